Background: an optimization exercise with open tools, aiming at small area. Do not read the settings as production practice.
RTL that was checked went through simulation tests only; none was proved equivalent to the original.
Order is by start time. A run may have started before the one above it ended, and the first run may already hold edits.
The series may have gaps, and a smaller design here may also do less where the tests do not look.
Only the layout flow was run in runs 4, 5, 8, 10 and 11; the RTL was not checked for function there.
No driver is modelled on the clock port, so clocking that relies on it looks cheaper here than on a real chip.
Power is estimated from default activity; no workload was simulated.

File: run.sh
#!/bin/bash
# synth_recipe.tcl (not shown) runs the flow's synth.tcl, then flattens the netlist and writes it again
# the make line also repeats each setting of config.mk as NAME=value (left out here)
make -C /OpenROAD-flow-scripts/flow DESIGN_CONFIG=/design/flow/config.mk WORK_HOME=/design/flow/orfs CLKGATE_MAP_FILE= SYNTH_SCRIPT=/design/flow/synth_recipe.tcl finish
File: config.mk
export PLATFORM = sky130hd
export DESIGN_NAME = multiplier
export DESIGN_NICKNAME = multiplier
export VERILOG_FILES = /design/flow/design.v
export SDC_FILE = /design/flow/constraint.sdc
export NUM_CORES = 4
export LEC_CHECK = 0
export CAP_MARGIN = 20
export CORE_MARGIN = 2
export CORE_UTILIZATION = 40
export SLEW_MARGIN = 20
File: constraint.sdc
create_clock -name core_clock -period 7.5 [get_ports {clk}]
set_input_delay 1.5000 -clock core_clock [delete_from_list [all_inputs] [get_ports {clk}]]
set_output_delay 1.5000 -clock core_clock [all_outputs]
set_load 0.01 [all_outputs]
File: design.v
module multiplier(
  input wire clk,
  input wire rst_n,
  input wire [15:0]a,
  input wire [15:0]b,
  output reg [31:0] res);
  always @(posedge clk or negedge rst_n) begin
    if(!rst_n) begin
      res<=0;
    end
    else begin
      res<=a*b;
    end
  end
endmodule
==> results by group, run 1 <==
Run status
  – Outcome: complete, no violations

Yosys
  – Cell Area, Synth: 9460 µm²
  – Syn_area_per_cell: 9.13 µm²
  – Synth Net Count: about 1400
  – Post-synth EDFFs: 0
  – Ys Warns: 1
  – Yosys reg bits: 32
  – Yosys top cell by area: fa_1
  – Largest cells by area after synthesis: fa_1, ha_1, inv_1
  – Synth Flop Type: dfrtp_1
  – Post-synth top cells: inv_1, fa_1, nand2_1, and2_1, ha_1
  – Most frequent cell after synthesis: inv_1
  – Sequential-to-total area share from yosys stat: approximately 8.5%
  – Cell variety after synth: 47
  – Post-synth ARST share: 100%
  – Mapped Cells: 1036
  – Post-synth top area share: between 40 and 50%

Finish
  – Area growth syn-to-layout: 15.5%
  – ANT cells: 0
  – Layout cell share with drive strength beyond 1: 6.42%
  – Largest register FFs: 32
  – Layout Nets: 1453
  – Biggest regs: res (32)
  – Fill cells: 2267
  – Biggest register: res

Timing
  – Final period util: 94.7%
  – Max transition margin: between 60% and 70%
  – Final hold violation count: 0
  – Fin Setup TNS: 0 ps
  – Final setup vio count: 0
  – Fin crit period: a little over 7000 ps
  – RSZ-0062 raised after global routing: no
  – Worst slew pin tran: between 500 and 600 ps
  – Slew Limit Fails: 0
  – Max Fclk: around 140 MHz

Worst setup path
  – Crit Path Class: input port to flip-flop
  – Peak per-stage delay on the critical path: roughly 700 ps
  – Crit-path cells: clkdlybuf4s50_1 -> and2_1 -> fa_1 -> inv_1 -> fa_1 -> inv_1 -> fa_1 -> fa_1 -> fa_1 -> inv_1 -> fa_1 -> inv_1 -> ha_1 -> a21oi_2 -> o21bai_1 -> a221o_1 -> a31oi_4 -> a31oi_1 -> xor2_1
  – Worst Setup SP: a[11]
  – Worst Path Buf+Inv: 5
  – Largest delay share family, worst path: adder cells
  – Startpoint Class: input port
  – Required @ worst endpoint: 7660 ps
  – CP max stage cell: clkdlybuf4s50_1
  – CP dominant cell by count: fa_1
  – Crit path DAT: around 7300 ps
  – Stages on the worst setup path: 19
  – Critical path peak fanout: 10
  – Crit end category: flip-flop

CTS
  – CTS sink cnt: 32
  – Clk root buf: clkbuf_16
  – Post-CTS setup buffers: 0
  – Cts repair resizes: 0
  – Clock transition at path regs: 60 ps
  – Inserted Clock Buffers: 5
  – H-tree Lvls: 2
  – CTS tree: yes
  – CTS max path bufs: 2
  – Hold buffers post-CTS: 0

Global routing
  – Largest net degree at the start of global routing: 33
  – GR Overflow Total: 0
  – Vias in the first global route: roughly 7500
  – GRT Util Overall: 18.8%
  – First-pass GRT wire length: 36900 µm
  – Initial antenna violation count: 0

Detailed routing
  – DRT Pass-1 Iters: 5
  – Routed WL: about 22000 µm
  – Vias: a little over 7000
  – Drt wl/cell: roughly 15 µm
  – Antenna Violating Nets Remaining: 0
  – Starting DRC count in detailed routing: approximately 320
  – # DRC: 0
  – Via density: about 4.9

Floorplanning
  – Row cnt: 56
  – Die height: between 150 and 200 µm
  – Die ar.: 24900 µm²
  – Io pins: 66
  – Width of the die: ~160 µm
  – Core area: 23300 µm²
  – Initial cell density of the core: 40.6%

Hold path
  – Tightest Hold Check Type: input port to async pin

Job
  – Number of max-cap violations: 0

Placed design
  – GPL Wtd Cong: approximately 0.86
  – PortBufs: 65
  – Final HPWL DP: 19400 µm
## layout by cell type (no fill, tap or decap), types with 2 or more instances in the layout
cell / count
a41oi_1: 2
xnor2_1: 19
nor3_1: 8
o21a_1: 2
xor2_1: 8
nor2_1: 15
clkbuf_16: 5
fa_1: 194
clkdlybuf4s50_1: 65
a21o_1: 10
nor3_2: 2
clkinvlp_4: 2
a21o_2: 2
buf_12: 3
nand2b_1: 3
a21oi_1: 21
nand3_1: 9
inv_1: 224
ha_1: 104
and2_1: 126
a31o_1: 2
nand4_1: 9
buf_4: 51
a211oi_1: 3
a221o_1: 2
nor2b_1: 4
o21ai_0: 8
o21ai_1: 9
nand2_1: 151
a31oi_1: 6
o21bai_1: 4
dfrtp_1: 32
## cell type report
cell class	instances	area (µm²)	area share [%]
clock buffer	6	139	1.27
tap	319	399	3.65
clock inverter	2	15.0	0.137
multi-input combinational	739	7640	69.9
sequential	32	801	7.33
inverter	224	841	7.70
timing repair buffer	119	1090	10.0
## per-stage QoR
stage / util (%) / area (µm²) / hold slack (ps) / worst slack (ps) / cells
finish: 46.8 / 10900 / 1610 / 395 / 1441
global placement: 46.2 / 10800 / 1930 / 155 / 1433
detailed placement: 46.2 / 10800 / 1940 / 134 / 1433
CTS: 46.8 / 10900 / 1630 / 407 / 1441
floorplan: - / 9460 / 1200 / 952 / 1036
global route: 46.8 / 10900 / 1650 / 199 / 1441
## cell families after synthesis
group	Yosys count	synth area share, %
flip-flops	32	8.46
buffers and inverters	265	10.8
XOR/XNOR	27	2.50
AND/OR/NAND/NOR	330	17.3
adder cells (fa/ha/maj)	298	54.8
AO/OA/AOI/OAI	84	6.06
## per-layer routing
metal | up-vias | routed length (µm) | track usage, %
met5 | - | 0 | 0
met4 | 0 | 219 | 2.38
met3 | 16 | 693 | 1.78
met2 | 123 | 11900 | 35.4
met1 | 3609 | 9330 | 24.0
li1 | 3289 | - | -
## final timing paths
kind	end
max	res[27]$_DFF_PN0_
min	res[26]$_DFF_PN0_
max in group asynchronous	res[0]$_DFF_PN0_
min in group core_clock	res[0]$_DFF_PN0_
Power of run 1 is not shown: default switching activity piles up to over one toggle a cycle in this logic, so the estimate is an artifact.
==> inputs of run 2 (changes only) <==
==> design.v (replaced) <==
module multiplier(
  input wire clk,
  input wire rst_n,
  input wire [15:0] a,
  input wire [15:0] b,
  output reg [31:0] res);
  wire w1;
  wire w2;
  wire w3;
  wire w4;
  wire w5;
  wire w6;
  wire w7;
  wire w8;
  wire w9;
  wire w10;
  wire w11;
  wire w12;
  wire w13;
  wire w14;
  wire w15;
  wire w16;
  wire w17;
  wire w18;
  wire w19;
  wire w20;
  wire w21;
  wire w22;
  wire w23;
  wire w24;
  wire w25;
  wire w26;
  wire w27;
  wire w28;
  wire w29;
  wire w30;
  wire w31;
  wire w32;
  wire w33;
  wire w34;
  wire w35;
  wire w36;
  wire w37;
  wire w38;
  wire w39;
  wire w40;
  wire w41;
  wire w42;
  wire w43;
  wire w44;
  wire w45;
  wire w46;
  wire w47;
  wire w48;
  wire w49;
  wire w50;
  wire w51;
  wire w52;
  wire w53;
  wire w54;
  wire w55;
  wire w56;
  wire w57;
  wire w58;
  wire w59;
  wire w60;
  wire w61;
  wire w62;
  wire w63;
  wire w64;
  wire w65;
  wire w66;
  wire w67;
  wire w68;
  wire w69;
  wire w70;
  wire w71;
  wire w72;
  wire w73;
  wire w74;
  wire w75;
  wire w76;
  wire w77;
  wire w78;
  wire w79;
  wire w80;
  wire w81;
  wire w82;
  wire w83;
  wire w84;
  wire w85;
  wire w86;
  wire w87;
  wire w88;
  wire w89;
  wire w90;
  wire w91;
  wire w92;
  wire w93;
  wire w94;
  wire w95;
  wire w96;
  wire w97;
  wire w98;
  wire w99;
  wire w100;
  wire w101;
  wire w102;
  wire w103;
  wire w104;
  wire w105;
  wire w106;
  wire w107;
  wire w108;
  wire w109;
  wire w110;
  wire w111;
  wire w112;
  wire w113;
  wire w114;
  wire w115;
  wire w116;
  wire w117;
  wire w118;
  wire w119;
  wire w120;
  wire w121;
  wire w122;
  wire w123;
  wire w124;
  wire w125;
  wire w126;
  wire w127;
  wire w128;
  wire w129;
  wire w130;
  wire w131;
  wire w132;
  wire w133;
  wire w134;
  wire w135;
  wire w136;
  wire w137;
  wire w138;
  wire w139;
  wire w140;
  wire w141;
  wire w142;
  wire w143;
  wire w144;
  wire w145;
  wire w146;
  wire w147;
  wire w148;
  wire w149;
  wire w150;
  wire w151;
  wire w152;
  wire w153;
  wire w154;
  wire w155;
  wire w156;
  wire w157;
  wire w158;
  wire w159;
  wire w160;
  wire w161;
  wire w162;
  wire w163;
  wire w164;
  wire w165;
  wire w166;
  wire w167;
  wire w168;
  wire w169;
  wire w170;
  wire w171;
  wire w172;
  wire w173;
  wire w174;
  wire w175;
  wire w176;
  wire w177;
  wire w178;
  wire w179;
  wire w180;
  wire w181;
  wire w182;
  wire w183;
  wire w184;
  wire w185;
  wire w186;
  wire w187;
  wire w188;
  wire w189;
  wire w190;
  wire w191;
  wire w192;
  wire w193;
  wire w194;
  wire w195;
  wire w196;
  wire w197;
  wire w198;
  wire w199;
  wire w200;
  wire w201;
  wire w202;
  wire w203;
  wire w204;
  wire w205;
  wire w206;
  wire w207;
  wire w208;
  wire w209;
  wire w210;
  wire w211;
  wire w212;
  wire w213;
  wire w214;
  wire w215;
  wire w216;
  wire w217;
  wire w218;
  wire w219;
  wire w220;
  wire w221;
  wire w222;
  wire w223;
  wire w224;
  wire w225;
  wire w226;
  wire w227;
  wire w228;
  wire w229;
  wire w230;
  wire w231;
  wire w232;
  wire w233;
  wire w234;
  wire w235;
  wire w236;
  wire w237;
  wire w238;
  wire w239;
  wire w240;
  wire w241;
  wire w242;
  wire w243;
  wire w244;
  wire w245;
  wire w246;
  wire w247;
  wire w248;
  wire w249;
  wire w250;
  wire w251;
  wire w252;
  wire w253;
  wire w254;
  wire w255;
  wire w256;
  wire w257;
  wire w258;
  wire w259;
  wire w260;
  wire w261;
  wire w262;
  wire w263;
  wire w264;
  wire w265;
  wire w266;
  wire w267;
  wire w268;
  wire w269;
  wire w270;
  wire w271;
  wire w272;
  wire w273;
  wire w274;
  wire w275;
  wire w276;
  wire w277;
  wire w278;
  wire w279;
  wire w280;
  wire w281;
  wire w282;
  wire w283;
  wire w284;
  wire w285;
  wire w286;
  wire w287;
  wire w288;
  wire w289;
  wire w290;
  wire w291;
  wire w292;
  wire w293;
  wire w294;
  wire w295;
  wire w296;
  wire w297;
  wire w298;
  wire w299;
  wire w300;
  wire w301;
  wire w302;
  wire w303;
  wire w304;
  wire w305;
  wire w306;
  wire w307;
  wire w308;
  wire w309;
  wire w310;
  wire w311;
  wire w312;
  wire w313;
  wire w314;
  wire w315;
  wire w316;
  wire w317;
  wire w318;
  wire w319;
  wire w320;
  wire w321;
  wire w322;
  wire w323;
  wire w324;
  wire w325;
  wire w326;
  wire w327;
  wire w328;
  wire w329;
  wire w330;
  wire w331;
  wire w332;
  wire w333;
  wire w334;
  wire w335;
  wire w336;
  wire w337;
  wire w338;
  wire w339;
  wire w340;
  wire w341;
  wire w342;
  wire w343;
  wire w344;
  wire w345;
  wire w346;
  wire w347;
  wire w348;
  wire w349;
  wire w350;
  wire w351;
  wire w352;
  wire w353;
  wire w354;
  wire w355;
  wire w356;
  wire w357;
  wire w358;
  wire w359;
  wire w360;
  wire w361;
  wire w362;
  wire w363;
  wire w364;
  wire w365;
  wire w366;
  wire w367;
  wire w368;
  wire w369;
  wire w370;
  wire w371;
  wire w372;
  wire w373;
  wire w374;
  wire w375;
  wire w376;
  wire w377;
  wire w378;
  wire w379;
  wire w380;
  wire w381;
  wire w382;
  wire w383;
  wire w384;
  wire w385;
  wire w386;
  wire w387;
  wire w388;
  wire w389;
  wire w390;
  wire w391;
  wire w392;
  wire w393;
  wire w394;
  wire w395;
  wire w396;
  wire w397;
  wire w398;
  wire w399;
  wire w400;
  wire w401;
  wire w402;
  wire w403;
  wire w404;
  wire w405;
  wire w406;
  wire w407;
  wire w408;
  wire w409;
  wire w410;
  wire w411;
  wire w412;
  wire w413;
  wire w414;
  wire w415;
  wire w416;
  wire w417;
  wire w418;
  wire w419;
  wire w420;
  wire w421;
  wire w422;
  wire w423;
  wire w424;
  wire w425;
  wire w426;
  wire w427;
  wire w428;
  wire w429;
  wire w430;
  wire w431;
  wire w432;
  wire w433;
  wire w434;
  wire w435;
  wire w436;
  wire w437;
  wire w438;
  wire w439;
  wire w440;
  wire w441;
  wire w442;
  wire w443;
  wire w444;
  wire w445;
  wire w446;
  wire w447;
  wire w448;
  wire w449;
  wire w450;
  wire w451;
  wire w452;
  wire w453;
  wire w454;
  wire w455;
  wire w456;
  wire w457;
  wire w458;
  wire w459;
  wire w460;
  wire w461;
  wire w462;
  wire w463;
  wire w464;
  wire w465;
  wire w466;
  wire w467;
  wire w468;
  wire w469;
  wire w470;
  wire w471;
  wire w472;
  wire w473;
  wire w474;
  wire w475;
  wire w476;
  wire w477;
  wire w478;
  wire w479;
  wire w480;
  wire w481;
  wire w482;
  wire w483;
  wire w484;
  wire w485;
  wire w486;
  wire w487;
  wire w488;
  wire w489;
  wire w490;
  wire w491;
  wire w492;
  wire w493;
  wire w494;
  wire w495;
  wire w496;
  wire w497;
  wire w498;
  wire w499;
  wire w500;
  wire w501;
  wire w502;
  wire w503;
  wire w504;
  wire w505;
  wire w506;
  wire w507;
  wire w508;
  wire w509;
  wire w510;
  wire w511;
  wire w512;
  wire w513;
  wire w514;
  wire w515;
  wire w516;
  wire w517;
  wire w518;
  wire w519;
  wire w520;
  wire w521;
  wire w522;
  wire w523;
  wire w524;
  wire w525;
  wire w526;
  wire w527;
  wire w528;
  wire w529;
  wire w530;
  wire w531;
  wire w532;
  wire w533;
  wire w534;
  wire w535;
  wire w536;
  wire w537;
  wire w538;
  wire w539;
  wire w540;
  wire w541;
  wire w542;
  wire w543;
  wire w544;
  wire w545;
  wire w546;
  wire w547;
  wire w548;
  wire w549;
  wire w550;
  wire w551;
  wire w552;
  wire w553;
  wire w554;
  wire w555;
  wire w556;
  wire w557;
  wire w558;
  wire w559;
  wire w560;
  wire w561;
  wire w562;
  wire w563;
  wire w564;
  wire w565;
  wire w566;
  wire w567;
  wire w568;
  wire w569;
  wire w570;
  wire w571;
  wire w572;
  wire w573;
  wire w574;
  wire w575;
  wire w576;
  wire w577;
  wire w578;
  wire w579;
  wire w580;
  wire w581;
  wire w582;
  wire w583;
  wire w584;
  wire w585;
  wire w586;
  wire w587;
  wire w588;
  wire w589;
  wire w590;
  wire w591;
  wire w592;
  wire w593;
  wire w594;
  wire w595;
  wire w596;
  wire w597;
  wire w598;
  wire w599;
  wire w600;
  wire w601;
  wire w602;
  wire w603;
  wire w604;
  wire w605;
  wire w606;
  wire w607;
  wire w608;
  wire w609;
  wire w610;
  wire w611;
  wire w612;
  wire w613;
  wire w614;
  wire w615;
  wire w616;
  wire w617;
  wire w618;
  wire w619;
  wire w620;
  wire w621;
  wire w622;
  wire w623;
  wire w624;
  wire w625;
  wire w626;
  wire w627;
  wire w628;
  wire w629;
  wire w630;
  wire w631;
  wire w632;
  wire w633;
  wire w634;
  wire w635;
  wire w636;
  wire w637;
  wire w638;
  wire w639;
  wire w640;
  wire w641;
  wire w642;
  wire w643;
  wire w644;
  wire w645;
  wire w646;
  wire w647;
  wire w648;
  wire w649;
  wire w650;
  wire w651;
  wire w652;
  wire w653;
  wire w654;
  wire w655;
  wire w656;
  wire w657;
  wire w658;
  wire w659;
  wire w660;
  wire w661;
  wire w662;
  wire w663;
  wire w664;
  wire w665;
  wire w666;
  wire w667;
  wire w668;
  wire w669;
  wire w670;
  wire w671;
  wire w672;
  wire w673;
  wire w674;
  wire w675;
  wire w676;
  wire w677;
  wire w678;
  wire w679;
  wire w680;
  wire w681;
  wire w682;
  wire w683;
  wire w684;
  wire w685;
  wire w686;
  wire w687;
  wire w688;
  wire w689;
  wire w690;
  wire w691;
  wire w692;
  wire w693;
  wire w694;
  wire w695;
  wire w696;
  wire w697;
  wire w698;
  wire w699;
  wire w700;
  wire w701;
  wire w702;
  wire w703;
  wire w704;
  wire w705;
  wire w706;
  wire w707;
  wire w708;
  wire w709;
  wire w710;
  wire w711;
  wire w712;
  wire w713;
  wire w714;
  wire w715;
  wire w716;
  wire w717;
  wire w718;
  wire w719;
  wire w720;
  wire w721;
  wire w722;
  wire w723;
  wire w724;
  wire w725;
  wire w726;
  wire w727;
  wire w728;
  wire w729;
  wire w730;
  wire w731;
  wire w732;
  wire w733;
  wire w734;
  wire w735;
  wire w736;
  wire w737;
  wire w738;
  wire w739;
  wire w740;
  wire w741;
  wire w742;
  wire w743;
  wire w744;
  wire w745;
  wire w746;
  wire w747;
  wire w748;
  wire w749;
  wire w750;
  wire w751;
  wire w752;
  wire w753;
  wire w754;
  wire w755;
  wire w756;
  wire w757;
  wire w758;
  wire w759;
  wire w760;
  wire w761;
  wire w762;
  wire w763;
  wire w764;
  wire w765;
  wire w766;
  wire w767;
  wire w769;
  wire w770;
  wire w771;
  wire w772;
  wire w773;
  wire w774;
  wire w775;
  wire w776;
  wire w777;
  wire w778;
  wire w779;
  wire w780;
  wire w781;
  wire w782;
  wire w783;
  wire w784;
  wire w785;
  wire w786;
  wire w787;
  wire w788;
  wire w789;
  wire w790;
  wire w791;
  wire w792;
  wire w793;
  wire w795;
  wire w796;
  wire w797;
  wire w798;
  wire w799;
  wire w800;
  wire w801;
  wire w802;
  wire w803;
  wire w804;
  wire w805;
  wire w806;
  wire w807;
  wire w808;
  wire w809;
  wire w810;
  wire w811;
  wire w812;
  wire w813;
  wire w814;
  wire w815;
  wire w816;
  wire w817;
  wire w818;
  wire w819;
  wire w821;
  wire w822;
  wire w823;
  wire w824;
  wire w825;
  wire w826;
  wire w827;
  wire w828;
  wire w829;
  wire w830;
  wire w831;
  wire w832;
  wire w833;
  wire w834;
  wire w835;
  wire w836;
  wire w837;
  wire w838;
  wire w839;
  wire w841;
  wire w842;
  wire w843;
  wire w844;
  wire w845;
  wire w846;
  wire w847;
  wire w848;
  wire w849;
  wire w850;
  wire w851;
  wire w852;
  wire w853;
  wire w854;
  wire w855;
  wire w856;
  wire [31:0] p;
  c_inv u0 (a[0], w1);
  c_inv u1 (a[1], w2);
  c_inv u2 (a[2], w3);
  c_inv u3 (a[3], w4);
  c_inv u4 (a[4], w5);
  c_inv u5 (a[5], w6);
  c_inv u6 (a[6], w7);
  c_inv u7 (a[7], w8);
  c_inv u8 (a[8], w9);
  c_inv u9 (a[9], w10);
  c_inv u10 (a[10], w11);
  c_inv u11 (a[11], w12);
  c_inv u12 (a[12], w13);
  c_inv u13 (a[13], w14);
  c_inv u14 (a[14], w15);
  c_inv u15 (a[15], w16);
  c_inv u16 (b[0], w17);
  c_inv u17 (b[1], w18);
  c_inv u18 (b[2], w19);
  c_inv u19 (b[3], w20);
  c_inv u20 (b[4], w21);
  c_inv u21 (b[5], w22);
  c_inv u22 (b[6], w23);
  c_inv u23 (b[7], w24);
  c_inv u24 (b[8], w25);
  c_inv u25 (b[9], w26);
  c_inv u26 (b[10], w27);
  c_inv u27 (b[11], w28);
  c_inv u28 (b[12], w29);
  c_inv u29 (b[13], w30);
  c_inv u30 (b[14], w31);
  c_inv u31 (b[15], w32);
  c_nor u32 (w1, w17, w33);
  c_nor u33 (w1, w18, w34);
  c_nor u34 (w1, w19, w35);
  c_nor u35 (w1, w20, w36);
  c_nor u36 (w1, w21, w37);
  c_nor u37 (w1, w22, w38);
  c_nor u38 (w1, w23, w39);
  c_nor u39 (w1, w24, w40);
  c_nor u40 (w1, w25, w41);
  c_nor u41 (w1, w26, w42);
  c_nor u42 (w1, w27, w43);
  c_nor u43 (w1, w28, w44);
  c_nor u44 (w1, w29, w45);
  c_nor u45 (w1, w30, w46);
  c_nor u46 (w1, w31, w47);
  c_nor u47 (w1, w32, w48);
  c_nor u48 (w2, w17, w49);
  c_nor u49 (w2, w18, w50);
  c_nor u50 (w2, w19, w51);
  c_nor u51 (w2, w20, w52);
  c_nor u52 (w2, w21, w53);
  c_nor u53 (w2, w22, w54);
  c_nor u54 (w2, w23, w55);
  c_nor u55 (w2, w24, w56);
  c_nor u56 (w2, w25, w57);
  c_nor u57 (w2, w26, w58);
  c_nor u58 (w2, w27, w59);
  c_nor u59 (w2, w28, w60);
  c_nor u60 (w2, w29, w61);
  c_nor u61 (w2, w30, w62);
  c_nor u62 (w2, w31, w63);
  c_nor u63 (w2, w32, w64);
  c_nor u64 (w3, w17, w65);
  c_nor u65 (w3, w18, w66);
  c_nor u66 (w3, w19, w67);
  c_nor u67 (w3, w20, w68);
  c_nor u68 (w3, w21, w69);
  c_nor u69 (w3, w22, w70);
  c_nor u70 (w3, w23, w71);
  c_nor u71 (w3, w24, w72);
  c_nor u72 (w3, w25, w73);
  c_nor u73 (w3, w26, w74);
  c_nor u74 (w3, w27, w75);
  c_nor u75 (w3, w28, w76);
  c_nor u76 (w3, w29, w77);
  c_nor u77 (w3, w30, w78);
  c_nor u78 (w3, w31, w79);
  c_nor u79 (w3, w32, w80);
  c_nor u80 (w4, w17, w81);
  c_nor u81 (w4, w18, w82);
  c_nor u82 (w4, w19, w83);
  c_nor u83 (w4, w20, w84);
  c_nor u84 (w4, w21, w85);
  c_nor u85 (w4, w22, w86);
  c_nor u86 (w4, w23, w87);
  c_nor u87 (w4, w24, w88);
  c_nor u88 (w4, w25, w89);
  c_nor u89 (w4, w26, w90);
  c_nor u90 (w4, w27, w91);
  c_nor u91 (w4, w28, w92);
  c_nor u92 (w4, w29, w93);
  c_nor u93 (w4, w30, w94);
  c_nor u94 (w4, w31, w95);
  c_nor u95 (w4, w32, w96);
  c_nor u96 (w5, w17, w97);
  c_nor u97 (w5, w18, w98);
  c_nor u98 (w5, w19, w99);
  c_nor u99 (w5, w20, w100);
  c_nor u100 (w5, w21, w101);
  c_nor u101 (w5, w22, w102);
  c_nor u102 (w5, w23, w103);
  c_nor u103 (w5, w24, w104);
  c_nor u104 (w5, w25, w105);
  c_nor u105 (w5, w26, w106);
  c_nor u106 (w5, w27, w107);
  c_nor u107 (w5, w28, w108);
  c_nor u108 (w5, w29, w109);
  c_nor u109 (w5, w30, w110);
  c_nor u110 (w5, w31, w111);
  c_nor u111 (w5, w32, w112);
  c_nor u112 (w6, w17, w113);
  c_nor u113 (w6, w18, w114);
  c_nor u114 (w6, w19, w115);
  c_nor u115 (w6, w20, w116);
  c_nor u116 (w6, w21, w117);
  c_nor u117 (w6, w22, w118);
  c_nor u118 (w6, w23, w119);
  c_nor u119 (w6, w24, w120);
  c_nor u120 (w6, w25, w121);
  c_nor u121 (w6, w26, w122);
  c_nor u122 (w6, w27, w123);
  c_nor u123 (w6, w28, w124);
  c_nor u124 (w6, w29, w125);
  c_nor u125 (w6, w30, w126);
  c_nor u126 (w6, w31, w127);
  c_nor u127 (w6, w32, w128);
  c_nor u128 (w7, w17, w129);
  c_nor u129 (w7, w18, w130);
  c_nor u130 (w7, w19, w131);
  c_nor u131 (w7, w20, w132);
  c_nor u132 (w7, w21, w133);
  c_nor u133 (w7, w22, w134);
  c_nor u134 (w7, w23, w135);
  c_nor u135 (w7, w24, w136);
  c_nor u136 (w7, w25, w137);
  c_nor u137 (w7, w26, w138);
  c_nor u138 (w7, w27, w139);
  c_nor u139 (w7, w28, w140);
  c_nor u140 (w7, w29, w141);
  c_nor u141 (w7, w30, w142);
  c_nor u142 (w7, w31, w143);
  c_nor u143 (w7, w32, w144);
  c_nor u144 (w8, w17, w145);
  c_nor u145 (w8, w18, w146);
  c_nor u146 (w8, w19, w147);
  c_nor u147 (w8, w20, w148);
  c_nor u148 (w8, w21, w149);
  c_nor u149 (w8, w22, w150);
  c_nor u150 (w8, w23, w151);
  c_nor u151 (w8, w24, w152);
  c_nor u152 (w8, w25, w153);
  c_nor u153 (w8, w26, w154);
  c_nor u154 (w8, w27, w155);
  c_nor u155 (w8, w28, w156);
  c_nor u156 (w8, w29, w157);
  c_nor u157 (w8, w30, w158);
  c_nor u158 (w8, w31, w159);
  c_nor u159 (w8, w32, w160);
  c_nor u160 (w9, w17, w161);
  c_nor u161 (w9, w18, w162);
  c_nor u162 (w9, w19, w163);
  c_nor u163 (w9, w20, w164);
  c_nor u164 (w9, w21, w165);
  c_nor u165 (w9, w22, w166);
  c_nor u166 (w9, w23, w167);
  c_nor u167 (w9, w24, w168);
  c_nor u168 (w9, w25, w169);
  c_nor u169 (w9, w26, w170);
  c_nor u170 (w9, w27, w171);
  c_nor u171 (w9, w28, w172);
  c_nor u172 (w9, w29, w173);
  c_nor u173 (w9, w30, w174);
  c_nor u174 (w9, w31, w175);
  c_nor u175 (w9, w32, w176);
  c_nor u176 (w10, w17, w177);
  c_nor u177 (w10, w18, w178);
  c_nor u178 (w10, w19, w179);
  c_nor u179 (w10, w20, w180);
  c_nor u180 (w10, w21, w181);
  c_nor u181 (w10, w22, w182);
  c_nor u182 (w10, w23, w183);
  c_nor u183 (w10, w24, w184);
  c_nor u184 (w10, w25, w185);
  c_nor u185 (w10, w26, w186);
  c_nor u186 (w10, w27, w187);
  c_nor u187 (w10, w28, w188);
  c_nor u188 (w10, w29, w189);
  c_nor u189 (w10, w30, w190);
  c_nor u190 (w10, w31, w191);
  c_nor u191 (w10, w32, w192);
  c_nor u192 (w11, w17, w193);
  c_nor u193 (w11, w18, w194);
  c_nor u194 (w11, w19, w195);
  c_nor u195 (w11, w20, w196);
  c_nor u196 (w11, w21, w197);
  c_nor u197 (w11, w22, w198);
  c_nor u198 (w11, w23, w199);
  c_nor u199 (w11, w24, w200);
  c_nor u200 (w11, w25, w201);
  c_nor u201 (w11, w26, w202);
  c_nor u202 (w11, w27, w203);
  c_nor u203 (w11, w28, w204);
  c_nor u204 (w11, w29, w205);
  c_nor u205 (w11, w30, w206);
  c_nor u206 (w11, w31, w207);
  c_nor u207 (w11, w32, w208);
  c_nor u208 (w12, w17, w209);
  c_nor u209 (w12, w18, w210);
  c_nor u210 (w12, w19, w211);
  c_nor u211 (w12, w20, w212);
  c_nor u212 (w12, w21, w213);
  c_nor u213 (w12, w22, w214);
  c_nor u214 (w12, w23, w215);
  c_nor u215 (w12, w24, w216);
  c_nor u216 (w12, w25, w217);
  c_nor u217 (w12, w26, w218);
  c_nor u218 (w12, w27, w219);
  c_nor u219 (w12, w28, w220);
  c_nor u220 (w12, w29, w221);
  c_nor u221 (w12, w30, w222);
  c_nor u222 (w12, w31, w223);
  c_nor u223 (w12, w32, w224);
  c_nor u224 (w13, w17, w225);
  c_nor u225 (w13, w18, w226);
  c_nor u226 (w13, w19, w227);
  c_nor u227 (w13, w20, w228);
  c_nor u228 (w13, w21, w229);
  c_nor u229 (w13, w22, w230);
  c_nor u230 (w13, w23, w231);
  c_nor u231 (w13, w24, w232);
  c_nor u232 (w13, w25, w233);
  c_nor u233 (w13, w26, w234);
  c_nor u234 (w13, w27, w235);
  c_nor u235 (w13, w28, w236);
  c_nor u236 (w13, w29, w237);
  c_nor u237 (w13, w30, w238);
  c_nor u238 (w13, w31, w239);
  c_nor u239 (w13, w32, w240);
  c_nor u240 (w14, w17, w241);
  c_nor u241 (w14, w18, w242);
  c_nor u242 (w14, w19, w243);
  c_nor u243 (w14, w20, w244);
  c_nor u244 (w14, w21, w245);
  c_nor u245 (w14, w22, w246);
  c_nor u246 (w14, w23, w247);
  c_nor u247 (w14, w24, w248);
  c_nor u248 (w14, w25, w249);
  c_nor u249 (w14, w26, w250);
  c_nor u250 (w14, w27, w251);
  c_nor u251 (w14, w28, w252);
  c_nor u252 (w14, w29, w253);
  c_nor u253 (w14, w30, w254);
  c_nor u254 (w14, w31, w255);
  c_nor u255 (w14, w32, w256);
  c_nor u256 (w15, w17, w257);
  c_nor u257 (w15, w18, w258);
  c_nor u258 (w15, w19, w259);
  c_nor u259 (w15, w20, w260);
  c_nor u260 (w15, w21, w261);
  c_nor u261 (w15, w22, w262);
  c_nor u262 (w15, w23, w263);
  c_nor u263 (w15, w24, w264);
  c_nor u264 (w15, w25, w265);
  c_nor u265 (w15, w26, w266);
  c_nor u266 (w15, w27, w267);
  c_nor u267 (w15, w28, w268);
  c_nor u268 (w15, w29, w269);
  c_nor u269 (w15, w30, w270);
  c_nor u270 (w15, w31, w271);
  c_nor u271 (w15, w32, w272);
  c_nor u272 (w16, w17, w273);
  c_nor u273 (w16, w18, w274);
  c_nor u274 (w16, w19, w275);
  c_nor u275 (w16, w20, w276);
  c_nor u276 (w16, w21, w277);
  c_nor u277 (w16, w22, w278);
  c_nor u278 (w16, w23, w279);
  c_nor u279 (w16, w24, w280);
  c_nor u280 (w16, w25, w281);
  c_nor u281 (w16, w26, w282);
  c_nor u282 (w16, w27, w283);
  c_nor u283 (w16, w28, w284);
  c_nor u284 (w16, w29, w285);
  c_nor u285 (w16, w30, w286);
  c_nor u286 (w16, w31, w287);
  c_nor u287 (w16, w32, w288);
  c_ha u288 (w46, w61, w289, w290);
  c_fa u289 (w47, w62, w77, w291, w292);
  c_ha u290 (w92, w107, w293, w294);
  c_fa u291 (w48, w63, w78, w295, w296);
  c_fa u292 (w93, w108, w123, w297, w298);
  c_ha u293 (w138, w153, w299, w300);
  c_fa u294 (w64, w79, w94, w301, w302);
  c_fa u295 (w109, w124, w139, w303, w304);
  c_ha u296 (w154, w169, w305, w306);
  c_fa u297 (w80, w95, w110, w307, w308);
  c_fa u298 (w125, w140, w155, w309, w310);
  c_fa u299 (w96, w111, w126, w311, w312);
  c_ha u300 (w42, w57, w313, w314);
  c_fa u301 (w43, w58, w73, w315, w316);
  c_ha u302 (w88, w103, w317, w318);
  c_fa u303 (w44, w59, w74, w319, w320);
  c_fa u304 (w89, w104, w119, w321, w322);
  c_ha u305 (w134, w149, w323, w324);
  c_fa u306 (w45, w60, w75, w325, w326);
  c_fa u307 (w90, w105, w120, w327, w328);
  c_fa u308 (w135, w150, w165, w329, w330);
  c_ha u309 (w180, w195, w331, w332);
  c_fa u310 (w76, w91, w106, w333, w334);
  c_fa u311 (w121, w136, w151, w335, w336);
  c_fa u312 (w166, w181, w196, w337, w338);
  c_fa u313 (w211, w226, w241, w339, w340);
  c_fa u314 (w122, w137, w152, w341, w342);
  c_fa u315 (w167, w182, w197, w343, w344);
  c_fa u316 (w212, w227, w242, w345, w346);
  c_fa u317 (w257, w290, w293, w347, w348);
  c_fa u318 (w168, w183, w198, w349, w350);
  c_fa u319 (w213, w228, w243, w351, w352);
  c_fa u320 (w258, w273, w294, w353, w354);
  c_fa u321 (w299, w292, w295, w355, w356);
  c_fa u322 (w184, w199, w214, w357, w358);
  c_fa u323 (w229, w244, w259, w359, w360);
  c_fa u324 (w274, w300, w305, w361, w362);
  c_fa u325 (w296, w298, w301, w363, w364);
  c_fa u326 (w170, w185, w200, w365, w366);
  c_fa u327 (w215, w230, w245, w367, w368);
  c_fa u328 (w260, w275, w306, w369, w370);
  c_fa u329 (w302, w304, w307, w371, w372);
  c_fa u330 (w141, w156, w171, w373, w374);
  c_fa u331 (w186, w201, w216, w375, w376);
  c_fa u332 (w231, w246, w261, w377, w378);
  c_fa u333 (w276, w308, w310, w379, w380);
  c_fa u334 (w112, w127, w142, w381, w382);
  c_fa u335 (w157, w172, w187, w383, w384);
  c_fa u336 (w202, w217, w232, w385, w386);
  c_fa u337 (w247, w262, w277, w387, w388);
  c_fa u338 (w128, w143, w158, w389, w390);
  c_fa u339 (w173, w188, w203, w391, w392);
  c_fa u340 (w218, w233, w248, w393, w394);
  c_fa u341 (w144, w159, w174, w395, w396);
  c_fa u342 (w189, w204, w219, w397, w398);
  c_fa u343 (w160, w175, w190, w399, w400);
  c_ha u344 (w39, w54, w401, w402);
  c_fa u345 (w40, w55, w70, w403, w404);
  c_ha u346 (w85, w100, w405, w406);
  c_fa u347 (w41, w56, w71, w407, w408);
  c_fa u348 (w86, w101, w116, w409, w410);
  c_ha u349 (w131, w146, w411, w412);
  c_fa u350 (w72, w87, w102, w413, w414);
  c_fa u351 (w117, w132, w147, w415, w416);
  c_fa u352 (w162, w177, w313, w417, w418);
  c_fa u353 (w118, w133, w148, w419, w420);
  c_fa u354 (w163, w178, w193, w421, w422);
  c_fa u355 (w314, w317, w315, w423, w424);
  c_fa u356 (w164, w179, w194, w425, w426);
  c_fa u357 (w209, w318, w323, w427, w428);
  c_fa u358 (w316, w319, w321, w429, w430);
  c_fa u359 (w210, w225, w324, w431, w432);
  c_fa u360 (w331, w320, w322, w433, w434);
  c_fa u361 (w325, w327, w329, w435, w436);
  c_fa u362 (w332, w289, w326, w437, w438);
  c_fa u363 (w328, w330, w333, w439, w440);
  c_fa u364 (w335, w337, w339, w441, w442);
  c_fa u365 (w334, w336, w338, w443, w444);
  c_fa u366 (w340, w341, w343, w445, w446);
  c_fa u367 (w345, w291, w347, w447, w448);
  c_fa u368 (w342, w344, w346, w449, w450);
  c_fa u369 (w349, w351, w297, w451, w452);
  c_fa u370 (w348, w353, w355, w453, w454);
  c_fa u371 (w350, w352, w357, w455, w456);
  c_fa u372 (w359, w303, w354, w457, w458);
  c_fa u373 (w361, w356, w363, w459, w460);
  c_fa u374 (w358, w360, w365, w461, w462);
  c_fa u375 (w367, w309, w362, w463, w464);
  c_fa u376 (w369, w364, w371, w465, w466);
  c_fa u377 (w366, w368, w373, w467, w468);
  c_fa u378 (w375, w377, w311, w469, w470);
  c_fa u379 (w370, w372, w379, w471, w472);
  c_fa u380 (w374, w376, w378, w473, w474);
  c_fa u381 (w312, w381, w383, w475, w476);
  c_fa u382 (w385, w387, w380, w477, w478);
  c_fa u383 (w263, w278, w382, w479, w480);
  c_fa u384 (w384, w386, w388, w481, w482);
  c_fa u385 (w389, w391, w393, w483, w484);
  c_fa u386 (w234, w249, w264, w485, w486);
  c_fa u387 (w279, w390, w392, w487, w488);
  c_fa u388 (w394, w395, w397, w489, w490);
  c_fa u389 (w205, w220, w235, w491, w492);
  c_fa u390 (w250, w265, w280, w493, w494);
  c_fa u391 (w396, w398, w399, w495, w496);
  c_fa u392 (w176, w191, w206, w497, w498);
  c_fa u393 (w221, w236, w251, w499, w500);
  c_fa u394 (w266, w281, w400, w501, w502);
  c_fa u395 (w192, w207, w222, w503, w504);
  c_fa u396 (w237, w252, w267, w505, w506);
  c_fa u397 (w208, w223, w238, w507, w508);
  c_ha u398 (w37, w52, w509, w510);
  c_fa u399 (w38, w53, w68, w511, w512);
  c_ha u400 (w83, w98, w513, w514);
  c_fa u401 (w69, w84, w99, w515, w516);
  c_fa u402 (w114, w129, w401, w517, w518);
  c_fa u403 (w115, w130, w145, w519, w520);
  c_fa u404 (w402, w405, w403, w521, w522);
  c_fa u405 (w161, w406, w411, w523, w524);
  c_fa u406 (w404, w407, w409, w525, w526);
  c_fa u407 (w412, w408, w410, w527, w528);
  c_fa u408 (w413, w415, w417, w529, w530);
  c_fa u409 (w414, w416, w419, w531, w532);
  c_fa u410 (w421, w418, w423, w533, w534);
  c_fa u411 (w420, w422, w425, w535, w536);
  c_fa u412 (w427, w424, w429, w537, w538);
  c_fa u413 (w426, w428, w431, w539, w540);
  c_fa u414 (w430, w433, w435, w541, w542);
  c_fa u415 (w432, w434, w437, w543, w544);
  c_fa u416 (w436, w439, w441, w545, w546);
  c_fa u417 (w438, w440, w442, w547, w548);
  c_fa u418 (w443, w445, w447, w549, w550);
  c_fa u419 (w444, w446, w449, w551, w552);
  c_fa u420 (w451, w448, w453, w553, w554);
  c_fa u421 (w450, w452, w455, w555, w556);
  c_fa u422 (w457, w454, w459, w557, w558);
  c_fa u423 (w456, w458, w461, w559, w560);
  c_fa u424 (w463, w460, w465, w561, w562);
  c_fa u425 (w462, w467, w469, w563, w564);
  c_fa u426 (w464, w466, w471, w565, w566);
  c_fa u427 (w468, w470, w473, w567, w568);
  c_fa u428 (w475, w477, w472, w569, w570);
  c_fa u429 (w474, w479, w476, w571, w572);
  c_fa u430 (w481, w483, w478, w573, w574);
  c_fa u431 (w485, w480, w482, w575, w576);
  c_fa u432 (w484, w487, w489, w577, w578);
  c_fa u433 (w486, w491, w493, w579, w580);
  c_fa u434 (w488, w490, w495, w581, w582);
  c_fa u435 (w492, w494, w497, w583, w584);
  c_fa u436 (w499, w496, w501, w585, w586);
  c_fa u437 (w282, w498, w500, w587, w588);
  c_fa u438 (w503, w505, w502, w589, w590);
  c_fa u439 (w253, w268, w283, w591, w592);
  c_fa u440 (w504, w506, w507, w593, w594);
  c_fa u441 (w224, w239, w254, w595, w596);
  c_fa u442 (w269, w284, w508, w597, w598);
  c_fa u443 (w240, w255, w270, w599, w600);
  c_ha u444 (w36, w51, w601, w602);
  c_fa u445 (w67, w82, w97, w603, w604);
  c_fa u446 (w113, w510, w513, w605, w606);
  c_fa u447 (w514, w512, w515, w607, w608);
  c_fa u448 (w516, w519, w518, w609, w610);
  c_fa u449 (w520, w523, w522, w611, w612);
  c_fa u450 (w524, w526, w527, w613, w614);
  c_fa u451 (w528, w531, w530, w615, w616);
  c_fa u452 (w532, w535, w534, w617, w618);
  c_fa u453 (w536, w539, w538, w619, w620);
  c_fa u454 (w540, w543, w542, w621, w622);
  c_fa u455 (w544, w547, w546, w623, w624);
  c_fa u456 (w548, w551, w550, w625, w626);
  c_fa u457 (w552, w555, w554, w627, w628);
  c_fa u458 (w556, w559, w558, w629, w630);
  c_fa u459 (w560, w563, w562, w631, w632);
  c_fa u460 (w564, w567, w566, w633, w634);
  c_fa u461 (w568, w571, w573, w635, w636);
  c_fa u462 (w575, w572, w577, w637, w638);
  c_fa u463 (w579, w576, w578, w639, w640);
  c_fa u464 (w580, w583, w582, w641, w642);
  c_fa u465 (w584, w587, w589, w643, w644);
  c_fa u466 (w591, w588, w593, w645, w646);
  c_fa u467 (w592, w595, w594, w647, w648);
  c_fa u468 (w285, w596, w599, w649, w650);
  c_fa u469 (w256, w271, w286, w651, w652);
  c_ha u470 (w35, w50, w653, w654);
  c_fa u471 (w66, w81, w601, w655, w656);
  c_fa u472 (w602, w509, w603, w657, w658);
  c_fa u473 (w604, w511, w605, w659, w660);
  c_fa u474 (w606, w517, w607, w661, w662);
  c_fa u475 (w608, w521, w609, w663, w664);
  c_fa u476 (w525, w610, w611, w665, w666);
  c_fa u477 (w529, w612, w613, w667, w668);
  c_fa u478 (w614, w533, w615, w669, w670);
  c_fa u479 (w537, w616, w617, w671, w672);
  c_fa u480 (w541, w618, w619, w673, w674);
  c_fa u481 (w545, w620, w621, w675, w676);
  c_fa u482 (w549, w622, w623, w677, w678);
  c_fa u483 (w624, w553, w625, w679, w680);
  c_fa u484 (w557, w626, w627, w681, w682);
  c_fa u485 (w561, w628, w629, w683, w684);
  c_fa u486 (w565, w630, w631, w685, w686);
  c_fa u487 (w569, w632, w633, w687, w688);
  c_fa u488 (w570, w634, w635, w689, w690);
  c_fa u489 (w574, w637, w636, w691, w692);
  c_fa u490 (w581, w638, w639, w693, w694);
  c_fa u491 (w585, w640, w641, w695, w696);
  c_fa u492 (w586, w642, w643, w697, w698);
  c_fa u493 (w590, w645, w644, w699, w700);
  c_fa u494 (w597, w646, w647, w701, w702);
  c_fa u495 (w598, w649, w648, w703, w704);
  c_fa u496 (w600, w651, w650, w705, w706);
  c_fa u497 (w272, w287, w652, w707, w708);
  c_ha u498 (w34, w49, w709, w710);
  c_fa u499 (w65, w710, w653, w711, w712);
  c_fa u500 (w654, w712, w655, w713, w714);
  c_fa u501 (w656, w657, w714, w715, w716);
  c_ha u502 (w658, w659, w717, w718);
  c_xor u503 (w717, w716, w719);
  c_a21oi u504 (w717, w716, w718, w720);
  c_xor u505 (w660, w661, w721);
  c_nor u506 (w660, w661, w722);
  c_xnor u507 (w721, w720, w723);
  c_a21oi u508 (w721, w720, w722, w724);
  c_ha u509 (w662, w663, w725, w726);
  c_xor u510 (w725, w724, w727);
  c_a21oi u511 (w725, w724, w726, w728);
  c_xor u512 (w664, w665, w729);
  c_nor u513 (w664, w665, w730);
  c_xnor u514 (w729, w728, w731);
  c_a21oi u515 (w729, w728, w730, w732);
  c_ha u516 (w666, w667, w733, w734);
  c_xor u517 (w733, w732, w735);
  c_a21oi u518 (w733, w732, w734, w736);
  c_xor u519 (w668, w669, w737);
  c_nor u520 (w668, w669, w738);
  c_xnor u521 (w737, w736, w739);
  c_a21oi u522 (w737, w736, w738, w740);
  c_ha u523 (w670, w671, w741, w742);
  c_xor u524 (w741, w740, w743);
  c_a21oi u525 (w741, w740, w742, w744);
  c_xor u526 (w672, w673, w745);
  c_nor u527 (w672, w673, w746);
  c_xnor u528 (w745, w744, w747);
  c_a21oi u529 (w745, w744, w746, w748);
  c_ha u530 (w674, w675, w749, w750);
  c_xor u531 (w749, w748, w751);
  c_a21oi u532 (w749, w748, w750, w752);
  c_xor u533 (w676, w677, w753);
  c_nor u534 (w676, w677, w754);
  c_xnor u535 (w753, w752, w755);
  c_a21oi u536 (w753, w752, w754, w756);
  c_ha u537 (w678, w679, w757, w758);
  c_xor u538 (w757, w756, w759);
  c_a21oi u539 (w757, w756, w758, w760);
  c_xor u540 (w680, w681, w761);
  c_nor u541 (w680, w681, w762);
  c_xnor u542 (w761, w760, w763);
  c_a21oi u543 (w761, w760, w762, w764);
  c_inv u544 (w764, w765);
  c_ha u545 (w682, w683, w766, w767);
  c_nor u546 (w682, w683, w769);
  c_inv u547 (w767, w770);
  c_xor u548 (w684, w685, w771);
  c_nor u549 (w684, w685, w772);
  c_a21oi u550 (w771, w770, w772, w773);
  c_a21oi u551 (w771, w769, w772, w774);
  c_ha u552 (w686, w687, w775, w776);
  c_a21oi u553 (w775, w773, w776, w777);
  c_a21oi u554 (w775, w774, w776, w778);
  c_xor u555 (w688, w689, w779);
  c_nor u556 (w688, w689, w780);
  c_a21oi u557 (w779, w777, w780, w781);
  c_a21oi u558 (w779, w778, w780, w782);
  c_xor u559 (w766, w764, w783);
  c_o21ai u560 (w765, w769, w770, w784);
  c_xor u561 (w771, w784, w785);
  c_a21oi u562 (w764, w774, w773, w786);
  c_xnor u563 (w775, w786, w787);
  c_o21ai u564 (w765, w778, w777, w788);
  c_xor u565 (w779, w788, w789);
  c_a21oi u566 (w764, w782, w781, w790);
  c_inv u567 (w790, w791);
  c_ha u568 (w690, w691, w792, w793);
  c_nor u569 (w690, w691, w795);
  c_inv u570 (w793, w796);
  c_xor u571 (w692, w693, w797);
  c_nor u572 (w692, w693, w798);
  c_a21oi u573 (w797, w796, w798, w799);
  c_a21oi u574 (w797, w795, w798, w800);
  c_ha u575 (w694, w695, w801, w802);
  c_a21oi u576 (w801, w799, w802, w803);
  c_a21oi u577 (w801, w800, w802, w804);
  c_xor u578 (w696, w697, w805);
  c_nor u579 (w696, w697, w806);
  c_a21oi u580 (w805, w803, w806, w807);
  c_a21oi u581 (w805, w804, w806, w808);
  c_xor u582 (w792, w791, w809);
  c_o21ai u583 (w790, w795, w796, w810);
  c_xor u584 (w797, w810, w811);
  c_a21oi u585 (w791, w800, w799, w812);
  c_xnor u586 (w801, w812, w813);
  c_o21ai u587 (w790, w804, w803, w814);
  c_xor u588 (w805, w814, w815);
  c_a21oi u589 (w791, w808, w807, w816);
  c_inv u590 (w816, w817);
  c_ha u591 (w698, w699, w818, w819);
  c_nor u592 (w698, w699, w821);
  c_inv u593 (w819, w822);
  c_xor u594 (w700, w701, w823);
  c_nor u595 (w700, w701, w824);
  c_a21oi u596 (w823, w822, w824, w825);
  c_a21oi u597 (w823, w821, w824, w826);
  c_ha u598 (w702, w703, w827, w828);
  c_a21oi u599 (w827, w825, w828, w829);
  c_a21oi u600 (w827, w826, w828, w830);
  c_xor u601 (w818, w817, w831);
  c_o21ai u602 (w816, w821, w822, w832);
  c_xor u603 (w823, w832, w833);
  c_a21oi u604 (w817, w826, w825, w834);
  c_xnor u605 (w827, w834, w835);
  c_o21ai u606 (w816, w830, w829, w836);
  c_inv u607 (w836, w837);
  c_ha u608 (w704, w705, w838, w839);
  c_nor u609 (w704, w705, w841);
  c_inv u610 (w839, w842);
  c_xor u611 (w706, w707, w843);
  c_nor u612 (w706, w707, w844);
  c_a21oi u613 (w843, w842, w844, w845);
  c_a21oi u614 (w843, w841, w844, w846);
  c_ha u615 (w708, w288, w847, w848);
  c_a21oi u616 (w847, w845, w848, w849);
  c_a21oi u617 (w847, w846, w848, w850);
  c_xor u618 (w838, w836, w851);
  c_o21ai u619 (w837, w841, w842, w852);
  c_xor u620 (w843, w852, w853);
  c_a21oi u621 (w836, w846, w845, w854);
  c_xnor u622 (w847, w854, w855);
  c_o21ai u623 (w837, w850, w849, w856);
  assign p[0] = w33;
  assign p[1] = w709;
  assign p[2] = w711;
  assign p[3] = w713;
  assign p[4] = w715;
  assign p[5] = w719;
  assign p[6] = w723;
  assign p[7] = w727;
  assign p[8] = w731;
  assign p[9] = w735;
  assign p[10] = w739;
  assign p[11] = w743;
  assign p[12] = w747;
  assign p[13] = w751;
  assign p[14] = w755;
  assign p[15] = w759;
  assign p[16] = w763;
  assign p[17] = w783;
  assign p[18] = w785;
  assign p[19] = w787;
  assign p[20] = w789;
  assign p[21] = w809;
  assign p[22] = w811;
  assign p[23] = w813;
  assign p[24] = w815;
  assign p[25] = w831;
  assign p[26] = w833;
  assign p[27] = w835;
  assign p[28] = w851;
  assign p[29] = w853;
  assign p[30] = w855;
  assign p[31] = w856;
  always @(posedge clk or negedge rst_n) begin
    if (!rst_n) res <= 32'd0;
    else res <= p;
  end
endmodule
module c_a21oi(input wire a1, input wire a2, input wire b1, output wire o);
  assign o = ~((a1 & a2) | b1);
endmodule
module c_fa(input wire x, input wire y, input wire z, output wire s, output wire c);
  assign s = x ^ y ^ z;
  assign c = (x & y) | (x & z) | (y & z);
endmodule
module c_ha(input wire x, input wire y, output wire s, output wire c);
  assign s = x ^ y;
  assign c = x & y;
endmodule
module c_inv(input wire x, output wire o);
  assign o = ~x;
endmodule
module c_nor(input wire x, input wire y, output wire o);
  assign o = ~(x | y);
endmodule
module c_o21ai(input wire a1, input wire a2, input wire b1, output wire o);
  assign o = ~((a1 | a2) & b1);
endmodule
module c_xnor(input wire x, input wire y, output wire o);
  assign o = ~(x ^ y);
endmodule
module c_xor(input wire x, input wire y, output wire o);
  assign o = x ^ y;
endmodule
--- a/config.mk
+++ b/config.mk
@@ -11 +11,3 @@
 export SLEW_MARGIN = 20
+export SYNTH_HIERARCHICAL = 1
+export SYNTH_MINIMUM_KEEP_SIZE = 0
==> results by group, run 2 <==
Placed design
  – PortBufs: 65 (unchanged)
  – Post-place instance area: 8300 µm² (was 10800 µm²)
  – Final HPWL DP: 16000 µm (was 19400 µm)
  – GPL Wtd Cong: 0.920 (was 0.858)

CTS
  – CTS sink cnt: 32 (unchanged)
  – CTS max path bufs: 2 (unchanged)
  – Hold buffers post-CTS: 0 (unchanged)
  – Post-CTS setup buffers: 0 (unchanged)
  – Cts repair resizes: 0 (unchanged)
  – CTS tree: yes (unchanged)
  – H-tree Lvls: 2 (unchanged)
  – Inserted Clock Buffers: 5 (unchanged)
  – Clk root buf: clkbuf_16 (unchanged)
  – Clock transition at path regs: 60 ps (about the same)

Timing
  – Final setup vio count: 0 (unchanged)
  – Max Fclk: 143 MHz (was 141 MHz)
  – Fin crit period: 6980 ps (was 7110 ps)
  – Final period util: 93.1% (was 94.7%)
  – Worst slew pin tran: 790 ps (was 583 ps)
  – Fin Setup TNS: 0 ps (unchanged)
  – Final hold violation count: 0 (unchanged)
  – Max transition margin: 47.3% (was 61.0%)
  – Slew Limit Fails: 0 (unchanged)
  – RSZ-0062 raised after global routing: no (unchanged)

Job
  – Number of max-cap violations: 0 (unchanged)

Finish
  – Layout cell share with drive strength beyond 1: 12.0% (was 6.42%)
  – Storage element area: 801 µm² (unchanged)
  – Layout Nets: 1036 (was 1453)
  – Most frequent cells in the layout: nor2_1, fa_1, clkdlybuf4s50_1 (was inv_1, fa_1, nand2_1)
  – Area growth syn-to-layout: 20.4% (was 15.5%)
  – Largest register FFs: 32 (unchanged)
  – Biggest regs: res (32) (unchanged)
  – Commonest non-fill, non-tap cell in the layout: nor2_1 (was inv_1)
  – Fill cells: 1576 (was 2267)
  – Design Area, Final: 8450 µm² (was 10900 µm²)
  – ANT cells: 0 (unchanged)
  – Biggest register: res (unchanged)
  – Multi-input gate area: 6070 µm² (was 7640 µm²)

Worst setup path
  – Startpoint Class: input port (unchanged)
  – Crit path capture: res[29]$_DFF_PN0_ (was res[27]$_DFF_PN0_)
  – Peak per-stage delay on the critical path: 560 ps (was 700 ps)
  – Crit-path cells: clkdlybuf4s50_1 -> inv_1 -> nor2_1 -> fa_1 -> fa_1 -> fa_1 -> fa_1 -> xor2_1 -> a21oi_2 -> a21oi_2 -> a21oi_2 -> a21oi_2 -> a21oi_2 -> a21oi_2 -> a21oi_2 -> a21oi_2 -> a21oi_2 -> a21oi_2 -> inv_1 -> a21oi_2 -> o21ai_1 -> inv_1 -> o21ai_1 -> xor2_1 (was clkdlybuf4s50_1 -> and2_1 -> fa_1 -> inv_1 -> fa_1 -> inv_1 -> fa_1 -> fa_1 -> fa_1 -> inv_1 -> fa_1 -> inv_1 -> ha_1 -> a21oi_2 -> o21bai_1 -> a221o_1 -> a31oi_4 -> a31oi_1 -> xor2_1)
  – CP max stage cell: fa_1 (was clkdlybuf4s50_1)
  – Crit Path Class: input port to flip-flop (unchanged)
  – Worst Setup SP: b[5] (was a[11])
  – Required @ worst endpoint: 7660 ps (about the same)
  – Crit path DAT: 7140 ps (was 7260 ps)
  – Critical path peak fanout: 11 (was 10)
  – Crit end category: flip-flop (unchanged)
  – CP dominant cell by count: a21oi_2 (was fa_1)

Yosys
  – Syn_area_per_cell: 10.7 µm² (was 9.13 µm²)
  – Post-synth top area share: 56.5% (was 41.0%)
  – Most frequent cell after synthesis: nor2_1 (was inv_1)
  – Yosys top cell by area: fa_1 (unchanged)
  – Cell variety after synth: 9 (was 47)
  – Mapped Cells: 656 (was 1036)
  – Post-synth ARST share: 100% (unchanged)
  – Cell Area, Synth: 7020 µm² (was 9460 µm²)
  – Post-synth top cells: nor2_1, fa_1, inv_1, a21oi_2, dfrtp_1 (was inv_1, fa_1, nand2_1, and2_1, ha_1)
  – Post-synth EDFFs: 0 (unchanged)
  – Largest cells by area after synthesis: fa_1, nor2_1, dfrtp_1 (was fa_1, ha_1, inv_1)
  – Synth Net Count: 918 (was 1368)
  – Sequential-to-total area share from yosys stat: 11.4% (was 8.46%)
  – Ys Warns: 7 (was 1)
  – Yosys reg bits: 32 (unchanged)
  – Synth Flop Type: dfrtp_1 (unchanged)

Detailed routing
  – Drt wl/cell: 19.1 µm (was 15.3 µm)
  – Starting DRC count in detailed routing: 349 (was 324)
  – Vias: 5221 (was 7037)
  – Via density: 5.22 (was 4.88)
  – DRT Pass-1 Iters: 4 (was 5)
  – Antenna Violating Nets Remaining: 0 (unchanged)
  – Routed WL: 19100 µm (was 22100 µm)
  – # DRC: 0 (unchanged)

Floorplanning
  – Width of the die: 136 µm (was 158 µm)
  – Row cnt: 48 (was 56)
  – Initial cell density of the core: 40.7% (was 40.6%)
  – Die height: 136 µm (was 158 µm)
  – Die ar.: 18600 µm² (was 24900 µm²)
  – Core area: 17200 µm² (was 23300 µm²)
  – Io pins: 66 (unchanged)

Global routing
  – Vias in the first global route: 6137 (was 7484)
  – GRT Util Overall: 22.8% (was 18.8%)
  – First-pass GRT wire length: 31600 µm (was 36900 µm)
  – GR Overflow Total: 0 (unchanged)
  – Initial antenna violation count: 0 (unchanged)
  – Largest net degree at the start of global routing: 33 (unchanged)

Run status
  – Outcome: complete, no violations (unchanged)

Hold path
  – Tightest Hold Check Type: input port to async pin (unchanged)
==> run 2: cell count changes in the layout (fill, tap and decap cells not counted), sizes merged, moves of 10 or more <==
cell / change
a21o: -12
a21oi: +16
and2: -126
ha: -74
inv: -184
nand2: -151
nor2: +257
nor3: -10
xor2: +20
==> run 2: worst max-delay path, delay by kind of cell <==
family	cells	cell delay, ps
xor gates and xnor gates	2	420
buffers and inverters	4	1010
adders and majority gates	4	1990
AOI/OAI and AO/OA	13	2060
and+or+nand+nor	1	150
==> run 2: layout make-up <==
type / count / share of cell area (%)
clock buffers: 5 / 1.48
repair buffers: 111 / 11.9
well taps: 225 / 3.33
inverters: 40 / 1.78
flip-flops and latches: 32 / 9.48
multi-input cells: 584 / 71.8
clock inverters: 3 / 0.222
==> run 2: metrics by stage <==
step | hold WS, ps | worst slack (ps) | instances | utilization (%)
CTS | 1330 | 499 | 1000 | 49.0
detailed placement | 1650 | 210 | 992 | 48.2
global placement | 1640 | 256 | 992 | 48.2
finish | 1290 | 519 | 1000 | 49.0
floorplan | 1200 | 1060 | 656 | -
global route | 1370 | 56.3 | 1000 | 49.0
==> run 2: metal layers <==
layer | track usage (%) | routed length [µm] | vias up | part of all wire (%)
met3 | 5.59 | 1410 | 39 | 7.3
met5 | 0 | 0 | - | 0
met1 | 27.7 | 7090 | 2745 | 37
met4 | 9.03 | 728 | 0 | 3.8
met2 | 39.2 | 9920 | 191 | 52
li1 | - | - | 2246 | -
==> run 2: worst min-delay path by stage <==
stage                       endpoint  start  slack, ps
floorplan           res[0]$_DFF_PN0_  rst_n       1200
global placement    res[2]$_DFF_PN0_  rst_n       1640
detailed placement  res[1]$_DFF_PN0_  rst_n       1650
CTS                 res[1]$_DFF_PN0_  rst_n       1330
global route        res[2]$_DFF_PN0_  rst_n       1370
finish              res[2]$_DFF_PN0_  rst_n       1290
==> run 2: logic make-up (layout without fill, tap and decap cells) <==
logic type,Yosys count,after routing,share of synthesized area [%]
flip-flops,32,32,11.4
AO/OA/AOI/OAI,46,46,5.31
AND/OR/NAND/NOR,272,272,14.6
adder cells (fa/ha/maj),228,228,61.8
buffers and inverters,40,159,2.14
XOR/XNOR,38,38,4.74
==> run 2: modules after synthesis, one instance, submodules excluded <==
module | flops+latches | area, µm² | cells
multiplier | 32 | 801 | 32
c_fa | 0 | 20.0 | 1
c_ha | 0 | 12.5 | 1
c_a21oi | 0 | 8.76 | 1
c_xnor | 0 | 8.76 | 1
c_xor | 0 | 8.76 | 1
c_o21ai | 0 | 5.00 | 1
c_inv | 0 | 3.75 | 1
c_nor | 0 | 3.75 | 1
Power of run 2 is not shown: the default activity estimate is doubtful for this run.
==> inputs of run 3 (changes only) <==
==> flow/run.sh (new file) <==
#!/bin/bash
# Own layout flow: the standard flow (standard.sh), with
#  - port buffers of the smallest buffer cell (buf_1) instead of the default choice,
#  - the a21oi cells that synthesis upsized put back to a21oi_1 before floorplanning
#    (the resizer upsizes again wherever timing needs it).
set -euo pipefail
here=$(pwd)
export BUFFER_PORTS_ARGS="-buffer_cell sky130_fd_sc_hd__buf_1"
export PRE_FLOORPLAN_TCL="$here/flow/pre_floorplan.tcl"
bash standard.sh > "$here/standard_flow.log" 2>&1
==> flow/pre_floorplan.tcl (new file) <==
# Put cells that synthesis upsized back to their smallest size; the resizer upsizes
# again where timing needs it.
set db [ord::get_db]
set swaps {sky130_fd_sc_hd__a21oi_2 sky130_fd_sc_hd__a21oi_1 sky130_fd_sc_hd__o21ai_2 sky130_fd_sc_hd__o21ai_1}
set n 0
foreach inst [[ord::get_db_block] getInsts] {
  set m [[$inst getMaster] getName]
  if {[dict exists $swaps $m]} {
    $inst swapMaster [$db findMaster [dict get $swaps $m]]
    incr n
  }
}
puts "pre_floorplan: downsized $n cells"
==> standard.sh (new file) <==
#!/bin/bash
# synth_recipe.tcl (not shown) runs the flow's synth.tcl, then flattens the netlist and writes it again
# the make line also repeats each setting of config.mk as NAME=value (left out here)
make -C /OpenROAD-flow-scripts/flow DESIGN_CONFIG=/design/flow/config.mk WORK_HOME=/design/flow/orfs CLKGATE_MAP_FILE= SYNTH_SCRIPT=/design/flow/synth_recipe.tcl "${@:-finish}"
--- a/config.mk
+++ b/config.mk
@@ -9,3 +9,5 @@
 export CORE_MARGIN = 2
-export CORE_UTILIZATION = 40
+export CORE_UTILIZATION = 70
+export CTS_BUF_LIST = sky130_fd_sc_hd__clkbuf_4 sky130_fd_sc_hd__clkbuf_8
+export GPL_TIMING_DRIVEN = 0
 export SLEW_MARGIN = 20
removed: run.sh
==> results by group, run 3 <==
Finish
  – Layout cell share with drive strength beyond 1: 8.70% (was 12.0%)
  – Largest register FFs: 32 (unchanged)
  – Most frequent cells in the layout: nor2_1, fa_1, buf_1 (was nor2_1, fa_1, clkdlybuf4s50_1)
  – ANT cells: 0 (unchanged)
  – Biggest register: res (unchanged)
  – Fill cells: 600 (was 1576)
  – Final Non-Filler Cells: 903 (was 1000)
  – Layout Nets: 1031 (was 1036)
  – Design Area, Final: 7790 µm² (was 8450 µm²)
  – Biggest regs: res (32) (unchanged)
  – Commonest non-fill, non-tap cell in the layout: nor2_1 (unchanged)

Global routing
  – First-pass GRT wire length: 27200 µm (was 31600 µm)
  – Initial antenna violation count: 0 (unchanged)
  – Largest net degree at the start of global routing: 33 (unchanged)
  – GRT Util Overall: 34.9% (was 22.8%)
  – Vias in the first global route: 5606 (was 6137)
  – GR Overflow Total: 0 (unchanged)

CTS
  – Clk root buf: clkbuf_8 (was clkbuf_16)
  – CTS sink cnt: 32 (unchanged)
  – H-tree Lvls: 2 (unchanged)
  – Inserted Clock Buffers: 5 (unchanged)
  – CTS max path bufs: 2 (unchanged)
  – Clock transition at path regs: 70 ps (was 60 ps)
  – CTS tree: yes (unchanged)

Timing
  – Final setup vio count: 0 (unchanged)
  – Final period util: 97.1% (was 93.1%)
  – Worst slew pin tran: 741 ps (was 790 ps)
  – Final hold violation count: 0 (unchanged)
  – Fin Setup TNS: 0 ps (unchanged)
  – Max Fclk: 137 MHz (was 143 MHz)
  – Max transition margin: 50.6% (was 47.3%)
  – Slew Limit Fails: 0 (unchanged)
  – Fin crit period: 7280 ps (was 6980 ps)

Run status
  – Outcome: complete, no violations (unchanged)

Floorplanning
  – Row cnt: 36 (was 48)
  – Width of the die: 103 µm (was 136 µm)
  – Die height: 103 µm (was 136 µm)
  – Die ar.: 10600 µm² (was 18600 µm²)
  – Initial cell density of the core: 71.3% (was 40.7%)
  – Io pins: 66 (unchanged)
  – Core area: 9640 µm² (was 17200 µm²)

Worst setup path
  – CP max stage cell: fa_1 (unchanged)
  – Crit-path cells: buf_1 -> clkinvlp_4 -> nor2_1 -> fa_1 -> fa_1 -> fa_1 -> fa_1 -> fa_1 -> ha_1 -> a21oi_1 -> a21oi_1 -> a21oi_1 -> a21oi_1 -> a21oi_1 -> a21oi_4 -> a21oi_2 -> inv_1 -> a21oi_2 -> o21ai_1 -> inv_1 -> o21ai_1 -> xor2_1 (was clkdlybuf4s50_1 -> inv_1 -> nor2_1 -> fa_1 -> fa_1 -> fa_1 -> fa_1 -> xor2_1 -> a21oi_2 -> a21oi_2 -> a21oi_2 -> a21oi_2 -> a21oi_2 -> a21oi_2 -> a21oi_2 -> a21oi_2 -> a21oi_2 -> a21oi_2 -> inv_1 -> a21oi_2 -> o21ai_1 -> inv_1 -> o21ai_1 -> xor2_1)
  – Startpoint Class: input port (unchanged)
  – Critical path peak fanout: 16 (was 11)
  – Crit path DAT: 7450 ps (was 7140 ps)
  – Crit Path Class: input port to flip-flop (unchanged)
  – Peak per-stage delay on the critical path: 540 ps (was 560 ps)
  – Worst Path Buf+Inv: 4 (unchanged)
  – Largest delay share family, worst path: adder cells (was compound AO/OA/AOI/OAI gates)
  – Required @ worst endpoint: 7670 ps (was 7660 ps)
  – Crit end category: flip-flop (unchanged)

Detailed routing
  – Antenna Violating Nets Remaining: 0 (unchanged)
  – # DRC: 0 (unchanged)
  – Vias: 5459 (was 5221)
  – Starting DRC count in detailed routing: 490 (was 349)
  – Via density: 6.05 (was 5.22)
  – Drt wl/cell: 19.9 µm (was 19.1 µm)
  – Routed WL: 18000 µm (was 19100 µm)
  – DRT Pass-1 Iters: 7 (was 4)

Power and ir drop
  – Internal power: between 1500 and 2000 µW
  – Comb power frac: a little under nine tenths
  – VDD IR-drop max: 0.620 mV
  – Switching share of power: between 50% and 60%
  – Clock share of power: under 10%
  – Net switching power: roughly 1800 µW
  – Lkg Pwr: approximately 0.0036 µW
  – Flop pwr share: roughly a tenth
  – Cell Pwr Density: roughly 450 nW/µm²

Placed design
  – Placed Cells: 854 (was 992)
  – Final HPWL DP: 12900 µm (was 16000 µm)
  – GPL Wtd Cong: 0.893 (was 0.920)
  – Post-place instance area: 7290 µm² (was 8300 µm²)
  – PortBufs: 65 (unchanged)

Yosys
  – Ys Warns: 7 (unchanged)
  – Synth Net Count: 918 (unchanged)
  – Mapped Cells: 656 (unchanged)

Job
  – Number of max-cap violations: 0 (unchanged)

Hold path
  – Tightest Hold Check Type: input port to async pin (unchanged)
==> run 3: per-stage QoR <==
stage                     utilization [%]  total power (µW)  worst slack [ps]  hold WS [ps]
final                                80.8              3520               221          1270
after global routing                 80.8              3900             -43.6          1320
after CTS                            77.1              3390              3.69          1290
after detailed placement             75.6              3220              -379          1610
after global placement               75.6              3090              -164          1940
after floorplan                         -              2600               871          1200
==> run 3: final timing paths <==
check | to | startpoint | cells after the start | slack [ps]
min in group core_clock | res[0]$_DFF_PN0_ | a[0] | 4 | 1720
worst min-delay path | res[9]$_DFF_PN0_ | rst_n | 1 | 1270
max in group asynchronous | res[22]$_DFF_PN0_ | rst_n | 1 | 5770
worst max-delay path | res[29]$_DFF_PN0_ | b[9] | 22 | 220
==> run 3: power by group through the flow <==
stage / Clock (µW) / Combinational, µW / Sequential [µW]
6_report: 152 / 3010 / 349
5_1_grt: 165 / 3370 / 362
4_1_cts: 157 / 2880 / 349
3_5_place_dp: 0 / 2870 / 352
3_3_place_gp: 0 / 2730 / 353
2_1_floorplan: 0 / 2200 / 400
==> run 3: cell type report <==
cell class / count / area (µm²) / area share, %
Sequential cell: 32 / 801 / 10.3
Clock buffer: 8 / 97.6 / 1.25
Multi-Input combinational cell: 584 / 5940 / 76.3
Tap cell: 133 / 166 / 2.14
Inverter: 40 / 203 / 2.60
Timing Repair Buffer: 106 / 578 / 7.42
==> run 3: timing repair <==
action | in CTS | in global routing
endpoints found under the setup margin | 2 | 7
hold buffers | 0 | 0
buffers inserted | 4 | 37
gates resized for setup | 5 | 13
hold endpoints to repair | 0 | 0
==> run 3: layer usage <==
layer	global-route usage [%]	vias up	wire length, µm
li1	-	2233	-
met1	42.7	2772	6080
met2	60.4	374	9380
met3	6.31	80	1680
met4	15.9	0	870
met5	3.85	-	0
==> inputs of run 4 (changes only) <==
--- a/design.v
+++ b/design.v
@@ -773,2 +773,3 @@
   wire w767;
+  wire w768;
   wire w769;
@@ -798,2 +799,3 @@
   wire w793;
+  wire w794;
   wire w795;
@@ -823,37 +825,3 @@
   wire w819;
-  wire w821;
-  wire w822;
-  wire w823;
-  wire w824;
-  wire w825;
-  wire w826;
-  wire w827;
-  wire w828;
-  wire w829;
-  wire w830;
-  wire w831;
-  wire w832;
-  wire w833;
-  wire w834;
-  wire w835;
-  wire w836;
-  wire w837;
-  wire w838;
-  wire w839;
-  wire w841;
-  wire w842;
-  wire w843;
-  wire w844;
-  wire w845;
-  wire w846;
-  wire w847;
-  wire w848;
-  wire w849;
-  wire w850;
-  wire w851;
-  wire w852;
-  wire w853;
-  wire w854;
-  wire w855;
-  wire w856;
+  wire w820;
   wire [31:0] p;
@@ -1403,82 +1371,51 @@
   c_a21oi u543 (w761, w760, w762, w764);
-  c_inv u544 (w764, w765);
-  c_ha u545 (w682, w683, w766, w767);
-  c_nor u546 (w682, w683, w769);
-  c_inv u547 (w767, w770);
-  c_xor u548 (w684, w685, w771);
-  c_nor u549 (w684, w685, w772);
-  c_a21oi u550 (w771, w770, w772, w773);
-  c_a21oi u551 (w771, w769, w772, w774);
-  c_ha u552 (w686, w687, w775, w776);
-  c_a21oi u553 (w775, w773, w776, w777);
-  c_a21oi u554 (w775, w774, w776, w778);
-  c_xor u555 (w688, w689, w779);
-  c_nor u556 (w688, w689, w780);
-  c_a21oi u557 (w779, w777, w780, w781);
-  c_a21oi u558 (w779, w778, w780, w782);
-  c_xor u559 (w766, w764, w783);
-  c_o21ai u560 (w765, w769, w770, w784);
-  c_xor u561 (w771, w784, w785);
-  c_a21oi u562 (w764, w774, w773, w786);
-  c_xnor u563 (w775, w786, w787);
-  c_o21ai u564 (w765, w778, w777, w788);
-  c_xor u565 (w779, w788, w789);
-  c_a21oi u566 (w764, w782, w781, w790);
-  c_inv u567 (w790, w791);
-  c_ha u568 (w690, w691, w792, w793);
-  c_nor u569 (w690, w691, w795);
-  c_inv u570 (w793, w796);
-  c_xor u571 (w692, w693, w797);
-  c_nor u572 (w692, w693, w798);
-  c_a21oi u573 (w797, w796, w798, w799);
-  c_a21oi u574 (w797, w795, w798, w800);
-  c_ha u575 (w694, w695, w801, w802);
-  c_a21oi u576 (w801, w799, w802, w803);
-  c_a21oi u577 (w801, w800, w802, w804);
-  c_xor u578 (w696, w697, w805);
-  c_nor u579 (w696, w697, w806);
-  c_a21oi u580 (w805, w803, w806, w807);
+  c_ha u544 (w682, w683, w765, w766);
+  c_xor u545 (w765, w764, w767);
+  c_a21oi u546 (w765, w764, w766, w768);
+  c_xor u547 (w684, w685, w769);
+  c_nor u548 (w684, w685, w770);
+  c_xnor u549 (w769, w768, w771);
+  c_a21oi u550 (w769, w768, w770, w772);
+  c_ha u551 (w686, w687, w773, w774);
+  c_xor u552 (w773, w772, w775);
+  c_a21oi u553 (w773, w772, w774, w776);
+  c_xor u554 (w688, w689, w777);
+  c_nor u555 (w688, w689, w778);
+  c_xnor u556 (w777, w776, w779);
+  c_a21oi u557 (w777, w776, w778, w780);
+  c_ha u558 (w690, w691, w781, w782);
+  c_xor u559 (w781, w780, w783);
+  c_a21oi u560 (w781, w780, w782, w784);
+  c_xor u561 (w692, w693, w785);
+  c_nor u562 (w692, w693, w786);
+  c_xnor u563 (w785, w784, w787);
+  c_a21oi u564 (w785, w784, w786, w788);
+  c_ha u565 (w694, w695, w789, w790);
+  c_xor u566 (w789, w788, w791);
+  c_a21oi u567 (w789, w788, w790, w792);
+  c_xor u568 (w696, w697, w793);
+  c_nor u569 (w696, w697, w794);
+  c_xnor u570 (w793, w792, w795);
+  c_a21oi u571 (w793, w792, w794, w796);
+  c_ha u572 (w698, w699, w797, w798);
+  c_xor u573 (w797, w796, w799);
+  c_a21oi u574 (w797, w796, w798, w800);
+  c_xor u575 (w700, w701, w801);
+  c_nor u576 (w700, w701, w802);
+  c_xnor u577 (w801, w800, w803);
+  c_a21oi u578 (w801, w800, w802, w804);
+  c_ha u579 (w702, w703, w805, w806);
+  c_xor u580 (w805, w804, w807);
   c_a21oi u581 (w805, w804, w806, w808);
-  c_xor u582 (w792, w791, w809);
-  c_o21ai u583 (w790, w795, w796, w810);
-  c_xor u584 (w797, w810, w811);
-  c_a21oi u585 (w791, w800, w799, w812);
-  c_xnor u586 (w801, w812, w813);
-  c_o21ai u587 (w790, w804, w803, w814);
-  c_xor u588 (w805, w814, w815);
-  c_a21oi u589 (w791, w808, w807, w816);
-  c_inv u590 (w816, w817);
-  c_ha u591 (w698, w699, w818, w819);
-  c_nor u592 (w698, w699, w821);
-  c_inv u593 (w819, w822);
-  c_xor u594 (w700, w701, w823);
-  c_nor u595 (w700, w701, w824);
-  c_a21oi u596 (w823, w822, w824, w825);
-  c_a21oi u597 (w823, w821, w824, w826);
-  c_ha u598 (w702, w703, w827, w828);
-  c_a21oi u599 (w827, w825, w828, w829);
-  c_a21oi u600 (w827, w826, w828, w830);
-  c_xor u601 (w818, w817, w831);
-  c_o21ai u602 (w816, w821, w822, w832);
-  c_xor u603 (w823, w832, w833);
-  c_a21oi u604 (w817, w826, w825, w834);
-  c_xnor u605 (w827, w834, w835);
-  c_o21ai u606 (w816, w830, w829, w836);
-  c_inv u607 (w836, w837);
-  c_ha u608 (w704, w705, w838, w839);
-  c_nor u609 (w704, w705, w841);
-  c_inv u610 (w839, w842);
-  c_xor u611 (w706, w707, w843);
-  c_nor u612 (w706, w707, w844);
-  c_a21oi u613 (w843, w842, w844, w845);
-  c_a21oi u614 (w843, w841, w844, w846);
-  c_ha u615 (w708, w288, w847, w848);
-  c_a21oi u616 (w847, w845, w848, w849);
-  c_a21oi u617 (w847, w846, w848, w850);
-  c_xor u618 (w838, w836, w851);
-  c_o21ai u619 (w837, w841, w842, w852);
-  c_xor u620 (w843, w852, w853);
-  c_a21oi u621 (w836, w846, w845, w854);
-  c_xnor u622 (w847, w854, w855);
-  c_o21ai u623 (w837, w850, w849, w856);
+  c_xor u582 (w704, w705, w809);
+  c_nor u583 (w704, w705, w810);
+  c_xnor u584 (w809, w808, w811);
+  c_a21oi u585 (w809, w808, w810, w812);
+  c_ha u586 (w706, w707, w813, w814);
+  c_xor u587 (w813, w812, w815);
+  c_a21oi u588 (w813, w812, w814, w816);
+  c_xor u589 (w708, w288, w817);
+  c_nor u590 (w708, w288, w818);
+  c_xnor u591 (w817, w816, w819);
+  c_a21oi u592 (w817, w816, w818, w820);
   assign p[0] = w33;
@@ -1500,17 +1437,17 @@
   assign p[16] = w763;
-  assign p[17] = w783;
-  assign p[18] = w785;
-  assign p[19] = w787;
-  assign p[20] = w789;
-  assign p[21] = w809;
-  assign p[22] = w811;
-  assign p[23] = w813;
-  assign p[24] = w815;
-  assign p[25] = w831;
-  assign p[26] = w833;
-  assign p[27] = w835;
-  assign p[28] = w851;
-  assign p[29] = w853;
-  assign p[30] = w855;
-  assign p[31] = w856;
+  assign p[17] = w767;
+  assign p[18] = w771;
+  assign p[19] = w775;
+  assign p[20] = w779;
+  assign p[21] = w783;
+  assign p[22] = w787;
+  assign p[23] = w791;
+  assign p[24] = w795;
+  assign p[25] = w799;
+  assign p[26] = w803;
+  assign p[27] = w807;
+  assign p[28] = w811;
+  assign p[29] = w815;
+  assign p[30] = w819;
+  assign p[31] = w820;
   always @(posedge clk or negedge rst_n) begin
@@ -1537,5 +1474,2 @@
 endmodule
-module c_o21ai(input wire a1, input wire a2, input wire b1, output wire o);
-  assign o = ~((a1 | a2) & b1);
-endmodule
 module c_xnor(input wire x, input wire y, output wire o);
==> results by group, run 4 <==
Run status
  – Outcome: aborted with a tool error (was complete, no violations)
  – Exit stage: global routing
  – Error: [ERROR GRT-0232] Routing congestion too high. Check the congestion heatmap in the GUI.

Floorplanning
  – Initial cell density of the core: 72.5% (was 71.3%)
  – Io pins: 66 (unchanged)
  – Row cnt: 35 (was 36)
  – Die height: 102 µm (was 103 µm)
  – Width of the die: 102 µm (was 103 µm)

Placed design
  – Pre-CTS WS: -1430 ps (was -379 ps)
  – Final HPWL DP: 12300 µm (was 12900 µm)
  – Placed Cells: 820 (was 854)
  – GPL Wtd Cong: 0.886 (was 0.893)
  – PortBufs: 65 (unchanged)
  – Post-place instance area: 7330 µm² (was 7290 µm²)

CTS
  – H-tree Lvls: 2 (unchanged)
  – Clk root buf: clkbuf_8 (unchanged)
  – CTS max path bufs: 2 (unchanged)
  – Hold buffers post-CTS: 0 (unchanged)
  – Inserted Clock Buffers: 5 (unchanged)

Yosys
  – Mapped Cells: 625 (was 656)
  – Ys Warns: 7 (unchanged)
  – Synth Net Count: 886 (was 918)

Global routing
  – Largest net degree at the start of global routing: 18
  – GR Overflow Total: approximately 390
  – GRT Util Overall: 90.1%

Timing
  – Pin type at the end of the worst path: sequential cell input
  – Worst-slack endpoint at the end of global-route timing repair: res[30]$_DFF_PN0_/D
-- run 4: metrics by stage --
step           util [%]  hold WS, ps
3_3_place_gp       78.6         1940
3_5_place_dp       78.9         1460
2_1_floorplan         -         1200
4_1_cts            87.8         1130
-- run 4: worst min-delay path by stage --
stage / from / end / slack [ps] / cells past startpoint
floorplan: rst_n / res[0]$_DFF_PN0_ / 1200 / 0
global placement: res[20]$_DFF_PN0_ / res[20] / 1940 / 1
detailed placement: rst_n / res[3]$_DFF_PN0_ / 1460 / 1
CTS: rst_n / res[18]$_DFF_PN0_ / 1130 / 1
-- run 4: timing repair --
item,4_1_cts
resized for setup,24
cloned,1
hold endpoints to repair,0
pin swaps,14
setup endpoints to repair,7
buffers inserted,76
-- run 4: metal layers --
metal / track usage [%] / GRT overflow
met1: 84.6 / 2
met2: 107 / 214
met3: 71.8 / 4
met4: 108 / 172
met5: 22.6 / 0
==> inputs of run 5 (changes only) <==
==> design.v (replaced) <==
module multiplier(
  input wire clk,
  input wire rst_n,
  input wire [15:0] a,
  input wire [15:0] b,
  output reg [31:0] res);
  wire w1;
  wire w2;
  wire w3;
  wire w4;
  wire w5;
  wire w6;
  wire w7;
  wire w8;
  wire w9;
  wire w10;
  wire w11;
  wire w12;
  wire w13;
  wire w14;
  wire w15;
  wire w16;
  wire w17;
  wire w18;
  wire w19;
  wire w20;
  wire w21;
  wire w22;
  wire w23;
  wire w24;
  wire w25;
  wire w26;
  wire w27;
  wire w28;
  wire w29;
  wire w30;
  wire w31;
  wire w32;
  wire w33;
  wire w34;
  wire w35;
  wire w36;
  wire w37;
  wire w38;
  wire w39;
  wire w40;
  wire w41;
  wire w42;
  wire w43;
  wire w44;
  wire w45;
  wire w46;
  wire w47;
  wire w48;
  wire w49;
  wire w50;
  wire w51;
  wire w52;
  wire w53;
  wire w54;
  wire w55;
  wire w56;
  wire w57;
  wire w58;
  wire w59;
  wire w60;
  wire w61;
  wire w62;
  wire w63;
  wire w64;
  wire w65;
  wire w66;
  wire w67;
  wire w68;
  wire w69;
  wire w70;
  wire w71;
  wire w72;
  wire w73;
  wire w74;
  wire w75;
  wire w76;
  wire w77;
  wire w78;
  wire w79;
  wire w80;
  wire w81;
  wire w82;
  wire w83;
  wire w84;
  wire w85;
  wire w86;
  wire w87;
  wire w88;
  wire w89;
  wire w90;
  wire w91;
  wire w92;
  wire w93;
  wire w94;
  wire w95;
  wire w96;
  wire w97;
  wire w98;
  wire w99;
  wire w100;
  wire w101;
  wire w102;
  wire w103;
  wire w104;
  wire w105;
  wire w106;
  wire w107;
  wire w108;
  wire w109;
  wire w110;
  wire w111;
  wire w112;
  wire w113;
  wire w114;
  wire w115;
  wire w116;
  wire w117;
  wire w118;
  wire w119;
  wire w120;
  wire w121;
  wire w122;
  wire w123;
  wire w124;
  wire w125;
  wire w126;
  wire w127;
  wire w128;
  wire w129;
  wire w130;
  wire w131;
  wire w132;
  wire w133;
  wire w134;
  wire w135;
  wire w136;
  wire w137;
  wire w138;
  wire w139;
  wire w140;
  wire w141;
  wire w142;
  wire w143;
  wire w144;
  wire w145;
  wire w146;
  wire w147;
  wire w148;
  wire w149;
  wire w150;
  wire w151;
  wire w152;
  wire w153;
  wire w154;
  wire w155;
  wire w156;
  wire w157;
  wire w158;
  wire w159;
  wire w160;
  wire w161;
  wire w162;
  wire w163;
  wire w164;
  wire w165;
  wire w166;
  wire w167;
  wire w168;
  wire w169;
  wire w170;
  wire w171;
  wire w172;
  wire w173;
  wire w174;
  wire w175;
  wire w176;
  wire w177;
  wire w178;
  wire w179;
  wire w180;
  wire w181;
  wire w182;
  wire w183;
  wire w184;
  wire w185;
  wire w186;
  wire w187;
  wire w188;
  wire w189;
  wire w190;
  wire w191;
  wire w192;
  wire w193;
  wire w194;
  wire w195;
  wire w196;
  wire w197;
  wire w198;
  wire w199;
  wire w200;
  wire w201;
  wire w202;
  wire w203;
  wire w204;
  wire w205;
  wire w206;
  wire w207;
  wire w208;
  wire w209;
  wire w210;
  wire w211;
  wire w212;
  wire w213;
  wire w214;
  wire w215;
  wire w216;
  wire w217;
  wire w218;
  wire w219;
  wire w220;
  wire w221;
  wire w222;
  wire w223;
  wire w224;
  wire w225;
  wire w226;
  wire w227;
  wire w228;
  wire w229;
  wire w230;
  wire w231;
  wire w232;
  wire w233;
  wire w234;
  wire w235;
  wire w236;
  wire w237;
  wire w238;
  wire w239;
  wire w240;
  wire w241;
  wire w242;
  wire w243;
  wire w244;
  wire w245;
  wire w246;
  wire w247;
  wire w248;
  wire w249;
  wire w250;
  wire w251;
  wire w252;
  wire w253;
  wire w254;
  wire w255;
  wire w256;
  wire w257;
  wire w258;
  wire w259;
  wire w260;
  wire w261;
  wire w262;
  wire w263;
  wire w264;
  wire w265;
  wire w266;
  wire w267;
  wire w268;
  wire w269;
  wire w270;
  wire w271;
  wire w272;
  wire w273;
  wire w274;
  wire w275;
  wire w276;
  wire w277;
  wire w278;
  wire w279;
  wire w280;
  wire w281;
  wire w282;
  wire w283;
  wire w284;
  wire w285;
  wire w286;
  wire w287;
  wire w288;
  wire w289;
  wire w290;
  wire w291;
  wire w292;
  wire w293;
  wire w294;
  wire w295;
  wire w296;
  wire w297;
  wire w298;
  wire w299;
  wire w300;
  wire w301;
  wire w302;
  wire w303;
  wire w304;
  wire w305;
  wire w306;
  wire w307;
  wire w308;
  wire w309;
  wire w310;
  wire w311;
  wire w312;
  wire w313;
  wire w314;
  wire w315;
  wire w316;
  wire w317;
  wire w318;
  wire w319;
  wire w320;
  wire w321;
  wire w322;
  wire w323;
  wire w324;
  wire w325;
  wire w326;
  wire w327;
  wire w328;
  wire w329;
  wire w330;
  wire w331;
  wire w332;
  wire w333;
  wire w334;
  wire w335;
  wire w336;
  wire w337;
  wire w338;
  wire w339;
  wire w340;
  wire w341;
  wire w342;
  wire w343;
  wire w344;
  wire w345;
  wire w346;
  wire w347;
  wire w348;
  wire w349;
  wire w350;
  wire w351;
  wire w352;
  wire w353;
  wire w354;
  wire w355;
  wire w356;
  wire w357;
  wire w358;
  wire w359;
  wire w360;
  wire w361;
  wire w362;
  wire w363;
  wire w364;
  wire w365;
  wire w366;
  wire w367;
  wire w368;
  wire w369;
  wire w370;
  wire w371;
  wire w372;
  wire w373;
  wire w374;
  wire w375;
  wire w376;
  wire w377;
  wire w378;
  wire w379;
  wire w380;
  wire w381;
  wire w382;
  wire w383;
  wire w384;
  wire w385;
  wire w386;
  wire w387;
  wire w388;
  wire w389;
  wire w390;
  wire w391;
  wire w392;
  wire w393;
  wire w394;
  wire w395;
  wire w396;
  wire w397;
  wire w398;
  wire w399;
  wire w400;
  wire w401;
  wire w402;
  wire w403;
  wire w404;
  wire w405;
  wire w406;
  wire w407;
  wire w408;
  wire w409;
  wire w410;
  wire w411;
  wire w412;
  wire w413;
  wire w414;
  wire w415;
  wire w416;
  wire w417;
  wire w418;
  wire w419;
  wire w420;
  wire w421;
  wire w422;
  wire w423;
  wire w424;
  wire w425;
  wire w426;
  wire w427;
  wire w428;
  wire w429;
  wire w430;
  wire w431;
  wire w432;
  wire w433;
  wire w434;
  wire w435;
  wire w436;
  wire w437;
  wire w438;
  wire w439;
  wire w440;
  wire w441;
  wire w442;
  wire w443;
  wire w444;
  wire w445;
  wire w446;
  wire w447;
  wire w448;
  wire w449;
  wire w450;
  wire w451;
  wire w452;
  wire w453;
  wire w454;
  wire w455;
  wire w456;
  wire w457;
  wire w458;
  wire w459;
  wire w460;
  wire w461;
  wire w462;
  wire w463;
  wire w464;
  wire w465;
  wire w466;
  wire w467;
  wire w468;
  wire w469;
  wire w470;
  wire w471;
  wire w472;
  wire w473;
  wire w474;
  wire w475;
  wire w476;
  wire w477;
  wire w478;
  wire w479;
  wire w480;
  wire w481;
  wire w482;
  wire w483;
  wire w484;
  wire w485;
  wire w486;
  wire w487;
  wire w488;
  wire w489;
  wire w490;
  wire w491;
  wire w492;
  wire w493;
  wire w494;
  wire w495;
  wire w496;
  wire w497;
  wire w498;
  wire w499;
  wire w500;
  wire w501;
  wire w502;
  wire w503;
  wire w504;
  wire w505;
  wire w506;
  wire w507;
  wire w508;
  wire w509;
  wire w510;
  wire w511;
  wire w512;
  wire w513;
  wire w514;
  wire w515;
  wire w516;
  wire w517;
  wire w518;
  wire w519;
  wire w520;
  wire w521;
  wire w522;
  wire w523;
  wire w524;
  wire w525;
  wire w526;
  wire w527;
  wire w528;
  wire w529;
  wire w530;
  wire w531;
  wire w532;
  wire w533;
  wire w534;
  wire w535;
  wire w536;
  wire w537;
  wire w538;
  wire w539;
  wire w540;
  wire w541;
  wire w542;
  wire w543;
  wire w544;
  wire w545;
  wire w546;
  wire w547;
  wire w548;
  wire w549;
  wire w550;
  wire w551;
  wire w552;
  wire w553;
  wire w554;
  wire w555;
  wire w556;
  wire w557;
  wire w558;
  wire w559;
  wire w560;
  wire w561;
  wire w562;
  wire w563;
  wire w564;
  wire w565;
  wire w566;
  wire w567;
  wire w568;
  wire w569;
  wire w570;
  wire w571;
  wire w572;
  wire w573;
  wire w574;
  wire w575;
  wire w576;
  wire w577;
  wire w578;
  wire w579;
  wire w580;
  wire w581;
  wire w582;
  wire w583;
  wire w584;
  wire w585;
  wire w586;
  wire w587;
  wire w588;
  wire w589;
  wire w590;
  wire w591;
  wire w592;
  wire w593;
  wire w594;
  wire w595;
  wire w596;
  wire w597;
  wire w598;
  wire w599;
  wire w600;
  wire w601;
  wire w602;
  wire w603;
  wire w604;
  wire w605;
  wire w606;
  wire w607;
  wire w608;
  wire w609;
  wire w610;
  wire w611;
  wire w612;
  wire w613;
  wire w614;
  wire w615;
  wire w616;
  wire w617;
  wire w618;
  wire w619;
  wire w620;
  wire w621;
  wire w622;
  wire w623;
  wire w624;
  wire w625;
  wire w626;
  wire w627;
  wire w628;
  wire w629;
  wire w630;
  wire w631;
  wire w632;
  wire w633;
  wire w634;
  wire w635;
  wire w636;
  wire w637;
  wire w638;
  wire w639;
  wire w640;
  wire w641;
  wire w642;
  wire w643;
  wire w644;
  wire w645;
  wire w646;
  wire w647;
  wire w648;
  wire w649;
  wire w650;
  wire w651;
  wire w652;
  wire w653;
  wire w654;
  wire w655;
  wire w656;
  wire w657;
  wire w658;
  wire w659;
  wire w660;
  wire w661;
  wire w662;
  wire w663;
  wire w664;
  wire w665;
  wire w666;
  wire w667;
  wire w668;
  wire w669;
  wire w670;
  wire w671;
  wire w672;
  wire w673;
  wire w674;
  wire w675;
  wire w676;
  wire w677;
  wire w678;
  wire w679;
  wire w680;
  wire w681;
  wire w682;
  wire w683;
  wire w684;
  wire w685;
  wire w686;
  wire w687;
  wire w688;
  wire w689;
  wire w690;
  wire w691;
  wire w692;
  wire w693;
  wire w694;
  wire w695;
  wire w696;
  wire w697;
  wire w698;
  wire w699;
  wire w700;
  wire w701;
  wire w702;
  wire w703;
  wire w704;
  wire w705;
  wire w706;
  wire w707;
  wire w708;
  wire w709;
  wire w710;
  wire w711;
  wire w712;
  wire w713;
  wire w714;
  wire w715;
  wire w716;
  wire w717;
  wire w718;
  wire w719;
  wire w720;
  wire w721;
  wire w722;
  wire w723;
  wire w724;
  wire w725;
  wire w726;
  wire w727;
  wire w728;
  wire w729;
  wire w730;
  wire w731;
  wire w732;
  wire w733;
  wire w734;
  wire w735;
  wire w736;
  wire w737;
  wire w738;
  wire w739;
  wire w740;
  wire w741;
  wire w742;
  wire w743;
  wire w744;
  wire w745;
  wire w746;
  wire w747;
  wire w748;
  wire w749;
  wire w750;
  wire w751;
  wire w752;
  wire w753;
  wire w754;
  wire w755;
  wire w756;
  wire w757;
  wire w758;
  wire w759;
  wire w760;
  wire w761;
  wire w762;
  wire w763;
  wire w764;
  wire w765;
  wire w766;
  wire w767;
  wire w768;
  wire w769;
  wire w770;
  wire w771;
  wire w772;
  wire w773;
  wire w774;
  wire w775;
  wire w776;
  wire w777;
  wire w778;
  wire w779;
  wire w780;
  wire w781;
  wire w782;
  wire w783;
  wire w784;
  wire w785;
  wire w786;
  wire w787;
  wire w788;
  wire w789;
  wire w790;
  wire w791;
  wire w792;
  wire w793;
  wire w794;
  wire w795;
  wire w796;
  wire w797;
  wire w798;
  wire w799;
  wire w800;
  wire w801;
  wire w802;
  wire w803;
  wire w804;
  wire w805;
  wire w806;
  wire w807;
  wire w808;
  wire w809;
  wire w810;
  wire w811;
  wire w812;
  wire w813;
  wire w814;
  wire w815;
  wire w816;
  wire w817;
  wire w818;
  wire w819;
  wire w820;
  wire w821;
  wire w822;
  wire w823;
  wire w824;
  wire w825;
  wire w826;
  wire w827;
  wire w828;
  wire w829;
  wire [31:0] p;
  c_nand u0 (a[0], b[0], w1);
  c_nand u1 (a[0], b[1], w2);
  c_nand u2 (a[0], b[2], w3);
  c_nand u3 (a[0], b[3], w4);
  c_nand u4 (a[0], b[4], w5);
  c_nand u5 (a[0], b[5], w6);
  c_nand u6 (a[0], b[6], w7);
  c_nand u7 (a[0], b[7], w8);
  c_nand u8 (a[0], b[8], w9);
  c_nand u9 (a[0], b[9], w10);
  c_nand u10 (a[0], b[10], w11);
  c_nand u11 (a[0], b[11], w12);
  c_nand u12 (a[0], b[12], w13);
  c_nand u13 (a[0], b[13], w14);
  c_nand u14 (a[0], b[14], w15);
  c_nand u15 (a[0], b[15], w16);
  c_nand u16 (a[1], b[0], w17);
  c_nand u17 (a[1], b[1], w18);
  c_nand u18 (a[1], b[2], w19);
  c_nand u19 (a[1], b[3], w20);
  c_nand u20 (a[1], b[4], w21);
  c_nand u21 (a[1], b[5], w22);
  c_nand u22 (a[1], b[6], w23);
  c_nand u23 (a[1], b[7], w24);
  c_nand u24 (a[1], b[8], w25);
  c_nand u25 (a[1], b[9], w26);
  c_nand u26 (a[1], b[10], w27);
  c_nand u27 (a[1], b[11], w28);
  c_nand u28 (a[1], b[12], w29);
  c_nand u29 (a[1], b[13], w30);
  c_nand u30 (a[1], b[14], w31);
  c_nand u31 (a[1], b[15], w32);
  c_nand u32 (a[2], b[0], w33);
  c_nand u33 (a[2], b[1], w34);
  c_nand u34 (a[2], b[2], w35);
  c_nand u35 (a[2], b[3], w36);
  c_nand u36 (a[2], b[4], w37);
  c_nand u37 (a[2], b[5], w38);
  c_nand u38 (a[2], b[6], w39);
  c_nand u39 (a[2], b[7], w40);
  c_nand u40 (a[2], b[8], w41);
  c_nand u41 (a[2], b[9], w42);
  c_nand u42 (a[2], b[10], w43);
  c_nand u43 (a[2], b[11], w44);
  c_nand u44 (a[2], b[12], w45);
  c_nand u45 (a[2], b[13], w46);
  c_nand u46 (a[2], b[14], w47);
  c_nand u47 (a[2], b[15], w48);
  c_nand u48 (a[3], b[0], w49);
  c_nand u49 (a[3], b[1], w50);
  c_nand u50 (a[3], b[2], w51);
  c_nand u51 (a[3], b[3], w52);
  c_nand u52 (a[3], b[4], w53);
  c_nand u53 (a[3], b[5], w54);
  c_nand u54 (a[3], b[6], w55);
  c_nand u55 (a[3], b[7], w56);
  c_nand u56 (a[3], b[8], w57);
  c_nand u57 (a[3], b[9], w58);
  c_nand u58 (a[3], b[10], w59);
  c_nand u59 (a[3], b[11], w60);
  c_nand u60 (a[3], b[12], w61);
  c_nand u61 (a[3], b[13], w62);
  c_nand u62 (a[3], b[14], w63);
  c_nand u63 (a[3], b[15], w64);
  c_nand u64 (a[4], b[0], w65);
  c_nand u65 (a[4], b[1], w66);
  c_nand u66 (a[4], b[2], w67);
  c_nand u67 (a[4], b[3], w68);
  c_nand u68 (a[4], b[4], w69);
  c_nand u69 (a[4], b[5], w70);
  c_nand u70 (a[4], b[6], w71);
  c_nand u71 (a[4], b[7], w72);
  c_nand u72 (a[4], b[8], w73);
  c_nand u73 (a[4], b[9], w74);
  c_nand u74 (a[4], b[10], w75);
  c_nand u75 (a[4], b[11], w76);
  c_nand u76 (a[4], b[12], w77);
  c_nand u77 (a[4], b[13], w78);
  c_nand u78 (a[4], b[14], w79);
  c_nand u79 (a[4], b[15], w80);
  c_nand u80 (a[5], b[0], w81);
  c_nand u81 (a[5], b[1], w82);
  c_nand u82 (a[5], b[2], w83);
  c_nand u83 (a[5], b[3], w84);
  c_nand u84 (a[5], b[4], w85);
  c_nand u85 (a[5], b[5], w86);
  c_nand u86 (a[5], b[6], w87);
  c_nand u87 (a[5], b[7], w88);
  c_nand u88 (a[5], b[8], w89);
  c_nand u89 (a[5], b[9], w90);
  c_nand u90 (a[5], b[10], w91);
  c_nand u91 (a[5], b[11], w92);
  c_nand u92 (a[5], b[12], w93);
  c_nand u93 (a[5], b[13], w94);
  c_nand u94 (a[5], b[14], w95);
  c_nand u95 (a[5], b[15], w96);
  c_nand u96 (a[6], b[0], w97);
  c_nand u97 (a[6], b[1], w98);
  c_nand u98 (a[6], b[2], w99);
  c_nand u99 (a[6], b[3], w100);
  c_nand u100 (a[6], b[4], w101);
  c_nand u101 (a[6], b[5], w102);
  c_nand u102 (a[6], b[6], w103);
  c_nand u103 (a[6], b[7], w104);
  c_nand u104 (a[6], b[8], w105);
  c_nand u105 (a[6], b[9], w106);
  c_nand u106 (a[6], b[10], w107);
  c_nand u107 (a[6], b[11], w108);
  c_nand u108 (a[6], b[12], w109);
  c_nand u109 (a[6], b[13], w110);
  c_nand u110 (a[6], b[14], w111);
  c_nand u111 (a[6], b[15], w112);
  c_nand u112 (a[7], b[0], w113);
  c_nand u113 (a[7], b[1], w114);
  c_nand u114 (a[7], b[2], w115);
  c_nand u115 (a[7], b[3], w116);
  c_nand u116 (a[7], b[4], w117);
  c_nand u117 (a[7], b[5], w118);
  c_nand u118 (a[7], b[6], w119);
  c_nand u119 (a[7], b[7], w120);
  c_nand u120 (a[7], b[8], w121);
  c_nand u121 (a[7], b[9], w122);
  c_nand u122 (a[7], b[10], w123);
  c_nand u123 (a[7], b[11], w124);
  c_nand u124 (a[7], b[12], w125);
  c_nand u125 (a[7], b[13], w126);
  c_nand u126 (a[7], b[14], w127);
  c_nand u127 (a[7], b[15], w128);
  c_nand u128 (a[8], b[0], w129);
  c_nand u129 (a[8], b[1], w130);
  c_nand u130 (a[8], b[2], w131);
  c_nand u131 (a[8], b[3], w132);
  c_nand u132 (a[8], b[4], w133);
  c_nand u133 (a[8], b[5], w134);
  c_nand u134 (a[8], b[6], w135);
  c_nand u135 (a[8], b[7], w136);
  c_nand u136 (a[8], b[8], w137);
  c_nand u137 (a[8], b[9], w138);
  c_nand u138 (a[8], b[10], w139);
  c_nand u139 (a[8], b[11], w140);
  c_nand u140 (a[8], b[12], w141);
  c_nand u141 (a[8], b[13], w142);
  c_nand u142 (a[8], b[14], w143);
  c_nand u143 (a[8], b[15], w144);
  c_nand u144 (a[9], b[0], w145);
  c_nand u145 (a[9], b[1], w146);
  c_nand u146 (a[9], b[2], w147);
  c_nand u147 (a[9], b[3], w148);
  c_nand u148 (a[9], b[4], w149);
  c_nand u149 (a[9], b[5], w150);
  c_nand u150 (a[9], b[6], w151);
  c_nand u151 (a[9], b[7], w152);
  c_nand u152 (a[9], b[8], w153);
  c_nand u153 (a[9], b[9], w154);
  c_nand u154 (a[9], b[10], w155);
  c_nand u155 (a[9], b[11], w156);
  c_nand u156 (a[9], b[12], w157);
  c_nand u157 (a[9], b[13], w158);
  c_nand u158 (a[9], b[14], w159);
  c_nand u159 (a[9], b[15], w160);
  c_nand u160 (a[10], b[0], w161);
  c_nand u161 (a[10], b[1], w162);
  c_nand u162 (a[10], b[2], w163);
  c_nand u163 (a[10], b[3], w164);
  c_nand u164 (a[10], b[4], w165);
  c_nand u165 (a[10], b[5], w166);
  c_nand u166 (a[10], b[6], w167);
  c_nand u167 (a[10], b[7], w168);
  c_nand u168 (a[10], b[8], w169);
  c_nand u169 (a[10], b[9], w170);
  c_nand u170 (a[10], b[10], w171);
  c_nand u171 (a[10], b[11], w172);
  c_nand u172 (a[10], b[12], w173);
  c_nand u173 (a[10], b[13], w174);
  c_nand u174 (a[10], b[14], w175);
  c_nand u175 (a[10], b[15], w176);
  c_nand u176 (a[11], b[0], w177);
  c_nand u177 (a[11], b[1], w178);
  c_nand u178 (a[11], b[2], w179);
  c_nand u179 (a[11], b[3], w180);
  c_nand u180 (a[11], b[4], w181);
  c_nand u181 (a[11], b[5], w182);
  c_nand u182 (a[11], b[6], w183);
  c_nand u183 (a[11], b[7], w184);
  c_nand u184 (a[11], b[8], w185);
  c_nand u185 (a[11], b[9], w186);
  c_nand u186 (a[11], b[10], w187);
  c_nand u187 (a[11], b[11], w188);
  c_nand u188 (a[11], b[12], w189);
  c_nand u189 (a[11], b[13], w190);
  c_nand u190 (a[11], b[14], w191);
  c_nand u191 (a[11], b[15], w192);
  c_nand u192 (a[12], b[0], w193);
  c_nand u193 (a[12], b[1], w194);
  c_nand u194 (a[12], b[2], w195);
  c_nand u195 (a[12], b[3], w196);
  c_nand u196 (a[12], b[4], w197);
  c_nand u197 (a[12], b[5], w198);
  c_nand u198 (a[12], b[6], w199);
  c_nand u199 (a[12], b[7], w200);
  c_nand u200 (a[12], b[8], w201);
  c_nand u201 (a[12], b[9], w202);
  c_nand u202 (a[12], b[10], w203);
  c_nand u203 (a[12], b[11], w204);
  c_nand u204 (a[12], b[12], w205);
  c_nand u205 (a[12], b[13], w206);
  c_nand u206 (a[12], b[14], w207);
  c_nand u207 (a[12], b[15], w208);
  c_nand u208 (a[13], b[0], w209);
  c_nand u209 (a[13], b[1], w210);
  c_nand u210 (a[13], b[2], w211);
  c_nand u211 (a[13], b[3], w212);
  c_nand u212 (a[13], b[4], w213);
  c_nand u213 (a[13], b[5], w214);
  c_nand u214 (a[13], b[6], w215);
  c_nand u215 (a[13], b[7], w216);
  c_nand u216 (a[13], b[8], w217);
  c_nand u217 (a[13], b[9], w218);
  c_nand u218 (a[13], b[10], w219);
  c_nand u219 (a[13], b[11], w220);
  c_nand u220 (a[13], b[12], w221);
  c_nand u221 (a[13], b[13], w222);
  c_nand u222 (a[13], b[14], w223);
  c_nand u223 (a[13], b[15], w224);
  c_nand u224 (a[14], b[0], w225);
  c_nand u225 (a[14], b[1], w226);
  c_nand u226 (a[14], b[2], w227);
  c_nand u227 (a[14], b[3], w228);
  c_nand u228 (a[14], b[4], w229);
  c_nand u229 (a[14], b[5], w230);
  c_nand u230 (a[14], b[6], w231);
  c_nand u231 (a[14], b[7], w232);
  c_nand u232 (a[14], b[8], w233);
  c_nand u233 (a[14], b[9], w234);
  c_nand u234 (a[14], b[10], w235);
  c_nand u235 (a[14], b[11], w236);
  c_nand u236 (a[14], b[12], w237);
  c_nand u237 (a[14], b[13], w238);
  c_nand u238 (a[14], b[14], w239);
  c_nand u239 (a[14], b[15], w240);
  c_nand u240 (a[15], b[0], w241);
  c_nand u241 (a[15], b[1], w242);
  c_nand u242 (a[15], b[2], w243);
  c_nand u243 (a[15], b[3], w244);
  c_nand u244 (a[15], b[4], w245);
  c_nand u245 (a[15], b[5], w246);
  c_nand u246 (a[15], b[6], w247);
  c_nand u247 (a[15], b[7], w248);
  c_nand u248 (a[15], b[8], w249);
  c_nand u249 (a[15], b[9], w250);
  c_nand u250 (a[15], b[10], w251);
  c_nand u251 (a[15], b[11], w252);
  c_nand u252 (a[15], b[12], w253);
  c_nand u253 (a[15], b[13], w254);
  c_nand u254 (a[15], b[14], w255);
  c_nand u255 (a[15], b[15], w256);
  c_fa u256 (w14, w29, w44, w257, w258);
  c_fa u257 (w15, w30, w45, w259, w260);
  c_fa u258 (w60, w75, w90, w261, w262);
  c_fa u259 (w16, w31, w46, w263, w264);
  c_fa u260 (w61, w76, w91, w265, w266);
  c_fa u261 (w106, w121, w136, w267, w268);
  c_fa u262 (w32, w47, w62, w269, w270);
  c_fa u263 (w77, w92, w107, w271, w272);
  c_fa u264 (w122, w137, w152, w273, w274);
  c_fa u265 (w48, w63, w78, w275, w276);
  c_fa u266 (w93, w108, w123, w277, w278);
  c_fa u267 (w64, w79, w94, w279, w280);
  c_fa u268 (w10, w25, w40, w281, w282);
  c_fa u269 (w11, w26, w41, w283, w284);
  c_fa u270 (w56, w71, w86, w285, w286);
  c_fa u271 (w12, w27, w42, w287, w288);
  c_fa u272 (w57, w72, w87, w289, w290);
  c_fa u273 (w102, w117, w132, w291, w292);
  c_fa u274 (w13, w28, w43, w293, w294);
  c_fa u275 (w58, w73, w88, w295, w296);
  c_fa u276 (w103, w118, w133, w297, w298);
  c_fa u277 (w148, w163, w178, w299, w300);
  c_fa u278 (w59, w74, w89, w301, w302);
  c_fa u279 (w104, w119, w134, w303, w304);
  c_fa u280 (w149, w164, w179, w305, w306);
  c_fa u281 (w194, w209, w257, w307, w308);
  c_fa u282 (w105, w120, w135, w309, w310);
  c_fa u283 (w150, w165, w180, w311, w312);
  c_fa u284 (w195, w210, w225, w313, w314);
  c_fa u285 (w258, w259, w261, w315, w316);
  c_fa u286 (w151, w166, w181, w317, w318);
  c_fa u287 (w196, w211, w226, w319, w320);
  c_fa u288 (w241, w260, w262, w321, w322);
  c_fa u289 (w263, w265, w267, w323, w324);
  c_fa u290 (w167, w182, w197, w325, w326);
  c_fa u291 (w212, w227, w242, w327, w328);
  c_fa u292 (w264, w266, w268, w329, w330);
  c_fa u293 (w269, w271, w273, w331, w332);
  c_fa u294 (w138, w153, w168, w333, w334);
  c_fa u295 (w183, w198, w213, w335, w336);
  c_fa u296 (w228, w243, w270, w337, w338);
  c_fa u297 (w272, w274, w275, w339, w340);
  c_fa u298 (w109, w124, w139, w341, w342);
  c_fa u299 (w154, w169, w184, w343, w344);
  c_fa u300 (w199, w214, w229, w345, w346);
  c_fa u301 (w244, w276, w278, w347, w348);
  c_fa u302 (w80, w95, w110, w349, w350);
  c_fa u303 (w125, w140, w155, w351, w352);
  c_fa u304 (w170, w185, w200, w353, w354);
  c_fa u305 (w215, w230, w245, w355, w356);
  c_fa u306 (w96, w111, w126, w357, w358);
  c_fa u307 (w141, w156, w171, w359, w360);
  c_fa u308 (w186, w201, w216, w361, w362);
  c_fa u309 (w112, w127, w142, w363, w364);
  c_fa u310 (w157, w172, w187, w365, w366);
  c_fa u311 (w128, w143, w158, w367, w368);
  c_fa u312 (w7, w22, w37, w369, w370);
  c_fa u313 (w8, w23, w38, w371, w372);
  c_fa u314 (w53, w68, w83, w373, w374);
  c_fa u315 (w9, w24, w39, w375, w376);
  c_fa u316 (w54, w69, w84, w377, w378);
  c_fa u317 (w99, w114, w129, w379, w380);
  c_fa u318 (w55, w70, w85, w381, w382);
  c_fa u319 (w100, w115, w130, w383, w384);
  c_xnor u320 (w145, w281, w385);
  c_or2 u321 (w145, w281, w386);
  c_fa u322 (w101, w116, w131, w387, w388);
  c_fa u323 (w146, w161, w282, w389, w390);
  c_xnor u324 (w283, w285, w391);
  c_or2 u325 (w283, w285, w392);
  c_fa u326 (w147, w162, w177, w393, w394);
  c_fa u327 (w284, w286, w287, w395, w396);
  c_xnor u328 (w289, w291, w397);
  c_or2 u329 (w289, w291, w398);
  c_fa u330 (w193, w288, w290, w399, w400);
  c_fa u331 (w292, w293, w295, w401, w402);
  c_xnor u332 (w297, w299, w403);
  c_or2 u333 (w297, w299, w404);
  c_fa u334 (w294, w296, w298, w405, w406);
  c_fa u335 (w300, w301, w303, w407, w408);
  c_xnor u336 (w305, w307, w409);
  c_or2 u337 (w305, w307, w410);
  c_fa u338 (w302, w304, w306, w411, w412);
  c_fa u339 (w309, w311, w313, w413, w414);
  c_xnor u340 (w308, w315, w415);
  c_or2 u341 (w308, w315, w416);
  c_fa u342 (w310, w312, w314, w417, w418);
  c_fa u343 (w317, w319, w316, w419, w420);
  c_xnor u344 (w321, w323, w421);
  c_or2 u345 (w321, w323, w422);
  c_fa u346 (w318, w320, w325, w423, w424);
  c_fa u347 (w327, w322, w324, w425, w426);
  c_xnor u348 (w329, w331, w427);
  c_or2 u349 (w329, w331, w428);
  c_fa u350 (w326, w328, w333, w429, w430);
  c_fa u351 (w335, w277, w330, w431, w432);
  c_fa u352 (w337, w332, w339, w433, w434);
  c_fa u353 (w334, w336, w341, w435, w436);
  c_fa u354 (w343, w345, w279, w437, w438);
  c_fa u355 (w338, w340, w347, w439, w440);
  c_fa u356 (w342, w344, w346, w441, w442);
  c_fa u357 (w280, w349, w351, w443, w444);
  c_fa u358 (w353, w355, w348, w445, w446);
  c_fa u359 (w231, w246, w350, w447, w448);
  c_fa u360 (w352, w354, w356, w449, w450);
  c_fa u361 (w357, w359, w361, w451, w452);
  c_fa u362 (w202, w217, w232, w453, w454);
  c_fa u363 (w247, w358, w360, w455, w456);
  c_fa u364 (w362, w363, w365, w457, w458);
  c_fa u365 (w173, w188, w203, w459, w460);
  c_fa u366 (w218, w233, w248, w461, w462);
  c_fa u367 (w364, w366, w367, w463, w464);
  c_fa u368 (w144, w159, w174, w465, w466);
  c_fa u369 (w189, w204, w219, w467, w468);
  c_fa u370 (w234, w249, w368, w469, w470);
  c_fa u371 (w160, w175, w190, w471, w472);
  c_fa u372 (w205, w220, w235, w473, w474);
  c_fa u373 (w176, w191, w206, w475, w476);
  c_fa u374 (w5, w20, w35, w477, w478);
  c_fa u375 (w6, w21, w36, w479, w480);
  c_fa u376 (w51, w66, w81, w481, w482);
  c_fa u377 (w52, w67, w82, w483, w484);
  c_xnor u378 (w97, w369, w485);
  c_or2 u379 (w97, w369, w486);
  c_fa u380 (w98, w113, w370, w487, w488);
  c_xnor u381 (w371, w373, w489);
  c_or2 u382 (w371, w373, w490);
  c_fa u383 (w372, w374, w375, w491, w492);
  c_xnor u384 (w377, w379, w493);
  c_or2 u385 (w377, w379, w494);
  c_fa u386 (w376, w378, w380, w495, w496);
  c_fa u387 (w381, w383, w385, w497, w498);
  c_fa u388 (w382, w384, w387, w499, w500);
  c_fa u389 (w386, w391, w389, w501, w502);
  c_fa u390 (w388, w393, w392, w503, w504);
  c_fa u391 (w397, w390, w395, w505, w506);
  c_fa u392 (w394, w398, w403, w507, w508);
  c_fa u393 (w396, w399, w401, w509, w510);
  c_fa u394 (w404, w400, w402, w511, w512);
  c_fa u395 (w405, w407, w409, w513, w514);
  c_fa u396 (w406, w408, w411, w515, w516);
  c_fa u397 (w413, w410, w415, w517, w518);
  c_fa u398 (w412, w414, w417, w519, w520);
  c_fa u399 (w416, w421, w419, w521, w522);
  c_fa u400 (w418, w423, w422, w523, w524);
  c_fa u401 (w427, w420, w425, w525, w526);
  c_fa u402 (w424, w429, w428, w527, w528);
  c_fa u403 (w426, w431, w433, w529, w530);
  c_fa u404 (w430, w435, w437, w531, w532);
  c_fa u405 (w432, w434, w439, w533, w534);
  c_fa u406 (w436, w438, w441, w535, w536);
  c_fa u407 (w443, w445, w440, w537, w538);
  c_fa u408 (w442, w447, w444, w539, w540);
  c_fa u409 (w449, w451, w446, w541, w542);
  c_fa u410 (w453, w448, w450, w543, w544);
  c_fa u411 (w452, w455, w457, w545, w546);
  c_fa u412 (w454, w459, w461, w547, w548);
  c_fa u413 (w456, w458, w463, w549, w550);
  c_fa u414 (w460, w462, w465, w551, w552);
  c_fa u415 (w467, w469, w464, w553, w554);
  c_fa u416 (w250, w466, w468, w555, w556);
  c_fa u417 (w471, w473, w470, w557, w558);
  c_fa u418 (w221, w236, w251, w559, w560);
  c_fa u419 (w472, w474, w475, w561, w562);
  c_fa u420 (w192, w207, w222, w563, w564);
  c_fa u421 (w237, w252, w476, w565, w566);
  c_fa u422 (w208, w223, w238, w567, w568);
  c_fa u423 (w4, w19, w34, w569, w570);
  c_fa u424 (w50, w65, w477, w571, w572);
  c_fa u425 (w478, w479, w481, w573, w574);
  c_fa u426 (w480, w482, w483, w575, w576);
  c_fa u427 (w484, w486, w489, w577, w578);
  c_fa u428 (w490, w493, w488, w579, w580);
  c_fa u429 (w494, w492, w495, w581, w582);
  c_fa u430 (w496, w499, w498, w583, w584);
  c_fa u431 (w500, w503, w502, w585, w586);
  c_fa u432 (w504, w507, w506, w587, w588);
  c_fa u433 (w508, w510, w511, w589, w590);
  c_fa u434 (w512, w515, w514, w591, w592);
  c_fa u435 (w516, w519, w518, w593, w594);
  c_fa u436 (w520, w523, w522, w595, w596);
  c_fa u437 (w524, w527, w526, w597, w598);
  c_fa u438 (w531, w528, w530, w599, w600);
  c_fa u439 (w532, w535, w534, w601, w602);
  c_fa u440 (w536, w539, w541, w603, w604);
  c_fa u441 (w540, w543, w545, w605, w606);
  c_fa u442 (w547, w544, w546, w607, w608);
  c_fa u443 (w548, w551, w550, w609, w610);
  c_fa u444 (w552, w555, w557, w611, w612);
  c_fa u445 (w559, w556, w561, w613, w614);
  c_fa u446 (w560, w563, w565, w615, w616);
  c_fa u447 (w253, w564, w567, w617, w618);
  c_fa u448 (w224, w239, w254, w619, w620);
  c_fa u449 (w3, w18, w33, w621, w622);
  c_xnor u450 (w49, w569, w623);
  c_or2 u451 (w49, w569, w624);
  c_xnor u452 (w570, w571, w625);
  c_or2 u453 (w570, w571, w626);
  c_xnor u454 (w572, w573, w627);
  c_or2 u455 (w572, w573, w628);
  c_fa u456 (w485, w574, w575, w629, w630);
  c_fa u457 (w487, w576, w577, w631, w632);
  c_fa u458 (w491, w578, w579, w633, w634);
  c_fa u459 (w580, w497, w581, w635, w636);
  c_fa u460 (w582, w501, w583, w637, w638);
  c_fa u461 (w505, w584, w585, w639, w640);
  c_fa u462 (w509, w586, w587, w641, w642);
  c_fa u463 (w513, w588, w589, w643, w644);
  c_fa u464 (w517, w590, w591, w645, w646);
  c_fa u465 (w521, w592, w593, w647, w648);
  c_fa u466 (w525, w594, w595, w649, w650);
  c_fa u467 (w529, w596, w597, w651, w652);
  c_fa u468 (w533, w598, w599, w653, w654);
  c_fa u469 (w537, w600, w601, w655, w656);
  c_fa u470 (w538, w603, w602, w657, w658);
  c_fa u471 (w542, w605, w604, w659, w660);
  c_fa u472 (w549, w606, w607, w661, w662);
  c_fa u473 (w553, w608, w609, w663, w664);
  c_fa u474 (w554, w610, w611, w665, w666);
  c_fa u475 (w558, w613, w612, w667, w668);
  c_fa u476 (w562, w615, w614, w669, w670);
  c_fa u477 (w566, w617, w616, w671, w672);
  c_fa u478 (w568, w619, w618, w673, w674);
  c_fa u479 (w240, w255, w620, w675, w676);
  c_inv u480 (w1, w677);
  c_xor u481 (w2, w17, w678);
  c_nor u482 (w2, w17, w679);
  c_xnor u483 (w621, w679, w680);
  c_nor2b u484 (w621, w679, w681);
  c_xor u485 (w622, w623, w682);
  c_nor u486 (w622, w623, w683);
  c_xor u487 (w682, w681, w684);
  c_a21oi u488 (w682, w681, w683, w685);
  c_ha u489 (w624, w625, w686, w687);
  c_xnor u490 (w686, w685, w688);
  c_a21oi u491 (w686, w685, w687, w689);
  c_xor u492 (w626, w627, w690);
  c_nor u493 (w626, w627, w691);
  c_xor u494 (w690, w689, w692);
  c_a21oi u495 (w690, w689, w691, w693);
  c_ha u496 (w628, w629, w694, w695);
  c_xnor u497 (w694, w693, w696);
  c_a21oi u498 (w694, w693, w695, w697);
  c_xor u499 (w630, w631, w698);
  c_nor u500 (w630, w631, w699);
  c_xor u501 (w698, w697, w700);
  c_a21oi u502 (w698, w697, w699, w701);
  c_ha u503 (w632, w633, w702, w703);
  c_xnor u504 (w702, w701, w704);
  c_a21oi u505 (w702, w701, w703, w705);
  c_xor u506 (w634, w635, w706);
  c_nor u507 (w634, w635, w707);
  c_xor u508 (w706, w705, w708);
  c_a21oi u509 (w706, w705, w707, w709);
  c_ha u510 (w636, w637, w710, w711);
  c_xnor u511 (w710, w709, w712);
  c_a21oi u512 (w710, w709, w711, w713);
  c_xor u513 (w638, w639, w714);
  c_nor u514 (w638, w639, w715);
  c_xor u515 (w714, w713, w716);
  c_a21oi u516 (w714, w713, w715, w717);
  c_ha u517 (w640, w641, w718, w719);
  c_xnor u518 (w718, w717, w720);
  c_a21oi u519 (w718, w717, w719, w721);
  c_inv u520 (w721, w722);
  c_xor u521 (w642, w643, w723);
  c_nor u522 (w642, w643, w724);
  c_nand u523 (w642, w643, w725);
  c_xor u524 (w644, w645, w726);
  c_nor u525 (w644, w645, w727);
  c_a21oi u526 (w726, w724, w727, w728);
  c_a21oi u527 (w726, w725, w727, w729);
  c_ha u528 (w646, w647, w730, w731);
  c_a21oi u529 (w730, w728, w731, w732);
  c_a21oi u530 (w730, w729, w731, w733);
  c_xor u531 (w723, w721, w734);
  c_a21oi u532 (w721, w725, w724, w735);
  c_xnor u533 (w726, w735, w736);
  c_o21ai u534 (w722, w729, w728, w737);
  c_xor u535 (w730, w737, w738);
  c_a21oi u536 (w721, w733, w732, w739);
  c_inv u537 (w739, w740);
  c_xor u538 (w648, w649, w741);
  c_nor u539 (w648, w649, w742);
  c_nand u540 (w648, w649, w743);
  c_xor u541 (w650, w651, w744);
  c_nor u542 (w650, w651, w745);
  c_a21oi u543 (w744, w742, w745, w746);
  c_a21oi u544 (w744, w743, w745, w747);
  c_ha u545 (w652, w653, w748, w749);
  c_a21oi u546 (w748, w746, w749, w750);
  c_a21oi u547 (w748, w747, w749, w751);
  c_xor u548 (w654, w655, w752);
  c_nor u549 (w654, w655, w753);
  c_a21oi u550 (w752, w750, w753, w754);
  c_a21oi u551 (w752, w751, w753, w755);
  c_xor u552 (w741, w740, w756);
  c_a21oi u553 (w740, w743, w742, w757);
  c_xnor u554 (w744, w757, w758);
  c_o21ai u555 (w739, w747, w746, w759);
  c_xor u556 (w748, w759, w760);
  c_a21oi u557 (w740, w751, w750, w761);
  c_xnor u558 (w752, w761, w762);
  c_o21ai u559 (w739, w755, w754, w763);
  c_inv u560 (w763, w764);
  c_xor u561 (w656, w657, w765);
  c_nor u562 (w656, w657, w766);
  c_nand u563 (w656, w657, w767);
  c_xor u564 (w658, w659, w768);
  c_nor u565 (w658, w659, w769);
  c_a21oi u566 (w768, w766, w769, w770);
  c_a21oi u567 (w768, w767, w769, w771);
  c_ha u568 (w660, w661, w772, w773);
  c_a21oi u569 (w772, w770, w773, w774);
  c_a21oi u570 (w772, w771, w773, w775);
  c_xor u571 (w662, w663, w776);
  c_nor u572 (w662, w663, w777);
  c_a21oi u573 (w776, w774, w777, w778);
  c_a21oi u574 (w776, w775, w777, w779);
  c_ha u575 (w664, w665, w780, w781);
  c_a21oi u576 (w780, w778, w781, w782);
  c_a21oi u577 (w780, w779, w781, w783);
  c_xor u578 (w765, w763, w784);
  c_a21oi u579 (w763, w767, w766, w785);
  c_xnor u580 (w768, w785, w786);
  c_o21ai u581 (w764, w771, w770, w787);
  c_xor u582 (w772, w787, w788);
  c_a21oi u583 (w763, w775, w774, w789);
  c_xnor u584 (w776, w789, w790);
  c_o21ai u585 (w764, w779, w778, w791);
  c_xor u586 (w780, w791, w792);
  c_a21oi u587 (w763, w783, w782, w793);
  c_inv u588 (w793, w794);
  c_xor u589 (w666, w667, w795);
  c_nor u590 (w666, w667, w796);
  c_nand u591 (w666, w667, w797);
  c_xor u592 (w668, w669, w798);
  c_nor u593 (w668, w669, w799);
  c_a21oi u594 (w798, w796, w799, w800);
  c_a21oi u595 (w798, w797, w799, w801);
  c_ha u596 (w670, w671, w802, w803);
  c_a21oi u597 (w802, w800, w803, w804);
  c_a21oi u598 (w802, w801, w803, w805);
  c_xor u599 (w672, w673, w806);
  c_nor u600 (w672, w673, w807);
  c_a21oi u601 (w806, w804, w807, w808);
  c_a21oi u602 (w806, w805, w807, w809);
  c_ha u603 (w674, w675, w810, w811);
  c_a21oi u604 (w810, w808, w811, w812);
  c_a21oi u605 (w810, w809, w811, w813);
  c_xor u606 (w676, w256, w814);
  c_nor u607 (w676, w256, w815);
  c_a21oi u608 (w814, w812, w815, w816);
  c_a21oi u609 (w814, w813, w815, w817);
  c_xor u610 (w795, w794, w818);
  c_a21oi u611 (w794, w797, w796, w819);
  c_xnor u612 (w798, w819, w820);
  c_o21ai u613 (w793, w801, w800, w821);
  c_xor u614 (w802, w821, w822);
  c_a21oi u615 (w794, w805, w804, w823);
  c_xnor u616 (w806, w823, w824);
  c_o21ai u617 (w793, w809, w808, w825);
  c_xor u618 (w810, w825, w826);
  c_a21oi u619 (w794, w813, w812, w827);
  c_xnor u620 (w814, w827, w828);
  c_o21ai u621 (w793, w817, w816, w829);
  assign p[0] = w677;
  assign p[1] = w678;
  assign p[2] = w680;
  assign p[3] = w684;
  assign p[4] = w688;
  assign p[5] = w692;
  assign p[6] = w696;
  assign p[7] = w700;
  assign p[8] = w704;
  assign p[9] = w708;
  assign p[10] = w712;
  assign p[11] = w716;
  assign p[12] = w720;
  assign p[13] = w734;
  assign p[14] = w736;
  assign p[15] = w738;
  assign p[16] = w756;
  assign p[17] = w758;
  assign p[18] = w760;
  assign p[19] = w762;
  assign p[20] = w784;
  assign p[21] = w786;
  assign p[22] = w788;
  assign p[23] = w790;
  assign p[24] = w792;
  assign p[25] = w818;
  assign p[26] = w820;
  assign p[27] = w822;
  assign p[28] = w824;
  assign p[29] = w826;
  assign p[30] = w828;
  assign p[31] = w829;
  always @(posedge clk or negedge rst_n) begin
    if (!rst_n) res <= 32'd0;
    else res <= p;
  end
endmodule
module c_a21oi(input wire a1, input wire a2, input wire b1, output wire o);
  assign o = ~((a1 & a2) | b1);
endmodule
module c_fa(input wire x, input wire y, input wire z, output wire s, output wire c);
  assign s = x ^ y ^ z;
  assign c = (x & y) | (x & z) | (y & z);
endmodule
module c_ha(input wire x, input wire y, output wire s, output wire c);
  assign s = x ^ y;
  assign c = x & y;
endmodule
module c_inv(input wire x, output wire o);
  assign o = ~x;
endmodule
module c_nand(input wire x, input wire y, output wire o);
  assign o = ~(x & y);
endmodule
module c_nor(input wire x, input wire y, output wire o);
  assign o = ~(x | y);
endmodule
module c_nor2b(input wire a, input wire bn, output wire o);
  assign o = ~(a | ~bn);
endmodule
module c_o21ai(input wire a1, input wire a2, input wire b1, output wire o);
  assign o = ~((a1 | a2) & b1);
endmodule
module c_or2(input wire x, input wire y, output wire o);
  assign o = x | y;
endmodule
module c_xnor(input wire x, input wire y, output wire o);
  assign o = ~(x ^ y);
endmodule
module c_xor(input wire x, input wire y, output wire o);
  assign o = x ^ y;
endmodule
--- a/config.mk
+++ b/config.mk
@@ -9,3 +9,3 @@
 export CORE_MARGIN = 2
-export CORE_UTILIZATION = 70
+export CORE_UTILIZATION = 65
 export CTS_BUF_LIST = sky130_fd_sc_hd__clkbuf_4 sky130_fd_sc_hd__clkbuf_8
==> results by group, run 5 <==
Run status
  – Outcome: complete, no violations (was aborted with a tool error)

Timing
  – Hold Slack: ~1000 ps
  – Max Fclk: around 140 MHz
  – RSZ-0062 raised after global routing: no
  – Final setup vio count: 0
  – Fin Setup TNS: 0 ps
  – Worst slew pin tran: about 1100 ps
  – Fin crit period: around 7300 ps
  – Final period util: between 90% and 100%
  – Max transition margin: around 29%
  – Slew Limit Fails: 0
  – Final hold violation count: 0

Global routing
  – GR Overflow Total: 0
  – Vias in the first global route: between 5000 and 6000
  – Largest net degree at the start of global routing: 30
  – GR Layer Usage met3: under 10%
  – First-pass GRT wire length: 29400 µm
  – Initial antenna violation count: 0
  – GRT Util Overall: around a third
  – Busiest layer in global routing: met2
  – M2 GR Usage: a little over three fifths
  – M1 GR Usage: a little over two fifths

CTS
  – Hold buffers post-CTS: 0 (unchanged)
  – CTS max path bufs: 2 (unchanged)
  – H-tree Lvls: 2 (unchanged)
  – CTS tree: yes
  – Clk root buf: clkbuf_8 (unchanged)
  – Clock transition at path regs: roughly 80 ps
  – Inserted Clock Buffers: 5 (unchanged)
  – CTS sink cnt: 32

Detailed routing
  – Routed WL: 17900 µm
  – # DRC: 0
  – Vias: approximately 5200
  – Antenna Violating Nets Remaining: 0
  – Starting DRC count in detailed routing: between 300 and 400
  – Drt wl/cell: between 20 and 25 µm
  – Via density: slightly above 6
  – DRT Pass-1 Iters: 5

Worst setup path
  – Critical path peak fanout: 16
  – Crit path DAT: roughly 7500 ps
  – Crit Path Class: input port to flip-flop
  – Startpoint Class: input port
  – Crit end category: flip-flop
  – Required @ worst endpoint: 7720 ps

Yosys
  – Synth Net Count: 895 (was 886)
  – Ys Warns: 7 (unchanged)
  – Mapped Cells: 654 (was 625)

Finish
  – ANT cells: 0
  – Fill cells: 775
  – Biggest regs: res (32)
  – Layout cell share with drive strength beyond 1: under 10%
  – Most frequent cells in the layout: nand2_1, fa_1, buf_1
  – Design Area, Final: 7410 µm²
  – Final Non-Filler Cells: 864
  – Largest register FFs: 32
  – Biggest register: res
  – Layout Nets: slightly below 1000
  – Commonest non-fill, non-tap cell in the layout: nand2_1

Floorplanning
  – Core area: roughly 10000 µm²
  – Row cnt: 37 (was 35)
  – Die height: 107 µm (was 102 µm)
  – Initial cell density of the core: 66.6% (was 72.5%)
  – Io pins: 66 (unchanged)
  – Width of the die: 107 µm (was 102 µm)
  – Die ar.: ~11000 µm²

Placed design
  – GPL Wtd Cong: 0.899 (was 0.886)
  – Post-place instance area: 7280 µm² (was 7330 µm²)
  – PortBufs: 65 (unchanged)
  – Placed Cells: 856 (was 820)
  – Final HPWL DP: 13100 µm (was 12300 µm)

Job
  – Number of max-cap violations: 0

Hold path
  – Tightest Hold Check Type: input port to async pin
==> run 5: repair_timing <==
item	in CTS	in global routing
resized for setup	0	13
buffers inserted	0	0
endpoints found under the hold margin	0	0
setup endpoints to repair	0	3
==> run 5: through the flow <==
stage | util [%] | worst slack, ps
2_1_floorplan | - | 1580
4_1_cts | 71.9 | 306
5_1_grt | 72.1 | 3.18
3_3_place_gp | 70.6 | 39.3
3_5_place_dp | 70.8 | -11.2
6_report | 72.1 | 200
==> run 5: final timing paths <==
check	startpoint	endpoint	slack [ps]	cells past startpoint
min in group core_clock	a[0]	res[0]$_DFF_PN0_	1730	3
min	rst_n	res[15]$_DFF_PN0_	1010	1
max	b[12]	res[28]$_DFF_PN0_	200	17
max in group asynchronous	rst_n	res[17]$_DFF_PN0_	6120	2
==> run 5: routing by layer <==
layer / up-vias / part of all wire (%)
li1: 2178 / -
met1: 2717 / 36
met2: 281 / 54
met3: 68 / 6.0
met4: 0 / 4.6
met5: - / 0
==> run 5: area by class of cell <==
cell class / count / area (µm²) / share of cell area [%]
Inverter: 5 / 18.8 / 0.253
Clock buffer: 5 / 68.8 / 0.928
Clock inverter: 3 / 42.5 / 0.574
Timing Repair Buffer: 66 / 290 / 3.92
Multi-Input combinational cell: 617 / 6020 / 81.2
Sequential cell: 32 / 801 / 10.8
Tap cell: 136 / 170 / 2.30
==> run 5: worst max-delay path: stages <==
cell     delay (ps)
buf_1           710
nand2_1         210
fa_1            620
fa_1            470
xnor2_1         180
fa_1            440
fa_1            570
fa_1            460
xor2_1          220
a21oi_1         220
a21oi_1         100
a21oi_1         520
o21ai_1         320
a21oi_1         450
inv_1           170
a21oi_1         210
xnor2_1         140
Power of run 5 is not shown: the default activity estimate is doubtful for this run.
==> inputs of run 6 (changes only) <==
--- a/design.v
+++ b/design.v
@@ -827,10 +827,2 @@
   wire w821;
-  wire w822;
-  wire w823;
-  wire w824;
-  wire w825;
-  wire w826;
-  wire w827;
-  wire w828;
-  wire w829;
   wire [31:0] p;
@@ -1356,104 +1348,96 @@
   c_a21oi u519 (w718, w717, w719, w721);
-  c_inv u520 (w721, w722);
-  c_xor u521 (w642, w643, w723);
-  c_nor u522 (w642, w643, w724);
-  c_nand u523 (w642, w643, w725);
-  c_xor u524 (w644, w645, w726);
-  c_nor u525 (w644, w645, w727);
-  c_a21oi u526 (w726, w724, w727, w728);
-  c_a21oi u527 (w726, w725, w727, w729);
-  c_ha u528 (w646, w647, w730, w731);
-  c_a21oi u529 (w730, w728, w731, w732);
+  c_xor u520 (w642, w643, w722);
+  c_nor u521 (w642, w643, w723);
+  c_xor u522 (w722, w721, w724);
+  c_a21oi u523 (w722, w721, w723, w725);
+  c_ha u524 (w644, w645, w726, w727);
+  c_xnor u525 (w726, w725, w728);
+  c_a21oi u526 (w726, w725, w727, w729);
+  c_xor u527 (w646, w647, w730);
+  c_nor u528 (w646, w647, w731);
+  c_xor u529 (w730, w729, w732);
   c_a21oi u530 (w730, w729, w731, w733);
-  c_xor u531 (w723, w721, w734);
-  c_a21oi u532 (w721, w725, w724, w735);
-  c_xnor u533 (w726, w735, w736);
-  c_o21ai u534 (w722, w729, w728, w737);
-  c_xor u535 (w730, w737, w738);
-  c_a21oi u536 (w721, w733, w732, w739);
-  c_inv u537 (w739, w740);
-  c_xor u538 (w648, w649, w741);
-  c_nor u539 (w648, w649, w742);
-  c_nand u540 (w648, w649, w743);
-  c_xor u541 (w650, w651, w744);
-  c_nor u542 (w650, w651, w745);
-  c_a21oi u543 (w744, w742, w745, w746);
-  c_a21oi u544 (w744, w743, w745, w747);
-  c_ha u545 (w652, w653, w748, w749);
-  c_a21oi u546 (w748, w746, w749, w750);
-  c_a21oi u547 (w748, w747, w749, w751);
-  c_xor u548 (w654, w655, w752);
-  c_nor u549 (w654, w655, w753);
-  c_a21oi u550 (w752, w750, w753, w754);
-  c_a21oi u551 (w752, w751, w753, w755);
-  c_xor u552 (w741, w740, w756);
-  c_a21oi u553 (w740, w743, w742, w757);
-  c_xnor u554 (w744, w757, w758);
-  c_o21ai u555 (w739, w747, w746, w759);
-  c_xor u556 (w748, w759, w760);
-  c_a21oi u557 (w740, w751, w750, w761);
-  c_xnor u558 (w752, w761, w762);
-  c_o21ai u559 (w739, w755, w754, w763);
-  c_inv u560 (w763, w764);
-  c_xor u561 (w656, w657, w765);
-  c_nor u562 (w656, w657, w766);
-  c_nand u563 (w656, w657, w767);
-  c_xor u564 (w658, w659, w768);
-  c_nor u565 (w658, w659, w769);
-  c_a21oi u566 (w768, w766, w769, w770);
-  c_a21oi u567 (w768, w767, w769, w771);
-  c_ha u568 (w660, w661, w772, w773);
-  c_a21oi u569 (w772, w770, w773, w774);
-  c_a21oi u570 (w772, w771, w773, w775);
-  c_xor u571 (w662, w663, w776);
-  c_nor u572 (w662, w663, w777);
-  c_a21oi u573 (w776, w774, w777, w778);
-  c_a21oi u574 (w776, w775, w777, w779);
-  c_ha u575 (w664, w665, w780, w781);
-  c_a21oi u576 (w780, w778, w781, w782);
-  c_a21oi u577 (w780, w779, w781, w783);
-  c_xor u578 (w765, w763, w784);
-  c_a21oi u579 (w763, w767, w766, w785);
-  c_xnor u580 (w768, w785, w786);
-  c_o21ai u581 (w764, w771, w770, w787);
-  c_xor u582 (w772, w787, w788);
-  c_a21oi u583 (w763, w775, w774, w789);
-  c_xnor u584 (w776, w789, w790);
-  c_o21ai u585 (w764, w779, w778, w791);
-  c_xor u586 (w780, w791, w792);
-  c_a21oi u587 (w763, w783, w782, w793);
-  c_inv u588 (w793, w794);
-  c_xor u589 (w666, w667, w795);
-  c_nor u590 (w666, w667, w796);
-  c_nand u591 (w666, w667, w797);
-  c_xor u592 (w668, w669, w798);
-  c_nor u593 (w668, w669, w799);
-  c_a21oi u594 (w798, w796, w799, w800);
-  c_a21oi u595 (w798, w797, w799, w801);
-  c_ha u596 (w670, w671, w802, w803);
+  c_ha u531 (w648, w649, w734, w735);
+  c_xnor u532 (w734, w733, w736);
+  c_a21oi u533 (w734, w733, w735, w737);
+  c_inv u534 (w737, w738);
+  c_xor u535 (w650, w651, w739);
+  c_nor u536 (w650, w651, w740);
+  c_nand u537 (w650, w651, w741);
+  c_xor u538 (w652, w653, w742);
+  c_nor u539 (w652, w653, w743);
+  c_a21oi u540 (w742, w740, w743, w744);
+  c_a21oi u541 (w742, w741, w743, w745);
+  c_ha u542 (w654, w655, w746, w747);
+  c_a21oi u543 (w746, w744, w747, w748);
+  c_a21oi u544 (w746, w745, w747, w749);
+  c_xor u545 (w739, w737, w750);
+  c_a21oi u546 (w737, w741, w740, w751);
+  c_xnor u547 (w742, w751, w752);
+  c_o21ai u548 (w738, w745, w744, w753);
+  c_xor u549 (w746, w753, w754);
+  c_a21oi u550 (w737, w749, w748, w755);
+  c_inv u551 (w755, w756);
+  c_xor u552 (w656, w657, w757);
+  c_nor u553 (w656, w657, w758);
+  c_nand u554 (w656, w657, w759);
+  c_xor u555 (w658, w659, w760);
+  c_nor u556 (w658, w659, w761);
+  c_a21oi u557 (w760, w758, w761, w762);
+  c_a21oi u558 (w760, w759, w761, w763);
+  c_ha u559 (w660, w661, w764, w765);
+  c_a21oi u560 (w764, w762, w765, w766);
+  c_a21oi u561 (w764, w763, w765, w767);
+  c_xor u562 (w757, w756, w768);
+  c_a21oi u563 (w756, w759, w758, w769);
+  c_xnor u564 (w760, w769, w770);
+  c_o21ai u565 (w755, w763, w762, w771);
+  c_xor u566 (w764, w771, w772);
+  c_a21oi u567 (w756, w767, w766, w773);
+  c_inv u568 (w773, w774);
+  c_xor u569 (w662, w663, w775);
+  c_nor u570 (w662, w663, w776);
+  c_nand u571 (w662, w663, w777);
+  c_xor u572 (w664, w665, w778);
+  c_nor u573 (w664, w665, w779);
+  c_a21oi u574 (w778, w776, w779, w780);
+  c_a21oi u575 (w778, w777, w779, w781);
+  c_ha u576 (w666, w667, w782, w783);
+  c_a21oi u577 (w782, w780, w783, w784);
+  c_a21oi u578 (w782, w781, w783, w785);
+  c_xor u579 (w668, w669, w786);
+  c_nor u580 (w668, w669, w787);
+  c_a21oi u581 (w786, w784, w787, w788);
+  c_a21oi u582 (w786, w785, w787, w789);
+  c_xor u583 (w775, w774, w790);
+  c_a21oi u584 (w774, w777, w776, w791);
+  c_xnor u585 (w778, w791, w792);
+  c_o21ai u586 (w773, w781, w780, w793);
+  c_xor u587 (w782, w793, w794);
+  c_a21oi u588 (w774, w785, w784, w795);
+  c_xnor u589 (w786, w795, w796);
+  c_o21ai u590 (w773, w789, w788, w797);
+  c_inv u591 (w797, w798);
+  c_xor u592 (w670, w671, w799);
+  c_nor u593 (w670, w671, w800);
+  c_nand u594 (w670, w671, w801);
+  c_xor u595 (w672, w673, w802);
+  c_nor u596 (w672, w673, w803);
   c_a21oi u597 (w802, w800, w803, w804);
   c_a21oi u598 (w802, w801, w803, w805);
-  c_xor u599 (w672, w673, w806);
-  c_nor u600 (w672, w673, w807);
-  c_a21oi u601 (w806, w804, w807, w808);
-  c_a21oi u602 (w806, w805, w807, w809);
-  c_ha u603 (w674, w675, w810, w811);
+  c_ha u599 (w674, w675, w806, w807);
+  c_a21oi u600 (w806, w804, w807, w808);
+  c_a21oi u601 (w806, w805, w807, w809);
+  c_xor u602 (w676, w256, w810);
+  c_nor u603 (w676, w256, w811);
   c_a21oi u604 (w810, w808, w811, w812);
   c_a21oi u605 (w810, w809, w811, w813);
-  c_xor u606 (w676, w256, w814);
-  c_nor u607 (w676, w256, w815);
-  c_a21oi u608 (w814, w812, w815, w816);
-  c_a21oi u609 (w814, w813, w815, w817);
-  c_xor u610 (w795, w794, w818);
-  c_a21oi u611 (w794, w797, w796, w819);
-  c_xnor u612 (w798, w819, w820);
-  c_o21ai u613 (w793, w801, w800, w821);
-  c_xor u614 (w802, w821, w822);
-  c_a21oi u615 (w794, w805, w804, w823);
-  c_xnor u616 (w806, w823, w824);
-  c_o21ai u617 (w793, w809, w808, w825);
-  c_xor u618 (w810, w825, w826);
-  c_a21oi u619 (w794, w813, w812, w827);
-  c_xnor u620 (w814, w827, w828);
-  c_o21ai u621 (w793, w817, w816, w829);
+  c_xor u606 (w799, w797, w814);
+  c_a21oi u607 (w797, w801, w800, w815);
+  c_xnor u608 (w802, w815, w816);
+  c_o21ai u609 (w798, w805, w804, w817);
+  c_xor u610 (w806, w817, w818);
+  c_a21oi u611 (w797, w809, w808, w819);
+  c_xnor u612 (w810, w819, w820);
+  c_o21ai u613 (w798, w813, w812, w821);
   assign p[0] = w677;
@@ -1471,21 +1455,21 @@
   assign p[12] = w720;
-  assign p[13] = w734;
-  assign p[14] = w736;
-  assign p[15] = w738;
-  assign p[16] = w756;
-  assign p[17] = w758;
-  assign p[18] = w760;
-  assign p[19] = w762;
-  assign p[20] = w784;
-  assign p[21] = w786;
-  assign p[22] = w788;
+  assign p[13] = w724;
+  assign p[14] = w728;
+  assign p[15] = w732;
+  assign p[16] = w736;
+  assign p[17] = w750;
+  assign p[18] = w752;
+  assign p[19] = w754;
+  assign p[20] = w768;
+  assign p[21] = w770;
+  assign p[22] = w772;
   assign p[23] = w790;
   assign p[24] = w792;
-  assign p[25] = w818;
-  assign p[26] = w820;
-  assign p[27] = w822;
-  assign p[28] = w824;
-  assign p[29] = w826;
-  assign p[30] = w828;
-  assign p[31] = w829;
+  assign p[25] = w794;
+  assign p[26] = w796;
+  assign p[27] = w814;
+  assign p[28] = w816;
+  assign p[29] = w818;
+  assign p[30] = w820;
+  assign p[31] = w821;
   always @(posedge clk or negedge rst_n) begin
==> results by group, run 6 <==
Timing
  – Final WS setup: 322 ps (was 200 ps)
  – Final setup vio count: 0 (unchanged)
  – Slew Limit Fails: 0 (unchanged)
  – Worst slew pin tran: 1050 ps (was 1060 ps)
  – Fin crit period: 7180 ps (was 7300 ps)
  – Final hold violation count: 0 (unchanged)
  – Max transition margin: 29.7% (was 29.0%)
  – Final period util: 95.7% (was 97.3%)
  – RSZ-0062 raised after global routing: no (unchanged)
  – Max Fclk: 139 MHz (was 137 MHz)

Global routing
  – First-pass GRT wire length: 28200 µm (was 29400 µm)
  – GR Overflow Total: 0 (unchanged)
  – Initial antenna violation count: 0 (unchanged)
  – GRT Util Overall: 33.2% (was 34.9%)
  – Largest net degree at the start of global routing: 25 (was 30)
  – Vias in the first global route: 5938 (was 5965)

Detailed routing
  – DRT Pass-1 Iters: 5 (unchanged)
  – Wl on met1: 6480 µm (was 6420 µm)
  – Metal3 WL: 1360 µm (was 1080 µm)
  – Highest routed layer: met4 (unchanged)
  – Antenna Violating Nets Remaining: 0 (unchanged)
  – Vias: 5139 (was 5244)
  – Routed WL: 17100 µm (was 17900 µm)
  – Drt wl/cell: 20.0 µm (was 20.8 µm)
  – Starting DRC count in detailed routing: 288 (was 332)
  – Via density: 6.00 (was 6.07)
  – # DRC: 0 (unchanged)
  – Met2 WL: 8760 µm (was 9600 µm)

Worst setup path
  – Required @ worst endpoint: 7680 ps (was 7720 ps)
  – Startpoint Class: input port (unchanged)
  – Crit end category: flip-flop (unchanged)
  – Crit Path Class: input port to flip-flop (unchanged)
  – Critical path peak fanout: 16 (unchanged)
  – Crit path DAT: 7360 ps (was 7520 ps)

Placed design
  – GPL Wtd Cong: 0.829 (was 0.899)
  – Final HPWL DP: 12700 µm (was 13100 µm)
  – Pre-CTS WS: -558 ps (was -11.2 ps)
  – PortBufs: 65 (unchanged)

CTS
  – Clk root buf: clkbuf_8 (unchanged)
  – Inserted Clock Buffers: 5 (unchanged)
  – Post-CTS setup buffers: 0 (unchanged)
  – H-tree Lvls: 2 (unchanged)
  – CTS max path bufs: 2 (unchanged)
  – Clock transition at path regs: 80 ps (about the same)
  – CTS sink cnt: 32 (unchanged)
  – CTS tree: yes (unchanged)

Finish
  – Most frequent cells in the layout: nand2_1, fa_1, buf_1 (unchanged)
  – ANT cells: 0 (unchanged)
  – Commonest non-fill, non-tap cell in the layout: nand2_1 (unchanged)
  – Layout cell share with drive strength beyond 1: 4.31% (was 2.20%)
  – Fill cells: 777 (was 775)
  – Layout Nets: 960 (was 968)
  – Biggest register: res (unchanged)
  – Biggest regs: res (32) (unchanged)
  – Largest register FFs: 32 (unchanged)

Floorplanning
  – Die ar.: 11300 µm² (was 11400 µm²)
  – Io pins: 66 (unchanged)
  – Initial cell density of the core: 66.5% (was 66.6%)
  – Core area: 10200 µm² (was 10300 µm²)
  – Width of the die: 106 µm (was 107 µm)
  – Row cnt: 37 (unchanged)
  – Die height: 106 µm (was 107 µm)

Yosys
  – Mapped Cells: 646 (was 654)
  – Synth Net Count: 887 (was 895)
  – Ys Warns: 7 (unchanged)

Job
  – Number of max-cap violations: 0 (unchanged)

Run status
  – Outcome: complete, no violations (unchanged)

Hold path
  – Tightest Hold Check Type: input port to async pin (unchanged)
[run 6: critical path, cell delays in order]
cell	delay (ps)
buf_1	670
nand2_1	190
fa_1	560
or2_1	250
fa_1	510
fa_1	590
fa_1	470
xor2_1	200
a21oi_1	270
a21oi_1	160
a21oi_1	240
a21oi_1	140
a21oi_1	260
a21oi_2	150
a21oi_1	270
inv_1	130
a21oi_2	320
o21ai_2	140
inv_1	90
o21ai_1	70
xor2_1	160
[run 6: final timing paths]
path,end,slack (ps),from
worst max-delay path,res[29]$_DFF_PN0_,320,b[9]
worst min-delay path,res[15]$_DFF_PN0_,1060,rst_n
max in group asynchronous,res[29]$_DFF_PN0_,6020,rst_n
min in group core_clock,res[0]$_DFF_PN0_,1660,b[0]
[run 6: what timing repair did]
item / CTS / global route
hold buffers: 0 / 0
resized for setup: 16 / 20
endpoints found under the setup margin: 8 / 9
pin swaps: 0 / 0
[run 6: through the flow]
| stage | hold WS (ps) | instance area [µm²] | util (%) | cells | TNS [ps] |
|---|---|---|---|---|---|
| floorplan | 1200 | 6800 | - | 646 | 0 |
| global placement | 1940 | 7210 | 70.5 | 847 | -1800 |
| detailed placement | 1390 | 7240 | 70.8 | 848 | -3860 |
| CTS | 1060 | 7400 | 72.4 | 856 | 0 |
| global route | 1070 | 7420 | 72.5 | 856 | 0 |
| finish | 1060 | 7420 | 72.5 | 856 | 0 |
[run 6: metal layers]
metal	vias to the layer above	track usage, %
met2	285	56.9
met1	2667	42.0
li1	2141	-
met3	46	6.38
met4	0	13.0
met5	-	0
[run 6: cell type report]
class	count	area, µm²	share of cell area, %
Clock inverter	2	35.0	0.472
Sequential cell	32	801	10.8
Clock buffer	6	76.3	1.03
Inverter	5	18.8	0.253
Timing Repair Buffer	66	324	4.37
Tap cell	136	170	2.29
Multi-Input combinational cell	609	5990	80.8
Power of run 6 is not shown: the default activity estimate is doubtful for this run.
==> inputs of run 7 (changes only) <==
==> flow/run.sh (replaced) <==
#!/bin/bash
# Own layout flow: the standard flow (standard.sh), with
#  - port buffers of the smallest buffer cell (buf_1) instead of the default choice,
#  - the a21oi/o21ai cells that synthesis upsized put back to size 1 before floorplanning
#    (the resizer upsizes again wherever timing needs it),
#  - clock tree synthesis with small clock buffers and no dummy loads.
set -euo pipefail
here=$(pwd)
export BUFFER_PORTS_ARGS="-buffer_cell sky130_fd_sc_hd__buf_1"
export PRE_FLOORPLAN_TCL="$here/flow/pre_floorplan.tcl"
export CTS_ARGS="-sink_clustering_enable -repair_clock_nets -dont_use_dummy_load -buf_list sky130_fd_sc_hd__clkbuf_4 -root_buf sky130_fd_sc_hd__clkbuf_4 -sink_clustering_size 8 -sink_clustering_max_diameter 60"
bash standard.sh > "$here/standard_flow.log" 2>&1
--- a/config.mk
+++ b/config.mk
@@ -9,4 +9,3 @@
 export CORE_MARGIN = 2
-export CORE_UTILIZATION = 65
-export CTS_BUF_LIST = sky130_fd_sc_hd__clkbuf_4 sky130_fd_sc_hd__clkbuf_8
+export CORE_UTILIZATION = 70
 export GPL_TIMING_DRIVEN = 0
==> results by group, run 7 <==
CTS
  – Post-CTS setup buffers: 0 (unchanged)
  – Clock transition at path regs: 120 ps (was 80 ps)
  – Cts repair resizes: 13 (was 16)
  – Inserted Clock Buffers: 5 (unchanged)
  – H-tree Lvls: 2 (unchanged)
  – Hold buffers post-CTS: 0 (unchanged)
  – CTS tree: yes (unchanged)
  – CTS max path bufs: 2 (unchanged)
  – CTS sink cnt: 32 (unchanged)
  – Clk root buf: clkbuf_4 (was clkbuf_8)

Floorplanning
  – Core area: 9330 µm² (was 10200 µm²)
  – Io pins: 66 (unchanged)
  – Width of the die: 103 µm (was 106 µm)
  – Die height: 103 µm (was 106 µm)
  – Row cnt: 35 (was 37)
  – Initial cell density of the core: 72.9% (was 66.5%)
  – Die ar.: 10500 µm² (was 11300 µm²)

Detailed routing
  – Drt wl/cell: 20.3 µm (was 20.0 µm)
  – Via density: 6.20 (was 6.00)
  – Vias: 5236 (was 5139)
  – # DRC: 0 (unchanged)
  – Routed WL: 17100 µm (about the same)
  – DRT Pass-1 Iters: 6 (was 5)
  – Antenna Violating Nets Remaining: 0 (unchanged)
  – Starting DRC count in detailed routing: 275 (was 288)

Yosys
  – Ys Warns: 7 (unchanged)
  – Mapped Cells: 646 (unchanged)
  – Synth Net Count: 887 (unchanged)

Worst setup path
  – CP dominant cell by count: a21oi_1 (unchanged)
  – Startpoint Class: input port (unchanged)
  – Largest delay share family, worst path: adder cells (unchanged)
  – Critical path peak fanout: 16 (unchanged)
  – Peak per-stage delay on the critical path: 650 ps (was 670 ps)
  – Crit path DAT: 7440 ps (was 7360 ps)
  – Crit-path cells: clkdlybuf4s15_1 -> nand2_1 -> fa_1 -> fa_1 -> fa_1 -> fa_1 -> fa_1 -> xor2_1 -> a21oi_1 -> a21oi_1 -> a21oi_1 -> a21oi_1 -> a21oi_1 -> a21oi_2 -> a21oi_1 -> inv_1 -> a21oi_2 -> o21ai_2 -> inv_1 -> o21ai_1 -> xor2_1 (was buf_1 -> nand2_1 -> fa_1 -> or2_1 -> fa_1 -> fa_1 -> fa_1 -> xor2_1 -> a21oi_1 -> a21oi_1 -> a21oi_1 -> a21oi_1 -> a21oi_1 -> a21oi_2 -> a21oi_1 -> inv_1 -> a21oi_2 -> o21ai_2 -> inv_1 -> o21ai_1 -> xor2_1)
  – Crit Path Class: input port to flip-flop (unchanged)
  – Crit end category: flip-flop (unchanged)
  – Required @ worst endpoint: 7740 ps (was 7680 ps)
  – Worst Path Buf+Inv: 3 (unchanged)
  – CP max stage cell: clkdlybuf4s15_1 (was buf_1)

Finish
  – Biggest register: res (unchanged)
  – Fin util: 78.2% (was 72.5%)
  – Layout cell share with drive strength beyond 1: 3.63% (was 4.31%)
  – ANT cells: 0 (unchanged)
  – Fill cells: 632 (was 777)
  – Commonest non-fill, non-tap cell in the layout: nand2_1 (unchanged)
  – Most frequent cells in the layout: nand2_1, fa_1, buf_1 (unchanged)
  – Biggest regs: res (32) (unchanged)
  – Layout Nets: 959 (was 960)
  – Storage element area: 801 µm² (unchanged)
  – Largest register FFs: 32 (unchanged)
  – Multi-input gate area: 5990 µm² (unchanged)
  – Final Non-Filler Cells: 845 (was 856)

Job
  – Number of max-cap violations: 0 (unchanged)

Timing
  – Worst slew pin tran: 1030 ps (was 1050 ps)
  – Slew Limit Fails: 0 (unchanged)
  – Final hold violation count: 0 (unchanged)
  – Final setup vio count: 0 (unchanged)
  – Fin crit period: 7200 ps (was 7180 ps)
  – Max Fclk: 139 MHz (about the same)
  – Final period util: 96.0% (was 95.7%)
  – Max transition margin: 31.0% (was 29.7%)
  – Final WS setup: 302 ps (was 322 ps)
  – RSZ-0062 raised after global routing: no (unchanged)

Global routing
  – Largest net degree at the start of global routing: 33 (was 25)
  – GRT Util Overall: 35.8% (was 33.2%)
  – First-pass GRT wire length: 27900 µm (was 28200 µm)
  – GR Overflow Total: 0 (unchanged)
  – Vias in the first global route: 5876 (was 5938)
  – Initial antenna violation count: 0 (unchanged)

Placed design
  – Pre-CTS WS: -571 ps (was -558 ps)
  – GPL Wtd Cong: 0.860 (was 0.829)
  – Final HPWL DP: 12700 µm (about the same)
  – PortBufs: 65 (unchanged)
  – Placed Cells: 840 (was 848)

Run status
  – Outcome: complete, no violations (unchanged)

Hold path
  – Tightest Hold Check Type: input port to async pin (unchanged)
==> run 7: metal layers <==
layer	track usage, %	share of wire (%)	vias to the layer above
met2	59.2	50	368
met5	0	0	-
li1	-	-	2142
met1	48.5	36	2662
met3	6.10	9.6	64
met4	14.1	3.8	0
==> run 7: metrics by stage <==
stage / hold WS, ps / cell area (µm²) / setup TNS, ps
2_1_floorplan: 1200 / 6800 / 0
3_3_place_gp: 1940 / 7210 / -1340
3_5_place_dp: 1620 / 7210 / -3630
4_1_cts: 1240 / 7290 / 0
5_1_grt: 1270 / 7300 / 0
6_report: 1200 / 7300 / 0
==> run 7: cell type report <==
cell class                 count  area share [%]
multi-input combinational    609            82.1
sequential                    32            11.0
timing repair buffer          65            3.94
tap                          129            2.21
clock buffer                   5           0.514
inverter                       5           0.257
==> run 7: worst max-delay path by stage <==
stage	startpoint	to	cells past startpoint
2_1_floorplan	a[1]	res[29]$_DFF_PN0_	22
3_3_place_gp	b[5]	res[29]$_DFF_PN0_	24
3_5_place_dp	b[5]	res[29]$_DFF_PN0_	24
4_1_cts	b[7]	res[29]$_DFF_PN0_	21
5_1_grt	b[4]	res[29]$_DFF_PN0_	26
6_report	b[9]	res[29]$_DFF_PN0_	21
Power of run 7 is not shown: the default activity estimate is doubtful for this run.
==> inputs of run 8 (changes only) <==
--- a/design.v
+++ b/design.v
@@ -815,14 +815,2 @@
   wire w809;
-  wire w810;
-  wire w811;
-  wire w812;
-  wire w813;
-  wire w814;
-  wire w815;
-  wire w816;
-  wire w817;
-  wire w818;
-  wire w819;
-  wire w820;
-  wire w821;
   wire [31:0] p;
@@ -1362,82 +1350,69 @@
   c_a21oi u533 (w734, w733, w735, w737);
-  c_inv u534 (w737, w738);
-  c_xor u535 (w650, w651, w739);
-  c_nor u536 (w650, w651, w740);
-  c_nand u537 (w650, w651, w741);
-  c_xor u538 (w652, w653, w742);
-  c_nor u539 (w652, w653, w743);
-  c_a21oi u540 (w742, w740, w743, w744);
-  c_a21oi u541 (w742, w741, w743, w745);
-  c_ha u542 (w654, w655, w746, w747);
-  c_a21oi u543 (w746, w744, w747, w748);
+  c_xor u534 (w650, w651, w738);
+  c_nor u535 (w650, w651, w739);
+  c_xor u536 (w738, w737, w740);
+  c_a21oi u537 (w738, w737, w739, w741);
+  c_ha u538 (w652, w653, w742, w743);
+  c_xnor u539 (w742, w741, w744);
+  c_a21oi u540 (w742, w741, w743, w745);
+  c_xor u541 (w654, w655, w746);
+  c_nor u542 (w654, w655, w747);
+  c_xor u543 (w746, w745, w748);
   c_a21oi u544 (w746, w745, w747, w749);
-  c_xor u545 (w739, w737, w750);
-  c_a21oi u546 (w737, w741, w740, w751);
-  c_xnor u547 (w742, w751, w752);
-  c_o21ai u548 (w738, w745, w744, w753);
-  c_xor u549 (w746, w753, w754);
-  c_a21oi u550 (w737, w749, w748, w755);
-  c_inv u551 (w755, w756);
-  c_xor u552 (w656, w657, w757);
-  c_nor u553 (w656, w657, w758);
-  c_nand u554 (w656, w657, w759);
-  c_xor u555 (w658, w659, w760);
-  c_nor u556 (w658, w659, w761);
-  c_a21oi u557 (w760, w758, w761, w762);
-  c_a21oi u558 (w760, w759, w761, w763);
-  c_ha u559 (w660, w661, w764, w765);
-  c_a21oi u560 (w764, w762, w765, w766);
-  c_a21oi u561 (w764, w763, w765, w767);
-  c_xor u562 (w757, w756, w768);
-  c_a21oi u563 (w756, w759, w758, w769);
-  c_xnor u564 (w760, w769, w770);
-  c_o21ai u565 (w755, w763, w762, w771);
-  c_xor u566 (w764, w771, w772);
-  c_a21oi u567 (w756, w767, w766, w773);
-  c_inv u568 (w773, w774);
-  c_xor u569 (w662, w663, w775);
-  c_nor u570 (w662, w663, w776);
-  c_nand u571 (w662, w663, w777);
-  c_xor u572 (w664, w665, w778);
-  c_nor u573 (w664, w665, w779);
-  c_a21oi u574 (w778, w776, w779, w780);
-  c_a21oi u575 (w778, w777, w779, w781);
-  c_ha u576 (w666, w667, w782, w783);
-  c_a21oi u577 (w782, w780, w783, w784);
-  c_a21oi u578 (w782, w781, w783, w785);
-  c_xor u579 (w668, w669, w786);
-  c_nor u580 (w668, w669, w787);
-  c_a21oi u581 (w786, w784, w787, w788);
-  c_a21oi u582 (w786, w785, w787, w789);
-  c_xor u583 (w775, w774, w790);
-  c_a21oi u584 (w774, w777, w776, w791);
-  c_xnor u585 (w778, w791, w792);
-  c_o21ai u586 (w773, w781, w780, w793);
-  c_xor u587 (w782, w793, w794);
-  c_a21oi u588 (w774, w785, w784, w795);
-  c_xnor u589 (w786, w795, w796);
-  c_o21ai u590 (w773, w789, w788, w797);
-  c_inv u591 (w797, w798);
-  c_xor u592 (w670, w671, w799);
-  c_nor u593 (w670, w671, w800);
-  c_nand u594 (w670, w671, w801);
-  c_xor u595 (w672, w673, w802);
-  c_nor u596 (w672, w673, w803);
-  c_a21oi u597 (w802, w800, w803, w804);
-  c_a21oi u598 (w802, w801, w803, w805);
-  c_ha u599 (w674, w675, w806, w807);
-  c_a21oi u600 (w806, w804, w807, w808);
-  c_a21oi u601 (w806, w805, w807, w809);
-  c_xor u602 (w676, w256, w810);
-  c_nor u603 (w676, w256, w811);
-  c_a21oi u604 (w810, w808, w811, w812);
-  c_a21oi u605 (w810, w809, w811, w813);
-  c_xor u606 (w799, w797, w814);
-  c_a21oi u607 (w797, w801, w800, w815);
-  c_xnor u608 (w802, w815, w816);
-  c_o21ai u609 (w798, w805, w804, w817);
-  c_xor u610 (w806, w817, w818);
-  c_a21oi u611 (w797, w809, w808, w819);
-  c_xnor u612 (w810, w819, w820);
-  c_o21ai u613 (w798, w813, w812, w821);
+  c_ha u545 (w656, w657, w750, w751);
+  c_xnor u546 (w750, w749, w752);
+  c_a21oi u547 (w750, w749, w751, w753);
+  c_xor u548 (w658, w659, w754);
+  c_nor u549 (w658, w659, w755);
+  c_xor u550 (w754, w753, w756);
+  c_a21oi u551 (w754, w753, w755, w757);
+  c_ha u552 (w660, w661, w758, w759);
+  c_xnor u553 (w758, w757, w760);
+  c_a21oi u554 (w758, w757, w759, w761);
+  c_inv u555 (w761, w762);
+  c_xor u556 (w662, w663, w763);
+  c_nor u557 (w662, w663, w764);
+  c_nand u558 (w662, w663, w765);
+  c_xor u559 (w664, w665, w766);
+  c_nor u560 (w664, w665, w767);
+  c_a21oi u561 (w766, w764, w767, w768);
+  c_a21oi u562 (w766, w765, w767, w769);
+  c_ha u563 (w666, w667, w770, w771);
+  c_a21oi u564 (w770, w768, w771, w772);
+  c_a21oi u565 (w770, w769, w771, w773);
+  c_xor u566 (w668, w669, w774);
+  c_nor u567 (w668, w669, w775);
+  c_a21oi u568 (w774, w772, w775, w776);
+  c_a21oi u569 (w774, w773, w775, w777);
+  c_xor u570 (w763, w761, w778);
+  c_a21oi u571 (w761, w765, w764, w779);
+  c_xnor u572 (w766, w779, w780);
+  c_o21ai u573 (w762, w769, w768, w781);
+  c_xor u574 (w770, w781, w782);
+  c_a21oi u575 (w761, w773, w772, w783);
+  c_xnor u576 (w774, w783, w784);
+  c_o21ai u577 (w762, w777, w776, w785);
+  c_inv u578 (w785, w786);
+  c_xor u579 (w670, w671, w787);
+  c_nor u580 (w670, w671, w788);
+  c_nand u581 (w670, w671, w789);
+  c_xor u582 (w672, w673, w790);
+  c_nor u583 (w672, w673, w791);
+  c_a21oi u584 (w790, w788, w791, w792);
+  c_a21oi u585 (w790, w789, w791, w793);
+  c_ha u586 (w674, w675, w794, w795);
+  c_a21oi u587 (w794, w792, w795, w796);
+  c_a21oi u588 (w794, w793, w795, w797);
+  c_xor u589 (w676, w256, w798);
+  c_nor u590 (w676, w256, w799);
+  c_a21oi u591 (w798, w796, w799, w800);
+  c_a21oi u592 (w798, w797, w799, w801);
+  c_xor u593 (w787, w785, w802);
+  c_a21oi u594 (w785, w789, w788, w803);
+  c_xnor u595 (w790, w803, w804);
+  c_o21ai u596 (w786, w793, w792, w805);
+  c_xor u597 (w794, w805, w806);
+  c_a21oi u598 (w785, w797, w796, w807);
+  c_xnor u599 (w798, w807, w808);
+  c_o21ai u600 (w786, w801, w800, w809);
   assign p[0] = w677;
@@ -1459,17 +1434,17 @@
   assign p[16] = w736;
-  assign p[17] = w750;
-  assign p[18] = w752;
-  assign p[19] = w754;
-  assign p[20] = w768;
-  assign p[21] = w770;
-  assign p[22] = w772;
-  assign p[23] = w790;
-  assign p[24] = w792;
-  assign p[25] = w794;
-  assign p[26] = w796;
-  assign p[27] = w814;
-  assign p[28] = w816;
-  assign p[29] = w818;
-  assign p[30] = w820;
-  assign p[31] = w821;
+  assign p[17] = w740;
+  assign p[18] = w744;
+  assign p[19] = w748;
+  assign p[20] = w752;
+  assign p[21] = w756;
+  assign p[22] = w760;
+  assign p[23] = w778;
+  assign p[24] = w780;
+  assign p[25] = w782;
+  assign p[26] = w784;
+  assign p[27] = w802;
+  assign p[28] = w804;
+  assign p[29] = w806;
+  assign p[30] = w808;
+  assign p[31] = w809;
   always @(posedge clk or negedge rst_n) begin
==> results by group, run 8 <==
Run status
  – Outcome: complete, no violations (unchanged)

Worst setup path
  – Startpoint Class: input port (unchanged)
  – Critical path peak fanout: 16 (unchanged)
  – Peak per-stage delay on the critical path: 560 ps (was 650 ps)
  – CP max stage cell: buf_1 (was clkdlybuf4s15_1)
  – Crit path DAT: 7330 ps (was 7440 ps)
  – Required @ worst endpoint: 7780 ps (was 7740 ps)
  – Crit Path Class: input port to flip-flop (unchanged)
  – Crit-path cells: buf_1 -> nand2_1 -> fa_1 -> fa_1 -> fa_1 -> fa_1 -> fa_1 -> fa_1 -> ha_1 -> a21oi_2 -> a21oi_2 -> a21oi_2 -> a21oi_2 -> a21oi_2 -> a21oi_1 -> a21oi_2 -> inv_1 -> o21ai_4 -> inv_1 -> o21ai_1 -> xor2_1 (was clkdlybuf4s15_1 -> nand2_1 -> fa_1 -> fa_1 -> fa_1 -> fa_1 -> fa_1 -> xor2_1 -> a21oi_1 -> a21oi_1 -> a21oi_1 -> a21oi_1 -> a21oi_1 -> a21oi_2 -> a21oi_1 -> inv_1 -> a21oi_2 -> o21ai_2 -> inv_1 -> o21ai_1 -> xor2_1)
  – Crit end category: flip-flop (unchanged)

Floorplanning
  – Die ar.: 10400 µm² (was 10500 µm²)
  – Width of the die: 102 µm (was 103 µm)
  – Core area: 9280 µm² (was 9330 µm²)
  – Row cnt: 35 (unchanged)
  – Io pins: 66 (unchanged)
  – Die height: 102 µm (was 103 µm)
  – Initial cell density of the core: 72.7% (was 72.9%)

Detailed routing
  – Starting DRC count in detailed routing: 335 (was 275)
  – Routed WL: 16500 µm (was 17100 µm)
  – DRT Pass-1 Iters: 8 (was 6)
  – Drt wl/cell: 19.8 µm (was 20.3 µm)
  – # DRC: 0 (unchanged)
  – Via density: 6.08 (was 6.20)
  – Antenna Violating Nets Remaining: 0 (unchanged)
  – Vias: 5071 (was 5236)

Finish
  – Biggest regs: res (32) (unchanged)
  – Layout cell share with drive strength beyond 1: 6.81% (was 3.63%)
  – Fin util: 79.2% (was 78.2%)
  – Fill cells: 599 (was 632)
  – Most frequent cells in the layout: nand2_1, fa_1, buf_1 (unchanged)
  – Commonest non-fill, non-tap cell in the layout: nand2_1 (unchanged)
  – Biggest register: res (unchanged)
  – Layout Nets: 949 (was 959)
  – ANT cells: 0 (unchanged)
  – Largest register FFs: 32 (unchanged)

Global routing
  – First-pass GRT wire length: 27800 µm (was 27900 µm)
  – Vias in the first global route: 5671 (was 5876)
  – Largest net degree at the start of global routing: 25 (was 33)
  – Initial antenna violation count: 0 (unchanged)
  – GRT Util Overall: 36.0% (was 35.8%)
  – GR Overflow Total: 0 (unchanged)

Timing
  – Fin Setup TNS: 0 ps (unchanged)
  – Final period util: 94.1% (was 96.0%)
  – Max transition margin: 32.3% (was 31.0%)
  – Max Fclk: 142 MHz (was 139 MHz)
  – Fin crit period: 7060 ps (was 7200 ps)
  – Final setup vio count: 0 (unchanged)
  – RSZ-0062 raised after global routing: no (unchanged)
  – Final hold violation count: 0 (unchanged)
  – Slew Limit Fails: 0 (unchanged)
  – Worst slew pin tran: 1020 ps (was 1030 ps)

CTS
  – CTS sink cnt: 32 (unchanged)
  – CTS max path bufs: 2 (unchanged)
  – Clk root buf: clkbuf_4 (unchanged)
  – H-tree Lvls: 2 (unchanged)
  – Inserted Clock Buffers: 5 (unchanged)
  – Hold buffers post-CTS: 0 (unchanged)
  – CTS tree: yes (unchanged)
  – Clock transition at path regs: 120 ps (about the same)

Yosys
  – Ys Warns: 7 (unchanged)
  – Mapped Cells: 633 (was 646)
  – Synth Net Count: 875 (was 887)

Power and ir drop
  – Lkg Pwr: 0.00261 µW
  – VDD IR-drop max: between 0.8 and 0.9 mV
  – Cell Pwr Density: around 460 nW/µm²

Job
  – Number of max-cap violations: 0 (unchanged)

Hold path
  – Tightest Hold Check Type: input port to async pin (unchanged)

Placed design
  – Final HPWL DP: 12000 µm (was 12700 µm)
  – GPL Wtd Cong: 0.843 (was 0.860)
  – PortBufs: 65 (unchanged)
[run 8: cell count changes in the layout (fill, tap and decap cells not counted), sizes merged, moves of 2 or more]
cell | previous run | this run
a21oi | 42 | 36
buf | 53 | 62
clkbuf | 13 | 7
clkdlybuf4s18 | 2 | 0
inv | 5 | 3
nand2 | 260 | 258
o21ai | 6 | 4
xor2 | 33 | 31
[run 8: worst paths after layout]
| path | startpoint | to | cells after the start |
|---|---|---|---|
| worst max-delay path | b[14] | res[29]$_DFF_PN0_ | 21 |
| worst min-delay path | rst_n | res[16]$_DFF_PN0_ | 1 |
| min in group core_clock | b[1] | res[1]$_DFF_PN0_ | 3 |
| max in group asynchronous | rst_n | res[27]$_DFF_PN0_ | 2 |
[run 8: routing by layer]
| layer | up-vias | track usage [%] | wire, µm |
|---|---|---|---|
| met4 | 0 | 11.8 | 507 |
| li1 | 2100 | - | - |
| met3 | 39 | 7.25 | 1590 |
| met2 | 308 | 59.6 | 8370 |
| met5 | - | 0 | 0 |
| met1 | 2624 | 49.0 | 6050 |
[run 8: power by group]
| part | switching (µW) | internal (µW) |
|---|---|---|
| sequential | 17.8 | 329 |
| clock | 70.7 | 31.5 |
| combinational | 1640 | 1300 |
| total | 1720 | 1660 |
[run 8: through the flow]
| stage | instance area, µm² | total power, µW | instances | hold slack, ps | worst slack [ps] |
|---|---|---|---|---|---|
| 4_1_cts | 7310 | 3210 | 834 | 995 | 0.465 |
| 5_1_grt | 7360 | 3790 | 834 | 1000 | 12.1 |
| 6_report | 7360 | 3380 | 834 | 1000 | 444 |
| 2_1_floorplan | 6750 | 2450 | 633 | 1200 | 601 |
| 3_5_place_dp | 7180 | 3020 | 828 | 1400 | -1270 |
| 3_3_place_gp | 7150 | 2880 | 827 | 1940 | -1030 |
[run 8: layout make-up]
class	instances	area, µm²	area share, %
multi-input cells	598	5990	81.4
flip-flops and latches	32	801	10.9
repair buffers	67	357	4.85
well taps	129	161	2.19
clock buffers	5	37.5	0.510
inverters	3	11.3	0.153
[run 8: repair_timing]
item | in CTS | in global routing
buffers inserted | 1 | 0
resized for setup | 64 | 14
pin swaps | 1 | 0
endpoints found under the setup margin | 9 | 9
[run 8: worst max-delay path, delay by kind of cell]
| kind | cells | cell delay (ps) |
|---|---|---|
| AOI/OAI and AO/OA | 9 | 1530 |
| xor gates and xnor gates | 1 | 140 |
| adders and majority gates | 7 | 3220 |
| buffers and inverters | 3 | 760 |
| and+or+nand+nor | 1 | 150 |
==> inputs of run 9 (changes only) <==
==> design.v: back to that of run 6 <==
--- a/config.mk
+++ b/config.mk
@@ -7,7 +7,7 @@
 export LEC_CHECK = 0
-export CAP_MARGIN = 20
+export CAP_MARGIN = 10
 export CORE_MARGIN = 2
-export CORE_UTILIZATION = 70
+export CORE_UTILIZATION = 78
 export GPL_TIMING_DRIVEN = 0
-export SLEW_MARGIN = 20
+export SLEW_MARGIN = 10
 export SYNTH_HIERARCHICAL = 1
==> results by group, run 9 <==
Timing
  – Max transition margin: 29.2% (was 32.3%)
  – RSZ-0062 raised after global routing: no (unchanged)
  – Fin Setup TNS: 0 ps (unchanged)
  – Max Fclk: 141 MHz (was 142 MHz)
  – Final setup vio count: 0 (unchanged)
  – Worst slew pin tran: 1060 ps (was 1020 ps)
  – Final hold violation count: 0 (unchanged)
  – Fin crit period: 7070 ps (was 7060 ps)
  – Final WS setup: 426 ps (was 444 ps)
  – Final period util: 94.3% (was 94.1%)
  – Slew Limit Fails: 0 (unchanged)

CTS
  – H-tree Lvls: 2 (unchanged)
  – Clk root buf: clkbuf_4 (unchanged)
  – Clock transition at path regs: 120 ps (about the same)
  – CTS sink cnt: 32 (unchanged)
  – Inserted Clock Buffers: 5 (unchanged)
  – Cts repair resizes: 8 (was 64)
  – Post-CTS setup buffers: 0 (was 1)
  – CTS max path bufs: 2 (unchanged)
  – CTS tree: yes (unchanged)
  – Hold buffers post-CTS: 0 (unchanged)

Global routing
  – Largest net degree at the start of global routing: 33 (was 25)
  – GRT Util Overall: 39.1% (was 36.0%)
  – Initial antenna violation count: 0 (unchanged)
  – First-pass GRT wire length: 28600 µm (was 27800 µm)
  – GR Overflow Total: 0 (unchanged)
  – Vias in the first global route: 6074 (was 5671)

Finish
  – Largest register FFs: 32 (unchanged)
  – Design Area, Final: 7260 µm² (was 7360 µm²)
  – Commonest non-fill, non-tap cell in the layout: nand2_1 (unchanged)
  – Biggest regs: res (32) (unchanged)
  – Layout Nets: 959 (was 949)
  – Final Non-Filler Cells: 824 (was 834)
  – Fill cells: 480 (was 599)
  – ANT cells: 0 (unchanged)
  – Layout cell share with drive strength beyond 1: 3.91% (was 6.81%)
  – Most frequent cells in the layout: nand2_1, fa_1, buf_1 (unchanged)
  – Biggest register: res (unchanged)

Detailed routing
  – Starting DRC count in detailed routing: 463 (was 335)
  – Routed WL: 17100 µm (was 16500 µm)
  – Via density: 6.36 (was 6.08)
  – Vias: 5242 (was 5071)
  – # DRC: 0 (unchanged)
  – DRT Pass-1 Iters: 7 (was 8)
  – Antenna Violating Nets Remaining: 0 (unchanged)
  – Drt wl/cell: 20.7 µm (was 19.8 µm)

Yosys
  – Synth Net Count: 887 (was 875)
  – Ys Warns: 7 (unchanged)
  – Mapped Cells: 646 (was 633)

Floorplanning
  – Core area: 8590 µm² (was 9280 µm²)
  – Initial cell density of the core: 79.1% (was 72.7%)
  – Die ar.: 9480 µm² (was 10400 µm²)
  – Row cnt: 34 (was 35)
  – Width of the die: 97.4 µm (was 102 µm)
  – Io pins: 66 (unchanged)
  – Die height: 97.4 µm (was 102 µm)

Placed design
  – Placed Cells: 819 (was 828)
  – Final HPWL DP: 12500 µm (was 12000 µm)
  – PortBufs: 65 (unchanged)
  – Post-place instance area: 7180 µm² (about the same)
  – GPL Wtd Cong: 0.859 (was 0.843)
  – Pre-CTS WS: -455 ps (was -1270 ps)

Worst setup path
  – Crit end category: flip-flop (unchanged)
  – Critical path peak fanout: 16 (unchanged)
  – Startpoint Class: input port (unchanged)
  – Crit Path Class: input port to flip-flop (unchanged)
  – Required @ worst endpoint: 7770 ps (was 7780 ps)
  – Crit path DAT: 7340 ps (was 7330 ps)

Job
  – Number of max-cap violations: 0 (unchanged)

Hold path
  – Tightest Hold Check Type: input port to async pin (unchanged)

Run status
  – Outcome: complete, no violations (unchanged)
## run 9: routing by layer
layer	wire length, µm	track usage, %	vias up
met3	2090	9.42	71
met1	5720	49.9	2614
met4	591	16.2	0
li1	-	-	2144
met5	0	0	-
met2	8670	65.4	413
## run 9: worst max-delay path, stage by stage
cell and delay [ps]:
clkdlybuf4s15_2 450, nand2_1 150, fa_1 490, fa_1 440, fa_1 560, fa_1 450
ha_1 360, a21oi_1 270, a21oi_1 140, a21oi_1 250, a21oi_1 160, a21oi_1 250
a21oi_1 140, a21oi_1 220, a21oi_1 150, a21oi_2 280, a21oi_1 150, inv_1 150
a21oi_2 120, o21ai_2 250, inv_1 90, o21ai_1 160, xor2_1 150
## run 9: path summary, 6_finish.rpt
check | from | slack, ps | to | cells after the start
max | b[5] | 430 | res[29]$_DFF_PN0_ | 23
min | rst_n | 1200 | res[0]$_DFF_PN0_ | 1
max in group asynchronous | rst_n | 5810 | res[28]$_DFF_PN0_ | 1
min in group core_clock | b[0] | 1590 | res[0]$_DFF_PN0_ | 3
## run 9: stage by stage
step                util [%]  hold WS, ps
finish                  84.5         1200
global route            84.5         1240
CTS                     84.3         1220
detailed placement      83.6         1610
global placement        83.5         1940
floorplan                  -         1200
## run 9: layout make-up
class	count	area [µm²]	share of cell area, %
inverters	5	18.8	0.259
multi-input cells	609	5990	82.6
repair buffers	65	274	3.78
flip-flops and latches	32	801	11.0
well taps	108	135	1.86
clock buffers	5	37.5	0.517
Power of run 9 is not shown: the default activity estimate is doubtful for this run.
==> inputs of run 10 (changes only) <==
==> design.v (replaced) <==
module multiplier(
  input wire clk,
  input wire rst_n,
  input wire [15:0] a,
  input wire [15:0] b,
  output reg [31:0] res);
  wire w1;
  wire w2;
  wire w3;
  wire w4;
  wire w5;
  wire w6;
  wire w7;
  wire w8;
  wire w9;
  wire w10;
  wire w11;
  wire w12;
  wire w13;
  wire w14;
  wire w15;
  wire w16;
  wire w17;
  wire w18;
  wire w19;
  wire w20;
  wire w21;
  wire w22;
  wire w23;
  wire w24;
  wire w25;
  wire w26;
  wire w27;
  wire w28;
  wire w29;
  wire w30;
  wire w31;
  wire w32;
  wire w33;
  wire w34;
  wire w35;
  wire w36;
  wire w37;
  wire w38;
  wire w39;
  wire w40;
  wire w41;
  wire w42;
  wire w43;
  wire w44;
  wire w45;
  wire w46;
  wire w47;
  wire w48;
  wire w49;
  wire w50;
  wire w51;
  wire w52;
  wire w53;
  wire w54;
  wire w55;
  wire w56;
  wire w57;
  wire w58;
  wire w59;
  wire w60;
  wire w61;
  wire w62;
  wire w63;
  wire w64;
  wire w65;
  wire w66;
  wire w67;
  wire w68;
  wire w69;
  wire w70;
  wire w71;
  wire w72;
  wire w73;
  wire w74;
  wire w75;
  wire w76;
  wire w77;
  wire w78;
  wire w79;
  wire w80;
  wire w81;
  wire w82;
  wire w83;
  wire w84;
  wire w85;
  wire w86;
  wire w87;
  wire w88;
  wire w89;
  wire w90;
  wire w91;
  wire w92;
  wire w93;
  wire w94;
  wire w95;
  wire w96;
  wire w97;
  wire w98;
  wire w99;
  wire w100;
  wire w101;
  wire w102;
  wire w103;
  wire w104;
  wire w105;
  wire w106;
  wire w107;
  wire w108;
  wire w109;
  wire w110;
  wire w111;
  wire w112;
  wire w113;
  wire w114;
  wire w115;
  wire w116;
  wire w117;
  wire w118;
  wire w119;
  wire w120;
  wire w121;
  wire w122;
  wire w123;
  wire w124;
  wire w125;
  wire w126;
  wire w127;
  wire w128;
  wire w129;
  wire w130;
  wire w131;
  wire w132;
  wire w133;
  wire w134;
  wire w135;
  wire w136;
  wire w137;
  wire w138;
  wire w139;
  wire w140;
  wire w141;
  wire w142;
  wire w143;
  wire w144;
  wire w145;
  wire w146;
  wire w147;
  wire w148;
  wire w149;
  wire w150;
  wire w151;
  wire w152;
  wire w153;
  wire w154;
  wire w155;
  wire w156;
  wire w157;
  wire w158;
  wire w159;
  wire w160;
  wire w161;
  wire w162;
  wire w163;
  wire w164;
  wire w165;
  wire w166;
  wire w167;
  wire w168;
  wire w169;
  wire w170;
  wire w171;
  wire w172;
  wire w173;
  wire w174;
  wire w175;
  wire w176;
  wire w177;
  wire w178;
  wire w179;
  wire w180;
  wire w181;
  wire w182;
  wire w183;
  wire w184;
  wire w185;
  wire w186;
  wire w187;
  wire w188;
  wire w189;
  wire w190;
  wire w191;
  wire w192;
  wire w193;
  wire w194;
  wire w195;
  wire w196;
  wire w197;
  wire w198;
  wire w199;
  wire w200;
  wire w201;
  wire w202;
  wire w203;
  wire w204;
  wire w205;
  wire w206;
  wire w207;
  wire w208;
  wire w209;
  wire w210;
  wire w211;
  wire w212;
  wire w213;
  wire w214;
  wire w215;
  wire w216;
  wire w217;
  wire w218;
  wire w219;
  wire w220;
  wire w221;
  wire w222;
  wire w223;
  wire w224;
  wire w225;
  wire w226;
  wire w227;
  wire w228;
  wire w229;
  wire w230;
  wire w231;
  wire w232;
  wire w233;
  wire w234;
  wire w235;
  wire w236;
  wire w237;
  wire w238;
  wire w239;
  wire w240;
  wire w241;
  wire w242;
  wire w243;
  wire w244;
  wire w245;
  wire w246;
  wire w247;
  wire w248;
  wire w249;
  wire w250;
  wire w251;
  wire w252;
  wire w253;
  wire w254;
  wire w255;
  wire w256;
  wire w257;
  wire w258;
  wire w259;
  wire w260;
  wire w261;
  wire w262;
  wire w263;
  wire w264;
  wire w265;
  wire w266;
  wire w267;
  wire w268;
  wire w269;
  wire w270;
  wire w271;
  wire w272;
  wire w273;
  wire w274;
  wire w275;
  wire w276;
  wire w277;
  wire w278;
  wire w279;
  wire w280;
  wire w281;
  wire w282;
  wire w283;
  wire w284;
  wire w285;
  wire w286;
  wire w287;
  wire w288;
  wire w289;
  wire w290;
  wire w291;
  wire w292;
  wire w293;
  wire w294;
  wire w295;
  wire w296;
  wire w297;
  wire w298;
  wire w299;
  wire w300;
  wire w301;
  wire w302;
  wire w303;
  wire w304;
  wire w305;
  wire w306;
  wire w307;
  wire w308;
  wire w309;
  wire w310;
  wire w311;
  wire w312;
  wire w313;
  wire w314;
  wire w315;
  wire w316;
  wire w317;
  wire w318;
  wire w319;
  wire w320;
  wire w321;
  wire w322;
  wire w323;
  wire w324;
  wire w325;
  wire w326;
  wire w327;
  wire w328;
  wire w329;
  wire w330;
  wire w331;
  wire w332;
  wire w333;
  wire w334;
  wire w335;
  wire w336;
  wire w337;
  wire w338;
  wire w339;
  wire w340;
  wire w341;
  wire w342;
  wire w343;
  wire w344;
  wire w345;
  wire w346;
  wire w347;
  wire w348;
  wire w349;
  wire w350;
  wire w351;
  wire w352;
  wire w353;
  wire w354;
  wire w355;
  wire w356;
  wire w357;
  wire w358;
  wire w359;
  wire w360;
  wire w361;
  wire w362;
  wire w363;
  wire w364;
  wire w365;
  wire w366;
  wire w367;
  wire w368;
  wire w369;
  wire w370;
  wire w371;
  wire w372;
  wire w373;
  wire w374;
  wire w375;
  wire w376;
  wire w377;
  wire w378;
  wire w379;
  wire w380;
  wire w381;
  wire w382;
  wire w383;
  wire w384;
  wire w385;
  wire w386;
  wire w387;
  wire w388;
  wire w389;
  wire w390;
  wire w391;
  wire w392;
  wire w393;
  wire w394;
  wire w395;
  wire w396;
  wire w397;
  wire w398;
  wire w399;
  wire w400;
  wire w401;
  wire w402;
  wire w403;
  wire w404;
  wire w405;
  wire w406;
  wire w407;
  wire w408;
  wire w409;
  wire w410;
  wire w411;
  wire w412;
  wire w413;
  wire w414;
  wire w415;
  wire w416;
  wire w417;
  wire w418;
  wire w419;
  wire w420;
  wire w421;
  wire w422;
  wire w423;
  wire w424;
  wire w425;
  wire w426;
  wire w427;
  wire w428;
  wire w429;
  wire w430;
  wire w431;
  wire w432;
  wire w433;
  wire w434;
  wire w435;
  wire w436;
  wire w437;
  wire w438;
  wire w439;
  wire w440;
  wire w441;
  wire w442;
  wire w443;
  wire w444;
  wire w445;
  wire w446;
  wire w447;
  wire w448;
  wire w449;
  wire w450;
  wire w451;
  wire w452;
  wire w453;
  wire w454;
  wire w455;
  wire w456;
  wire w457;
  wire w458;
  wire w459;
  wire w460;
  wire w461;
  wire w462;
  wire w463;
  wire w464;
  wire w465;
  wire w466;
  wire w467;
  wire w468;
  wire w469;
  wire w470;
  wire w471;
  wire w472;
  wire w473;
  wire w474;
  wire w475;
  wire w476;
  wire w477;
  wire w478;
  wire w479;
  wire w480;
  wire w481;
  wire w482;
  wire w483;
  wire w484;
  wire w485;
  wire w486;
  wire w487;
  wire w488;
  wire w489;
  wire w490;
  wire w491;
  wire w492;
  wire w493;
  wire w494;
  wire w495;
  wire w496;
  wire w497;
  wire w498;
  wire w499;
  wire w500;
  wire w501;
  wire w502;
  wire w503;
  wire w504;
  wire w505;
  wire w506;
  wire w507;
  wire w508;
  wire w509;
  wire w510;
  wire w511;
  wire w512;
  wire w513;
  wire w514;
  wire w515;
  wire w516;
  wire w517;
  wire w518;
  wire w519;
  wire w520;
  wire w521;
  wire w522;
  wire w523;
  wire w524;
  wire w525;
  wire w526;
  wire w527;
  wire w528;
  wire w529;
  wire w530;
  wire w531;
  wire w532;
  wire w533;
  wire w534;
  wire w535;
  wire w536;
  wire w537;
  wire w538;
  wire w539;
  wire w540;
  wire w541;
  wire w542;
  wire w543;
  wire w544;
  wire w545;
  wire w546;
  wire w547;
  wire w548;
  wire w549;
  wire w550;
  wire w551;
  wire w552;
  wire w553;
  wire w554;
  wire w555;
  wire w556;
  wire w557;
  wire w558;
  wire w559;
  wire w560;
  wire w561;
  wire w562;
  wire w563;
  wire w564;
  wire w565;
  wire w566;
  wire w567;
  wire w568;
  wire w569;
  wire w570;
  wire w571;
  wire w572;
  wire w573;
  wire w574;
  wire w575;
  wire w576;
  wire w577;
  wire w578;
  wire w579;
  wire w580;
  wire w581;
  wire w582;
  wire w583;
  wire w584;
  wire w585;
  wire w586;
  wire w587;
  wire w588;
  wire w589;
  wire w590;
  wire [31:0] p;
  c_xor u0 (a[1], a[0], w1);
  c_nand u1 (a[1], a[0], w2);
  c_xor u2 (a[2], a[1], w3);
  c_nor u3 (a[2], a[1], w4);
  c_xnor u4 (w3, w2, w5);
  c_a21oi u5 (w3, w2, w4, w6);
  c_inv u6 (w6, w7);
  c_xor u7 (a[3], a[2], w8);
  c_nand u8 (a[3], a[2], w9);
  c_nor u9 (a[3], a[2], w10);
  c_xor u10 (a[4], a[3], w11);
  c_nor u11 (a[4], a[3], w12);
  c_a21oi u12 (w11, w9, w12, w13);
  c_a21oi u13 (w11, w10, w12, w14);
  c_xor u14 (w8, w6, w15);
  c_o21ai u15 (w7, w10, w9, w16);
  c_xor u16 (w11, w16, w17);
  c_a21oi u17 (w6, w14, w13, w18);
  c_inv u18 (w18, w19);
  c_xor u19 (a[5], a[4], w20);
  c_nand u20 (a[5], a[4], w21);
  c_nor u21 (a[5], a[4], w22);
  c_xor u22 (a[6], a[5], w23);
  c_nor u23 (a[6], a[5], w24);
  c_a21oi u24 (w23, w21, w24, w25);
  c_a21oi u25 (w23, w22, w24, w26);
  c_ha u26 (a[7], a[6], w27, w28);
  c_a21oi u27 (w27, w25, w28, w29);
  c_a21oi u28 (w27, w26, w28, w30);
  c_xor u29 (w20, w19, w31);
  c_o21ai u30 (w18, w22, w21, w32);
  c_xor u31 (w23, w32, w33);
  c_a21oi u32 (w19, w26, w25, w34);
  c_xnor u33 (w27, w34, w35);
  c_o21ai u34 (w18, w30, w29, w36);
  c_inv u35 (w36, w37);
  c_xor u36 (a[8], a[7], w38);
  c_nand u37 (a[8], a[7], w39);
  c_nor u38 (a[8], a[7], w40);
  c_xor u39 (a[9], a[8], w41);
  c_nor u40 (a[9], a[8], w42);
  c_a21oi u41 (w41, w39, w42, w43);
  c_a21oi u42 (w41, w40, w42, w44);
  c_ha u43 (a[10], a[9], w45, w46);
  c_a21oi u44 (w45, w43, w46, w47);
  c_a21oi u45 (w45, w44, w46, w48);
  c_xor u46 (a[11], a[10], w49);
  c_nor u47 (a[11], a[10], w50);
  c_a21oi u48 (w49, w47, w50, w51);
  c_a21oi u49 (w49, w48, w50, w52);
  c_xor u50 (w38, w36, w53);
  c_o21ai u51 (w37, w40, w39, w54);
  c_xor u52 (w41, w54, w55);
  c_a21oi u53 (w36, w44, w43, w56);
  c_xnor u54 (w45, w56, w57);
  c_o21ai u55 (w37, w48, w47, w58);
  c_xor u56 (w49, w58, w59);
  c_a21oi u57 (w36, w52, w51, w60);
  c_inv u58 (w60, w61);
  c_xor u59 (a[12], a[11], w62);
  c_nand u60 (a[12], a[11], w63);
  c_nor u61 (a[12], a[11], w64);
  c_xor u62 (a[13], a[12], w65);
  c_nor u63 (a[13], a[12], w66);
  c_a21oi u64 (w65, w63, w66, w67);
  c_a21oi u65 (w65, w64, w66, w68);
  c_ha u66 (a[14], a[13], w69, w70);
  c_a21oi u67 (w69, w67, w70, w71);
  c_a21oi u68 (w69, w68, w70, w72);
  c_xor u69 (a[15], a[14], w73);
  c_nor u70 (a[15], a[14], w74);
  c_a21oi u71 (w73, w71, w74, w75);
  c_a21oi u72 (w73, w72, w74, w76);
  c_xor u73 (w62, w61, w77);
  c_o21ai u74 (w60, w64, w63, w78);
  c_xor u75 (w65, w78, w79);
  c_a21oi u76 (w61, w68, w67, w80);
  c_xnor u77 (w69, w80, w81);
  c_o21ai u78 (w60, w72, w71, w82);
  c_xor u79 (w73, w82, w83);
  c_a21oi u80 (w61, w76, w75, w84);
  c_xnor u81 (a[15], w84, w85);
  c_nor2b u82 (w84, a[15], w86);
  c_nor2b u83 (b[1], b[0], w87);
  c_nor2b u84 (b[0], b[1], w88);
  c_and2 u85 (b[0], b[1], w89);
  c_nand u86 (b[0], a[0], w90);
  c_a222oi u87 (w87, a[1], w88, a[0], w89, w1, w91);
  c_a222oi u88 (w87, a[2], w88, a[1], w89, w5, w92);
  c_a222oi u89 (w87, a[3], w88, a[2], w89, w15, w93);
  c_a222oi u90 (w87, a[4], w88, a[3], w89, w17, w94);
  c_a222oi u91 (w87, a[5], w88, a[4], w89, w31, w95);
  c_a222oi u92 (w87, a[6], w88, a[5], w89, w33, w96);
  c_a222oi u93 (w87, a[7], w88, a[6], w89, w35, w97);
  c_a222oi u94 (w87, a[8], w88, a[7], w89, w53, w98);
  c_a222oi u95 (w87, a[9], w88, a[8], w89, w55, w99);
  c_a222oi u96 (w87, a[10], w88, a[9], w89, w57, w100);
  c_a222oi u97 (w87, a[11], w88, a[10], w89, w59, w101);
  c_a222oi u98 (w87, a[12], w88, a[11], w89, w77, w102);
  c_a222oi u99 (w87, a[13], w88, a[12], w89, w79, w103);
  c_a222oi u100 (w87, a[14], w88, a[13], w89, w81, w104);
  c_a222oi u101 (w87, a[15], w88, a[14], w89, w83, w105);
  c_a22oi u102 (w88, a[15], w89, w85, w106);
  c_nand u103 (w89, w86, w107);
  c_nor2b u104 (b[3], b[2], w108);
  c_nor2b u105 (b[2], b[3], w109);
  c_and2 u106 (b[2], b[3], w110);
  c_nand u107 (b[2], a[0], w111);
  c_a222oi u108 (w108, a[1], w109, a[0], w110, w1, w112);
  c_a222oi u109 (w108, a[2], w109, a[1], w110, w5, w113);
  c_a222oi u110 (w108, a[3], w109, a[2], w110, w15, w114);
  c_a222oi u111 (w108, a[4], w109, a[3], w110, w17, w115);
  c_a222oi u112 (w108, a[5], w109, a[4], w110, w31, w116);
  c_a222oi u113 (w108, a[6], w109, a[5], w110, w33, w117);
  c_a222oi u114 (w108, a[7], w109, a[6], w110, w35, w118);
  c_a222oi u115 (w108, a[8], w109, a[7], w110, w53, w119);
  c_a222oi u116 (w108, a[9], w109, a[8], w110, w55, w120);
  c_a222oi u117 (w108, a[10], w109, a[9], w110, w57, w121);
  c_a222oi u118 (w108, a[11], w109, a[10], w110, w59, w122);
  c_a222oi u119 (w108, a[12], w109, a[11], w110, w77, w123);
  c_a222oi u120 (w108, a[13], w109, a[12], w110, w79, w124);
  c_a222oi u121 (w108, a[14], w109, a[13], w110, w81, w125);
  c_a222oi u122 (w108, a[15], w109, a[14], w110, w83, w126);
  c_a22oi u123 (w109, a[15], w110, w85, w127);
  c_nand u124 (w110, w86, w128);
  c_nor2b u125 (b[5], b[4], w129);
  c_nor2b u126 (b[4], b[5], w130);
  c_and2 u127 (b[4], b[5], w131);
  c_nand u128 (b[4], a[0], w132);
  c_a222oi u129 (w129, a[1], w130, a[0], w131, w1, w133);
  c_a222oi u130 (w129, a[2], w130, a[1], w131, w5, w134);
  c_a222oi u131 (w129, a[3], w130, a[2], w131, w15, w135);
  c_a222oi u132 (w129, a[4], w130, a[3], w131, w17, w136);
  c_a222oi u133 (w129, a[5], w130, a[4], w131, w31, w137);
  c_a222oi u134 (w129, a[6], w130, a[5], w131, w33, w138);
  c_a222oi u135 (w129, a[7], w130, a[6], w131, w35, w139);
  c_a222oi u136 (w129, a[8], w130, a[7], w131, w53, w140);
  c_a222oi u137 (w129, a[9], w130, a[8], w131, w55, w141);
  c_a222oi u138 (w129, a[10], w130, a[9], w131, w57, w142);
  c_a222oi u139 (w129, a[11], w130, a[10], w131, w59, w143);
  c_a222oi u140 (w129, a[12], w130, a[11], w131, w77, w144);
  c_a222oi u141 (w129, a[13], w130, a[12], w131, w79, w145);
  c_a222oi u142 (w129, a[14], w130, a[13], w131, w81, w146);
  c_a222oi u143 (w129, a[15], w130, a[14], w131, w83, w147);
  c_a22oi u144 (w130, a[15], w131, w85, w148);
  c_nand u145 (w131, w86, w149);
  c_nor2b u146 (b[7], b[6], w150);
  c_nor2b u147 (b[6], b[7], w151);
  c_and2 u148 (b[6], b[7], w152);
  c_nand u149 (b[6], a[0], w153);
  c_a222oi u150 (w150, a[1], w151, a[0], w152, w1, w154);
  c_a222oi u151 (w150, a[2], w151, a[1], w152, w5, w155);
  c_a222oi u152 (w150, a[3], w151, a[2], w152, w15, w156);
  c_a222oi u153 (w150, a[4], w151, a[3], w152, w17, w157);
  c_a222oi u154 (w150, a[5], w151, a[4], w152, w31, w158);
  c_a222oi u155 (w150, a[6], w151, a[5], w152, w33, w159);
  c_a222oi u156 (w150, a[7], w151, a[6], w152, w35, w160);
  c_a222oi u157 (w150, a[8], w151, a[7], w152, w53, w161);
  c_a222oi u158 (w150, a[9], w151, a[8], w152, w55, w162);
  c_a222oi u159 (w150, a[10], w151, a[9], w152, w57, w163);
  c_a222oi u160 (w150, a[11], w151, a[10], w152, w59, w164);
  c_a222oi u161 (w150, a[12], w151, a[11], w152, w77, w165);
  c_a222oi u162 (w150, a[13], w151, a[12], w152, w79, w166);
  c_a222oi u163 (w150, a[14], w151, a[13], w152, w81, w167);
  c_a222oi u164 (w150, a[15], w151, a[14], w152, w83, w168);
  c_a22oi u165 (w151, a[15], w152, w85, w169);
  c_nand u166 (w152, w86, w170);
  c_nor2b u167 (b[9], b[8], w171);
  c_nor2b u168 (b[8], b[9], w172);
  c_and2 u169 (b[8], b[9], w173);
  c_nand u170 (b[8], a[0], w174);
  c_a222oi u171 (w171, a[1], w172, a[0], w173, w1, w175);
  c_a222oi u172 (w171, a[2], w172, a[1], w173, w5, w176);
  c_a222oi u173 (w171, a[3], w172, a[2], w173, w15, w177);
  c_a222oi u174 (w171, a[4], w172, a[3], w173, w17, w178);
  c_a222oi u175 (w171, a[5], w172, a[4], w173, w31, w179);
  c_a222oi u176 (w171, a[6], w172, a[5], w173, w33, w180);
  c_a222oi u177 (w171, a[7], w172, a[6], w173, w35, w181);
  c_a222oi u178 (w171, a[8], w172, a[7], w173, w53, w182);
  c_a222oi u179 (w171, a[9], w172, a[8], w173, w55, w183);
  c_a222oi u180 (w171, a[10], w172, a[9], w173, w57, w184);
  c_a222oi u181 (w171, a[11], w172, a[10], w173, w59, w185);
  c_a222oi u182 (w171, a[12], w172, a[11], w173, w77, w186);
  c_a222oi u183 (w171, a[13], w172, a[12], w173, w79, w187);
  c_a222oi u184 (w171, a[14], w172, a[13], w173, w81, w188);
  c_a222oi u185 (w171, a[15], w172, a[14], w173, w83, w189);
  c_a22oi u186 (w172, a[15], w173, w85, w190);
  c_nand u187 (w173, w86, w191);
  c_nor2b u188 (b[11], b[10], w192);
  c_nor2b u189 (b[10], b[11], w193);
  c_and2 u190 (b[10], b[11], w194);
  c_nand u191 (b[10], a[0], w195);
  c_a222oi u192 (w192, a[1], w193, a[0], w194, w1, w196);
  c_a222oi u193 (w192, a[2], w193, a[1], w194, w5, w197);
  c_a222oi u194 (w192, a[3], w193, a[2], w194, w15, w198);
  c_a222oi u195 (w192, a[4], w193, a[3], w194, w17, w199);
  c_a222oi u196 (w192, a[5], w193, a[4], w194, w31, w200);
  c_a222oi u197 (w192, a[6], w193, a[5], w194, w33, w201);
  c_a222oi u198 (w192, a[7], w193, a[6], w194, w35, w202);
  c_a222oi u199 (w192, a[8], w193, a[7], w194, w53, w203);
  c_a222oi u200 (w192, a[9], w193, a[8], w194, w55, w204);
  c_a222oi u201 (w192, a[10], w193, a[9], w194, w57, w205);
  c_a222oi u202 (w192, a[11], w193, a[10], w194, w59, w206);
  c_a222oi u203 (w192, a[12], w193, a[11], w194, w77, w207);
  c_a222oi u204 (w192, a[13], w193, a[12], w194, w79, w208);
  c_a222oi u205 (w192, a[14], w193, a[13], w194, w81, w209);
  c_a222oi u206 (w192, a[15], w193, a[14], w194, w83, w210);
  c_a22oi u207 (w193, a[15], w194, w85, w211);
  c_nand u208 (w194, w86, w212);
  c_nor2b u209 (b[13], b[12], w213);
  c_nor2b u210 (b[12], b[13], w214);
  c_and2 u211 (b[12], b[13], w215);
  c_nand u212 (b[12], a[0], w216);
  c_a222oi u213 (w213, a[1], w214, a[0], w215, w1, w217);
  c_a222oi u214 (w213, a[2], w214, a[1], w215, w5, w218);
  c_a222oi u215 (w213, a[3], w214, a[2], w215, w15, w219);
  c_a222oi u216 (w213, a[4], w214, a[3], w215, w17, w220);
  c_a222oi u217 (w213, a[5], w214, a[4], w215, w31, w221);
  c_a222oi u218 (w213, a[6], w214, a[5], w215, w33, w222);
  c_a222oi u219 (w213, a[7], w214, a[6], w215, w35, w223);
  c_a222oi u220 (w213, a[8], w214, a[7], w215, w53, w224);
  c_a222oi u221 (w213, a[9], w214, a[8], w215, w55, w225);
  c_a222oi u222 (w213, a[10], w214, a[9], w215, w57, w226);
  c_a222oi u223 (w213, a[11], w214, a[10], w215, w59, w227);
  c_a222oi u224 (w213, a[12], w214, a[11], w215, w77, w228);
  c_a222oi u225 (w213, a[13], w214, a[12], w215, w79, w229);
  c_a222oi u226 (w213, a[14], w214, a[13], w215, w81, w230);
  c_a222oi u227 (w213, a[15], w214, a[14], w215, w83, w231);
  c_a22oi u228 (w214, a[15], w215, w85, w232);
  c_nand u229 (w215, w86, w233);
  c_nor2b u230 (b[15], b[14], w234);
  c_nor2b u231 (b[14], b[15], w235);
  c_and2 u232 (b[14], b[15], w236);
  c_nand u233 (b[14], a[0], w237);
  c_a222oi u234 (w234, a[1], w235, a[0], w236, w1, w238);
  c_a222oi u235 (w234, a[2], w235, a[1], w236, w5, w239);
  c_a222oi u236 (w234, a[3], w235, a[2], w236, w15, w240);
  c_a222oi u237 (w234, a[4], w235, a[3], w236, w17, w241);
  c_a222oi u238 (w234, a[5], w235, a[4], w236, w31, w242);
  c_a222oi u239 (w234, a[6], w235, a[5], w236, w33, w243);
  c_a222oi u240 (w234, a[7], w235, a[6], w236, w35, w244);
  c_a222oi u241 (w234, a[8], w235, a[7], w236, w53, w245);
  c_a222oi u242 (w234, a[9], w235, a[8], w236, w55, w246);
  c_a222oi u243 (w234, a[10], w235, a[9], w236, w57, w247);
  c_a222oi u244 (w234, a[11], w235, a[10], w236, w59, w248);
  c_a222oi u245 (w234, a[12], w235, a[11], w236, w77, w249);
  c_a222oi u246 (w234, a[13], w235, a[12], w236, w79, w250);
  c_a222oi u247 (w234, a[14], w235, a[13], w236, w81, w251);
  c_a222oi u248 (w234, a[15], w235, a[14], w236, w83, w252);
  c_a22oi u249 (w235, a[15], w236, w85, w253);
  c_nand u250 (w236, w86, w254);
  c_fa u251 (w216, w197, w178, w255, w256);
  c_fa u252 (w217, w198, w179, w257, w258);
  c_fa u253 (w237, w218, w199, w259, w260);
  c_fa u254 (w161, w180, w142, w261, w262);
  c_fa u255 (w238, w219, w200, w263, w264);
  c_fa u256 (w181, w143, w162, w265, w266);
  c_fa u257 (w239, w220, w182, w267, w268);
  c_fa u258 (w201, w163, w144, w269, w270);
  c_fa u259 (w240, w221, w107, w271, w272);
  c_fa u260 (w202, w164, w183, w273, w274);
  c_fa u261 (w241, w203, w222, w275, w276);
  c_fa u262 (w184, w165, w127, w277, w278);
  c_fa u263 (w242, w128, w223, w279, w280);
  c_fa u264 (w185, w204, w147, w281, w282);
  c_fa u265 (w224, w243, w205, w283, w284);
  c_fa u266 (w149, w244, w206, w285, w286);
  c_fa u267 (w174, w155, w136, w287, w288);
  c_fa u268 (w175, w156, w137, w289, w290);
  c_fa u269 (w195, w176, w157, w291, w292);
  c_fa u270 (w119, w138, w100, w293, w294);
  c_fa u271 (w196, w177, w158, w295, w296);
  c_fa u272 (w139, w101, w120, w297, w298);
  c_fa u273 (w140, w159, w121, w299, w300);
  c_xnor u274 (w102, w255, w301);
  c_or2 u275 (w102, w255, w302);
  c_fa u276 (w160, w122, w141, w303, w304);
  c_fa u277 (w256, w103, w257, w305, w306);
  c_fa u278 (w123, w258, w259, w307, w308);
  c_xnor u279 (w104, w261, w309);
  c_or2 u280 (w104, w261, w310);
  c_fa u281 (w260, w105, w124, w311, w312);
  c_fa u282 (w263, w262, w265, w313, w314);
  c_fa u283 (w106, w264, w125, w315, w316);
  c_fa u284 (w267, w266, w269, w317, w318);
  c_fa u285 (w126, w145, w268, w319, w320);
  c_fa u286 (w271, w270, w273, w321, w322);
  c_fa u287 (w272, w146, w275, w323, w324);
  c_xnor u288 (w274, w277, w325);
  c_or2 u289 (w274, w277, w326);
  c_fa u290 (w166, w276, w279, w327, w328);
  c_xnor u291 (w278, w281, w329);
  c_or2 u292 (w278, w281, w330);
  c_fa u293 (w186, w148, w167, w331, w332);
  c_fa u294 (w280, w283, w282, w333, w334);
  c_fa u295 (w225, w168, w187, w335, w336);
  c_xnor u296 (w284, w285, w337);
  c_or2 u297 (w284, w285, w338);
  c_fa u298 (w245, w226, w207, w339, w340);
  c_fa u299 (w169, w188, w286, w341, w342);
  c_fa u300 (w170, w227, w246, w343, w344);
  c_xnor u301 (w189, w208, w345);
  c_or2 u302 (w189, w208, w346);
  c_fa u303 (w247, w228, w190, w347, w348);
  c_fa u304 (w191, w248, w210, w349, w350);
  c_fa u305 (w153, w134, w115, w351, w352);
  c_fa u306 (w154, w135, w116, w353, w354);
  c_fa u307 (w98, w117, w287, w355, w356);
  c_fa u308 (w118, w99, w288, w357, w358);
  c_fa u309 (w290, w291, w293, w359, w360);
  c_fa u310 (w292, w295, w294, w361, w362);
  c_fa u311 (w296, w301, w299, w363, w364);
  c_fa u312 (w300, w302, w303, w365, w366);
  c_fa u313 (w304, w306, w309, w367, w368);
  c_fa u314 (w308, w310, w311, w369, w370);
  c_fa u315 (w312, w315, w314, w371, w372);
  c_fa u316 (w316, w319, w318, w373, w374);
  c_fa u317 (w320, w325, w323, w375, w376);
  c_fa u318 (w324, w326, w329, w377, w378);
  c_fa u319 (w331, w328, w330, w379, w380);
  c_fa u320 (w332, w335, w337, w381, w382);
  c_fa u321 (w339, w336, w338, w383, w384);
  c_fa u322 (w345, w340, w343, w385, w386);
  c_fa u323 (w209, w346, w344, w387, w388);
  c_fa u324 (w229, w348, w349, w389, w390);
  c_fa u325 (w249, w211, w230, w391, w392);
  c_fa u326 (w212, w231, w250, w393, w394);
  c_fa u327 (w132, w113, w94, w395, w396);
  c_fa u328 (w133, w114, w95, w397, w398);
  c_xnor u329 (w96, w351, w399);
  c_or2 u330 (w96, w351, w400);
  c_fa u331 (w97, w352, w353, w401, w402);
  c_xnor u332 (w354, w355, w403);
  c_or2 u333 (w354, w355, w404);
  c_fa u334 (w289, w356, w357, w405, w406);
  c_xnor u335 (w358, w359, w407);
  c_or2 u336 (w358, w359, w408);
  c_fa u337 (w297, w360, w361, w409, w410);
  c_fa u338 (w298, w362, w363, w411, w412);
  c_fa u339 (w305, w364, w365, w413, w414);
  c_fa u340 (w307, w366, w367, w415, w416);
  c_fa u341 (w368, w313, w369, w417, w418);
  c_fa u342 (w317, w370, w371, w419, w420);
  c_fa u343 (w321, w372, w373, w421, w422);
  c_fa u344 (w322, w374, w375, w423, w424);
  c_fa u345 (w327, w376, w377, w425, w426);
  c_fa u346 (w333, w378, w379, w427, w428);
  c_fa u347 (w334, w380, w381, w429, w430);
  c_fa u348 (w341, w382, w383, w431, w432);
  c_fa u349 (w342, w385, w384, w433, w434);
  c_fa u350 (w347, w386, w387, w435, w436);
  c_xnor u351 (w388, w389, w437);
  c_or2 u352 (w388, w389, w438);
  c_fa u353 (w350, w391, w390, w439, w440);
  c_xnor u354 (w392, w393, w441);
  c_or2 u355 (w392, w393, w442);
  c_fa u356 (w232, w251, w394, w443, w444);
  c_xnor u357 (w233, w252, w445);
  c_or2 u358 (w233, w252, w446);
  c_inv u359 (w90, w447);
  c_inv u360 (w91, w448);
  c_xor u361 (w111, w92, w449);
  c_nor u362 (w111, w92, w450);
  c_xor u363 (w112, w93, w451);
  c_nor u364 (w112, w93, w452);
  c_xor u365 (w451, w450, w453);
  c_a21oi u366 (w451, w450, w452, w454);
  c_xor u367 (w395, w454, w455);
  c_nor u368 (w395, w454, w456);
  c_xor u369 (w396, w397, w457);
  c_nor u370 (w396, w397, w458);
  c_xor u371 (w457, w456, w459);
  c_a21oi u372 (w457, w456, w458, w460);
  c_ha u373 (w398, w399, w461, w462);
  c_xnor u374 (w461, w460, w463);
  c_a21oi u375 (w461, w460, w462, w464);
  c_xor u376 (w400, w401, w465);
  c_nor u377 (w400, w401, w466);
  c_xor u378 (w465, w464, w467);
  c_a21oi u379 (w465, w464, w466, w468);
  c_ha u380 (w402, w403, w469, w470);
  c_xnor u381 (w469, w468, w471);
  c_a21oi u382 (w469, w468, w470, w472);
  c_xor u383 (w404, w405, w473);
  c_nor u384 (w404, w405, w474);
  c_xor u385 (w473, w472, w475);
  c_a21oi u386 (w473, w472, w474, w476);
  c_ha u387 (w406, w407, w477, w478);
  c_xnor u388 (w477, w476, w479);
  c_a21oi u389 (w477, w476, w478, w480);
  c_xor u390 (w408, w409, w481);
  c_nor u391 (w408, w409, w482);
  c_xor u392 (w481, w480, w483);
  c_a21oi u393 (w481, w480, w482, w484);
  c_ha u394 (w410, w411, w485, w486);
  c_xnor u395 (w485, w484, w487);
  c_a21oi u396 (w485, w484, w486, w488);
  c_xor u397 (w412, w413, w489);
  c_nor u398 (w412, w413, w490);
  c_xor u399 (w489, w488, w491);
  c_a21oi u400 (w489, w488, w490, w492);
  c_ha u401 (w414, w415, w493, w494);
  c_xnor u402 (w493, w492, w495);
  c_a21oi u403 (w493, w492, w494, w496);
  c_xor u404 (w416, w417, w497);
  c_nor u405 (w416, w417, w498);
  c_xor u406 (w497, w496, w499);
  c_a21oi u407 (w497, w496, w498, w500);
  c_ha u408 (w418, w419, w501, w502);
  c_xnor u409 (w501, w500, w503);
  c_a21oi u410 (w501, w500, w502, w504);
  c_inv u411 (w504, w505);
  c_xor u412 (w420, w421, w506);
  c_nor u413 (w420, w421, w507);
  c_nand u414 (w420, w421, w508);
  c_xor u415 (w422, w423, w509);
  c_nor u416 (w422, w423, w510);
  c_a21oi u417 (w509, w507, w510, w511);
  c_a21oi u418 (w509, w508, w510, w512);
  c_ha u419 (w424, w425, w513, w514);
  c_a21oi u420 (w513, w511, w514, w515);
  c_a21oi u421 (w513, w512, w514, w516);
  c_xor u422 (w506, w504, w517);
  c_a21oi u423 (w504, w508, w507, w518);
  c_xnor u424 (w509, w518, w519);
  c_o21ai u425 (w505, w512, w511, w520);
  c_xor u426 (w513, w520, w521);
  c_a21oi u427 (w504, w516, w515, w522);
  c_inv u428 (w522, w523);
  c_xor u429 (w426, w427, w524);
  c_nor u430 (w426, w427, w525);
  c_nand u431 (w426, w427, w526);
  c_xor u432 (w428, w429, w527);
  c_nor u433 (w428, w429, w528);
  c_a21oi u434 (w527, w525, w528, w529);
  c_a21oi u435 (w527, w526, w528, w530);
  c_ha u436 (w430, w431, w531, w532);
  c_a21oi u437 (w531, w529, w532, w533);
  c_a21oi u438 (w531, w530, w532, w534);
  c_xor u439 (w524, w523, w535);
  c_a21oi u440 (w523, w526, w525, w536);
  c_xnor u441 (w527, w536, w537);
  c_o21ai u442 (w522, w530, w529, w538);
  c_xor u443 (w531, w538, w539);
  c_a21oi u444 (w523, w534, w533, w540);
  c_inv u445 (w540, w541);
  c_xor u446 (w432, w433, w542);
  c_nor u447 (w432, w433, w543);
  c_nand u448 (w432, w433, w544);
  c_xor u449 (w434, w435, w545);
  c_nor u450 (w434, w435, w546);
  c_a21oi u451 (w545, w543, w546, w547);
  c_a21oi u452 (w545, w544, w546, w548);
  c_ha u453 (w437, w436, w549, w550);
  c_a21oi u454 (w549, w547, w550, w551);
  c_a21oi u455 (w549, w548, w550, w552);
  c_xor u456 (w438, w439, w553);
  c_nor u457 (w438, w439, w554);
  c_a21oi u458 (w553, w551, w554, w555);
  c_a21oi u459 (w553, w552, w554, w556);
  c_xor u460 (w542, w541, w557);
  c_a21oi u461 (w541, w544, w543, w558);
  c_xnor u462 (w545, w558, w559);
  c_o21ai u463 (w540, w548, w547, w560);
  c_xor u464 (w549, w560, w561);
  c_a21oi u465 (w541, w552, w551, w562);
  c_xnor u466 (w553, w562, w563);
  c_o21ai u467 (w540, w556, w555, w564);
  c_inv u468 (w564, w565);
  c_xor u469 (w441, w440, w566);
  c_nor u470 (w441, w440, w567);
  c_nand u471 (w441, w440, w568);
  c_xor u472 (w442, w443, w569);
  c_nor u473 (w442, w443, w570);
  c_a21oi u474 (w569, w567, w570, w571);
  c_a21oi u475 (w569, w568, w570, w572);
  c_ha u476 (w445, w444, w573, w574);
  c_a21oi u477 (w573, w571, w574, w575);
  c_a21oi u478 (w573, w572, w574, w576);
  c_xor u479 (w253, w446, w577);
  c_nor u480 (w253, w446, w578);
  c_a21oi u481 (w577, w575, w578, w579);
  c_a21oi u482 (w577, w576, w578, w580);
  c_xor u483 (w566, w564, w581);
  c_a21oi u484 (w564, w568, w567, w582);
  c_xnor u485 (w569, w582, w583);
  c_o21ai u486 (w565, w572, w571, w584);
  c_xor u487 (w573, w584, w585);
  c_a21oi u488 (w564, w576, w575, w586);
  c_xnor u489 (w577, w586, w587);
  c_o21ai u490 (w565, w580, w579, w588);
  c_xnor u491 (w254, w588, w589);
  c_nor2b u492 (w254, w588, w590);
  assign p[0] = w447;
  assign p[1] = w448;
  assign p[2] = w449;
  assign p[3] = w453;
  assign p[4] = w455;
  assign p[5] = w459;
  assign p[6] = w463;
  assign p[7] = w467;
  assign p[8] = w471;
  assign p[9] = w475;
  assign p[10] = w479;
  assign p[11] = w483;
  assign p[12] = w487;
  assign p[13] = w491;
  assign p[14] = w495;
  assign p[15] = w499;
  assign p[16] = w503;
  assign p[17] = w517;
  assign p[18] = w519;
  assign p[19] = w521;
  assign p[20] = w535;
  assign p[21] = w537;
  assign p[22] = w539;
  assign p[23] = w557;
  assign p[24] = w559;
  assign p[25] = w561;
  assign p[26] = w563;
  assign p[27] = w581;
  assign p[28] = w583;
  assign p[29] = w585;
  assign p[30] = w587;
  assign p[31] = w589;
  always @(posedge clk or negedge rst_n) begin
    if (!rst_n) res <= 32'd0;
    else res <= p;
  end
endmodule
module c_a21oi(input wire a1, input wire a2, input wire b1, output wire o);
  assign o = ~((a1 & a2) | b1);
endmodule
module c_a222oi(input wire a1, input wire a2, input wire b1, input wire b2, input wire c1, input wire c2, output wire o);
  assign o = ~((a1 & a2) | (b1 & b2) | (c1 & c2));
endmodule
module c_a22oi(input wire a1, input wire a2, input wire b1, input wire b2, output wire o);
  assign o = ~((a1 & a2) | (b1 & b2));
endmodule
module c_and2(input wire x, input wire y, output wire o);
  assign o = x & y;
endmodule
module c_fa(input wire x, input wire y, input wire z, output wire s, output wire c);
  assign s = x ^ y ^ z;
  assign c = (x & y) | (x & z) | (y & z);
endmodule
module c_ha(input wire x, input wire y, output wire s, output wire c);
  assign s = x ^ y;
  assign c = x & y;
endmodule
module c_inv(input wire x, output wire o);
  assign o = ~x;
endmodule
module c_nand(input wire x, input wire y, output wire o);
  assign o = ~(x & y);
endmodule
module c_nor(input wire x, input wire y, output wire o);
  assign o = ~(x | y);
endmodule
module c_nor2b(input wire a, input wire bn, output wire o);
  assign o = ~(a | ~bn);
endmodule
module c_o21ai(input wire a1, input wire a2, input wire b1, output wire o);
  assign o = ~((a1 | a2) & b1);
endmodule
module c_or2(input wire x, input wire y, output wire o);
  assign o = x | y;
endmodule
module c_xnor(input wire x, input wire y, output wire o);
  assign o = ~(x ^ y);
endmodule
module c_xor(input wire x, input wire y, output wire o);
  assign o = x ^ y;
endmodule
==> flow/pre_floorplan.tcl (replaced) <==
# Put cells that synthesis upsized back to their smallest size; the resizer upsizes
# again where timing or slew needs it.
set db [ord::get_db]
set swaps {
  sky130_fd_sc_hd__a21oi_2 sky130_fd_sc_hd__a21oi_1
  sky130_fd_sc_hd__o21ai_2 sky130_fd_sc_hd__o21ai_1
  sky130_fd_sc_hd__nor2b_2 sky130_fd_sc_hd__nor2b_1
  sky130_fd_sc_hd__nor2b_4 sky130_fd_sc_hd__nor2b_1
  sky130_fd_sc_hd__a22oi_2 sky130_fd_sc_hd__a22oi_1
  sky130_fd_sc_hd__a222oi_2 sky130_fd_sc_hd__a222oi_1
}
set n 0
foreach inst [[ord::get_db_block] getInsts] {
  set m [[$inst getMaster] getName]
  if {[dict exists $swaps $m]} {
    $inst swapMaster [$db findMaster [dict get $swaps $m]]
    incr n
  }
}
puts "pre_floorplan: downsized $n cells"
--- a/config.mk
+++ b/config.mk
@@ -8,4 +8,6 @@
 export CAP_MARGIN = 10
+export CELL_PAD_IN_SITES_DETAIL_PLACEMENT = 1
+export CELL_PAD_IN_SITES_GLOBAL_PLACEMENT = 1
 export CORE_MARGIN = 2
-export CORE_UTILIZATION = 78
+export CORE_UTILIZATION = 65
 export GPL_TIMING_DRIVEN = 0
==> results by group, run 10 <==
Run status
  – Outcome: aborted with a tool error (was complete, no violations)
  – Exit stage: clock tree synthesis
  – Error: [ERROR DPL-0033] detailed placement checks failed during check placement.

CTS
  – CTS max path bufs: 2 (unchanged)
  – Clk root buf: clkbuf_4 (unchanged)
  – H-tree Lvls: 2 (unchanged)
  – Hold buffers post-CTS: 0 (unchanged)
  – Cts repair resizes: 97 (was 8)
  – Inserted Clock Buffers: 5 (unchanged)
  – Post-CTS setup buffers: 2 (was 0)

Placed design
  – PortBufs: 65 (unchanged)
  – GPL Wtd Cong: 0.980 (was 0.859)
  – Pre-CTS WS: -1790 ps (was -455 ps)
  – Final HPWL DP: 17700 µm (was 12500 µm)

Yosys
  – Ys Warns: 7 (unchanged)
  – Synth Net Count: 655 (was 887)
  – Mapped Cells: 524 (was 646)

Floorplanning
  – Width of the die: 96.2 µm (was 97.4 µm)
  – Initial cell density of the core: 67.3% (was 79.1%)
  – Row cnt: 33 (was 34)
  – Io pins: 66 (unchanged)
  – Die height: 96.2 µm (was 97.4 µm)
run 10: metrics by stage:
stage	area, µm²	cells	utilization (%)
after floorplan	5530	524	-
after global placement	5910	694	71.9
after detailed placement	5910	694	71.9
run 10: how the worst min path moves through the flow:
stage               start                end  slack [ps]  depth (start not counted)
global placement     b[0]   res[0]$_DFF_PN0_        1740                          3
detailed placement  rst_n  res[14]$_DFF_PN0_        1630                          1
floorplan           rst_n   res[0]$_DFF_PN0_        1200                          0
==> inputs of run 11 (changes only) <==
==> flow/run.sh (replaced) <==
#!/bin/bash
# Own layout flow: the standard flow (standard.sh), with
#  - port buffers of the smallest buffer cell (buf_1) instead of the default choice,
#  - the cells that synthesis upsized put back to size 1 before floorplanning
#    (the resizer upsizes again wherever timing needs it),
#  - clock tree synthesis with small clock buffers and no dummy loads,
#  - a free site on each side of a222oi cells in detailed placement (pin access).
set -euo pipefail
here=$(pwd)
export BUFFER_PORTS_ARGS="-buffer_cell sky130_fd_sc_hd__buf_1"
export PRE_FLOORPLAN_TCL="$here/flow/pre_floorplan.tcl"
export PRE_DETAIL_PLACE_TCL="$here/flow/pad.tcl"
export PRE_CTS_TCL="$here/flow/pad.tcl"
export PRE_GLOBAL_ROUTE_TCL="$here/flow/pad.tcl"
export CTS_ARGS="-sink_clustering_enable -repair_clock_nets -dont_use_dummy_load -buf_list sky130_fd_sc_hd__clkbuf_4 -root_buf sky130_fd_sc_hd__clkbuf_4 -sink_clustering_size 8 -sink_clustering_max_diameter 60"
bash standard.sh > "$here/standard_flow.log" 2>&1
==> flow/pad.tcl (new file) <==
# Keep a free site on each side of the six-input a222oi cells in detailed placement:
# their input pins sit in one dense row and need room for the router to reach them.
set_placement_padding -masters [get_lib_cells sky130_fd_sc_hd__a222oi_1] -left 1 -right 1
--- a/config.mk
+++ b/config.mk
@@ -8,6 +8,4 @@
 export CAP_MARGIN = 10
-export CELL_PAD_IN_SITES_DETAIL_PLACEMENT = 1
-export CELL_PAD_IN_SITES_GLOBAL_PLACEMENT = 1
 export CORE_MARGIN = 2
-export CORE_UTILIZATION = 65
+export CORE_UTILIZATION = 55
 export GPL_TIMING_DRIVEN = 0
==> results by group, run 11 <==
Run status
  – Outcome: aborted with a tool error (unchanged)
  – Error: [ERROR DPL-0039] "_0037f94a937f0000_p_LibertyCell" did not match any masters. (was [ERROR DPL-0033] detailed placement checks failed during check placement.)
  – Exit stage: detailed placement (was clock tree synthesis)

Floorplanning
  – Io pins: 66 (unchanged)
  – Die height: 104 µm (was 96.2 µm)
  – Row cnt: 36 (was 33)
  – Initial cell density of the core: 56.6% (was 67.3%)
  – Width of the die: 104 µm (was 96.2 µm)

Yosys
  – Synth Net Count: 655 (unchanged)
  – Ys Warns: 7 (unchanged)
  – Mapped Cells: 524 (unchanged)

Placed design
  – GPL Wtd Cong: 0.936 (was 0.980)
  – PortBufs: 65 (unchanged)
[run 11: stage by stage]
| step | hold slack, ps | setup WS (ps) |
|---|---|---|
| floorplan | 1200 | 815 |
| global placement | 1740 | -1160 |
[run 11: how the worst min path moves through the flow]
stage             startpoint                to  slack, ps
floorplan              rst_n  res[0]$_DFF_PN0_       1200
global placement        b[0]  res[0]$_DFF_PN0_       1740

## afterwards: timing with drivers on the ports
Ports are ideal in the flow. The routed layouts listed here were re-timed in OpenROAD.
Step 1 (the two cells are an assumption about what drives the block):
set clk [get_ports {clk}]
set_driving_cell -lib_cell sky130_fd_sc_hd__clkbuf_16 $clk
set_driving_cell -lib_cell sky130_fd_sc_hd__buf_2 [delete_from_list [all_inputs] $clk]
Step 2 adds t to the input delays and takes it off the output delays; t is the mean of the earliest and latest rising clock arrival at the registers after step 1. Input paths then give back, and output paths get back, about the clock's delay inside the block.
Three values: no drivers, after step 1, after step 2; two values: the first two.
run | t (ns) | setup WS [ns] | worst setup path after step 2 | latest minus earliest clock arrival (ns) | worst register clock-pin slew, ns
run 1 | 0.313 | 0.395 / 0.404 / 0.091 | input to register | 0.005 / 0.006 | 0.06 / 0.06
run 2 | 0.337 | 0.519 / 0.534 / 0.197 | input to register | 0.006 / 0.006 | 0.06 / 0.06
run 3 | 0.336 | 0.221 / 0.240 / -0.095 | input to register | 0.004 / 0.005 | 0.07 / 0.07
run 5 | 0.340 | 0.200 / 0.210 / -0.130 | input to register | 0.018 / 0.018 | 0.10 / 0.10
run 6 | 0.331 | 0.322 / 0.331 / 0.000 | input to register | 0.008 / 0.008 | 0.08 / 0.08
run 7 | 0.375 | 0.302 / 0.298 / -0.077 | input to register | 0.014 / 0.014 | 0.12 / 0.12
run 8 | 0.383 | 0.444 / 0.443 / 0.060 | input to register | 0.013 / 0.013 | 0.12 / 0.12
run 9 | 0.376 | 0.426 / 0.436 / 0.060 | input to register | 0.017 / 0.017 | 0.12 / 0.12
Met with ideal ports but missed after step 2: setup timing in run 3, run 5 and run 7. The setup slack of run 8, which loses most, moves by -0.001 ns with the drivers and by -0.384 ns with both steps.
